Source: an optimization exercise on an open RTL-to-GDS flow (aim: small area). Production flows keep margins and buffers that such runs may drop. RTL that was checked went through simulation tests only; none was proved equivalent to the original. Runs are listed by start time; runs that overlapped did not see each other's results, and the first one shown may already differ from the original design. Not every run is shown, and edits may drop behaviour that the tests do not exercise. Function not checked in run 2: the RTL went through the layout flow alone.

==> flow/config.mk <==
export PLATFORM = sky130hd
export DESIGN_NAME = gpio_axil
export DESIGN_NICKNAME = gpio_axil
export VERILOG_FILES = /design/flow/design.v
export SDC_FILE = /design/flow/constraint.sdc
export NUM_CORES = 4
export LEC_CHECK = 0
export CAP_MARGIN = 20
export CORE_MARGIN = 2
export CORE_UTILIZATION = 40
export SLEW_MARGIN = 20
==> flow/constraint.sdc <==
create_clock -name core_clock -period 5.0 [get_ports {clk}]
set_input_delay 1.0000 -clock core_clock [delete_from_list [all_inputs] [get_ports {clk}]]
set_output_delay 1.0000 -clock core_clock [all_outputs]
set_load 0.01 [all_outputs]
==> flow/design.v <==
`resetall
`timescale 1ns / 1ps
`default_nettype none
module gpio_axil #
(
    parameter NUM_GPIO = 32,  
    parameter AXIL_ADDR_WIDTH = 16,
    parameter AXIL_ADDR_BASE = 0,
    parameter RB_NEXT_PTR = 0
)
(
    input  wire                         clk,
    input  wire                         rst,
    input  wire [AXIL_ADDR_WIDTH-1:0]   s_axil_awaddr,
    input  wire [2:0]                   s_axil_awprot,
    input  wire                         s_axil_awvalid,
    output wire                         s_axil_awready,
    input  wire [31:0]                  s_axil_wdata,
    input  wire [3:0]                   s_axil_wstrb,
    input  wire                         s_axil_wvalid,
    output wire                         s_axil_wready,
    output wire [1:0]                   s_axil_bresp,
    output wire                         s_axil_bvalid,
    input  wire                         s_axil_bready,
    input  wire [AXIL_ADDR_WIDTH-1:0]   s_axil_araddr,
    input  wire [2:0]                   s_axil_arprot,
    input  wire                         s_axil_arvalid,
    output wire                         s_axil_arready,
    output wire [31:0]                  s_axil_rdata,
    output wire [1:0]                   s_axil_rresp,
    output wire                         s_axil_rvalid,
    input  wire                         s_axil_rready,
    output wire                         irq,
    input  wire [NUM_GPIO-1:0]          gpio_i,
    output wire [NUM_GPIO-1:0]          gpio_t,
    output wire [NUM_GPIO-1:0]          gpio_o
);
reg s_axil_awready_reg, s_axil_awready_next;
reg s_axil_wready_reg, s_axil_wready_next;
reg s_axil_bvalid_reg, s_axil_bvalid_next;
reg s_axil_arready_reg, s_axil_arready_next;
reg [31:0] s_axil_rdata_reg;
reg s_axil_rvalid_reg, s_axil_rvalid_next;
reg do_axil_write, do_axil_read;
assign s_axil_awready = s_axil_awready_reg;
assign s_axil_wready = s_axil_wready_reg;
assign s_axil_bresp = 2'b00;
assign s_axil_bvalid = s_axil_bvalid_reg;
assign s_axil_arready = s_axil_arready_reg;
assign s_axil_rdata = s_axil_rdata_reg;
assign s_axil_rresp = 2'b00;
assign s_axil_rvalid = s_axil_rvalid_reg;
reg software_rst;
reg [31:0] data_direct_reg;
reg [31:0] data_output_reg;
reg [31:0]  data_input_reg;
assign gpio_o = data_output_reg[NUM_GPIO-1:0];
assign gpio_t = ~data_direct_reg[NUM_GPIO-1:0];
reg [31:0] irq_redge_en;
reg [31:0] irq_fedge_en;
reg [31:0] irq_status_summary;
reg [31:0] irq_status_summary_last;
reg [31:0] irq_bit_mask;
reg [31:0] data_input_reg_last;
wire [31:0] data_input_redge;
wire [31:0] data_input_fedge;
assign data_input_redge = (~data_input_reg_last & data_input_reg);
assign data_input_fedge = (data_input_reg_last & ~data_input_reg);
assign irq = (|(irq_status_summary & ~irq_status_summary_last));
always @* begin
    do_axil_write = 1'b0;
    s_axil_awready_next = 1'b0;
    s_axil_wready_next = 1'b0;
    s_axil_bvalid_next = s_axil_bvalid_reg && !s_axil_bready;
    if (s_axil_awvalid && s_axil_wvalid && (!s_axil_bvalid || s_axil_bready) && (!s_axil_awready && !s_axil_wready)) begin
        s_axil_awready_next = 1'b1;
        s_axil_wready_next = 1'b1;
        s_axil_bvalid_next = 1'b1;
        do_axil_write = 1'b1;
    end
end
always @(posedge clk) begin
    if (rst) begin
        s_axil_awready_reg <= 1'b0;
        s_axil_wready_reg <= 1'b0;
        s_axil_bvalid_reg <= 1'b0;
    end else begin
        s_axil_awready_reg <= s_axil_awready_next;
        s_axil_wready_reg <= s_axil_wready_next;
        s_axil_bvalid_reg <= s_axil_bvalid_next;
    end
end
always @(posedge clk) begin
    if (rst) begin
        software_rst <= 1'b0;
        data_output_reg <= 32'b0;
        data_input_reg <= 32'b0;
        data_direct_reg <= 32'b0;
        data_input_reg_last <= 32'b0;
        irq_status_summary_last <= 32'b0;
        irq_redge_en <= 32'b0;
        irq_fedge_en <= 32'b0;
        irq_bit_mask <= 32'b0;
    end else if (software_rst) begin
        software_rst <= 1'b0;
        data_output_reg <= 32'b0;
        data_input_reg <= 32'b0;
        data_direct_reg <= 32'b0;
    end else begin
        data_input_reg[NUM_GPIO-1:0] <= gpio_i;
        data_input_reg_last <= data_input_reg;
        irq_status_summary_last <= irq_status_summary;
        if (do_axil_write) begin
            case ({s_axil_awaddr >> 2, 2'b00})
                AXIL_ADDR_BASE+8'h10: begin
                    if (s_axil_wdata == 32'h0000000A) begin
                        software_rst <= 1'b1;
                    end
                end
                AXIL_ADDR_BASE+8'h24: begin
                    if (s_axil_wstrb[0]) begin
                        data_direct_reg[7:0] <= s_axil_wdata[7:0];
                    end
                    if (s_axil_wstrb[1]) begin
                        data_direct_reg[15:8] <= s_axil_wdata[15:8];
                    end
                    if (s_axil_wstrb[2]) begin
                        data_direct_reg[23:16] <= s_axil_wdata[23:16];
                    end
                    if (s_axil_wstrb[3]) begin
                        data_direct_reg[31:24] <= s_axil_wdata[31:24];
                    end
                end
                AXIL_ADDR_BASE+8'h28: begin
                    if (s_axil_wstrb[0]) begin
                        data_output_reg[7:0] <= s_axil_wdata[7:0];
                    end
                    if (s_axil_wstrb[1]) begin
                        data_output_reg[15:8] <= s_axil_wdata[15:8];
                    end
                    if (s_axil_wstrb[2]) begin
                        data_output_reg[23:16] <= s_axil_wdata[23:16];
                    end
                    if (s_axil_wstrb[3]) begin
                        data_output_reg[31:24] <= s_axil_wdata[31:24];
                    end
                end
                AXIL_ADDR_BASE+8'h30: begin
                    if (s_axil_wstrb[0]) begin
                        irq_redge_en[7:0] <= s_axil_wdata[7:0];
                    end
                    if (s_axil_wstrb[1]) begin
                        irq_redge_en[15:8] <= s_axil_wdata[15:8];
                    end
                    if (s_axil_wstrb[2]) begin
                        irq_redge_en[23:16] <= s_axil_wdata[23:16];
                    end
                    if (s_axil_wstrb[3]) begin
                        irq_redge_en[31:24] <= s_axil_wdata[31:24];
                    end
                end
                AXIL_ADDR_BASE+8'h34: begin
                    if (s_axil_wstrb[0]) begin
                        irq_fedge_en[7:0] <= s_axil_wdata[7:0];
                    end
                    if (s_axil_wstrb[1]) begin
                        irq_fedge_en[15:8] <= s_axil_wdata[15:8];
                    end
                    if (s_axil_wstrb[2]) begin
                        irq_fedge_en[23:16] <= s_axil_wdata[23:16];
                    end
                    if (s_axil_wstrb[3]) begin
                        irq_fedge_en[31:24] <= s_axil_wdata[31:24];
                    end
                end
                AXIL_ADDR_BASE+8'h38: begin
                    if (s_axil_wstrb[0]) begin
                        irq_bit_mask[7:0] <= s_axil_wdata[7:0];
                    end
                    if (s_axil_wstrb[1]) begin
                        irq_bit_mask[15:8] <= s_axil_wdata[15:8];
                    end
                    if (s_axil_wstrb[2]) begin
                        irq_bit_mask[23:16] <= s_axil_wdata[23:16];
                    end
                    if (s_axil_wstrb[3]) begin
                        irq_bit_mask[31:24] <= s_axil_wdata[31:24];
                    end
                end
                AXIL_ADDR_BASE+8'h3C: begin
                    if (s_axil_wdata == 32'd01) begin
                        irq_status_summary_last <= 32'd0;
                    end
                end
                default: ;
            endcase
        end  
    end
end
always @* begin
    do_axil_read = 1'b0;
    s_axil_arready_next = 1'b0;
    s_axil_rvalid_next = s_axil_rvalid_reg && !s_axil_rready;
    if (s_axil_arvalid && (!s_axil_rvalid || s_axil_rready) && (!s_axil_arready)) begin
        s_axil_arready_next = 1'b1;
        s_axil_rvalid_next = 1'b1;
        do_axil_read = 1'b1;
    end
end
always @(posedge clk) begin
    if (rst) begin
        s_axil_arready_reg <= 1'b0;
        s_axil_rvalid_reg <= 1'b0;
        s_axil_rdata_reg <= 32'd0;
    end else begin
        s_axil_arready_reg <= s_axil_arready_next;
        s_axil_rvalid_reg <= s_axil_rvalid_next;
        if (!(s_axil_rvalid_reg && !s_axil_rready)) begin
            s_axil_rdata_reg <= 32'd0;
        end
        if (do_axil_read) begin
            case ({s_axil_araddr >> 2, 2'b00})
                AXIL_ADDR_BASE+8'h00: s_axil_rdata_reg <= 32'h294EC110;
                AXIL_ADDR_BASE+8'h04: s_axil_rdata_reg <= 32'h00000100;
                AXIL_ADDR_BASE+8'h08: s_axil_rdata_reg <= RB_NEXT_PTR;
                AXIL_ADDR_BASE+8'h20: s_axil_rdata_reg <= NUM_GPIO;
                AXIL_ADDR_BASE+8'h24: s_axil_rdata_reg <= data_direct_reg;
                AXIL_ADDR_BASE+8'h28: s_axil_rdata_reg <= data_output_reg;
                AXIL_ADDR_BASE+8'h2C: s_axil_rdata_reg <= data_input_reg;
                AXIL_ADDR_BASE+8'h30: s_axil_rdata_reg <= irq_redge_en;
                AXIL_ADDR_BASE+8'h34: s_axil_rdata_reg <= irq_fedge_en;
                AXIL_ADDR_BASE+8'h38: s_axil_rdata_reg <= irq_bit_mask;
                AXIL_ADDR_BASE+8'h3C: s_axil_rdata_reg <= irq_status_summary_last;
                default: ;
            endcase
        end  
    end
end
always @* begin
    if (irq_status_summary_last == 32'd0) begin
        irq_status_summary = irq_bit_mask & (
                                (data_input_redge & irq_redge_en) |
                                (data_input_fedge & irq_fedge_en)
                            );
    end else begin
        irq_status_summary = irq_status_summary_last;
    end
end
endmodule
`resetall
==> flow/run.sh <==
#!/bin/bash
# synth_recipe.tcl (not shown) runs the flow's synth.tcl, then flattens the netlist and writes it again
# the make line also repeats each setting of config.mk as NAME=value (left out here)
make -C /OpenROAD-flow-scripts/flow DESIGN_CONFIG=/design/flow/config.mk WORK_HOME=/design/flow/orfs CLKGATE_MAP_FILE= SYNTH_SCRIPT=/design/flow/synth_recipe.tcl finish
==> summary.txt, run 1 <==
* DRT iter0 DRCs at 1227
* DRC viols at 0
* Routability congestion estimate at 0.846
* Largest net degree at the start of global routing at 89
* Setup WS pre-CTS at 0.962 ns
* DP Area at 0.0159 sq mm
* Ports at 219
* Cell family with most CP delay: compound AO/OA/AOI/OAI gates
* Hold-fix buffers, CTS at 0
* Fin nets at 1741
* Distinct cells, synth at 51
* Hold Violations, Final at 0
* Clk_skew at 0.0141 ns
* Die area at 0.0351 sq mm
* Synth top area cells: dfxtp_1 44%, mux2i_1 14%, nor2_1 5.8%
* R2R depth at 6
* Slew of the pin with the lowest slew margin at 1.04 ns
* Status: finished clean
* Post-CTS setup buffer count at 0
* Slowest CP cell: o21ai_0
* Total gr overflow at 0
* Max-slew headroom at the worst pin at 30.8%
* Synth top area share at 43.7%
* #FFs+latches synth at 293
* Ys Warns at 1
* Cell Rows at 67
* Antenna diodes at 0
* Period utilisation layout at 78.4%
* HPWL after DPL at 30700 um
* Initial antenna violation count at 0
* Setup WS post-layout at 1.08 ns
* CP cell instances: and3b_1 > o21ai_0 > nand4_1 > nor4_1 > a211oi_1 > clkdlybuf4s50_1
* Tmin final at 3.92 ns
* First-pass GRT wire length at 70400 um
* CTS sink cnt at 293
* Critical path class: reg -> out
* Final Setup Violations at 0
* Main synth FF type: dfxtp_1
* Core ar. at 0.0333 sq mm
* IO buf count at 204
* DRT antenna net count at 0
* DR vias/cell at 5.78
* Die Wd at 187 um
* Synthesized area per cell at 9.15 sq um
* Sequential element share of the synthesized area at 43.7%
* Post-synth top cells: 293 x dfxtp_1, 209 x nor2_1, 192 x mux2i_1, 89 x clkbuf_1, 65 x and3b_1
* Crit start category: flop
* RSZ-0062 raised after global routing: false
* Max Fanout on Critical Path at 4
* H-tree lvl count at 2
* CP Data Required Time at 4.00 ns
* Post-CTS sizing at 0
* Worst Path Arrival at 2.92 ns
* Fin area at 0.0170 sq mm
* Longest Clk Path Bufs at 3
* Cell count along the critical path at 6
* Crit path buf inv count at 1
* CP endpoint kind: output port
* EDFF count, synth at 0
* Min-Delay Path Class: reg -> reg
* Total iterations of the first detailed-routing run at 6
* Routed wire per std cell at 22.2 um
* Final wirelength at 46600 um
* Max Fclk at 255 MHz
* Count leader, synth: dfxtp_1
* Die H at 187 um
* Cells after Synth at 1468
* Hold Path Cell Cnt at 2
* Pins over their slew limit at 0
* Setup TNS at 0 ns
* Max_cap viols at 0
* Layout cells sized above 1 at 7.26%
* GRT Util Overall at 25.8%
* Core Util, Final at 51.2%
* Cell accounting for the most synthesized area: dfxtp_1
* CP max stage delay at 0.58 ns
* Vias at 12100
* Reg clk slew, reported paths at 0.06 ns
* Synthesized area at 0.0134 sq mm
* Inserted Clock Buffers at 35
* CTS tree: built
* Root buf cell: clkbuf_16
* Vias in the first global route at 11400
* Initial core utilization at 40.4%
* Worst-skew pair later-pin latency at 0.52 ns
* Layout area overhead at 26.8%
* Asr flop ratio synth at 0%
tightest hold or removal path: stages (launching register included):
cell and delay, ns:
dfxtp_1 0.31, nand2_1 0.05, a21oi_1 0.05
cells by family after synthesis:
kind of cell,share of synthesized area (%)
other cells,0.0279
compound gates,12.9
buf+inv,4.54
mux,14.4
flops,43.7
simple gates,24.5
through the flow:
step	hold WS, ns	std cells
finish	0.458	2101
global placement	0.453	2039
floorplan	0.458	1471
CTS	0.458	2101
detailed placement	0.450	2039
global route	0.498	2101
cell type report:
cell class                      count  area (sq um)
Fill cell                        3119         16200
Multi-Input combinational cell   1029          7030
Sequential cell                   293          5870
Timing Repair Buffer              236          2280
Clock buffer                       55          1080
Tap cell                          448           561
Inverter                           33           124
Clock inverter                      7          87.6
placed cells by master (no fill, tap or decap), drive strengths merged, types with 3 or more instances in the layout:
master	netlist	routed
nor3	18	18
and4	6	6
clkinv	0	4
inv	33	33
nor2b	40	40
and2	32	32
or2	3	3
and3	3	3
nand2b	10	10
a222oi	22	22
nand2	62	62
nor4	50	50
nor2	209	209
nor4bb	3	3
a2bb2oi	9	9
nand4	36	36
or4	6	6
nor4b	4	4
a31oi	13	13
o21ai	66	66
and4b	3	3
buf	27	33
nand3	10	10
clkdlybuf4s50	0	203
or3	5	5
nand3b	3	3
dfxtp	293	293
and3b	65	65
nor3b	10	10
a22o	14	14
clkbuf	89	55
a22oi	35	35
o22ai	31	31
mux2i	192	192
a221oi	20	20
a21o	13	13
a21oi	25	25
conb	1	4
final timing paths:
check | slack, ns | startpoint | end
worst max register to register | 2.38 | s_axil_wready_reg | data_output_reg[20]
worst max-delay path | 1.08 | data_input_reg[2] | irq
worst min register to register | 0.46 | s_axil_rdata_reg[8] | s_axil_rdata_reg[8]
worst min-delay path | 0.46 | s_axil_rdata_reg[8] | s_axil_rdata_reg[8]
per-layer routing:
metal,share of wire (%),GRT usage [%]
met5,0,0
met4,2.3,7.20
met3,7.8,4.33
met2,45,40.4
met1,45,36.4
Power of run 1 is not shown: the default activity estimate is doubtful for this run.
==> run 2, diff against run 1 <==
==> flow/design.v (replaced) <==
`resetall
`timescale 1ns / 1ps
`default_nettype none
module gpio_axil #
(
    parameter NUM_GPIO = 32,  
    parameter AXIL_ADDR_WIDTH = 16,
    parameter AXIL_ADDR_BASE = 0,
    parameter RB_NEXT_PTR = 0
)
(
    input  wire                         clk,
    input  wire                         rst,
    input  wire [AXIL_ADDR_WIDTH-1:0]   s_axil_awaddr,
    input  wire [2:0]                   s_axil_awprot,
    input  wire                         s_axil_awvalid,
    output wire                         s_axil_awready,
    input  wire [31:0]                  s_axil_wdata,
    input  wire [3:0]                   s_axil_wstrb,
    input  wire                         s_axil_wvalid,
    output wire                         s_axil_wready,
    output wire [1:0]                   s_axil_bresp,
    output wire                         s_axil_bvalid,
    input  wire                         s_axil_bready,
    input  wire [AXIL_ADDR_WIDTH-1:0]   s_axil_araddr,
    input  wire [2:0]                   s_axil_arprot,
    input  wire                         s_axil_arvalid,
    output wire                         s_axil_arready,
    output wire [31:0]                  s_axil_rdata,
    output wire [1:0]                   s_axil_rresp,
    output wire                         s_axil_rvalid,
    input  wire                         s_axil_rready,
    output wire                         irq,
    input  wire [NUM_GPIO-1:0]          gpio_i,
    output wire [NUM_GPIO-1:0]          gpio_t,
    output wire [NUM_GPIO-1:0]          gpio_o
);
reg s_axil_awready_reg;
reg s_axil_bvalid_reg;
reg s_axil_arready_reg;
reg s_axil_rvalid_reg;
reg [31:0] s_axil_rdata_reg;
assign s_axil_awready = s_axil_awready_reg;
assign s_axil_wready = s_axil_awready_reg;
assign s_axil_bresp = 2'b00;
assign s_axil_bvalid = s_axil_bvalid_reg;
assign s_axil_arready = s_axil_arready_reg;
assign s_axil_rdata = s_axil_rdata_reg;
assign s_axil_rresp = 2'b00;
assign s_axil_rvalid = s_axil_rvalid_reg;
reg software_rst;
reg [31:0] data_direct_reg;
reg [31:0] data_output_reg;
reg [31:0] data_input_reg;
reg [31:0] data_input_reg_last;
reg [31:0] irq_redge_en;
reg [31:0] irq_fedge_en;
reg [31:0] irq_bit_mask;
reg [31:0] irq_status_summary_last;
assign gpio_o = data_output_reg[NUM_GPIO-1:0];
assign gpio_t = ~data_direct_reg[NUM_GPIO-1:0];
wire do_axil_write = s_axil_awvalid && s_axil_wvalid && !s_axil_awready_reg &&
                     (!s_axil_bvalid_reg || s_axil_bready);
wire do_axil_read  = s_axil_arvalid && !s_axil_arready_reg &&
                     (!s_axil_rvalid_reg || s_axil_rready);
wire       wr_hi_zero = (s_axil_awaddr[15:6] == 10'd0);
wire [3:0] wr_word    = s_axil_awaddr[5:2];
wire       wr_blk     = do_axil_write && wr_hi_zero;
wire wr_swrst  = wr_blk && (wr_word == 4'h4) && (s_axil_wdata == 32'h0000000A);
wire wr_clear  = wr_blk && (wr_word == 4'hF) && (s_axil_wdata == 32'h00000001);
wire wr_dir    = wr_blk && (wr_word == 4'h9);
wire wr_out    = wr_blk && (wr_word == 4'hA);
wire wr_redge  = wr_blk && (wr_word == 4'hC);
wire wr_fedge  = wr_blk && (wr_word == 4'hD);
wire wr_mask   = wr_blk && (wr_word == 4'hE);
wire kill = rst || software_rst;
wire [31:0] wdk = s_axil_wdata & {32{!kill}};
wire [3:0] en_dir   = ({4{wr_dir}}   & s_axil_wstrb) | {4{kill}};
wire [3:0] en_out   = ({4{wr_out}}   & s_axil_wstrb) | {4{kill}};
wire [3:0] en_redge = ({4{wr_redge}} & s_axil_wstrb) | {4{rst}};
wire [3:0] en_fedge = ({4{wr_fedge}} & s_axil_wstrb) | {4{rst}};
wire [3:0] en_mask  = ({4{wr_mask}}  & s_axil_wstrb) | {4{rst}};
function [31:0] ld;
    input [31:0] q;
    input [31:0] d;
    input [3:0]  en;
    integer b;
    begin
        for (b = 0; b < 4; b = b + 1)
            ld[b*8 +: 8] = (q[b*8 +: 8] & {8{!en[b]}}) | (d[b*8 +: 8] & {8{en[b]}});
    end
endfunction
wire [31:0] new_events = irq_bit_mask & (
                            (~data_input_reg_last & data_input_reg & irq_redge_en) |
                            (data_input_reg_last & ~data_input_reg & irq_fedge_en));
wire status_zero = (irq_status_summary_last == 32'd0);
wire capture     = status_zero && !software_rst;
wire status_kill = rst || wr_clear;
assign irq = status_zero && (|new_events);
always @(posedge clk) begin
    s_axil_awready_reg <= !rst && do_axil_write;
    s_axil_bvalid_reg  <= !rst && (do_axil_write || (s_axil_bvalid_reg && !s_axil_bready));
    s_axil_arready_reg <= !rst && do_axil_read;
    s_axil_rvalid_reg  <= !rst && (do_axil_read || (s_axil_rvalid_reg && !s_axil_rready));
    software_rst       <= !rst && wr_swrst;
    data_direct_reg <= ld(data_direct_reg, wdk, en_dir);
    data_output_reg <= ld(data_output_reg, wdk, en_out);
    irq_redge_en    <= ld(irq_redge_en, wdk, en_redge);
    irq_fedge_en    <= ld(irq_fedge_en, wdk, en_fedge);
    irq_bit_mask    <= ld(irq_bit_mask, wdk, en_mask);
    data_input_reg  <= gpio_i & {32{!kill}};
    data_input_reg_last <= software_rst ? data_input_reg_last : data_input_reg;
    irq_status_summary_last <= {32{!status_kill}} &
                               (irq_status_summary_last | ({32{capture}} & new_events));
end
wire       rd_hold    = s_axil_rvalid_reg && !s_axil_rready;
wire       rd_blk     = !rd_hold && (s_axil_araddr[15:6] == 10'd0);
wire [3:0] rd_word    = s_axil_araddr[5:2];
wire rs_id    = rd_blk && (rd_word == 4'h0);
wire rs_rev   = rd_blk && (rd_word == 4'h1);
wire rs_cnt   = rd_blk && (rd_word == 4'h8);
wire rs_dir   = rd_blk && (rd_word == 4'h9);
wire rs_out   = rd_blk && (rd_word == 4'hA);
wire rs_in    = rd_blk && (rd_word == 4'hB);
wire rs_redge = rd_blk && (rd_word == 4'hC);
wire rs_fedge = rd_blk && (rd_word == 4'hD);
wire rs_mask  = rd_blk && (rd_word == 4'hE);
wire rs_stat  = rd_blk && (rd_word == 4'hF);
always @(posedge clk) begin
    s_axil_rdata_reg <= ({32{rd_hold}}  & s_axil_rdata_reg) |
                        ({32{rs_id}}    & 32'h294EC110) |
                        ({32{rs_rev}}   & 32'h00000100) |
                        ({32{rs_cnt}}   & NUM_GPIO) |
                        ({32{rs_dir}}   & data_direct_reg) |
                        ({32{rs_out}}   & data_output_reg) |
                        ({32{rs_in}}    & data_input_reg) |
                        ({32{rs_redge}} & irq_redge_en) |
                        ({32{rs_fedge}} & irq_fedge_en) |
                        ({32{rs_mask}}  & irq_bit_mask) |
                        ({32{rs_stat}}  & irq_status_summary_last);
end
endmodule
`resetall
==> flow/flow/run.sh (new file) <==
#!/bin/bash
# Standard layout, with the smallest buffer on the ports.
set -o pipefail
bash standard.sh "BUFFER_PORTS_ARGS=-buffer_cell sky130_fd_sc_hd__buf_1" finish > standard.log 2>&1
==> flow/standard.sh (new file) <==
#!/bin/bash
# synth_recipe.tcl (not shown) runs the flow's synth.tcl, then flattens the netlist and writes it again
# the make line also repeats each setting of config.mk as NAME=value (left out here)
make -C /OpenROAD-flow-scripts/flow DESIGN_CONFIG=/design/flow/config.mk WORK_HOME=/design/flow/orfs CLKGATE_MAP_FILE= SYNTH_SCRIPT=/design/flow/synth_recipe.tcl "${@:-finish}"
--- a/flow/config.mk
+++ b/flow/config.mk
@@ -7,5 +7,6 @@
 export LEC_CHECK = 0
 export CAP_MARGIN = 20
 export CORE_MARGIN = 2
-export CORE_UTILIZATION = 40
+export CORE_UTILIZATION = 50
+export CTS_BUF_LIST = sky130_fd_sc_hd__clkbuf_4
 export SLEW_MARGIN = 20
removed: flow/run.sh
==> summary.txt, run 2 <==
* Initial core utilization at 51.0% (was 40.4%)
* RSZ-0062 raised after global routing: false (unchanged)
* Max_cap viols at 0 (unchanged)
* CTS sink cnt at 293 (unchanged)
* Ys Warns at 1 (unchanged)
* DRT antenna net count at 0 (unchanged)
* Distinct cells, synth at 44 (was 51)
* Worst r2r src: irq_status_summary_last[11] (was s_axil_wready_reg)
* CTS tree: built (unchanged)
* Layout area overhead at 18.4% (was 26.8%)
* Min-Delay Path Class: reg -> reg (unchanged)
* Vias in the first global route at 8410 (was 11400)
* IO buf count at 204 (unchanged)
* Status: finished clean (unchanged)
* Fin nets at 1243 (was 1741)
* CP Data Required Time at 4.00 ns (about the same)
* Die Wd at 156 um (was 187 um)
* Hold-fix buffers, CTS at 0 (unchanged)
* WL met2 at 15600 um (was 20800 um)
* Routability congestion estimate at 0.832 (was 0.846)
* Cell Rows at 55 (was 67)
* Max Fanout on Critical Path at 2 (was 4)
* Main synth FF type: edfxtp_1 (was dfxtp_1)
* Max-slew headroom at the worst pin at 26.6% (was 30.8%)
* Initial antenna violation count at 4 (was 0)
* Hold wc startpoint: data_input_reg[19] (was s_axil_rdata_reg[8])
* Period utilisation layout at 82.5% (was 78.4%)
* EDFF count, synth at 192 (was 0)
* Post-CTS setup buffer count at 0 (unchanged)
* DRT iter0 DRCs at 858 (was 1227)
* Post-CTS sizing at 0 (unchanged)
* Worst Path Arrival at 3.12 ns (was 2.92 ns)
* Worst-skew pair later-pin latency at 0.68 ns (was 0.52 ns)
* Total gr overflow at 0 (unchanged)
* Slew of the pin with the lowest slew margin at 1.10 ns (was 1.04 ns)
* Crit start category: flop (unchanged)
* Inserted Clock Buffers at 76 (was 35)
* Layout cells sized above 1 at 13.8% (was 7.26%)
* Total iterations of the first detailed-routing run at 5 (was 6)
* DRC viols at 0 (unchanged)
* Longest Clk Path Bufs at 3 (unchanged)
* First-pass GRT wire length at 48800 um (was 70400 um)
* Worst hold slack at 0.471 ns (was 0.458 ns)
* Final Setup Violations at 0 (unchanged)
* Die area at 0.0243 sq mm (was 0.0351 sq mm)
* Root buf cell: clkbuf_4 (was clkbuf_16)
* Routed wire per std cell at 22.8 um (was 22.2 um)
* H-tree lvl count at 3 (was 2)
* Largest net degree at the start of global routing at 48 (was 89)
* Vias at 8675 (was 12100)
* Synthesized area at 0.0115 sq mm (was 0.0134 sq mm)
* Routed length on met3 at 3120 um (was 3630 um)
* Critical path class: reg -> out (unchanged)
* Hold Path Cell Cnt at 0 (was 2)
* Die H at 156 um (was 187 um)
* CP endpoint kind: output port (unchanged)
* Setup TNS at 0 ns (unchanged)
* HPWL after DPL at 22000 um (was 30700 um)
* Most frequent cells in the layout: 204 x buf_1, 192 x edfxtp_1, 111 x clkbuf_4, 101 x dfxtp_1 (was 292 x dfxtp_1, 208 x nor2_1, 203 x clkdlybuf4s50_1, 192 x mux2i_1, 65 x and3b_1)
* DR vias/cell at 5.87 (was 5.78)
* Hold Violations, Final at 0 (unchanged)
* R2R depth at 6 (unchanged)
* Most common cell after layout, fill and taps aside: buf_1 (was dfxtp_1)
* Pins over their slew limit at 0 (unchanged)
* Sequential element share of the synthesized area at 67.5% (was 43.7%)
* DR top layer: met5 (was met4)
* Cells after Synth at 869 (was 1468)
* Reg clk slew, reported paths at 0.07 ns (was 0.06 ns)
* GRT Util Overall at 27.4% (was 25.8%)
* Count leader, synth: edfxtp_1 (was dfxtp_1)
* Tmin final at 4.12 ns (was 3.92 ns)
* Max Fclk at 243 MHz (was 255 MHz)
* Synth top area cells: edfxtp_1 50%, dfxtp_1 18%, a222oi_1 4.5% (was dfxtp_1 44%, mux2i_1 14%, nor2_1 5.8%)
* Post-synth top cells: 192 x edfxtp_1, 101 x dfxtp_1, 64 x and2_1, 64 x nand2_1, 52 x a222oi_1 (was 293 x dfxtp_1, 209 x nor2_1, 192 x mux2i_1, 89 x clkbuf_1, 65 x and3b_1)
* Synthesized area per cell at 13.3 sq um (was 9.15 sq um)
* Synth top area share at 49.9% (was 43.7%)
* Core ar. at 0.0226 sq mm (was 0.0333 sq mm)
* Fillers at 1950 (was 3119)
* Cell accounting for the most synthesized area: edfxtp_1 (was dfxtp_1)
* #FFs+latches synth at 293 (unchanged)
* Clk_skew at 0.0578 ns (was 0.0141 ns)
* Asr flop ratio synth at 0% (unchanged)
* Ports at 219 (unchanged)
* Final wirelength at 33700 um (was 46600 um)
* Met1 wire length at 14100 um (was 21000 um)
[run 2: cell types whose count changed in the layout (fill, tap and decap cells not counted), sizes merged, moves of 31 or more]
cell	change
clkdlybuf4s50	-203
buf	+196
dfxtp	-192
edfxtp	+192
mux2i	-192
nor2	-189
and3b	-65
clkbuf	+56
nor2b	-39
nand4b	+36
o21ai	-34
and2	+32
o21a	+31
o22ai	-31
[run 2: critical path, cell delays in order, from the launching register on]
cell       delay [ns]
edfxtp_1         0.39
nand3b_1         0.09
o21ai_0          0.12
a2111oi_1        0.87
nand4_1          0.32
o41a_1           0.52
buf_1            0.14
[run 2: kinds of logic after synthesis]
kind of cell / Yosys count / synth area share, %
simple gates: 292 / 16.0
flops: 293 / 67.5
buf+inv: 84 / 3.38
other cells: 1 / 0.0325
compound gates: 199 / 13.2
[run 2: through the flow]
stage / util (%) / area, sq um / instances / setup WS, ns
finish: 60.3 / 13700 / 1478 / 0.877
global route: 60.3 / 13700 / 1478 / 0.766
CTS: 60.3 / 13600 / 1476 / 0.650
detailed placement: 55.9 / 12600 / 1337 / 1.39
global placement: 55.9 / 12600 / 1337 / 1.46
floorplan: - / 11600 / 872 / 2.09
[run 2: path summary, 6_finish.rpt]
kind,end,slack (ns)
setup / recovery,irq,0.88
hold / removal,data_input_reg_last[19],0.47
setup reg to reg,irq_status_summary_last[14],2.42
hold reg to reg,data_input_reg_last[19],0.47
[run 2: metal layers]
layer | vias to the layer above | track usage, %
met5 | - | 0
met4 | 2 | 11.3
met3 | 67 | 7.31
met2 | 457 | 42.9
met1 | 4160 | 36.5
li1 | 3989 | -
[run 2: area by class of cell]
type	count	area (sq um)	area share, %
clock inverter	28	163	1.19
antenna	2	5.00	0.0366
clock buffer	111	833	6.10
inverter	35	131	0.962
sequential	293	7790	57.0
timing repair buffer	229	966	7.07
tap	285	357	2.61
multi-input combinational	495	3420	25.0
Power of run 2 is not shown: the default activity estimate is doubtful for this run.
==> run 3, diff against run 2 <==
==> flow/design.v (replaced) <==
`resetall
`timescale 1ns / 1ps
`default_nettype none
module gpio_axil #
(
    parameter NUM_GPIO = 32,  
    parameter AXIL_ADDR_WIDTH = 16,
    parameter AXIL_ADDR_BASE = 0,
    parameter RB_NEXT_PTR = 0
)
(
    input  wire                         clk,
    input  wire                         rst,
    input  wire [AXIL_ADDR_WIDTH-1:0]   s_axil_awaddr,
    input  wire [2:0]                   s_axil_awprot,
    input  wire                         s_axil_awvalid,
    output wire                         s_axil_awready,
    input  wire [31:0]                  s_axil_wdata,
    input  wire [3:0]                   s_axil_wstrb,
    input  wire                         s_axil_wvalid,
    output wire                         s_axil_wready,
    output wire [1:0]                   s_axil_bresp,
    output wire                         s_axil_bvalid,
    input  wire                         s_axil_bready,
    input  wire [AXIL_ADDR_WIDTH-1:0]   s_axil_araddr,
    input  wire [2:0]                   s_axil_arprot,
    input  wire                         s_axil_arvalid,
    output wire                         s_axil_arready,
    output wire [31:0]                  s_axil_rdata,
    output wire [1:0]                   s_axil_rresp,
    output wire                         s_axil_rvalid,
    input  wire                         s_axil_rready,
    output wire                         irq,
    input  wire [NUM_GPIO-1:0]          gpio_i,
    output wire [NUM_GPIO-1:0]          gpio_t,
    output wire [NUM_GPIO-1:0]          gpio_o
);
localparam [31:0] ID_VALUE  = 32'h294EC110;
localparam [31:0] REV_VALUE = 32'h00000100;
localparam [31:0] PTR_VALUE = RB_NEXT_PTR;
localparam [31:0] CNT_VALUE = NUM_GPIO;
reg s_axil_awready_reg;
reg s_axil_bvalid_reg;
reg s_axil_arready_reg;
reg s_axil_rvalid_reg;
reg [31:0] s_axil_rdata_reg;
assign s_axil_awready = s_axil_awready_reg;
assign s_axil_wready = s_axil_awready_reg;
assign s_axil_bresp = 2'b00;
assign s_axil_bvalid = s_axil_bvalid_reg;
assign s_axil_arready = s_axil_arready_reg;
assign s_axil_rdata = s_axil_rdata_reg;
assign s_axil_rresp = 2'b00;
assign s_axil_rvalid = s_axil_rvalid_reg;
reg software_rst;
reg [31:0] data_direct_reg;
reg [31:0] data_output_reg;
reg [31:0] data_input_reg;
reg [31:0] data_input_reg_last;
assign gpio_o = data_output_reg[NUM_GPIO-1:0];
assign gpio_t = ~data_direct_reg[NUM_GPIO-1:0];
reg [31:0] irq_redge_en;
reg [31:0] irq_fedge_en;
reg [31:0] irq_bit_mask;
reg [31:0] irq_status_summary_last;
wire do_axil_write = s_axil_awvalid && s_axil_wvalid && !s_axil_awready_reg &&
                     (!s_axil_bvalid_reg || s_axil_bready);
wire do_axil_read  = s_axil_arvalid && !s_axil_arready_reg &&
                     (!s_axil_rvalid_reg || s_axil_rready);
wire       wr_blk  = do_axil_write && (s_axil_awaddr[15:6] == 10'd0);
wire [3:0] wr_word = s_axil_awaddr[5:2];
wire wr_swrst = wr_blk && (wr_word == 4'h4) && (s_axil_wdata == 32'h0000000A);
wire wr_clear = wr_blk && (wr_word == 4'hF) && (s_axil_wdata == 32'h00000001);
wire [3:0] st_dir   = {4{wr_blk && (wr_word == 4'h9)}} & s_axil_wstrb;
wire [3:0] st_out   = {4{wr_blk && (wr_word == 4'hA)}} & s_axil_wstrb;
wire [3:0] st_redge = {4{wr_blk && (wr_word == 4'hC)}} & s_axil_wstrb;
wire [3:0] st_fedge = {4{wr_blk && (wr_word == 4'hD)}} & s_axil_wstrb;
wire [3:0] st_mask  = {4{wr_blk && (wr_word == 4'hE)}} & s_axil_wstrb;
wire kill = rst || software_rst;
wire [31:0] nx_dir, nx_out, nx_redge, nx_fedge, nx_mask, nx_last;
genvar gb;
generate
    for (gb = 0; gb < 4; gb = gb + 1) begin : g_byte
        gpio_axil_ld8 u_dir (
            .q(data_direct_reg[gb*8 +: 8]), .d(s_axil_wdata[gb*8 +: 8]),
            .hold(!st_dir[gb] && !kill), .load(st_dir[gb] && !kill),
            .y(nx_dir[gb*8 +: 8]));
        gpio_axil_ld8 u_out (
            .q(data_output_reg[gb*8 +: 8]), .d(s_axil_wdata[gb*8 +: 8]),
            .hold(!st_out[gb] && !kill), .load(st_out[gb] && !kill),
            .y(nx_out[gb*8 +: 8]));
        gpio_axil_ld8 u_redge (
            .q(irq_redge_en[gb*8 +: 8]), .d(s_axil_wdata[gb*8 +: 8]),
            .hold(!st_redge[gb] && !rst), .load(st_redge[gb] && !rst),
            .y(nx_redge[gb*8 +: 8]));
        gpio_axil_ld8 u_fedge (
            .q(irq_fedge_en[gb*8 +: 8]), .d(s_axil_wdata[gb*8 +: 8]),
            .hold(!st_fedge[gb] && !rst), .load(st_fedge[gb] && !rst),
            .y(nx_fedge[gb*8 +: 8]));
        gpio_axil_ld8 u_mask (
            .q(irq_bit_mask[gb*8 +: 8]), .d(s_axil_wdata[gb*8 +: 8]),
            .hold(!st_mask[gb] && !rst), .load(st_mask[gb] && !rst),
            .y(nx_mask[gb*8 +: 8]));
        gpio_axil_ld8 u_last (
            .q(data_input_reg_last[gb*8 +: 8]), .d(data_input_reg[gb*8 +: 8]),
            .hold(software_rst), .load(!software_rst),
            .y(nx_last[gb*8 +: 8]));
    end
endgenerate
wire [31:0] new_events;
wire [31:0] nx_status;
reg  status_zero;
wire capture     = status_zero && !software_rst;
wire status_clr  = rst || wr_clear;
genvar gi;
generate
    for (gi = 0; gi < 32; gi = gi + 1) begin : g_irq
        gpio_axil_irq1 u_irq (
            .cur(data_input_reg[gi]), .prev(data_input_reg_last[gi]),
            .redge(irq_redge_en[gi]), .fedge(irq_fedge_en[gi]), .mask(irq_bit_mask[gi]),
            .status(irq_status_summary_last[gi]), .capture(capture), .clr(status_clr),
            .event_o(new_events[gi]), .status_next(nx_status[gi]));
    end
endgenerate
assign irq = status_zero && (|new_events);
wire       rd_hold = s_axil_rvalid_reg && !s_axil_rready;
wire       rd_blk  = !rd_hold && (s_axil_araddr[15:6] == 10'd0);
wire [3:0] rd_word = s_axil_araddr[5:2];
wire [7:0] rd_sel = {
    rd_hold,
    rd_blk && (rd_word == 4'hF),    
    rd_blk && (rd_word == 4'hE),    
    rd_blk && (rd_word == 4'hD),    
    rd_blk && (rd_word == 4'hC),    
    rd_blk && (rd_word == 4'hB),    
    rd_blk && (rd_word == 4'hA),    
    rd_blk && (rd_word == 4'h9)     
};
wire rs_id  = rd_blk && (rd_word == 4'h0);
wire rs_rev = rd_blk && (rd_word == 4'h1);
wire rs_ptr = rd_blk && (rd_word == 4'h2);
wire rs_cnt = rd_blk && (rd_word == 4'h8);
wire [31:0] rd_const = ({32{rs_id}}  & ID_VALUE) |
                       ({32{rs_rev}} & REV_VALUE) |
                       ({32{rs_ptr}} & PTR_VALUE) |
                       ({32{rs_cnt}} & CNT_VALUE);
wire [31:0] nx_rdata;
genvar gr;
generate
    for (gr = 0; gr < 32; gr = gr + 1) begin : g_rd
        if ((ID_VALUE[gr] | REV_VALUE[gr] | PTR_VALUE[gr] | CNT_VALUE[gr]) != 1'b0) begin : g_c
            gpio_axil_rd8c u_rd (
                .sel(rd_sel),
                .d({s_axil_rdata_reg[gr], irq_status_summary_last[gr], irq_bit_mask[gr],
                    irq_fedge_en[gr], irq_redge_en[gr], data_input_reg[gr],
                    data_output_reg[gr], data_direct_reg[gr]}),
                .c(rd_const[gr]), .y(nx_rdata[gr]));
        end else begin : g_n
            gpio_axil_rd8 u_rd (
                .sel(rd_sel),
                .d({s_axil_rdata_reg[gr], irq_status_summary_last[gr], irq_bit_mask[gr],
                    irq_fedge_en[gr], irq_redge_en[gr], data_input_reg[gr],
                    data_output_reg[gr], data_direct_reg[gr]}),
                .y(nx_rdata[gr]));
        end
    end
endgenerate
always @(posedge clk) begin
    s_axil_awready_reg <= !rst && do_axil_write;
    s_axil_bvalid_reg  <= !rst && (do_axil_write || (s_axil_bvalid_reg && !s_axil_bready));
    s_axil_arready_reg <= !rst && do_axil_read;
    s_axil_rvalid_reg  <= !rst && (do_axil_read || (s_axil_rvalid_reg && !s_axil_rready));
    software_rst       <= !rst && wr_swrst;
    data_direct_reg <= nx_dir;
    data_output_reg <= nx_out;
    irq_redge_en    <= nx_redge;
    irq_fedge_en    <= nx_fedge;
    irq_bit_mask    <= nx_mask;
    data_input_reg  <= gpio_i & {32{!kill}};
    data_input_reg_last <= nx_last;
    irq_status_summary_last <= nx_status;
    status_zero <= status_clr || (status_zero && (software_rst || !(|new_events)));
    s_axil_rdata_reg <= nx_rdata;
end
endmodule
module gpio_axil_ld8
(
    input  wire [7:0] q,
    input  wire [7:0] d,
    input  wire       hold,
    input  wire       load,
    output wire [7:0] y
);
assign y = (q & {8{hold}}) | (d & {8{load}});
endmodule
module gpio_axil_irq1
(
    input  wire cur,
    input  wire prev,
    input  wire redge,
    input  wire fedge,
    input  wire mask,
    input  wire status,
    input  wire capture,
    input  wire clr,
    output wire event_o,
    output wire status_next
);
wire rise_n, fall_n, keep_n;
gpio_axil_nand4b u_rise (.a_n(prev), .b(cur),  .c(redge), .d(mask), .y(rise_n));
gpio_axil_nand4b u_fall (.a_n(cur),  .b(prev), .c(fedge), .d(mask), .y(fall_n));
gpio_axil_nand2  u_ev   (.a(rise_n), .b(fall_n), .y(event_o));
gpio_axil_aoi21  u_keep (.a1(capture), .a2(event_o), .b1(status), .y(keep_n));
gpio_axil_nor2   u_next (.a(clr), .b(keep_n), .y(status_next));
endmodule
module gpio_axil_rd8
(
    input  wire [7:0] sel,
    input  wire [7:0] d,
    output wire       y
);
wire [2:0] t;
gpio_axil_aoi222 u_t0 (.a1(sel[0]), .a2(d[0]), .b1(sel[1]), .b2(d[1]), .c1(sel[2]), .c2(d[2]), .y(t[0]));
gpio_axil_aoi222 u_t1 (.a1(sel[3]), .a2(d[3]), .b1(sel[4]), .b2(d[4]), .c1(sel[5]), .c2(d[5]), .y(t[1]));
gpio_axil_aoi22  u_t2 (.a1(sel[6]), .a2(d[6]), .b1(sel[7]), .b2(d[7]), .y(t[2]));
gpio_axil_nand3  u_y  (.a(t[0]), .b(t[1]), .c(t[2]), .y(y));
endmodule
module gpio_axil_rd8c
(
    input  wire [7:0] sel,
    input  wire [7:0] d,
    input  wire       c,
    output wire       y
);
wire [2:0] t;
gpio_axil_aoi222 u_t0 (.a1(sel[0]), .a2(d[0]), .b1(sel[1]), .b2(d[1]), .c1(sel[2]), .c2(d[2]), .y(t[0]));
gpio_axil_aoi222 u_t1 (.a1(sel[3]), .a2(d[3]), .b1(sel[4]), .b2(d[4]), .c1(sel[5]), .c2(d[5]), .y(t[1]));
gpio_axil_aoi221 u_t2 (.a1(sel[6]), .a2(d[6]), .b1(sel[7]), .b2(d[7]), .c1(c), .y(t[2]));
gpio_axil_nand3  u_y  (.a(t[0]), .b(t[1]), .c(t[2]), .y(y));
endmodule
module gpio_axil_nand2 (input wire a, input wire b, output wire y);
assign y = ~(a & b);
endmodule
module gpio_axil_nand3 (input wire a, input wire b, input wire c, output wire y);
assign y = ~(a & b & c);
endmodule
module gpio_axil_nor2 (input wire a, input wire b, output wire y);
assign y = ~(a | b);
endmodule
module gpio_axil_nand4b (input wire a_n, input wire b, input wire c, input wire d, output wire y);
assign y = ~(~a_n & b & c & d);
endmodule
module gpio_axil_aoi21 (input wire a1, input wire a2, input wire b1, output wire y);
assign y = ~((a1 & a2) | b1);
endmodule
module gpio_axil_aoi22 (input wire a1, input wire a2, input wire b1, input wire b2, output wire y);
assign y = ~((a1 & a2) | (b1 & b2));
endmodule
module gpio_axil_aoi221 (input wire a1, input wire a2, input wire b1, input wire b2, input wire c1,
                         output wire y);
assign y = ~((a1 & a2) | (b1 & b2) | c1);
endmodule
module gpio_axil_aoi222 (input wire a1, input wire a2, input wire b1, input wire b2, input wire c1,
                         input wire c2, output wire y);
assign y = ~((a1 & a2) | (b1 & b2) | (c1 & c2));
endmodule
`resetall
==> flow/flow/run.sh (replaced) <==
#!/bin/bash
# Standard layout, except: combinational cells start at their smallest drive
# strength, the ports get the smallest buffer, and the clock tree uses
# larger leaf clusters.
set -o pipefail
here=$(cd "$(dirname "$0")" && pwd)
bash standard.sh \
  "PRE_FLOORPLAN_TCL=$here/downsize.tcl" \
  "BUFFER_PORTS_ARGS=-buffer_cell sky130_fd_sc_hd__buf_1" \
  "CTS_ARGS=-sink_clustering_enable -repair_clock_nets -buf_list sky130_fd_sc_hd__clkbuf_8 -sink_clustering_size 24 -sink_clustering_max_diameter 80" \
  finish > standard.log 2>&1
==> flow/flow/downsize.tcl (new file) <==
# Before floorplanning: put every combinational cell at the smallest drive
# strength of its function. The repairs later in the flow size up whatever
# timing, slew or capacitance needs.
set lib_area {}
foreach lib [get_libs *] {
  foreach cell [get_lib_cells -quiet [get_name $lib]/*] {
    dict set lib_area [get_name $cell] [get_property $cell area]
  }
}
set dont_use {}
foreach c $::env(DONT_USE_CELLS) { lappend dont_use $c }
set n 0
foreach inst [[ord::get_db_block] getInsts] {
  set master [[$inst getMaster] getName]
  if {![regexp {^(sky130_fd_sc_hd__[a-z0-9]+)_([0-9]+)$} $master -> base drive]} { continue }
  if {[regexp {__(df|edf|sdf|dl|conb|tap|fill|decap|clk)} $base]} { continue }
  set best $master
  set best_area [dict get $lib_area $master]
  foreach cand [dict keys $lib_area ${base}_*] {
    if {![regexp "^${base}_\[0-9\]+\$" $cand]} { continue }
    if {[lsearch -exact $dont_use $cand] >= 0} { continue }
    set a [dict get $lib_area $cand]
    if {$a < $best_area - 1e-6} { set best $cand; set best_area $a }
  }
  if {$best ne $master} {
    replace_cell $inst [get_lib_cells $best]
    incr n
  }
}
puts "downsize: $n cells set to their smallest drive strength"
--- a/flow/config.mk
+++ b/flow/config.mk
@@ -8,5 +8,5 @@
 export CAP_MARGIN = 20
 export CORE_MARGIN = 2
 export CORE_UTILIZATION = 50
-export CTS_BUF_LIST = sky130_fd_sc_hd__clkbuf_4
 export SLEW_MARGIN = 20
+export SYNTH_HIERARCHICAL = 1
==> summary.txt, run 3 <==
* Status: did not finish (was finished clean)
* Stopped at: floorplan
* Tool error: [ERROR STA-0124] instance type 'odb__dbInst' is not an instance.
* Ys Warns at 7 (was 1)
==> run 4, diff against run 3 <==
--- a/flow/flow/run.sh
+++ b/flow/flow/run.sh
@@ -7,5 +7,5 @@
 bash standard.sh \
   "PRE_FLOORPLAN_TCL=$here/downsize.tcl" \
   "BUFFER_PORTS_ARGS=-buffer_cell sky130_fd_sc_hd__buf_1" \
-  "CTS_ARGS=-sink_clustering_enable -repair_clock_nets -buf_list sky130_fd_sc_hd__clkbuf_8 -sink_clustering_size 24 -sink_clustering_max_diameter 80" \
+  "CTS_ARGS=-sink_clustering_enable -repair_clock_nets -buf_list sky130_fd_sc_hd__clkbuf_8 -sink_clustering_size 16 -sink_clustering_max_diameter 50" \
   finish > standard.log 2>&1
==> summary.txt, run 4 <==
* Stopped at: floorplan (unchanged)
* Status: did not finish (unchanged)
* Ys Warns at 7 (unchanged)
* Tool error: [ERROR STA-0124] instance type 'odb__dbInst' is not an instance. (unchanged)
==> run 5, diff against run 4 <==
==> flow/flow/downsize.tcl (replaced) <==
# Before floorplanning: put every combinational cell at the smallest drive
# strength of its function. The repairs later in the flow size up whatever
# timing, slew or capacitance needs.
set ds_dont_use $::env(DONT_USE_CELLS)
set ds_count 0
foreach inst [get_cells *] {
  set master [get_property $inst ref_name]
  if {![regexp {^(sky130_fd_sc_hd__[a-z0-9]+)_([0-9]+)$} $master -> base drive]} { continue }
  if {[regexp {__(df|edf|sdf|dl|conb|tap|fill|decap|clk)} $base]} { continue }
  set best $master
  set best_area [get_property [lindex [get_lib_cells */$master] 0] area]
  foreach cand [get_lib_cells */${base}_*] {
    set cname [get_name $cand]
    if {![regexp "^${base}_\[0-9\]+\$" $cname]} { continue }
    if {[lsearch -exact $ds_dont_use $cname] >= 0} { continue }
    set a [get_property $cand area]
    if {$a < $best_area - 1e-6} { set best $cname; set best_area $a }
  }
  if {$best ne $master} {
    replace_cell $inst [lindex [get_lib_cells */$best] 0]
    incr ds_count
  }
}
puts "downsize: $ds_count cells set to their smallest drive strength"
==> summary.txt, run 5 <==
* Ys Warns at 7 (unchanged)
* CP max stage delay at 0.85 ns
* RSZ-0062 raised after global routing: false
* Multi-input combinational cell area at 0.00470 sq mm
* Cells after Synth at 1034
* Final wirelength at 36300 um
* Pins over their slew limit at 0
* Root buf cell: clkbuf_8
* Longest Clk Path Bufs at 3
* Largest net degree at the start of global routing at 34
* DRT iter0 DRCs at 1017
* Hold wc startpoint: irq_status_summary_last[20]
* Most frequent cells in the layout: 294 x dfxtp_1, 204 x buf_1, 192 x a22o_1, 64 x nand4b_1, 64 x a222oi_1
* CP cell instances: nand4b_1 > nand2_1 > nor4_1 > nand4_1 > o21a_1 > buf_1
* Most common cell after layout, fill and taps aside: dfxtp_1
* IO buf count at 204
* Final Setup Violations at 0
* HPWL after DPL at 23500 um
* CP Data Required Time at 4.00 ns
* Worst Path Arrival at 2.70 ns
* Post-CTS sizing at 0
* Hold Path End: irq_status_summary_last[20]
* CTS tree: built
* Initial antenna violation count at 0
* Ports at 219
* Vias in the first global route at 8908
* Layout cells sized above 1 at 6.70%
* GRT Util Overall at 30.5%
* Fin nets at 1346
* Vias at 9785
* Die Wd at 152 um
* Inserted Clock Buffers at 30
* Post-CTS setup buffer count at 0
* Worst r2r src: software_rst
* Core ar. at 0.0212 sq mm
* Max_cap viols at 0
* Die area at 0.0230 sq mm
* DRC viols at 0
* Worst-skew pair later-pin latency at 0.60 ns
* Hold Path Cell Cnt at 2
* Slew of the pin with the lowest slew margin at 1.11 ns
* Total iterations of the first detailed-routing run at 6
* Hold-fix buffers, CTS at 0
* Setup TNS at 0 ns
* RR Endpoint: data_input_reg_last[13]
* Hold Violations, Final at 0
* Max-slew headroom at the worst pin at 25.7%
* Critical path class: reg -> out
* Reg2reg setup slack at 2.12 ns
* Die H at 152 um
* Routability congestion estimate at 0.859
* Register Area at 0.00589 sq mm
* Initial core utilization at 51.3%
* Min-Delay Path Class: reg -> reg
* Clk_skew at 0.0327 ns
* DR vias/cell at 6.40
* Reg clk slew, reported paths at 0.09 ns
* DRT antenna net count at 0
* Fillers at 1938
* Tmin final at 3.70 ns
* CP endpoint kind: output port
* Routed wire per std cell at 23.7 um
* Crit start category: flop
* CTS sink cnt at 294
* Cell Rows at 53
* R2R depth at 4
* Period utilisation layout at 74.0%
* Max Fanout on Critical Path at 4
* Total gr overflow at 0
* Status: finished clean (was did not finish)
* Max Fclk at 270 MHz
* H-tree lvl count at 1
* First-pass GRT wire length at 53200 um
* Slowest CP cell: nor4_1
run 5: layout make-up:
type	count	area share, %
sequential	294	46.5
inverter	36	1.07
multi-input combinational	647	37.1
clock buffer	30	3.26
tap	275	2.72
antenna	2	0.0395
clock inverter	22	2.06
timing repair buffer	224	7.33
run 5: through the flow:
| step | cells | utilization, % | hold WS [ns] | cell area (sq um) | setup WS (ns) |
|---|---|---|---|---|---|
| floorplan | 1037 | - | 0.452 | 10900 | 0.611 |
| global placement | 1476 | 56.5 | 0.463 | 12000 | 1.17 |
| detailed placement | 1476 | 56.5 | 0.468 | 12000 | 1.18 |
| CTS | 1528 | 59.7 | 0.493 | 12700 | 1.36 |
| global route | 1528 | 59.7 | 0.508 | 12700 | 1.29 |
| finish | 1530 | 59.7 | 0.490 | 12700 | 1.30 |
run 5: how the worst max path moves through the flow:
stage | start | cells after the start | slack (ns) | end
after floorplan | s_axil_araddr[10] | 5 | 0.61 | s_axil_rdata_reg[0]
after global placement | s_axil_awaddr[7] | 6 | 1.17 | data_output_reg[17]
after detailed placement | s_axil_awaddr[7] | 7 | 1.18 | data_output_reg[9]
after CTS | data_input_reg[1] | 6 | 1.36 | irq
after global routing | data_input_reg[1] | 6 | 1.29 | irq
final | data_input_reg[1] | 6 | 1.30 | irq
run 5: critical path: cells and delay by family, from the launching register on:
kind | cells | cell delay, ns
AO/OA/AOI/OAI | 1 | 0.27
buffers and inverters | 1 | 0.14
flip-flops | 1 | 0.40
AND/OR/NAND/NOR | 4 | 1.28
run 5: layer usage:
metal  vias to the layer above  part of all wire [%]  GRT usage [%]  wire length, um
li1                       4504                     -              -                -
met1                      4755                    42           41.8            15300
met2                       447                    46           48.6            16800
met3                        79                   8.4           5.36             3030
met4                         0                   3.2           10.9             1170
met5                         -                     0              0                0
Power of run 5 is not shown: the default activity estimate is doubtful for this run.
==> run 6, diff against run 5 <==
--- a/flow/flow/run.sh
+++ b/flow/flow/run.sh
@@ -7,5 +7,5 @@
 bash standard.sh \
   "PRE_FLOORPLAN_TCL=$here/downsize.tcl" \
   "BUFFER_PORTS_ARGS=-buffer_cell sky130_fd_sc_hd__buf_1" \
-  "CTS_ARGS=-sink_clustering_enable -repair_clock_nets -buf_list sky130_fd_sc_hd__clkbuf_8 -sink_clustering_size 16 -sink_clustering_max_diameter 50" \
+  "CTS_ARGS=-sink_clustering_enable -repair_clock_nets -buf_list sky130_fd_sc_hd__clkbuf_16 -sink_clustering_size 30 -sink_clustering_max_diameter 60" \
   finish > standard.log 2>&1
==> summary.txt, run 6 <==
* Crit start category: flop (unchanged)
* Total gr overflow at 0 (unchanged)
* Initial antenna violation count at 0 (unchanged)
* CP Data Required Time at 4.00 ns (about the same)
* Hold-fix buffers, CTS at 0 (unchanged)
* Hold Violations, Final at 0 (unchanged)
* Hold Path End: irq_status_summary_last[20] (unchanged)
* Worst r2r src: software_rst (unchanged)
* CTS tree: built (unchanged)
* Max Fclk at 279 MHz (was 270 MHz)
* Tmin final at 3.58 ns (was 3.70 ns)
* DR vias/cell at 6.43 (was 6.40)
* Worst-skew pair later-pin latency at 0.52 ns (was 0.60 ns)
* Fillers at 1928 (was 1938)
* Total iterations of the first detailed-routing run at 8 (was 6)
* IO buf count at 204 (unchanged)
* Hold Path Cell Cnt at 2 (unchanged)
* Die H at 152 um (unchanged)
* Die area at 0.0230 sq mm (unchanged)
* GRT Util Overall at 30.4% (was 30.5%)
* R2R depth at 5 (was 4)
* Max_cap viols at 0 (unchanged)
* Status: finished clean (unchanged)
* Critical path class: reg -> out (unchanged)
* Inserted Clock Buffers at 19 (was 30)
* Root buf cell: clkbuf_16 (was clkbuf_8)
* Core ar. at 0.0212 sq mm (unchanged)
* Routability congestion estimate at 0.859 (unchanged)
* Layout cells sized above 1 at 5.11% (was 6.70%)
* Period utilisation layout at 71.6% (was 74.0%)
* Max Fanout on Critical Path at 4 (unchanged)
* Die Wd at 152 um (unchanged)
* Clk_skew at 0.0193 ns (was 0.0327 ns)
* Post-CTS sizing at 0 (unchanged)
* Longest Clk Path Bufs at 3 (unchanged)
* Cells after Synth at 1034 (unchanged)
* Setup TNS at 0 ns (unchanged)
* Most common cell after layout, fill and taps aside: dfxtp_1 (unchanged)
* H-tree lvl count at 1 (unchanged)
* HPWL after DPL at 23500 um (unchanged)
* Min-Delay Path Class: reg -> reg (unchanged)
* Max-slew headroom at the worst pin at 24.8% (was 25.7%)
* Most frequent cells in the layout: 294 x dfxtp_1, 204 x buf_1, 192 x a22o_1, 64 x nand4b_1, 64 x a222oi_1 (unchanged)
* Reg2reg setup slack at 2.09 ns (was 2.12 ns)
* Reg clk slew, reported paths at 0.09 ns (about the same)
* Fin nets at 1335 (was 1346)
* Cell Rows at 53 (unchanged)
* Post-CTS setup buffer count at 0 (unchanged)
* RSZ-0062 raised after global routing: false (unchanged)
* DRT iter0 DRCs at 1080 (was 1017)
* Vias in the first global route at 8856 (was 8908)
* Ports at 219 (unchanged)
* RR Endpoint: status_zero (was data_input_reg_last[13])
* Largest net degree at the start of global routing at 34 (unchanged)
* DRT antenna net count at 0 (unchanged)
* Worst Path Arrival at 2.58 ns (was 2.70 ns)
* Initial core utilization at 51.3% (unchanged)
* Hold wc startpoint: irq_status_summary_last[20] (unchanged)
* CP endpoint kind: output port (unchanged)
* Final wirelength at 36100 um (was 36300 um)
* First-pass GRT wire length at 53000 um (was 53200 um)
* CTS sink cnt at 294 (unchanged)
* Final Setup Violations at 0 (unchanged)
* Pins over their slew limit at 0 (unchanged)
* DRC viols at 0 (unchanged)
* Slew of the pin with the lowest slew margin at 1.13 ns (was 1.11 ns)
* Routed wire per std cell at 24.0 um (was 23.7 um)
* Vias at 9703 (was 9785)
* Ys Warns at 7 (unchanged)
run 6: layer usage:
metal,routed length [um],track usage [%],share of wire [%],vias up
met5,0,0,0,-
met4,1130,10.2,3.1,0
met3,2690,4.49,7.4,77
met2,16600,48.6,46,422
met1,15800,42.3,44,4734
li1,-,-,-,4470
run 6: area by class of cell:
cell class / count / area (sq um) / share of cell area [%]
sequential: 294 / 5890 / 46.6
multi-input combinational: 647 / 4700 / 37.2
timing repair buffer: 224 / 928 / 7.35
clock buffer: 19 / 475 / 3.76
tap: 275 / 344 / 2.72
clock inverter: 13 / 169 / 1.34
inverter: 36 / 135 / 1.07
antenna: 1 / 2.50 / 0.0198
run 6: per-stage QoR:
| step | utilization, % | hold WS (ns) | setup WS [ns] | std cells | area (sq um) |
|---|---|---|---|---|---|
| floorplan | - | 0.452 | 0.611 | 1037 | 10900 |
| global placement | 56.5 | 0.463 | 1.17 | 1476 | 12000 |
| detailed placement | 56.5 | 0.468 | 1.18 | 1476 | 12000 |
| CTS | 59.5 | 0.490 | 1.44 | 1508 | 12600 |
| global route | 59.5 | 0.507 | 1.41 | 1508 | 12600 |
| finish | 59.6 | 0.488 | 1.42 | 1509 | 12600 |
run 6: critical path: stages (launching register included):
cell and delay [ns]:
dfxtp_1 0.39, nand4b_1 0.13, nand2_1 0.08, nor4_1 0.83
nand4_1 0.22, o21a_1 0.27, buf_1 0.14
run 6: worst max-delay path by stage:
stage | to | cells past startpoint | startpoint | slack (ns)
floorplan | s_axil_rdata_reg[0] | 5 | s_axil_araddr[10] | 0.61
global placement | data_output_reg[17] | 6 | s_axil_awaddr[7] | 1.17
detailed placement | data_output_reg[9] | 7 | s_axil_awaddr[7] | 1.18
CTS | irq | 6 | data_input_reg[1] | 1.44
global route | data_output_reg[14] | 7 | s_axil_awaddr[7] | 1.41
finish | irq | 6 | data_input_reg[1] | 1.42
Power of run 6 is not shown: the default activity estimate is doubtful for this run.
==> run 7, diff against run 6 <==
--- a/flow/design.v
+++ b/flow/design.v
@@ -53,12 +53,12 @@
 assign s_axil_rresp = 2'b00;
 assign s_axil_rvalid = s_axil_rvalid_reg;
 reg software_rst;
-reg [31:0] data_direct_reg;
+reg [31:0] data_tristate_reg;  
 reg [31:0] data_output_reg;
 reg [31:0] data_input_reg;
 reg [31:0] data_input_reg_last;
 assign gpio_o = data_output_reg[NUM_GPIO-1:0];
-assign gpio_t = ~data_direct_reg[NUM_GPIO-1:0];
+assign gpio_t = data_tristate_reg[NUM_GPIO-1:0];
 reg [31:0] irq_redge_en;
 reg [31:0] irq_fedge_en;
 reg [31:0] irq_bit_mask;
@@ -81,10 +81,10 @@
 genvar gb;
 generate
     for (gb = 0; gb < 4; gb = gb + 1) begin : g_byte
-        gpio_axil_ld8 u_dir (
-            .q(data_direct_reg[gb*8 +: 8]), .d(s_axil_wdata[gb*8 +: 8]),
-            .hold(!st_dir[gb] && !kill), .load(st_dir[gb] && !kill),
-            .y(nx_dir[gb*8 +: 8]));
+        gpio_axil_ld8n u_dir (
+            .q_n(data_tristate_reg[gb*8 +: 8]), .d(s_axil_wdata[gb*8 +: 8]),
+            .hold_n(st_dir[gb] || kill), .load(st_dir[gb] && !kill),
+            .y_n(nx_dir[gb*8 +: 8]));
         gpio_axil_ld8 u_out (
             .q(data_output_reg[gb*8 +: 8]), .d(s_axil_wdata[gb*8 +: 8]),
             .hold(!st_out[gb] && !kill), .load(st_out[gb] && !kill),
@@ -126,24 +126,24 @@
 wire       rd_hold = s_axil_rvalid_reg && !s_axil_rready;
 wire       rd_blk  = !rd_hold && (s_axil_araddr[15:6] == 10'd0);
 wire [3:0] rd_word = s_axil_araddr[5:2];
-wire [7:0] rd_sel = {
+wire [6:0] rd_sel = {
     rd_hold,
     rd_blk && (rd_word == 4'hF),    
     rd_blk && (rd_word == 4'hE),    
     rd_blk && (rd_word == 4'hD),    
     rd_blk && (rd_word == 4'hC),    
     rd_blk && (rd_word == 4'hB),    
-    rd_blk && (rd_word == 4'hA),    
-    rd_blk && (rd_word == 4'h9)     
+    rd_blk && (rd_word == 4'hA)     
 };
+wire rd_dir_n = !(rd_blk && (rd_word == 4'h9));
 wire rs_id  = rd_blk && (rd_word == 4'h0);
 wire rs_rev = rd_blk && (rd_word == 4'h1);
 wire rs_ptr = rd_blk && (rd_word == 4'h2);
 wire rs_cnt = rd_blk && (rd_word == 4'h8);
-wire [31:0] rd_const = ({32{rs_id}}  & ID_VALUE) |
-                       ({32{rs_rev}} & REV_VALUE) |
-                       ({32{rs_ptr}} & PTR_VALUE) |
-                       ({32{rs_cnt}} & CNT_VALUE);
+wire [31:0] rd_const_n = ~(({32{rs_id}}  & ID_VALUE) |
+                           ({32{rs_rev}} & REV_VALUE) |
+                           ({32{rs_ptr}} & PTR_VALUE) |
+                           ({32{rs_cnt}} & CNT_VALUE));
 wire [31:0] nx_rdata;
 genvar gr;
 generate
@@ -153,14 +153,16 @@
                 .sel(rd_sel),
                 .d({s_axil_rdata_reg[gr], irq_status_summary_last[gr], irq_bit_mask[gr],
                     irq_fedge_en[gr], irq_redge_en[gr], data_input_reg[gr],
-                    data_output_reg[gr], data_direct_reg[gr]}),
-                .c(rd_const[gr]), .y(nx_rdata[gr]));
+                    data_output_reg[gr]}),
+                .sel_n(rd_dir_n), .d_n(data_tristate_reg[gr]),
+                .c_n(rd_const_n[gr]), .y(nx_rdata[gr]));
         end else begin : g_n
             gpio_axil_rd8 u_rd (
                 .sel(rd_sel),
                 .d({s_axil_rdata_reg[gr], irq_status_summary_last[gr], irq_bit_mask[gr],
                     irq_fedge_en[gr], irq_redge_en[gr], data_input_reg[gr],
-                    data_output_reg[gr], data_direct_reg[gr]}),
+                    data_output_reg[gr]}),
+                .sel_n(rd_dir_n), .d_n(data_tristate_reg[gr]),
                 .y(nx_rdata[gr]));
         end
     end
@@ -171,7 +173,7 @@
     s_axil_arready_reg <= !rst && do_axil_read;
     s_axil_rvalid_reg  <= !rst && (do_axil_read || (s_axil_rvalid_reg && !s_axil_rready));
     software_rst       <= !rst && wr_swrst;
-    data_direct_reg <= nx_dir;
+    data_tristate_reg <= nx_dir;
     data_output_reg <= nx_out;
     irq_redge_en    <= nx_redge;
     irq_fedge_en    <= nx_fedge;
@@ -215,34 +217,51 @@
 endmodule
 module gpio_axil_rd8
 (
-    input  wire [7:0] sel,
-    input  wire [7:0] d,
+    input  wire [6:0] sel,
+    input  wire [6:0] d,
+    input  wire       sel_n,
+    input  wire       d_n,
     output wire       y
 );
 wire [2:0] t;
 gpio_axil_aoi222 u_t0 (.a1(sel[0]), .a2(d[0]), .b1(sel[1]), .b2(d[1]), .c1(sel[2]), .c2(d[2]), .y(t[0]));
 gpio_axil_aoi222 u_t1 (.a1(sel[3]), .a2(d[3]), .b1(sel[4]), .b2(d[4]), .c1(sel[5]), .c2(d[5]), .y(t[1]));
-gpio_axil_aoi22  u_t2 (.a1(sel[6]), .a2(d[6]), .b1(sel[7]), .b2(d[7]), .y(t[2]));
+gpio_axil_a2bb2oi u_t2 (.a1_n(sel_n), .a2_n(d_n), .b1(sel[6]), .b2(d[6]), .y(t[2]));
 gpio_axil_nand3  u_y  (.a(t[0]), .b(t[1]), .c(t[2]), .y(y));
 endmodule
 module gpio_axil_rd8c
 (
-    input  wire [7:0] sel,
-    input  wire [7:0] d,
-    input  wire       c,
+    input  wire [6:0] sel,
+    input  wire [6:0] d,
+    input  wire       sel_n,
+    input  wire       d_n,
+    input  wire       c_n,
     output wire       y
 );
 wire [2:0] t;
 gpio_axil_aoi222 u_t0 (.a1(sel[0]), .a2(d[0]), .b1(sel[1]), .b2(d[1]), .c1(sel[2]), .c2(d[2]), .y(t[0]));
 gpio_axil_aoi222 u_t1 (.a1(sel[3]), .a2(d[3]), .b1(sel[4]), .b2(d[4]), .c1(sel[5]), .c2(d[5]), .y(t[1]));
-gpio_axil_aoi221 u_t2 (.a1(sel[6]), .a2(d[6]), .b1(sel[7]), .b2(d[7]), .c1(c), .y(t[2]));
-gpio_axil_nand3  u_y  (.a(t[0]), .b(t[1]), .c(t[2]), .y(y));
+gpio_axil_a2bb2oi u_t2 (.a1_n(sel_n), .a2_n(d_n), .b1(sel[6]), .b2(d[6]), .y(t[2]));
+gpio_axil_nand4  u_y  (.a(t[0]), .b(t[1]), .c(t[2]), .d(c_n), .y(y));
+endmodule
+module gpio_axil_ld8n
+(
+    input  wire [7:0] q_n,
+    input  wire [7:0] d,
+    input  wire       hold_n,
+    input  wire       load,
+    output wire [7:0] y_n
+);
+assign y_n = ~((~q_n & {8{~hold_n}}) | (d & {8{load}}));
 endmodule
 module gpio_axil_nand2 (input wire a, input wire b, output wire y);
 assign y = ~(a & b);
 endmodule
 module gpio_axil_nand3 (input wire a, input wire b, input wire c, output wire y);
 assign y = ~(a & b & c);
+endmodule
+module gpio_axil_nand4 (input wire a, input wire b, input wire c, input wire d, output wire y);
+assign y = ~(a & b & c & d);
 endmodule
 module gpio_axil_nor2 (input wire a, input wire b, output wire y);
 assign y = ~(a | b);
@@ -260,6 +279,10 @@
                          output wire y);
 assign y = ~((a1 & a2) | (b1 & b2) | c1);
 endmodule
+module gpio_axil_a2bb2oi (input wire a1_n, input wire a2_n, input wire b1, input wire b2,
+                          output wire y);
+assign y = ~((~a1_n & ~a2_n) | (b1 & b2));
+endmodule
 module gpio_axil_aoi222 (input wire a1, input wire a2, input wire b1, input wire b2, input wire c1,
                          input wire c2, output wire y);
 assign y = ~((a1 & a2) | (b1 & b2) | (c1 & c2));
--- a/flow/flow/run.sh
+++ b/flow/flow/run.sh
@@ -7,5 +7,5 @@
 bash standard.sh \
   "PRE_FLOORPLAN_TCL=$here/downsize.tcl" \
   "BUFFER_PORTS_ARGS=-buffer_cell sky130_fd_sc_hd__buf_1" \
-  "CTS_ARGS=-sink_clustering_enable -repair_clock_nets -buf_list sky130_fd_sc_hd__clkbuf_16 -sink_clustering_size 30 -sink_clustering_max_diameter 60" \
+  "CTS_ARGS=-sink_clustering_enable -repair_clock_nets -dont_use_dummy_load -buf_list sky130_fd_sc_hd__clkbuf_8 -sink_clustering_size 20 -sink_clustering_max_diameter 50" \
   finish > standard.log 2>&1
==> summary.txt, run 7 <==
* First-pass GRT wire length at 51800 um (was 53000 um)
* Ports at 219 (unchanged)
* Max_cap viols at 0 (unchanged)
* CTS sink cnt at 294 (unchanged)
* Clk_skew at 0.0438 ns (was 0.0193 ns)
* Hold Violations, Final at 0 (unchanged)
* Pins over their slew limit at 0 (unchanged)
* Status: finished clean (unchanged)
* Worst-skew pair later-pin latency at 0.54 ns (was 0.52 ns)
* Reg clk slew, reported paths at 0.07 ns (was 0.09 ns)
* Crit start category: input pin (was flop)
* Hold-fix buffers, CTS at 0 (unchanged)
* Max-slew headroom at the worst pin at 23.8% (was 24.8%)
* Critical path class: in -> reg (was reg -> out)
* Longest Clk Path Bufs at 3 (unchanged)
* DR vias/cell at 6.51 (was 6.43)
* Min-Delay Path Class: reg -> reg (unchanged)
* Setup TNS at 0 ns (unchanged)
* Vias at 9629 (was 9703)
* Die Wd at 151 um (was 152 um)
* Root buf cell: clkbuf_8 (was clkbuf_16)
* Die area at 0.0228 sq mm (was 0.0230 sq mm)
* Die H at 151 um (was 152 um)
* Initial core utilization at 51.2% (was 51.3%)
* Routed wire per std cell at 24.0 um (about the same)
* DRT antenna net count at 0 (unchanged)
* GRT Util Overall at 30.0% (was 30.4%)
* Fin nets at 1317 (was 1335)
* Post-route insts no fill at 1478 (was 1509)
* Post-CTS setup buffer count at 0 (unchanged)
* Largest net degree at the start of global routing at 37 (was 34)
* Tmin final at 3.40 ns (was 3.58 ns)
* Post-CTS sizing at 0 (unchanged)
* Most frequent cells in the layout: 293 x dfxtp_1, 204 x buf_1, 160 x a22o_1 (was 294 x dfxtp_1, 204 x buf_1, 192 x a22o_1, 64 x nand4b_1, 64 x a222oi_1)
* Initial antenna violation count at 2 (was 0)
* Total gr overflow at 0 (unchanged)
* Final wirelength at 35500 um (was 36100 um)
* HPWL after DPL at 22300 um (was 23500 um)
* Cell Rows at 53 (unchanged)
* Cells after Synth at 1004 (was 1034)
* Ys Warns at 7 (unchanged)
* CP endpoint kind: flop (was output port)
* DRC viols at 0 (unchanged)
* H-tree lvl count at 2 (was 1)
* RSZ-0062 raised after global routing: false (unchanged)
* Core ar. at 0.0211 sq mm (was 0.0212 sq mm)
* Core Util, Final at 58.5% (was 59.6%)
* Final Setup Violations at 0 (unchanged)
* Most common cell after layout, fill and taps aside: dfxtp_1 (unchanged)
* Slew of the pin with the lowest slew margin at 1.14 ns (was 1.13 ns)
* DRT iter0 DRCs at 920 (was 1080)
* Max Fclk at 294 MHz (was 279 MHz)
* Total iterations of the first detailed-routing run at 6 (was 8)
* Max Fanout on Critical Path at 8 (was 4)
* Period utilisation layout at 68.0% (was 71.6%)
* Vias in the first global route at 8789 (was 8856)
* CP Data Required Time at 5.40 ns (was 4.00 ns)
* Routability congestion estimate at 0.810 (was 0.859)
* Layout cells sized above 1 at 5.49% (was 5.11%)
* CTS tree: built (unchanged)
* Worst Path Arrival at 3.80 ns (was 2.58 ns)
* IO buf count at 204 (unchanged)
* Dpl cells at 1443 (was 1476)
* Inserted Clock Buffers at 34 (was 19)
-- run 7: layout make-up --
cell class / instances / area (sq um)
diodes: 1 / 2.50
clock buffers: 34 / 468
fillers: 1928 / 8750
inverters: 8 / 30.0
multi-input cells: 644 / 4710
flip-flops and latches: 294 / 5890
well taps: 275 / 344
repair buffers: 222 / 901
-- run 7: layer usage --
| layer | vias to the layer above | wire [um] | track usage, % |
|---|---|---|---|
| met5 | - | 0 | 0 |
| met4 | 0 | 797 | 9.35 |
| met3 | 60 | 2980 | 5.69 |
| met2 | 461 | 15800 | 46.2 |
| met1 | 4718 | 15900 | 42.8 |
| li1 | 4390 | - | - |
-- run 7: worst paths after layout --
path	startpoint	endpoint	slack, ns	depth (start not counted)
worst max-delay path	s_axil_awaddr[7]	data_tristate_reg[16]	1.60	7
worst min-delay path	irq_status_summary_last[24]	irq_status_summary_last[24]	0.49	2
worst max register to register	s_axil_awready_reg	data_tristate_reg[16]	2.13	6
worst min register to register	irq_status_summary_last[24]	irq_status_summary_last[24]	0.49	2
-- run 7: worst max-delay path, stage by stage --
cell,delay [ns]
buf_1,0.07
or4_1,0.58
or2_0,0.31
or4_1,0.73
nor3_1,0.76
buf_4,0.27
a2bb2oi_1,0.06
-- run 7: per-stage QoR --
stage,cell area (sq um),hold WS [ns],setup WS (ns)
after CTS,12300,0.488,1.66
after global routing,12300,0.505,1.52
final,12300,0.485,1.60
after global placement,11900,0.462,1.10
after detailed placement,11900,0.473,1.11
after floorplan,10800,0.451,0.937
Power of run 7 is not shown: the default activity estimate is doubtful for this run.
==> run 8, diff against run 7 <==
==> flow/flow/run.sh (replaced) <==
#!/bin/bash
# Standard layout, except: combinational cells start at their smallest drive
# strength, the ports get the smallest buffer, and the clock tree uses
# larger leaf clusters.
set -o pipefail
here=$(cd "$(dirname "$0")" && pwd)
bash standard.sh \
  "PRE_FLOORPLAN_TCL=$here/downsize.tcl" \
  "BUFFER_PORTS_ARGS=-buffer_cell sky130_fd_sc_hd__buf_1" \
  "CTS_ARGS=-sink_clustering_enable -repair_clock_nets -dont_use_dummy_load -buf_list sky130_fd_sc_hd__clkbuf_16 -sink_clustering_size 36 -sink_clustering_max_diameter 70" \
  finish > standard.log 2>&1
==> summary.txt, run 8 <==
* Routed wire per std cell at 24.0 um (about the same)
* Hold Path End: data_tristate_reg[9] (was irq_status_summary_last[24])
* Longest Clk Path Bufs at 3 (unchanged)
* Worst-skew pair later-pin latency at 0.50 ns (was 0.54 ns)
* Cells after Synth at 1004 (unchanged)
* CP endpoint kind: flop (unchanged)
* DRC viols at 0 (unchanged)
* Max_cap viols at 0 (unchanged)
* Min-Delay Path Class: reg -> reg (unchanged)
* Root buf cell: clkbuf_16 (was clkbuf_8)
* Post-CTS sizing at 0 (unchanged)
* Reg2reg setup slack at 2.15 ns (was 2.13 ns)
* Pins over their slew limit at 0 (unchanged)
* Routability congestion estimate at 0.810 (unchanged)
* Tmin final at 3.42 ns (was 3.40 ns)
* CP most frequent cell: or4_1 (unchanged)
* CP cell instances: buf_1 > or4_1 > or2_0 > or4_1 > nor3_1 > buf_4 > a2bb2oi_1 (unchanged)
* Final wirelength at 35100 um (was 35500 um)
* Layout cells sized above 1 at 3.97% (was 5.49%)
* DRT antenna net count at 0 (unchanged)
* Cell Rows at 53 (unchanged)
* Final Setup Violations at 0 (unchanged)
* GRT Util Overall at 29.6% (was 30.0%)
* Die H at 151 um (unchanged)
* Post-CTS setup buffer count at 0 (unchanged)
* Most frequent cells in the layout: 293 x dfxtp_1, 204 x buf_1, 160 x a22o_1 (unchanged)
* First-pass GRT wire length at 51200 um (was 51800 um)
* CP Data Required Time at 5.38 ns (was 5.40 ns)
* RR Endpoint: data_tristate_reg[22] (was data_tristate_reg[16])
* Largest net degree at the start of global routing at 37 (unchanged)
* Clk_skew at 0.0273 ns (was 0.0438 ns)
* Slowest CP cell: nor3_1 (unchanged)
* Total gr overflow at 0 (unchanged)
* Critical path class: in -> reg (unchanged)
* Worst Path Arrival at 3.80 ns (about the same)
* Most common cell after layout, fill and taps aside: dfxtp_1 (unchanged)
* Setup TNS at 0 ns (unchanged)
* Worst hold slack at 0.491 ns (was 0.485 ns)
* Die area at 0.0228 sq mm (unchanged)
* IO buf count at 204 (unchanged)
* Slew of the pin with the lowest slew margin at 1.17 ns (was 1.14 ns)
* DR vias/cell at 6.49 (was 6.51)
* Max Fanout on Critical Path at 8 (unchanged)
* Worst r2r src: s_axil_awready_reg (unchanged)
* Ports at 219 (unchanged)
* RSZ-0062 raised after global routing: false (unchanged)
* Vias at 9479 (was 9629)
* Hold Violations, Final at 0 (unchanged)
* CTS tree: built (unchanged)
* Total iterations of the first detailed-routing run at 6 (unchanged)
* Crit path buf inv count at 2 (unchanged)
* Inserted Clock Buffers at 15 (was 34)
* H-tree lvl count at 1 (was 2)
* Hold-fix buffers, CTS at 0 (unchanged)
* Status: finished clean (unchanged)
* R2R depth at 6 (unchanged)
* Period utilisation layout at 68.3% (was 68.0%)
* Max-slew headroom at the worst pin at 21.9% (was 23.8%)
* Cell family with most CP delay: simple AND/OR/NAND/NOR gates (unchanged)
* Crit start category: input pin (unchanged)
* HPWL after DPL at 22300 um (unchanged)
* Ys Warns at 7 (unchanged)
* DRT iter0 DRCs at 1033 (was 920)
* Initial core utilization at 51.2% (unchanged)
* CTS sink cnt at 294 (unchanged)
* Max Fclk at 293 MHz (was 294 MHz)
* Die Wd at 151 um (unchanged)
* Vias in the first global route at 8622 (was 8789)
* CP max stage delay at 0.74 ns (was 0.76 ns)
* Hold wc startpoint: data_tristate_reg[9] (was irq_status_summary_last[24])
* Hold Path Cell Cnt at 1 (was 2)
* Initial antenna violation count at 2 (unchanged)
* Core ar. at 0.0211 sq mm (unchanged)
* Reg clk slew, reported paths at 0.10 ns (was 0.07 ns)
* Fin nets at 1298 (was 1317)
==> run 8: cell type report <==
cell class / instances / area [sq um]
antenna: 3 / 7.51
fill: 1939 / 8830
tap: 275 / 344
multi-input combinational: 644 / 4710
clock buffer: 15 / 375
sequential: 294 / 5890
inverter: 8 / 30.0
timing repair buffer: 222 / 901
==> run 8: routing by layer <==
metal  GRT usage [%]  up-vias  wire, um
met2            45.8      441     15800
met4            9.35        0       778
met3            4.10       48      2880
li1                -     4367         -
met5               0        -         0
met1            42.8     4623     15700
==> run 8: worst max path at each step <==
stage / from / end / cells past startpoint
3_3_place_gp: s_axil_awaddr[7] / data_tristate_reg[17] / 7
2_1_floorplan: s_axil_araddr[10] / s_axil_rdata_reg[14] / 6
5_1_grt: s_axil_awaddr[7] / data_tristate_reg[27] / 6
4_1_cts: s_axil_awaddr[7] / data_tristate_reg[22] / 7
3_5_place_dp: s_axil_awaddr[7] / data_tristate_reg[22] / 7
6_report: s_axil_awaddr[7] / data_tristate_reg[22] / 7
==> run 8: through the flow <==
stage               util, %  cell area, sq um  setup WS, ns  cells
global placement       56.3             11900          1.10   1443
floorplan                 -             10800         0.937   1007
finish                 58.1             12300          1.58   1461
global route           58.1             12300          1.49   1460
detailed placement     56.3             11900          1.11   1443
CTS                    58.1             12200          1.62   1458
Power of run 8 is not shown: the default activity estimate is doubtful for this run.
==> run 9, diff against run 8 <==
--- a/flow/config.mk
+++ b/flow/config.mk
@@ -5,8 +5,8 @@
 export SDC_FILE = /design/flow/constraint.sdc
 export NUM_CORES = 4
 export LEC_CHECK = 0
-export CAP_MARGIN = 20
+export CAP_MARGIN = 5
 export CORE_MARGIN = 2
 export CORE_UTILIZATION = 50
-export SLEW_MARGIN = 20
+export SLEW_MARGIN = 5
 export SYNTH_HIERARCHICAL = 1
==> summary.txt, run 9 <==
* Status: finished clean (unchanged)
* Reg clk slew, reported paths at 0.10 ns (about the same)
* Clk_skew at 0.0273 ns (unchanged)
* Die H at 151 um (unchanged)
* Largest net degree at the start of global routing at 37 (unchanged)
* Vias at 9479 (unchanged)
* Slew of the pin with the lowest slew margin at 1.17 ns (unchanged)
* Tmin final at 3.42 ns (unchanged)
* Period utilisation layout at 68.3% (unchanged)
* DR top layer: met4 (unchanged)
* IO buf count at 204 (unchanged)
* Layout cells sized above 1 at 3.97% (unchanged)
* DRT antenna net count at 0 (unchanged)
* H-tree lvl count at 1 (unchanged)
* Die Wd at 151 um (unchanged)
* CP Data Required Time at 5.38 ns (about the same)
* Routability congestion estimate at 0.810 (unchanged)
* Total iterations of the first detailed-routing run at 6 (unchanged)
* Worst r2r src: s_axil_awready_reg (unchanged)
* Ys Warns at 7 (unchanged)
* Cells after Synth at 1004 (unchanged)
* Worst hold slack at 0.491 ns (unchanged)
* Setup TNS at 0 ns (unchanged)
* Pins over their slew limit at 0 (unchanged)
* Inserted Clock Buffers at 15 (unchanged)
* Final wirelength at 35100 um (unchanged)
* Cell Rows at 53 (unchanged)
* Fillers at 1939 (unchanged)
* Max-slew headroom at the worst pin at 21.9% (unchanged)
* Die area at 0.0228 sq mm (unchanged)
* CP endpoint kind: flop (unchanged)
* Critical Path Start: s_axil_awaddr[7] (unchanged)
* CP most frequent cell: or4_1 (unchanged)
* DP Area at 0.0119 sq mm (unchanged)
* Min-Delay Path Class: reg -> reg (unchanged)
* DRT iter0 DRCs at 1033 (unchanged)
* Most common cell after layout, fill and taps aside: dfxtp_1 (unchanged)
* RSZ-0062 raised after global routing: false (unchanged)
* Core ar. at 0.0211 sq mm (unchanged)
* Routed length on met3 at 2880 um (unchanged)
* Hold-fix buffers, CTS at 0 (unchanged)
* Fin nets at 1298 (unchanged)
* Fin area at 0.0123 sq mm (unchanged)
* Worst Path Arrival at 3.80 ns (about the same)
* Vias in the first global route at 8622 (unchanged)
* Hold Violations, Final at 0 (unchanged)
* Post-CTS setup buffer count at 0 (unchanged)
* Dpl cells at 1443 (unchanged)
* Max Fanout on Critical Path at 8 (unchanged)
* DRC viols at 0 (unchanged)
* CP max stage delay at 0.74 ns (about the same)
* RR Endpoint: data_tristate_reg[22] (unchanged)
* Ports at 219 (unchanged)
* DR vias/cell at 6.49 (unchanged)
* Longest Clk Path Bufs at 3 (unchanged)
* Worst-skew pair later-pin latency at 0.50 ns (about the same)
* CP cell instances: buf_1 > or4_1 > or2_0 > or4_1 > nor3_1 > buf_4 > a2bb2oi_1 (unchanged)
* GRT Util Overall at 29.6% (unchanged)
* Crit start category: input pin (unchanged)
* Critical path class: in -> reg (unchanged)
* First-pass GRT wire length at 51200 um (unchanged)
* Total gr overflow at 0 (unchanged)
* Reg2reg setup slack at 2.15 ns (about the same)
* Met1 wire length at 15700 um (unchanged)
* CTS tree: built (unchanged)
* Post-CTS sizing at 0 (unchanged)
* Initial core utilization at 51.2% (unchanged)
* Most frequent cells in the layout: 293 x dfxtp_1, 204 x buf_1, 160 x a22o_1 (unchanged)
* Slowest CP cell: nor3_1 (unchanged)
* Initial antenna violation count at 2 (unchanged)
* Routed wire per std cell at 24.0 um (unchanged)
* HPWL after DPL at 22300 um (unchanged)
* Max Fclk at 293 MHz (unchanged)
* Root buf cell: clkbuf_16 (unchanged)
* CTS sink cnt at 294 (unchanged)
* R2R depth at 6 (unchanged)
* Max_cap viols at 0 (unchanged)
* Final Setup Violations at 0 (unchanged)
* WL met2 at 15800 um (unchanged)
* Worst Setup EP: data_tristate_reg[22] (unchanged)
* Post-route insts no fill at 1461 (unchanged)
## run 9: metal layers
layer / vias up / global-route usage, %
met5: - / 0
met4: 0 / 9.35
met3: 48 / 4.10
met2: 441 / 45.8
met1: 4623 / 42.8
li1: 4367 / -
## run 9: worst min path at each step
stage                                start                          end  slack (ns)  cells past startpoint
2_1_floorplan   irq_status_summary_last[0]   irq_status_summary_last[0]        0.45                      2
3_3_place_gp   irq_status_summary_last[19]  irq_status_summary_last[19]        0.46                      2
3_5_place_dp   irq_status_summary_last[28]  irq_status_summary_last[28]        0.47                      2
4_1_cts              data_tristate_reg[20]        data_tristate_reg[20]        0.49                      1
5_1_grt               data_tristate_reg[8]         data_tristate_reg[8]        0.51                      1
6_report              data_tristate_reg[9]         data_tristate_reg[9]        0.49                      1
## run 9: critical path: cells and delay by family
family,cells,cell delay [ns]
simple gates,4,2.38
buf+inv,2,0.34
compound gates,1,0.07
## run 9: final cells by class
cell class | instances | area [sq um] | share of cell area (%)
timing repair buffer | 222 | 901 | 7.35
clock buffer | 15 | 375 | 3.06
multi-input combinational | 644 | 4710 | 38.4
sequential | 294 | 5890 | 48.0
tap | 275 | 344 | 2.81
inverter | 8 | 30.0 | 0.245
antenna | 3 | 7.51 | 0.0613
## run 9: stage by stage
| stage | util [%] | setup WS, ns |
|---|---|---|
| floorplan | - | 0.937 |
| global placement | 56.3 | 1.10 |
| detailed placement | 56.3 | 1.11 |
| CTS | 58.1 | 1.62 |
| global route | 58.1 | 1.49 |
| finish | 58.1 | 1.58 |
Power of run 9 is not shown: the default activity estimate is doubtful for this run.
==> run 10, diff against run 9 <==
--- a/flow/flow/run.sh
+++ b/flow/flow/run.sh
@@ -6,6 +6,7 @@
 here=$(cd "$(dirname "$0")" && pwd)
 bash standard.sh \
   "PRE_FLOORPLAN_TCL=$here/downsize.tcl" \
+  REMOVE_ABC_BUFFERS=1 \
   "BUFFER_PORTS_ARGS=-buffer_cell sky130_fd_sc_hd__buf_1" \
   "CTS_ARGS=-sink_clustering_enable -repair_clock_nets -dont_use_dummy_load -buf_list sky130_fd_sc_hd__clkbuf_16 -sink_clustering_size 36 -sink_clustering_max_diameter 70" \
   finish > standard.log 2>&1
--- a/flow/config.mk
+++ b/flow/config.mk
@@ -5,8 +5,9 @@
 export SDC_FILE = /design/flow/constraint.sdc
 export NUM_CORES = 4
 export LEC_CHECK = 0
-export CAP_MARGIN = 5
+export CAP_MARGIN = 20
 export CORE_MARGIN = 2
 export CORE_UTILIZATION = 50
-export SLEW_MARGIN = 5
+export GPL_TIMING_DRIVEN = 0
+export SLEW_MARGIN = 20
 export SYNTH_HIERARCHICAL = 1
==> summary.txt, run 10 <==
* IO buf count at 204 (unchanged)
* Longest Clk Path Bufs at 3 (unchanged)
* Register Area at 0.00589 sq mm (unchanged)
* Layout cells sized above 1 at 5.21% (was 3.97%)
* Fin nets at 1305 (was 1298)
* Max Fclk at 288 MHz (was 293 MHz)
* Post-CTS sizing at 0 (unchanged)
* Vias in the first global route at 8859 (was 8622)
* Initial antenna violation count at 2 (unchanged)
* Routability congestion estimate at 0.819 (was 0.810)
* HPWL after DPL at 24000 um (was 22300 um)
* Post-CTS setup buffer count at 0 (unchanged)
* Hold Path End: irq_status_summary_last[12] (was data_tristate_reg[9])
* Worst r2r src: s_axil_awready_reg (unchanged)
* Cells after Synth at 1004 (unchanged)
* Ports at 219 (unchanged)
* Reg2reg setup slack at 2.01 ns (was 2.15 ns)
* CP endpoint kind: flop (unchanged)
* RR Endpoint: data_tristate_reg[16] (was data_tristate_reg[22])
* Vias at 9686 (was 9479)
* Die Wd at 151 um (unchanged)
* First-pass GRT wire length at 52500 um (was 51200 um)
* Final Setup Violations at 0 (unchanged)
* Root buf cell: clkbuf_16 (unchanged)
* Max Fanout on Critical Path at 8 (unchanged)
* Clk_skew at 0.0433 ns (was 0.0273 ns)
* Crit start category: input pin (unchanged)
* Slew of the pin with the lowest slew margin at 1.05 ns (was 1.17 ns)
* Status: finished clean (unchanged)
* DR vias/cell at 6.60 (was 6.49)
* Multi-input combinational cell area at 0.00475 sq mm (was 0.00471 sq mm)
* DRT antenna net count at 0 (unchanged)
* Hold-fix buffers, CTS at 0 (unchanged)
* Tmin final at 3.47 ns (was 3.42 ns)
* Initial core utilization at 51.2% (unchanged)
* Fillers at 1887 (was 1939)
* RSZ-0062 raised after global routing: false (unchanged)
* Reg clk slew, reported paths at 0.09 ns (was 0.10 ns)
* Most frequent cells in the layout: 293 x dfxtp_1, 203 x buf_1, 160 x a22o_1 (was 293 x dfxtp_1, 204 x buf_1, 160 x a22o_1)
* Min-Delay Path Class: reg -> reg (unchanged)
* Core ar. at 0.0211 sq mm (unchanged)
* Cell Rows at 53 (unchanged)
* Period utilisation layout at 69.4% (was 68.3%)
* Max-slew headroom at the worst pin at 29.7% (was 21.9%)
* Inserted Clock Buffers at 15 (unchanged)
* Total gr overflow at 0 (unchanged)
* Most common cell after layout, fill and taps aside: dfxtp_1 (unchanged)
* Routed wire per std cell at 24.3 um (was 24.0 um)
* Largest net degree at the start of global routing at 35 (was 37)
* GRT Util Overall at 30.2% (was 29.6%)
* CP Data Required Time at 5.41 ns (was 5.38 ns)
* CTS tree: built (unchanged)
* Max_cap viols at 0 (unchanged)
* Pins over their slew limit at 0 (unchanged)
* Worst Path Arrival at 3.88 ns (was 3.80 ns)
* Critical path class: in -> reg (unchanged)
* Ys Warns at 7 (unchanged)
* Die area at 0.0228 sq mm (unchanged)
* Total iterations of the first detailed-routing run at 7 (was 6)
* Die H at 151 um (unchanged)
* Worst-skew pair later-pin latency at 0.51 ns (was 0.50 ns)
* DRC viols at 0 (unchanged)
* DRT iter0 DRCs at 1018 (was 1033)
* Hold Violations, Final at 0 (unchanged)
* CTS sink cnt at 294 (unchanged)
* Hold Path Cell Cnt at 2 (was 1)
* Final wirelength at 35600 um (was 35100 um)
* Hold wc startpoint: irq_status_summary_last[12] (was data_tristate_reg[9])
* H-tree lvl count at 1 (unchanged)
* Worst hold slack at 0.491 ns (about the same)
* R2R depth at 5 (was 6)
==> run 10: changes by cell type in the layout (fill, tap and decap cells not counted), moves of 3 or more <==
cell / delta
nor3_2: +4
nor3_1: -4
buf_16: +3
buf_6: +7
buf_4: -8
buf_12: +3
==> run 10: cell type report <==
cell class	count	area share, %
Antenna cell	2	0.0401
Clock buffer	15	3.01
Inverter	8	0.241
Multi-Input combinational cell	644	38.0
Sequential cell	294	47.2
Tap cell	275	2.76
Timing Repair Buffer	229	8.76
==> run 10: metal layers <==
layer / part of all wire (%) / up-vias / global-route usage, %
met2: 44 / 455 / 47.0
li1: - / 4383 / -
met1: 45 / 4776 / 44.0
met5: 0.037 / - / 0
met3: 7.5 / 70 / 4.13
met4: 2.6 / 2 / 8.18
==> run 10: critical path, stage by stage <==
cell and delay, ns:
buf_1 0.06, or4_1 0.59, or2_0 0.33, or4_1 0.77, o21ai_1 0.87, a2bb2oi_1 0.26
==> run 10: worst max-delay path by stage <==
| stage | start | endpoint | slack, ns | depth (start not counted) |
|---|---|---|---|---|
| global placement | s_axil_araddr[6] | s_axil_rdata_reg[5] | -2.11 | 7 |
| detailed placement | s_axil_awaddr[7] | data_tristate_reg[29] | 1.07 | 6 |
| CTS | s_axil_awaddr[7] | data_tristate_reg[16] | 1.58 | 6 |
| floorplan | s_axil_araddr[10] | s_axil_rdata_reg[14] | 0.94 | 6 |
| global route | s_axil_awaddr[7] | data_tristate_reg[16] | 1.43 | 6 |
| finish | s_axil_awaddr[7] | data_tristate_reg[16] | 1.53 | 6 |
==> run 10: metrics by stage <==
stage | cells | area (sq um) | TNS (ns) | setup WS, ns | utilization (%)
floorplan | 946 | 10600 | 0 | 0.937 | -
global placement | 1425 | 11700 | -94.47 | -2.11 | 55.4
detailed placement | 1450 | 12100 | 0 | 1.07 | 57.4
CTS | 1465 | 12500 | 0 | 1.58 | 59.2
global route | 1466 | 12500 | 0 | 1.43 | 59.2
finish | 1467 | 12500 | 0 | 1.53 | 59.2
Power of run 10 is not shown: the default activity estimate is doubtful for this run.
==> run 11, diff against run 10 <==
==> flow/flow/run.sh (replaced) <==
#!/bin/bash
# Standard layout, except: combinational cells start at their smallest drive
# strength, the ports get the smallest buffer, and the clock tree uses
# larger leaf clusters.
set -o pipefail
here=$(cd "$(dirname "$0")" && pwd)
bash standard.sh \
  "PRE_FLOORPLAN_TCL=$here/downsize.tcl" \
  "BUFFER_PORTS_ARGS=-buffer_cell sky130_fd_sc_hd__buf_1" \
  "CTS_ARGS=-sink_clustering_enable -repair_clock_nets -dont_use_dummy_load -buf_list {sky130_fd_sc_hd__clkbuf_8 sky130_fd_sc_hd__clkbuf_16} -sink_clustering_size 36 -sink_clustering_max_diameter 70" \
  finish > standard.log 2>&1
--- a/flow/config.mk
+++ b/flow/config.mk
@@ -8,6 +8,5 @@
 export CAP_MARGIN = 20
 export CORE_MARGIN = 2
 export CORE_UTILIZATION = 50
-export GPL_TIMING_DRIVEN = 0
 export SLEW_MARGIN = 20
 export SYNTH_HIERARCHICAL = 1
==> summary.txt, run 11 <==
* RSZ-0062 raised after global routing: false (unchanged)
* Worst r2r src: s_axil_awready_reg (unchanged)
* Cells after Synth at 1004 (unchanged)
* DR vias/cell at 6.49 (was 6.60)
* Worst hold slack at 0.491 ns (about the same)
* Period utilisation layout at 68.3% (was 69.4%)
* Routed wire per std cell at 24.0 um (was 24.3 um)
* Vias at 9479 (was 9686)
* Dpl cells at 1443 (was 1450)
* Reg2reg setup slack at 2.15 ns (was 2.01 ns)
* RR Endpoint: data_tristate_reg[22] (was data_tristate_reg[16])
* Reg clk slew, reported paths at 0.10 ns (was 0.09 ns)
* Post-CTS sizing at 0 (unchanged)
* Max-slew headroom at the worst pin at 21.9% (was 29.7%)
* DRT antenna net count at 0 (unchanged)
* Post-route insts no fill at 1461 (was 1467)
* Most common cell after layout, fill and taps aside: dfxtp_1 (unchanged)
* Max_cap viols at 0 (unchanged)
* Worst Setup EP: data_tristate_reg[22] (was data_tristate_reg[16])
* Most frequent cells in the layout: 293 x dfxtp_1, 204 x buf_1, 160 x a22o_1 (was 293 x dfxtp_1, 203 x buf_1, 160 x a22o_1)
* Setup WS post-layout at 1.58 ns (was 1.53 ns)
* Vias in the first global route at 8622 (was 8859)
* Total iterations of the first detailed-routing run at 6 (was 7)
* Crit start category: input pin (unchanged)
* Initial antenna violation count at 2 (unchanged)
* Inserted Clock Buffers at 15 (unchanged)
* Final wirelength at 35100 um (was 35600 um)
* Die H at 151 um (unchanged)
* Largest net degree at the start of global routing at 37 (was 35)
* CTS tree: built (unchanged)
* HPWL after DPL at 22300 um (was 24000 um)
* Fin nets at 1298 (was 1305)
* GRT Util Overall at 29.6% (was 30.2%)
* Final Setup Violations at 0 (unchanged)
* Setup WS pre-CTS at 1.11 ns (was 1.07 ns)
* Hold Violations, Final at 0 (unchanged)
* R2R depth at 6 (was 5)
* IO buf count at 204 (unchanged)
* Longest Clk Path Bufs at 3 (unchanged)
* Root buf cell: clkbuf_16 (unchanged)
* Status: finished clean (unchanged)
* Ports at 219 (unchanged)
* Post-CTS setup buffer count at 0 (unchanged)
* Initial core utilization at 51.2% (unchanged)
* Max Fanout on Critical Path at 8 (unchanged)
* Tmin final at 3.42 ns (was 3.47 ns)
* Die area at 0.0228 sq mm (unchanged)
* Routability congestion estimate at 0.810 (was 0.819)
* CP endpoint kind: flop (unchanged)
* H-tree lvl count at 1 (unchanged)
* Clk_skew at 0.0273 ns (was 0.0433 ns)
* Min-Delay Path Class: reg -> reg (unchanged)
* Critical Path Start: s_axil_awaddr[7] (unchanged)
* Critical path class: in -> reg (unchanged)
* DRC viols at 0 (unchanged)
* Total gr overflow at 0 (unchanged)
* Max Fclk at 293 MHz (was 288 MHz)
* Setup TNS at 0 ns (unchanged)
* Core ar. at 0.0211 sq mm (unchanged)
* Cell Rows at 53 (unchanged)
* First-pass GRT wire length at 51200 um (was 52500 um)
* Worst-skew pair later-pin latency at 0.50 ns (was 0.51 ns)
* Ys Warns at 7 (unchanged)
* CTS sink cnt at 294 (unchanged)
* CP Data Required Time at 5.38 ns (was 5.41 ns)
* Layout cells sized above 1 at 3.97% (was 5.21%)
* Die Wd at 151 um (unchanged)
* DRT iter0 DRCs at 1033 (was 1018)
* Pins over their slew limit at 0 (unchanged)
* Slew of the pin with the lowest slew margin at 1.17 ns (was 1.05 ns)
* Hold-fix buffers, CTS at 0 (unchanged)
* Worst Path Arrival at 3.80 ns (was 3.88 ns)
==> run 11: worst max-delay path: stages <==
cell and delay (ns):
buf_1 0.07, or4_1 0.60, or2_0 0.31, or4_1 0.73
nor3_1 0.74, buf_4 0.27, a2bb2oi_1 0.07
==> run 11: layout make-up <==
class | instances | area (sq um)
Multi-Input combinational cell | 644 | 4710
Timing Repair Buffer | 222 | 901
Antenna cell | 3 | 7.51
Clock buffer | 15 | 375
Inverter | 8 | 30.0
Tap cell | 275 | 344
Sequential cell | 294 | 5890
Fill cell | 1939 | 8830
==> run 11: stage by stage <==
step	instance area [sq um]	utilization, %
final	12300	58.1
after global routing	12300	58.1
after CTS	12200	58.1
after detailed placement	11900	56.3
after global placement	11900	56.3
after floorplan	10800	-
==> run 11: worst min-delay path by stage <==
stage	endpoint	startpoint	cells after the start
final	data_tristate_reg[9]	data_tristate_reg[9]	1
after global routing	data_tristate_reg[8]	data_tristate_reg[8]	1
after CTS	data_tristate_reg[20]	data_tristate_reg[20]	1
after detailed placement	irq_status_summary_last[28]	irq_status_summary_last[28]	2
after global placement	irq_status_summary_last[19]	irq_status_summary_last[19]	2
after floorplan	irq_status_summary_last[0]	irq_status_summary_last[0]	2
==> run 11: per-layer routing <==
metal	vias up	wire (um)	global-route usage, %
met5	-	0	0
met4	0	778	9.35
met3	48	2880	4.10
met2	441	15800	45.8
met1	4623	15700	42.8
li1	4367	-	-
Power of run 11 is not shown: the default activity estimate is doubtful for this run.
==> run 12, diff against run 11 <==
==> flow/flow/run.sh (replaced) <==
#!/bin/bash
# Standard layout, except: combinational cells start at their smallest drive
# strength, the ports get the smallest buffer, and the clock tree uses
# larger leaf clusters.
set -o pipefail
here=$(cd "$(dirname "$0")" && pwd)
bash standard.sh \
  "PRE_FLOORPLAN_TCL=$here/downsize.tcl" \
  "BUFFER_PORTS_ARGS=-buffer_cell sky130_fd_sc_hd__buf_1" \
  "CTS_ARGS=-sink_clustering_enable -repair_clock_nets -dont_use_dummy_load -buf_list sky130_fd_sc_hd__clkbuf_8 -sink_clustering_size 16 -sink_clustering_max_diameter 60" \
  finish > standard.log 2>&1
==> summary.txt, run 12 <==
* DRT iter0 DRCs at 995 (was 1033)
* Ports at 219 (unchanged)
* CTS sink cnt at 294 (unchanged)
* Reg2reg setup slack at 2.11 ns (was 2.15 ns)
* Worst Path Arrival at 2.40 ns (was 3.80 ns)
* Initial core utilization at 51.2% (unchanged)
* Hold-fix buffers, CTS at 0 (unchanged)
* Largest net degree at the start of global routing at 37 (unchanged)
* Max-slew headroom at the worst pin at 23.8% (was 21.9%)
* First-pass GRT wire length at 51400 um (was 51200 um)
* CP Data Required Time at 4.00 ns (was 5.38 ns)
* Routed wire per std cell at 24.1 um (was 24.0 um)
* Core ar. at 0.0211 sq mm (unchanged)
* Vias in the first global route at 8649 (was 8622)
* DRC viols at 0 (unchanged)
* Inserted Clock Buffers at 22 (was 15)
* Total gr overflow at 0 (unchanged)
* Fin nets at 1305 (was 1298)
* Hold wc startpoint: data_tristate_reg[9] (unchanged)
* Post-CTS sizing at 0 (unchanged)
* Final Setup Violations at 0 (unchanged)
* Slew of the pin with the lowest slew margin at 1.14 ns (was 1.17 ns)
* CTS tree: built (unchanged)
* Total iterations of the first detailed-routing run at 8 (was 6)
* DRT antenna net count at 0 (unchanged)
* GRT Util Overall at 29.7% (was 29.6%)
* Pins over their slew limit at 0 (unchanged)
* Status: finished clean (unchanged)
* Clk_skew at 0.0273 ns (about the same)
* Layout cells sized above 1 at 4.54% (was 3.97%)
* Post-CTS setup buffer count at 0 (unchanged)
* Max Fanout on Critical Path at 4 (was 8)
* Vias at 9527 (was 9479)
* Max Fclk at 294 MHz (was 293 MHz)
* RR Endpoint: data_tristate_reg[17] (was data_tristate_reg[22])
* Tmin final at 3.40 ns (was 3.42 ns)
* Final wirelength at 35400 um (was 35100 um)
* Max_cap viols at 0 (unchanged)
* Min-Delay Path Class: reg -> reg (unchanged)
* CP endpoint kind: output port (was flop)
* Critical path class: reg -> out (was in -> reg)
* Cells after Synth at 1004 (unchanged)
* Hold Path Cell Cnt at 1 (unchanged)
* Most common cell after layout, fill and taps aside: dfxtp_1 (unchanged)
* Cell Rows at 53 (unchanged)
* HPWL after DPL at 22300 um (unchanged)
* H-tree lvl count at 1 (unchanged)
* Hold Path End: data_tristate_reg[9] (unchanged)
* Longest Clk Path Bufs at 3 (unchanged)
* R2R depth at 6 (unchanged)
* Routability congestion estimate at 0.810 (unchanged)
* IO buf count at 204 (unchanged)
* RSZ-0062 raised after global routing: false (unchanged)
* Die area at 0.0228 sq mm (unchanged)
* Die H at 151 um (unchanged)
* Crit start category: flop (was input pin)
* Most frequent cells in the layout: 293 x dfxtp_1, 204 x buf_1, 160 x a22o_1 (unchanged)
* Fillers at 1945 (was 1939)
* Hold Violations, Final at 0 (unchanged)
* Setup TNS at 0 ns (unchanged)
* Ys Warns at 7 (unchanged)
* Period utilisation layout at 68.1% (was 68.3%)
* Root buf cell: clkbuf_8 (was clkbuf_16)
* Worst-skew pair later-pin latency at 0.56 ns (was 0.50 ns)
* Reg clk slew, reported paths at 0.10 ns (about the same)
* Die Wd at 151 um (unchanged)
* Initial antenna violation count at 1 (was 2)
* Worst r2r src: s_axil_awready_reg (unchanged)
* DR vias/cell at 6.49 (about the same)
==> run 12: cell types whose count changed in the layout (fill, tap and decap cells not counted) <==
cell / before / now
clkbuf_16: 15 / 0
diode_2: 3 / 2
clkbuf_8: 0 / 22
==> run 12: layout make-up <==
cell class	count	area, sq um	share of cell area, %
sequential	294	5890	48.3
multi-input combinational	644	4710	38.7
timing repair buffer	222	901	7.40
tap	275	344	2.83
clock buffer	22	303	2.49
inverter	8	30.0	0.247
antenna	2	5.00	0.0411
==> run 12: how the worst max path moves through the flow <==
| stage | startpoint | cells past startpoint | slack, ns | endpoint |
|---|---|---|---|---|
| global placement | s_axil_awaddr[7] | 7 | 1.10 | data_tristate_reg[17] |
| CTS | s_axil_awaddr[7] | 7 | 1.69 | data_tristate_reg[22] |
| floorplan | s_axil_araddr[10] | 6 | 0.94 | s_axil_rdata_reg[14] |
| finish | data_input_reg[1] | 6 | 1.60 | irq |
| global route | s_axil_awaddr[7] | 6 | 1.54 | data_tristate_reg[25] |
| detailed placement | s_axil_awaddr[7] | 7 | 1.11 | data_tristate_reg[22] |
==> run 12: worst max-delay path: stages, from the launching register on <==
cell and delay (ns):
dfxtp_1 0.39, nand4b_1 0.13, nand2_1 0.07, nor4_1 0.56, nand4_1 0.25, o21a_1 0.29, buf_1 0.15
==> run 12: routing by layer <==
layer  share of wire, %  GRT usage (%)  vias up  wire length (um)
met2                 45           46.4      442             15800
met4                2.3           8.93        0               799
met5                  0              0        -                 0
met3                7.7           4.04       54              2710
li1                   -              -     4372                 -
met1                 45           42.9     4659             16100
==> run 12: through the flow <==
stage	hold WS [ns]	instance area [sq um]	instances	setup WS, ns	util (%)
floorplan	0.451	10800	1007	0.937	-
global placement	0.462	11900	1443	1.10	56.3
detailed placement	0.473	11900	1443	1.11	56.3
CTS	0.494	12200	1465	1.69	57.7
global route	0.513	12200	1466	1.54	57.7
finish	0.492	12200	1467	1.60	57.8
Power of run 12 is not shown: the default activity estimate is doubtful for this run.
==> run 13, diff against run 12 <==
--- a/flow/design.v
+++ b/flow/design.v
@@ -55,8 +55,8 @@
 reg software_rst;
 reg [31:0] data_tristate_reg;  
 reg [31:0] data_output_reg;
-reg [31:0] data_input_reg;
-reg [31:0] data_input_reg_last;
+reg [31:0] data_input_reg_n;       
+reg [31:0] data_input_reg_last_n;  
 assign gpio_o = data_output_reg[NUM_GPIO-1:0];
 assign gpio_t = data_tristate_reg[NUM_GPIO-1:0];
 reg [31:0] irq_redge_en;
@@ -102,7 +102,7 @@
             .hold(!st_mask[gb] && !rst), .load(st_mask[gb] && !rst),
             .y(nx_mask[gb*8 +: 8]));
         gpio_axil_ld8 u_last (
-            .q(data_input_reg_last[gb*8 +: 8]), .d(data_input_reg[gb*8 +: 8]),
+            .q(data_input_reg_last_n[gb*8 +: 8]), .d(data_input_reg_n[gb*8 +: 8]),
             .hold(software_rst), .load(!software_rst),
             .y(nx_last[gb*8 +: 8]));
     end
@@ -116,7 +116,7 @@
 generate
     for (gi = 0; gi < 32; gi = gi + 1) begin : g_irq
         gpio_axil_irq1 u_irq (
-            .cur(data_input_reg[gi]), .prev(data_input_reg_last[gi]),
+            .cur_n(data_input_reg_n[gi]), .prev_n(data_input_reg_last_n[gi]),
             .redge(irq_redge_en[gi]), .fedge(irq_fedge_en[gi]), .mask(irq_bit_mask[gi]),
             .status(irq_status_summary_last[gi]), .capture(capture), .clr(status_clr),
             .event_o(new_events[gi]), .status_next(nx_status[gi]));
@@ -126,16 +126,18 @@
 wire       rd_hold = s_axil_rvalid_reg && !s_axil_rready;
 wire       rd_blk  = !rd_hold && (s_axil_araddr[15:6] == 10'd0);
 wire [3:0] rd_word = s_axil_araddr[5:2];
-wire [6:0] rd_sel = {
+wire [5:0] rd_sel = {
     rd_hold,
     rd_blk && (rd_word == 4'hF),    
     rd_blk && (rd_word == 4'hE),    
     rd_blk && (rd_word == 4'hD),    
     rd_blk && (rd_word == 4'hC),    
-    rd_blk && (rd_word == 4'hB),    
     rd_blk && (rd_word == 4'hA)     
 };
-wire rd_dir_n = !(rd_blk && (rd_word == 4'h9));
+wire [1:0] rd_sel_n = {
+    !(rd_blk && (rd_word == 4'hB)),  
+    !(rd_blk && (rd_word == 4'h9))   
+};
 wire rs_id  = rd_blk && (rd_word == 4'h0);
 wire rs_rev = rd_blk && (rd_word == 4'h1);
 wire rs_ptr = rd_blk && (rd_word == 4'h2);
@@ -152,17 +154,15 @@
             gpio_axil_rd8c u_rd (
                 .sel(rd_sel),
                 .d({s_axil_rdata_reg[gr], irq_status_summary_last[gr], irq_bit_mask[gr],
-                    irq_fedge_en[gr], irq_redge_en[gr], data_input_reg[gr],
-                    data_output_reg[gr]}),
-                .sel_n(rd_dir_n), .d_n(data_tristate_reg[gr]),
+                    irq_fedge_en[gr], irq_redge_en[gr], data_output_reg[gr]}),
+                .sel_n(rd_sel_n), .d_n({data_input_reg_n[gr], data_tristate_reg[gr]}),
                 .c_n(rd_const_n[gr]), .y(nx_rdata[gr]));
         end else begin : g_n
             gpio_axil_rd8 u_rd (
                 .sel(rd_sel),
                 .d({s_axil_rdata_reg[gr], irq_status_summary_last[gr], irq_bit_mask[gr],
-                    irq_fedge_en[gr], irq_redge_en[gr], data_input_reg[gr],
-                    data_output_reg[gr]}),
-                .sel_n(rd_dir_n), .d_n(data_tristate_reg[gr]),
+                    irq_fedge_en[gr], irq_redge_en[gr], data_output_reg[gr]}),
+                .sel_n(rd_sel_n), .d_n({data_input_reg_n[gr], data_tristate_reg[gr]}),
                 .y(nx_rdata[gr]));
         end
     end
@@ -178,8 +178,8 @@
     irq_redge_en    <= nx_redge;
     irq_fedge_en    <= nx_fedge;
     irq_bit_mask    <= nx_mask;
-    data_input_reg  <= gpio_i & {32{!kill}};
-    data_input_reg_last <= nx_last;
+    data_input_reg_n <= ~(gpio_i & {32{!kill}});
+    data_input_reg_last_n <= nx_last;
     irq_status_summary_last <= nx_status;
     status_zero <= status_clr || (status_zero && (software_rst || !(|new_events)));
     s_axil_rdata_reg <= nx_rdata;
@@ -197,8 +197,8 @@
 endmodule
 module gpio_axil_irq1
 (
-    input  wire cur,
-    input  wire prev,
+    input  wire cur_n,
+    input  wire prev_n,
     input  wire redge,
     input  wire fedge,
     input  wire mask,
@@ -209,39 +209,39 @@
     output wire status_next
 );
 wire rise_n, fall_n, keep_n;
-gpio_axil_nand4b u_rise (.a_n(prev), .b(cur),  .c(redge), .d(mask), .y(rise_n));
-gpio_axil_nand4b u_fall (.a_n(cur),  .b(prev), .c(fedge), .d(mask), .y(fall_n));
+gpio_axil_nand4b u_rise (.a_n(cur_n),  .b(prev_n), .c(redge), .d(mask), .y(rise_n));
+gpio_axil_nand4b u_fall (.a_n(prev_n), .b(cur_n),  .c(fedge), .d(mask), .y(fall_n));
 gpio_axil_nand2  u_ev   (.a(rise_n), .b(fall_n), .y(event_o));
 gpio_axil_aoi21  u_keep (.a1(capture), .a2(event_o), .b1(status), .y(keep_n));
 gpio_axil_nor2   u_next (.a(clr), .b(keep_n), .y(status_next));
 endmodule
 module gpio_axil_rd8
 (
-    input  wire [6:0] sel,
-    input  wire [6:0] d,
-    input  wire       sel_n,
-    input  wire       d_n,
+    input  wire [5:0] sel,
+    input  wire [5:0] d,
+    input  wire [1:0] sel_n,
+    input  wire [1:0] d_n,
     output wire       y
 );
 wire [2:0] t;
 gpio_axil_aoi222 u_t0 (.a1(sel[0]), .a2(d[0]), .b1(sel[1]), .b2(d[1]), .c1(sel[2]), .c2(d[2]), .y(t[0]));
 gpio_axil_aoi222 u_t1 (.a1(sel[3]), .a2(d[3]), .b1(sel[4]), .b2(d[4]), .c1(sel[5]), .c2(d[5]), .y(t[1]));
-gpio_axil_a2bb2oi u_t2 (.a1_n(sel_n), .a2_n(d_n), .b1(sel[6]), .b2(d[6]), .y(t[2]));
+gpio_axil_o22a   u_t2 (.a1(sel_n[0]), .a2(d_n[0]), .b1(sel_n[1]), .b2(d_n[1]), .x(t[2]));
 gpio_axil_nand3  u_y  (.a(t[0]), .b(t[1]), .c(t[2]), .y(y));
 endmodule
 module gpio_axil_rd8c
 (
-    input  wire [6:0] sel,
-    input  wire [6:0] d,
-    input  wire       sel_n,
-    input  wire       d_n,
+    input  wire [5:0] sel,
+    input  wire [5:0] d,
+    input  wire [1:0] sel_n,
+    input  wire [1:0] d_n,
     input  wire       c_n,
     output wire       y
 );
 wire [2:0] t;
 gpio_axil_aoi222 u_t0 (.a1(sel[0]), .a2(d[0]), .b1(sel[1]), .b2(d[1]), .c1(sel[2]), .c2(d[2]), .y(t[0]));
 gpio_axil_aoi222 u_t1 (.a1(sel[3]), .a2(d[3]), .b1(sel[4]), .b2(d[4]), .c1(sel[5]), .c2(d[5]), .y(t[1]));
-gpio_axil_a2bb2oi u_t2 (.a1_n(sel_n), .a2_n(d_n), .b1(sel[6]), .b2(d[6]), .y(t[2]));
+gpio_axil_o22a   u_t2 (.a1(sel_n[0]), .a2(d_n[0]), .b1(sel_n[1]), .b2(d_n[1]), .x(t[2]));
 gpio_axil_nand4  u_y  (.a(t[0]), .b(t[1]), .c(t[2]), .d(c_n), .y(y));
 endmodule
 module gpio_axil_ld8n
@@ -279,9 +279,8 @@
                          output wire y);
 assign y = ~((a1 & a2) | (b1 & b2) | c1);
 endmodule
-module gpio_axil_a2bb2oi (input wire a1_n, input wire a2_n, input wire b1, input wire b2,
-                          output wire y);
-assign y = ~((~a1_n & ~a2_n) | (b1 & b2));
+module gpio_axil_o22a (input wire a1, input wire a2, input wire b1, input wire b2, output wire x);
+assign x = (a1 | a2) & (b1 | b2);
 endmodule
 module gpio_axil_aoi222 (input wire a1, input wire a2, input wire b1, input wire b2, input wire c1,
                          input wire c2, output wire y);
==> summary.txt, run 13 <==
* Layout cells sized above 1 at 4.69% (was 4.54%)
* DRC viols at 0 (unchanged)
* Reg2reg setup slack at 2.09 ns (was 2.11 ns)
* HPWL after DPL at 23100 um (was 22300 um)
* Min-Delay Path Class: reg -> reg (unchanged)
* Vias in the first global route at 9048 (was 8649)
* Met1 wire length at 16100 um (about the same)
* Routed length on met3 at 3640 um (was 2710 um)
* Cell Rows at 53 (unchanged)
* Critical Path Start: data_input_reg_n[16] (was data_input_reg[1])
* Worst-skew pair later-pin latency at 0.57 ns (was 0.56 ns)
* DR vias/cell at 6.59 (was 6.49)
* Max Fclk at 290 MHz (was 294 MHz)
* Total iterations of the first detailed-routing run at 9 (was 8)
* Dpl cells at 1446 (was 1443)
* Reg clk slew, reported paths at 0.09 ns (was 0.10 ns)
* RR Endpoint: data_output_reg[14] (was data_tristate_reg[17])
* DRT antenna net count at 0 (unchanged)
* Total gr overflow at 0 (unchanged)
* Status: finished clean (unchanged)
* Vias at 9694 (was 9527)
* Fin area at 0.0121 sq mm (was 0.0122 sq mm)
* GRT Util Overall at 31.8% (was 29.7%)
* Period utilisation layout at 69.1% (was 68.1%)
* Post-CTS setup buffer count at 0 (unchanged)
* Pins over their slew limit at 0 (unchanged)
* Worst Path Arrival at 2.45 ns (was 2.40 ns)
* Core ar. at 0.0210 sq mm (was 0.0211 sq mm)
* CP endpoint kind: output port (unchanged)
* Register Area at 0.00589 sq mm (about the same)
* Worst r2r src: s_axil_awready_reg (unchanged)
* Die Wd at 150 um (was 151 um)
* CP Data Required Time at 4.00 ns (about the same)
* Initial core utilization at 51.0% (was 51.2%)
* R2R depth at 6 (unchanged)
* Fin nets at 1310 (was 1305)
* Largest net degree at the start of global routing at 34 (was 37)
* Ys Warns at 7 (unchanged)
* Multi-input combinational cell area at 0.00462 sq mm (was 0.00471 sq mm)
* RSZ-0062 raised after global routing: false (unchanged)
* Clk_skew at 0.0386 ns (was 0.0273 ns)
* Routed wire per std cell at 25.1 um (was 24.1 um)
* Core Util, Final at 57.7% (was 57.8%)
* Most common cell after layout, fill and taps aside: dfxtp_1 (unchanged)
* Die area at 0.0226 sq mm (was 0.0228 sq mm)
* Setup TNS at 0 ns (unchanged)
* Initial antenna violation count at 2 (was 1)
* Hold-fix buffers, CTS at 0 (unchanged)
* Final Setup Violations at 0 (unchanged)
* Max-slew headroom at the worst pin at 27.9% (was 23.8%)
* Fillers at 1899 (was 1945)
* DRT iter0 DRCs at 1139 (was 995)
* H-tree lvl count at 1 (unchanged)
* Post-route insts no fill at 1472 (was 1467)
* Crit start category: flop (unchanged)
* Final wirelength at 36900 um (was 35400 um)
* Post-CTS sizing at 0 (unchanged)
* Routability congestion estimate at 0.836 (was 0.810)
* Max Fanout on Critical Path at 4 (unchanged)
* Hold Violations, Final at 0 (unchanged)
* DR top layer: met4 (unchanged)
* CTS tree: built (unchanged)
* Critical path class: reg -> out (unchanged)
* Ports at 219 (unchanged)
* Root buf cell: clkbuf_8 (unchanged)
* Slew of the pin with the lowest slew margin at 1.08 ns (was 1.14 ns)
* IO buf count at 204 (unchanged)
* Inserted Clock Buffers at 24 (was 22)
* First-pass GRT wire length at 54700 um (was 51400 um)
* Worst Setup EP: irq (unchanged)
* Die H at 150 um (was 151 um)
* Most frequent cells in the layout: 294 x dfxtp_1, 204 x buf_1, 160 x a22o_1, 69 x nand2_1 (was 293 x dfxtp_1, 204 x buf_1, 160 x a22o_1)
* CTS sink cnt at 294 (unchanged)
* DP Area at 0.0118 sq mm (was 0.0119 sq mm)
* Longest Clk Path Bufs at 3 (unchanged)
* Cells after Synth at 1004 (unchanged)
* Max_cap viols at 0 (unchanged)
* Tmin final at 3.45 ns (was 3.40 ns)
* WL met2 at 16300 um (was 15800 um)
-- run 13: cell count changes in the layout (fill, tap and decap cells not counted), moves of 2 or more --
cell / change
and2_1: -32
clkbuf_8: +2
o22a_1: +32
a2bb2oi_1: -32
o21ai_1: -4
o21ai_0: +4
nand2_1: +31
buf_4: +3
-- run 13: worst min-delay path by stage --
| stage | start | endpoint | cells after the start |
|---|---|---|---|
| finish | irq_status_summary_last[31] | s_axil_rdata_reg[31] | 2 |
| global route | data_tristate_reg[25] | data_tristate_reg[25] | 1 |
| CTS | irq_status_summary_last[22] | s_axil_rdata_reg[22] | 2 |
| detailed placement | irq_status_summary_last[30] | s_axil_rdata_reg[30] | 2 |
| global placement | irq_status_summary_last[3] | s_axil_rdata_reg[3] | 2 |
| floorplan | irq_status_summary_last[0] | s_axil_rdata_reg[0] | 2 |
-- run 13: final cells by class --
type / count / share of cell area (%)
inverter: 8 / 0.247
sequential: 294 / 48.5
tap: 275 / 2.84
antenna: 2 / 0.0412
multi-input combinational: 644 / 38.0
clock buffer: 24 / 2.72
timing repair buffer: 225 / 7.61
-- run 13: stage by stage --
step / worst slack [ns] / hold slack [ns]
floorplan: 1.36 / 0.449
detailed placement: 1.06 / 0.465
global placement: 1.08 / 0.461
finish: 1.55 / 0.491
global route: 1.47 / 0.511
CTS: 1.55 / 0.489
-- run 13: worst max-delay path: stages (launching register included) --
cell and delay [ns]:
dfxtp_1 0.39, nand4b_1 0.13, nand2_1 0.08, nor4_1 0.68, nand4_1 0.21, o21a_1 0.23
buf_1 0.17
-- run 13: metal layers --
metal  global-route usage (%)  vias to the layer above
li1                         -                     4395
met1                     45.7                     4687
met4                     8.77                        0
met3                     5.61                       61
met5                        0                        -
met2                     49.1                      551
Power of run 13 is not shown: the default activity estimate is doubtful for this run.
==> run 14, diff against run 13 <==
==> flow/flow/run.sh (replaced) <==
#!/bin/bash
# Standard layout, except: combinational cells start at their smallest drive
# strength, the ports get the smallest buffer, and the clock tree uses
# larger leaf clusters.
set -o pipefail
here=$(cd "$(dirname "$0")" && pwd)
bash standard.sh \
  "PRE_FLOORPLAN_TCL=$here/downsize.tcl" \
  "BUFFER_PORTS_ARGS=-buffer_cell sky130_fd_sc_hd__buf_1" \
  "CTS_ARGS=-sink_clustering_enable -repair_clock_nets -dont_use_dummy_load -buf_list sky130_fd_sc_hd__clkbuf_8 -sink_clustering_size 18 -sink_clustering_max_diameter 60" \
  finish > standard.log 2>&1
==> summary.txt, run 14 <==
* Layout cells sized above 1 at 4.69% (unchanged)
* Largest net degree at the start of global routing at 34 (unchanged)
* Reg2reg setup slack at 2.08 ns (was 2.09 ns)
* Max Fclk at 289 MHz (was 290 MHz)
* Die Wd at 150 um (unchanged)
* Multi-input combinational cell area at 0.00462 sq mm (unchanged)
* Initial antenna violation count at 2 (unchanged)
* Fin nets at 1310 (unchanged)
* Register Area at 0.00589 sq mm (unchanged)
* Hold-fix buffers, CTS at 0 (unchanged)
* Slowest CP cell: nor4_1 (unchanged)
* Reg clk slew, reported paths at 0.11 ns (was 0.09 ns)
* Setup WS post-layout at 1.54 ns (was 1.55 ns)
* IO buf count at 204 (unchanged)
* Vias at 9729 (was 9694)
* Initial core utilization at 51.0% (unchanged)
* Slew of the pin with the lowest slew margin at 1.05 ns (was 1.08 ns)
* Fillers at 1897 (was 1899)
* CTS sink cnt at 294 (unchanged)
* Final Setup Violations at 0 (unchanged)
* Period utilisation layout at 69.1% (about the same)
* Total gr overflow at 0 (unchanged)
* Cell Rows at 53 (unchanged)
* Worst Path Arrival at 2.46 ns (was 2.45 ns)
* RSZ-0062 raised after global routing: false (unchanged)
* CTS tree: built (unchanged)
* Most common cell after layout, fill and taps aside: dfxtp_1 (unchanged)
* CP max stage delay at 0.67 ns (was 0.68 ns)
* Hold wc startpoint: irq_status_summary_last[8] (was irq_status_summary_last[31])
* Ports at 219 (unchanged)
* Inserted Clock Buffers at 24 (unchanged)
* Total iterations of the first detailed-routing run at 6 (was 9)
* Vias in the first global route at 9042 (was 9048)
* Max Fanout on Critical Path at 4 (unchanged)
* Cells after Synth at 1004 (unchanged)
* Routability congestion estimate at 0.836 (unchanged)
* Setup WS pre-CTS at 1.06 ns (unchanged)
* DR vias/cell at 6.61 (was 6.59)
* DRT antenna net count at 0 (unchanged)
* Critical path class: reg -> out (unchanged)
* Post-route insts no fill at 1472 (unchanged)
* Worst r2r src: s_axil_awready_reg (unchanged)
* Hold Path Cell Cnt at 2 (unchanged)
* DRC viols at 0 (unchanged)
* Clk_skew at 0.0487 ns (was 0.0386 ns)
* CP cell instances: nand4b_1 > nand2_1 > nor4_1 > nand4_1 > o21a_1 > buf_1 (unchanged)
* Max_cap viols at 0 (unchanged)
* Longest Clk Path Bufs at 3 (unchanged)
* Ys Warns at 7 (unchanged)
* Hold Path End: s_axil_rdata_reg[8] (was s_axil_rdata_reg[31])
* GRT Util Overall at 31.8% (about the same)
* Die area at 0.0226 sq mm (unchanged)
* DRT iter0 DRCs at 1171 (was 1139)
* Most frequent cells in the layout: 294 x dfxtp_1, 204 x buf_1, 160 x a22o_1, 69 x nand2_1 (unchanged)
* Setup TNS at 0 ns (unchanged)
* Crit start category: flop (unchanged)
* R2R depth at 6 (unchanged)
* Min-Delay Path Class: reg -> reg (unchanged)
* Core ar. at 0.0210 sq mm (unchanged)
* Root buf cell: clkbuf_8 (unchanged)
* Core Util, Final at 57.7% (unchanged)
* Tmin final at 3.46 ns (was 3.45 ns)
* RR Endpoint: data_tristate_reg[2] (was data_output_reg[14])
* First-pass GRT wire length at 54600 um (was 54700 um)
* Routed wire per std cell at 25.1 um (about the same)
* H-tree lvl count at 1 (unchanged)
* Die H at 150 um (unchanged)
* CP endpoint kind: output port (unchanged)
* Final wirelength at 36900 um (about the same)
* Worst-skew pair later-pin latency at 0.56 ns (was 0.57 ns)
* Dpl cells at 1446 (unchanged)
* Pins over their slew limit at 0 (unchanged)
* Status: finished clean (unchanged)
* Post-CTS sizing at 0 (unchanged)
* CP Data Required Time at 4.00 ns (about the same)
* Max-slew headroom at the worst pin at 28.9% (was 27.9%)
* Post-CTS setup buffer count at 0 (unchanged)
* Hold Violations, Final at 0 (unchanged)
* HPWL after DPL at 23100 um (unchanged)
[run 14: cell type report]
| type | count | area share, % |
|---|---|---|
| Timing Repair Buffer | 225 | 7.61 |
| Tap cell | 275 | 2.84 |
| Antenna cell | 2 | 0.0412 |
| Inverter | 8 | 0.247 |
| Sequential cell | 294 | 48.5 |
| Multi-Input combinational cell | 644 | 38.0 |
| Clock buffer | 24 | 2.72 |
[run 14: how the worst max path moves through the flow]
stage,cells past startpoint,to,start
finish,6,irq,data_input_reg_n[16]
global route,6,irq,data_input_reg_n[16]
CTS,6,irq,data_input_reg_n[16]
detailed placement,7,data_tristate_reg[0],s_axil_awaddr[7]
global placement,7,data_tristate_reg[2],s_axil_awaddr[7]
floorplan,5,s_axil_rdata_reg[14],s_axil_araddr[10]
[run 14: layer usage]
metal  track usage, %  share of wire [%]  wire (um)
met2             49.0                 45      16400
met1             45.7                 44      16100
met5                0                  0          0
met3             5.85                9.6       3560
met4             8.73                2.1        780
[run 14: metrics by stage]
| stage | hold slack, ns | cell area (sq um) |
|---|---|---|
| after global routing | 0.461 | 12100 |
| after CTS | 0.448 | 12100 |
| after detailed placement | 0.465 | 11800 |
| after floorplan | 0.449 | 10700 |
| final | 0.445 | 12100 |
| after global placement | 0.461 | 11800 |
[run 14: worst max-delay path: cells and delay by family (launching register included)]
kind	cells	cell delay (ns)
flops	1	0.40
simple gates	4	1.09
buf+inv	1	0.17
compound gates	1	0.23
Power of run 14 is not shown: the default activity estimate is doubtful for this run.
==> run 15, diff against run 14 <==
==> flow/flow/run.sh (replaced) <==
#!/bin/bash
# Standard layout, except: combinational cells start at their smallest drive
# strength, the ports get the smallest buffer, and the clock tree uses
# larger leaf clusters.
set -o pipefail
here=$(cd "$(dirname "$0")" && pwd)
bash standard.sh \
  "PRE_FLOORPLAN_TCL=$here/downsize.tcl" \
  "BUFFER_PORTS_ARGS=-buffer_cell sky130_fd_sc_hd__buf_1" \
  "CTS_ARGS=-sink_clustering_enable -repair_clock_nets -dont_use_dummy_load -buf_list sky130_fd_sc_hd__clkbuf_8 -sink_clustering_size 20 -sink_clustering_max_diameter 50" \
  finish > standard.log 2>&1
==> summary.txt, run 15 <==
* Status: finished clean (unchanged)
* Total gr overflow at 0 (unchanged)
* Reg2reg setup slack at 2.08 ns (about the same)
* Root buf cell: clkbuf_8 (unchanged)
* Worst hold slack at 0.459 ns (was 0.445 ns)
* Total iterations of the first detailed-routing run at 8 (was 6)
* CP endpoint kind: output port (unchanged)
* Fin nets at 1315 (was 1310)
* Setup TNS at 0 ns (unchanged)
* Period utilisation layout at 68.8% (was 69.1%)
* Post-CTS setup buffer count at 0 (unchanged)
* Cell Rows at 53 (unchanged)
* Final wirelength at 37000 um (was 36900 um)
* Fin area at 0.0122 sq mm (was 0.0121 sq mm)
* Die Wd at 150 um (unchanged)
* Ys Warns at 7 (unchanged)
* Longest Clk Path Bufs at 3 (unchanged)
* Largest net degree at the start of global routing at 34 (unchanged)
* Layout cells sized above 1 at 5.08% (was 4.69%)
* DRT antenna net count at 0 (unchanged)
* H-tree lvl count at 1 (unchanged)
* Vias in the first global route at 9127 (was 9042)
* Max Fanout on Critical Path at 4 (unchanged)
* Reg clk slew, reported paths at 0.08 ns (was 0.11 ns)
* IO buf count at 204 (unchanged)
* Slew of the pin with the lowest slew margin at 1.07 ns (was 1.05 ns)
* Post-CTS sizing at 0 (unchanged)
* Pins over their slew limit at 0 (unchanged)
* CTS tree: built (unchanged)
* Vias at 9783 (was 9729)
* Max_cap viols at 0 (unchanged)
* Inserted Clock Buffers at 29 (was 24)
* GRT Util Overall at 31.9% (was 31.8%)
* Most common cell after layout, fill and taps aside: dfxtp_1 (unchanged)
* Hold Violations, Final at 0 (unchanged)
* Core ar. at 0.0210 sq mm (unchanged)
* DRC viols at 0 (unchanged)
* Max Fclk at 291 MHz (was 289 MHz)
* RSZ-0062 raised after global routing: false (unchanged)
* Critical path class: reg -> out (unchanged)
* Initial core utilization at 51.0% (unchanged)
* Routability congestion estimate at 0.836 (unchanged)
* Die area at 0.0226 sq mm (unchanged)
* Final Setup Violations at 0 (unchanged)
* CTS sink cnt at 294 (unchanged)
* Tmin final at 3.44 ns (was 3.46 ns)
* Setup WS post-layout at 1.56 ns (was 1.54 ns)
* Worst Path Arrival at 2.44 ns (was 2.46 ns)
* Initial antenna violation count at 2 (unchanged)
* HPWL after DPL at 23100 um (unchanged)
* Die H at 150 um (unchanged)
* DP Area at 0.0118 sq mm (unchanged)
* DR vias/cell at 6.62 (was 6.61)
* CP Data Required Time at 4.00 ns (about the same)
* Crit start category: flop (unchanged)
* Routed wire per std cell at 25.0 um (was 25.1 um)
* Worst-skew pair later-pin latency at 0.60 ns (was 0.56 ns)
* DRT iter0 DRCs at 1131 (was 1171)
* Min-Delay Path Class: reg -> reg (unchanged)
* Max-slew headroom at the worst pin at 28.7% (was 28.9%)
* First-pass GRT wire length at 54800 um (was 54600 um)
* Cells after Synth at 1004 (unchanged)
* Ports at 219 (unchanged)
* Hold-fix buffers, CTS at 0 (unchanged)
* Setup WS pre-CTS at 1.06 ns (unchanged)
* Clk_skew at 0.0607 ns (was 0.0487 ns)
* Most frequent cells in the layout: 294 x dfxtp_1, 204 x buf_1, 160 x a22o_1, 69 x nand2_1 (unchanged)
-- run 15: path summary, 6_finish.rpt --
| path | start | cells past startpoint | to |
|---|---|---|---|
| setup / recovery | data_input_reg_n[16] | 6 | irq |
| setup reg to reg | s_axil_awready_reg | 6 | data_tristate_reg[2] |
| hold / removal | irq_status_summary_last[30] | 2 | s_axil_rdata_reg[30] |
| hold reg to reg | irq_status_summary_last[30] | 2 | s_axil_rdata_reg[30] |
-- run 15: final cells by class --
cell class,count,area [sq um]
Sequential cell,294,5890
Antenna cell,2,5.00
Clock buffer,29,399
Multi-Input combinational cell,644,4620
Tap cell,275,344
Fill cell,1888,8820
Timing Repair Buffer,225,923
Inverter,8,30.0
-- run 15: through the flow --
step                      util (%)  std cells
after detailed placement      56.1       1446
after floorplan                  -       1007
after global placement        56.1       1446
after global routing          58.0       1476
after CTS                     58.0       1475
final                         58.1       1477
-- run 15: metal layers --
| metal | routed length [um] | track usage [%] | vias to the layer above |
|---|---|---|---|
| met4 | 754 | 9.86 | 0 |
| met1 | 16200 | 45.9 | 4806 |
| met3 | 3580 | 5.82 | 65 |
| li1 | - | - | 4401 |
| met5 | 0 | 0 | - |
| met2 | 16500 | 48.5 | 511 |
-- run 15: worst max-delay path, stage by stage (launching register included) --
cell and delay, ns:
dfxtp_1 0.38, nand4b_1 0.14, nand2_1 0.08, nor4_1 0.67, nand4_1 0.22, o21a_1 0.23
buf_1 0.18
Power of run 15 is not shown: the default activity estimate is doubtful for this run.
==> run 16, diff against run 15 <==
==> flow/flow/run.sh (replaced) <==
#!/bin/bash
# Standard layout, except: combinational cells start at their smallest drive
# strength, the ports get the smallest buffer, and the clock tree uses
# larger leaf clusters.
set -o pipefail
here=$(cd "$(dirname "$0")" && pwd)
bash standard.sh \
  "PRE_FLOORPLAN_TCL=$here/downsize.tcl" \
  "BUFFER_PORTS_ARGS=-buffer_cell sky130_fd_sc_hd__buf_1" \
  "CTS_ARGS=-sink_clustering_enable -repair_clock_nets -dont_use_dummy_load -buf_list sky130_fd_sc_hd__clkbuf_8 -sink_clustering_size 24 -sink_clustering_max_diameter 45" \
  finish > standard.log 2>&1
--- a/flow/config.mk
+++ b/flow/config.mk
@@ -7,6 +7,6 @@
 export LEC_CHECK = 0
 export CAP_MARGIN = 20
 export CORE_MARGIN = 2
-export CORE_UTILIZATION = 50
+export CORE_UTILIZATION = 57
 export SLEW_MARGIN = 20
 export SYNTH_HIERARCHICAL = 1
==> summary.txt, run 16 <==
* Initial antenna violation count at 3 (was 2)
* Total iterations of the first detailed-routing run at 6 (was 8)
* Period utilisation layout at 69.7% (was 68.8%)
* RR Endpoint: data_output_reg[23] (was data_tristate_reg[2])
* CP cell instances: nand4b_1 > nand2_1 > nor4_1 > nand4_1 > o21a_1 > buf_1 (unchanged)
* Cell family with most CP delay: simple AND/OR/NAND/NOR gates (unchanged)
* Setup TNS at 0 ns (unchanged)
* Longest Clk Path Bufs at 3 (unchanged)
* GRT Util Overall at 34.7% (was 31.9%)
* Hold-fix buffers, CTS at 0 (unchanged)
* Vias at 9911 (was 9783)
* Post-CTS setup buffer count at 0 (unchanged)
* Hold wc startpoint: irq_status_summary_last[29] (was irq_status_summary_last[30])
* Die Wd at 141 um (was 150 um)
* Cells after Synth at 1004 (unchanged)
* Core Util, Final at 65.4% (was 58.1%)
* Crit start category: flop (unchanged)
* Cell Rows at 50 (was 53)
* Crit path buf inv count at 1 (unchanged)
* Setup WS pre-CTS at 1.19 ns (was 1.06 ns)
* Final Setup Violations at 0 (unchanged)
* Ys Warns at 7 (unchanged)
* Routability congestion estimate at 0.838 (was 0.836)
* Worst r2r src: s_axil_awready_reg (unchanged)
* RSZ-0062 raised after global routing: false (unchanged)
* HPWL after DPL at 22100 um (was 23100 um)
* CTS sink cnt at 294 (unchanged)
* Clk_skew at 0.0594 ns (was 0.0607 ns)
* Worst Path Arrival at 2.49 ns (was 2.44 ns)
* Max_cap viols at 0 (unchanged)
* Most frequent cells in the layout: 294 x dfxtp_1, 204 x buf_1, 160 x a22o_1, 69 x nand2_1 (unchanged)
* Most common cell after layout, fill and taps aside: dfxtp_1 (unchanged)
* CP max stage delay at 0.74 ns (was 0.67 ns)
* Layout cells sized above 1 at 5.00% (was 5.08%)
* DRT antenna net count at 0 (unchanged)
* Vias in the first global route at 9150 (was 9127)
* H-tree lvl count at 1 (unchanged)
* Slowest CP cell: nor4_1 (unchanged)
* Reg2reg setup slack at 2.14 ns (was 2.08 ns)
* Post-route insts no fill at 1436 (was 1477)
* Routed wire per std cell at 25.1 um (was 25.0 um)
* Critical path class: reg -> out (unchanged)
* Inserted Clock Buffers at 29 (unchanged)
* Worst-skew pair later-pin latency at 0.60 ns (about the same)
* CP Data Required Time at 4.00 ns (about the same)
* Slew of the pin with the lowest slew margin at 1.07 ns (about the same)
* Hold Path End: s_axil_rdata_reg[29] (was s_axil_rdata_reg[30])
* Post-CTS sizing at 0 (unchanged)
* Fin nets at 1314 (was 1315)
* IO buf count at 204 (unchanged)
* Pins over their slew limit at 0 (unchanged)
* DR vias/cell at 6.90 (was 6.62)
* CTS tree: built (unchanged)
* Max Fclk at 287 MHz (was 291 MHz)
* Total gr overflow at 0 (unchanged)
* Hold Path Cell Cnt at 2 (unchanged)
* Max Fanout on Critical Path at 4 (unchanged)
* Die H at 141 um (was 150 um)
* Ports at 219 (unchanged)
* Status: finished clean (unchanged)
* Min-Delay Path Class: reg -> reg (unchanged)
* DRC viols at 0 (unchanged)
* Max-slew headroom at the worst pin at 28.5% (was 28.7%)
* First-pass GRT wire length at 53200 um (was 54800 um)
* Root buf cell: clkbuf_8 (unchanged)
* Dpl cells at 1404 (was 1446)
* Reg clk slew, reported paths at 0.07 ns (was 0.08 ns)
* R2R depth at 6 (unchanged)
* DRT iter0 DRCs at 1285 (was 1131)
* Initial core utilization at 57.7% (was 51.0%)
* Core ar. at 0.0186 sq mm (was 0.0210 sq mm)
* Fillers at 1578 (was 1888)
* Setup WS post-layout at 1.51 ns (was 1.56 ns)
* CP endpoint kind: output port (unchanged)
* Hold Violations, Final at 0 (unchanged)
* Final wirelength at 36000 um (was 37000 um)
* Largest net degree at the start of global routing at 36 (was 34)
* Tmin final at 3.49 ns (was 3.44 ns)
* Die area at 0.0199 sq mm (was 0.0226 sq mm)
==> run 16: worst reg2reg max path: cells and delay by family (launching register included) <==
| kind | cells | cell delay (ns) |
|---|---|---|
| and+or+nand+nor | 3 | 1.49 |
| AOI/OAI and AO/OA | 2 | 0.64 |
| DFF | 1 | 0.33 |
| buffers and inverters | 1 | 0.28 |
==> run 16: how the worst max path moves through the flow <==
| stage | end | from | depth (start not counted) |
|---|---|---|---|
| finish | irq | data_input_reg_n[16] | 6 |
| global route | irq | data_input_reg_n[16] | 6 |
| CTS | irq | data_input_reg_n[16] | 6 |
| detailed placement | data_output_reg[22] | s_axil_awaddr[7] | 7 |
| global placement | data_output_reg[21] | s_axil_awaddr[7] | 7 |
| floorplan | s_axil_rdata_reg[14] | s_axil_araddr[10] | 5 |
==> run 16: cell type report <==
class / count / area (sq um) / share of cell area [%]
flip-flops and latches: 294 / 5890 / 48.5
multi-input cells: 644 / 4620 / 38.0
repair buffers: 224 / 916 / 7.54
clock buffers: 29 / 399 / 3.29
well taps: 234 / 293 / 2.41
inverters: 8 / 30.0 / 0.247
diodes: 3 / 7.51 / 0.0618
==> run 16: stage by stage <==
stage               hold WS, ns  area, sq um
floorplan                 0.449        10700
detailed placement        0.467        11700
CTS                       0.473        12100
finish                    0.487        12100
global placement          0.464        11700
global route              0.497        12100
==> run 16: layer usage <==
layer  share of wire (%)  vias to the layer above  track usage [%]  routed length (um)
li1                    -                     4411                -                   -
met1                  42                     4790             48.3               15000
met2                  44                      621             51.6               15700
met3                  11                       89             9.21                4080
met4                 3.5                        0             13.7                1250
met5                   0                        -                0                   0
Power of run 16 is not shown: the default activity estimate is doubtful for this run.
==> run 17, diff against run 16 <==
==> flow/flow/run.sh (replaced) <==
#!/bin/bash
# Standard layout, except: combinational cells start at their smallest drive
# strength, the ports get the smallest buffer, and the clock tree uses
# larger leaf clusters.
set -o pipefail
here=$(cd "$(dirname "$0")" && pwd)
bash standard.sh \
  "PRE_FLOORPLAN_TCL=$here/downsize.tcl" \
  "BUFFER_PORTS_ARGS=-buffer_cell sky130_fd_sc_hd__buf_1" \
  "CTS_ARGS=-sink_clustering_enable -repair_clock_nets -dont_use_dummy_load -buf_list sky130_fd_sc_hd__clkbuf_8 -sink_clustering_size 20 -sink_clustering_max_diameter 60" \
  finish > standard.log 2>&1
==> summary.txt, run 17 <==
* Most common cell after layout, fill and taps aside: dfxtp_1 (unchanged)
* Cell family with most CP delay: simple AND/OR/NAND/NOR gates (unchanged)
* Max_cap viols at 0 (unchanged)
* Largest net degree at the start of global routing at 36 (unchanged)
* Total gr overflow at 0 (unchanged)
* HPWL after DPL at 22100 um (unchanged)
* CTS tree: built (unchanged)
* Crit start category: flop (unchanged)
* Final wirelength at 36000 um (about the same)
* Clk_skew at 0.0498 ns (was 0.0594 ns)
* Max Fanout on Critical Path at 4 (unchanged)
* CP max stage delay at 0.70 ns (was 0.74 ns)
* DRT iter0 DRCs at 1293 (was 1285)
* First-pass GRT wire length at 53200 um (about the same)
* CP cell instances: nand4b_1 > nand2_1 > nor4_1 > nand4_1 > o21a_1 > buf_1 (unchanged)
* Most frequent cells in the layout: 294 x dfxtp_1, 204 x buf_1, 160 x a22o_1, 69 x nand2_1 (unchanged)
* Pins over their slew limit at 0 (unchanged)
* Core ar. at 0.0186 sq mm (unchanged)
* Post-CTS sizing at 0 (unchanged)
* Worst-skew pair later-pin latency at 0.55 ns (was 0.60 ns)
* Reg clk slew, reported paths at 0.12 ns (was 0.07 ns)
* H-tree lvl count at 1 (unchanged)
* CTS sink cnt at 294 (unchanged)
* Status: finished clean (unchanged)
* Die Wd at 141 um (unchanged)
* Max Fclk at 291 MHz (was 287 MHz)
* Multi-input combinational cell area at 0.00462 sq mm (unchanged)
* Period utilisation layout at 68.6% (was 69.7%)
* Fin nets at 1305 (was 1314)
* IO buf count at 204 (unchanged)
* CP Data Required Time at 4.00 ns (about the same)
* Cells after Synth at 1004 (unchanged)
* Worst Path Arrival at 2.43 ns (was 2.49 ns)
* Longest Clk Path Bufs at 3 (unchanged)
* DR vias/cell at 6.96 (was 6.90)
* Inserted Clock Buffers at 20 (was 29)
* Slowest CP cell: nor4_1 (unchanged)
* Total iterations of the first detailed-routing run at 9 (was 6)
* Post-CTS setup buffer count at 0 (unchanged)
* Ports at 219 (unchanged)
* Routability congestion estimate at 0.838 (unchanged)
* Crit path buf inv count at 1 (unchanged)
* RSZ-0062 raised after global routing: false (unchanged)
* Root buf cell: clkbuf_8 (unchanged)
* DRT antenna net count at 0 (unchanged)
* Ys Warns at 7 (unchanged)
* Final Setup Violations at 0 (unchanged)
* CP endpoint kind: output port (unchanged)
* Max-slew headroom at the worst pin at 27.3% (was 28.5%)
* Initial antenna violation count at 2 (was 3)
* Initial core utilization at 57.7% (unchanged)
* Hold-fix buffers, CTS at 0 (unchanged)
* Min-Delay Path Class: reg -> reg (unchanged)
* Vias in the first global route at 9096 (was 9150)
* Die area at 0.0199 sq mm (unchanged)
* Setup TNS at 0 ns (unchanged)
* Hold Violations, Final at 0 (unchanged)
* Reg2reg setup slack at 2.07 ns (was 2.14 ns)
* Routed wire per std cell at 25.2 um (was 25.1 um)
* DRC viols at 0 (unchanged)
* Die H at 141 um (unchanged)
* Critical path class: reg -> out (unchanged)
* Register Area at 0.00589 sq mm (unchanged)
* Vias at 9923 (was 9911)
* Slew of the pin with the lowest slew margin at 1.09 ns (was 1.07 ns)
* Tmin final at 3.43 ns (was 3.49 ns)
* Cell Rows at 50 (unchanged)
* GRT Util Overall at 34.6% (was 34.7%)
* Fillers at 1598 (was 1578)
* Layout cells sized above 1 at 4.29% (was 5.00%)
## run 17: cell types whose count changed in the layout (fill, tap and decap cells not counted), sizes merged
cell | previous run | this run
clkbuf | 29 | 20
diode | 3 | 2
## run 17: layout make-up
class,instances,area share (%)
antenna,2,0.0416
multi-input combinational,644,38.4
inverter,8,0.250
tap,234,2.44
timing repair buffer,224,7.62
clock buffer,20,2.29
sequential,294,49.0
## run 17: worst register-to-register path, delay by kind of cell (launching register included)
family	cells	cell delay [ns]
buf+inv	1	0.28
flops	1	0.34
compound gates	1	0.20
simple gates	4	2.01
## run 17: metrics by stage
stage / hold WS [ns] / cell area (sq um) / utilization (%) / worst slack [ns] / instances
final: 0.482 / 12000 / 64.7 / 1.57 / 1426
after detailed placement: 0.467 / 11700 / 63.2 / 1.19 / 1404
after global routing: 0.503 / 12000 / 64.7 / 1.34 / 1425
after CTS: 0.478 / 12000 / 64.7 / 1.60 / 1424
after floorplan: 0.449 / 10700 / - / 1.36 / 1007
after global placement: 0.464 / 11700 / 63.2 / 1.26 / 1404
## run 17: worst paths after layout
path / endpoint / cells past startpoint / from
setup / recovery: irq / 6 / data_input_reg_n[19]
hold / removal: s_axil_rdata_reg[6] / 2 / irq_status_summary_last[6]
setup reg to reg: data_output_reg[19] / 6 / s_axil_awready_reg
hold reg to reg: s_axil_rdata_reg[6] / 2 / irq_status_summary_last[6]
## run 17: layer usage
| metal | track usage [%] | wire [um] |
|---|---|---|
| met1 | 48.0 | 14700 |
| met2 | 51.9 | 15600 |
| met3 | 9.24 | 4350 |
| met4 | 12.9 | 1380 |
| met5 | 0 | 0 |
Power of run 17 is not shown: the default activity estimate is doubtful for this run.
==> run 18, diff against run 17 <==
==> flow/flow/run.sh (replaced) <==
#!/bin/bash
# Standard layout, except: combinational cells start at their smallest drive
# strength, the ports get the smallest buffer, and the clock tree uses
# larger leaf clusters.
set -o pipefail
here=$(cd "$(dirname "$0")" && pwd)
bash standard.sh \
  "PRE_FLOORPLAN_TCL=$here/downsize.tcl" \
  "BUFFER_PORTS_ARGS=-buffer_cell sky130_fd_sc_hd__buf_1" \
  "CTS_ARGS=-sink_clustering_enable -repair_clock_nets -dont_use_dummy_load -buf_list sky130_fd_sc_hd__clkbuf_8 -sink_clustering_size 16 -sink_clustering_max_diameter 60" \
  finish > standard.log 2>&1
==> summary.txt, run 18 <==
* Core ar. at 0.0186 sq mm (unchanged)
* DRT iter0 DRCs at 1345 (was 1293)
* Cell Rows at 50 (unchanged)
* Slowest CP cell: nor4_1 (unchanged)
* RSZ-0062 raised after global routing: false (unchanged)
* Period utilisation layout at 69.1% (was 68.6%)
* Longest Clk Path Bufs at 3 (unchanged)
* DR vias/cell at 6.93 (was 6.96)
* HPWL after DPL at 22100 um (unchanged)
* Busiest grt layer: met2 (unchanged)
* Status: finished clean (unchanged)
* Post-CTS setup buffer count at 0 (unchanged)
* Initial core utilization at 57.7% (unchanged)
* H-tree lvl count at 1 (unchanged)
* Routability congestion estimate at 0.838 (unchanged)
* Largest net degree at the start of global routing at 36 (unchanged)
* Hold Violations, Final at 0 (unchanged)
* IO buf count at 204 (unchanged)
* Reg clk slew, reported paths at 0.10 ns (was 0.12 ns)
* Ys Warns at 7 (unchanged)
* CP max stage delay at 0.71 ns (was 0.70 ns)
* Most frequent cells in the layout: 294 x dfxtp_1, 204 x buf_1, 160 x a22o_1, 69 x nand2_1 (unchanged)
* Worst Path Arrival at 2.45 ns (was 2.43 ns)
* Tmin final at 3.45 ns (was 3.43 ns)
* Routing usage on met1 at 48.5% (was 48.0%)
* Initial antenna violation count at 2 (unchanged)
* Min-Delay Path Class: reg -> reg (unchanged)
* Total iterations of the first detailed-routing run at 8 (was 9)
* Cell family with most CP delay: simple AND/OR/NAND/NOR gates (unchanged)
* Ports at 219 (unchanged)
* CP Data Required Time at 4.00 ns (about the same)
* Die area at 0.0199 sq mm (unchanged)
* DRC viols at 0 (unchanged)
* Most common cell after layout, fill and taps aside: dfxtp_1 (unchanged)
* Crit path buf inv count at 1 (unchanged)
* Hold-fix buffers, CTS at 0 (unchanged)
* Vias in the first global route at 9073 (was 9096)
* Setup TNS at 0 ns (unchanged)
* Root buf cell: clkbuf_8 (unchanged)
* Max_cap viols at 0 (unchanged)
* Routed wire per std cell at 25.2 um (about the same)
* GRT Util Overall at 34.7% (was 34.6%)
* Pins over their slew limit at 0 (unchanged)
* Routing usage on met2 at 51.7% (was 51.9%)
* First-pass GRT wire length at 53200 um (about the same)
* Final wirelength at 36000 um (about the same)
* Vias at 9896 (was 9923)
* Inserted Clock Buffers at 23 (was 20)
* Reg2reg setup slack at 2.10 ns (was 2.07 ns)
* Die H at 141 um (unchanged)
* Fillers at 1579 (was 1598)
* Worst-skew pair later-pin latency at 0.56 ns (was 0.55 ns)
* Layout cells sized above 1 at 4.53% (was 4.29%)
* Total gr overflow at 0 (unchanged)
* Slew of the pin with the lowest slew margin at 1.07 ns (was 1.09 ns)
* Crit start category: flop (unchanged)
* CTS tree: built (unchanged)
* CP cell instances: nand4b_1 > nand2_1 > nor4_1 > nand4_1 > o21a_1 > buf_1 (unchanged)
* Die Wd at 141 um (unchanged)
* GR Layer Usage met3 at 8.83% (was 9.24%)
* Cells after Synth at 1004 (unchanged)
* DRT antenna net count at 0 (unchanged)
* CP endpoint kind: output port (unchanged)
* Max Fanout on Critical Path at 4 (unchanged)
* Max Fclk at 290 MHz (was 291 MHz)
* Max-slew headroom at the worst pin at 28.7% (was 27.3%)
* Clk_skew at 0.0403 ns (was 0.0498 ns)
* Post-CTS sizing at 0 (unchanged)
* CTS sink cnt at 294 (unchanged)
* Critical path class: reg -> out (unchanged)
* Final Setup Violations at 0 (unchanged)
* Fin nets at 1308 (was 1305)
==> run 18: path summary, 6_finish.rpt <==
| kind | startpoint | end | depth (start not counted) |
|---|---|---|---|
| worst min-delay path | irq_status_summary_last[9] | s_axil_rdata_reg[9] | 2 |
| worst min register to register | irq_status_summary_last[9] | s_axil_rdata_reg[9] | 2 |
| worst max-delay path | data_input_reg_n[16] | irq | 6 |
| worst max register to register | s_axil_awready_reg | data_output_reg[22] | 6 |
==> run 18: through the flow <==
stage,hold WS [ns],utilization (%),cell area [sq um],setup slack (ns),instances
after floorplan,0.449,-,10700,1.36,1007
after global placement,0.464,63.2,11700,1.26,1404
after detailed placement,0.467,63.2,11700,1.19,1404
after CTS,0.475,64.9,12100,1.57,1427
after global routing,0.502,64.9,12100,1.33,1428
final,0.490,64.9,12100,1.55,1429
==> run 18: area by class of cell <==
cell class	count	area, sq um	area share (%)
well taps	234	293	2.43
repair buffers	224	916	7.59
clock buffers	23	317	2.62
flip-flops and latches	294	5890	48.8
inverters	8	30.0	0.249
diodes	2	5.00	0.0415
multi-input cells	644	4620	38.3
==> run 18: tightest hold or removal path: stages (launching register included) <==
cell	delay, ns
dfxtp_1	0.35
a222oi_1	0.07
nand3_1	0.06
==> run 18: routing by layer <==
layer / share of wire (%) / up-vias / routed length, um
met5: 0 / - / 0
met4: 3.6 / 0 / 1300
met3: 12 / 97 / 4350
met2: 44 / 654 / 15700
met1: 41 / 4749 / 14700
li1: - / 4396 / -
Power of run 18 is not shown: the default activity estimate is doubtful for this run.
==> run 19, diff against run 18 <==
==> flow/flow/run.sh (replaced) <==
#!/bin/bash
# Standard layout, except: combinational cells start at their smallest drive
# strength, the ports get the smallest buffer, and the clock tree uses
# larger leaf clusters.
set -o pipefail
here=$(cd "$(dirname "$0")" && pwd)
bash standard.sh \
  "PRE_FLOORPLAN_TCL=$here/downsize.tcl" \
  "BUFFER_PORTS_ARGS=-buffer_cell sky130_fd_sc_hd__buf_1" \
  "CTS_ARGS=-sink_clustering_enable -repair_clock_nets -dont_use_dummy_load -buf_list sky130_fd_sc_hd__clkbuf_8 -sink_clustering_size 18 -sink_clustering_max_diameter 60" \
  finish > standard.log 2>&1
==> summary.txt, run 19 <==
* Vias at 9891 (was 9896)
* Hold wc startpoint: irq_status_summary_last[0] (was irq_status_summary_last[9])
* Cell family with most CP delay: simple AND/OR/NAND/NOR gates (unchanged)
* DRT antenna net count at 0 (unchanged)
* Cells after Synth at 1004 (unchanged)
* Hold Violations, Final at 0 (unchanged)
* Routability congestion estimate at 0.838 (unchanged)
* Layout cells sized above 1 at 4.37% (was 4.53%)
* Min-Delay Path Class: reg -> reg (unchanged)
* Pins over their slew limit at 0 (unchanged)
* Worst Path Arrival at 2.45 ns (about the same)
* Ports at 219 (unchanged)
* CP endpoint kind: output port (unchanged)
* RSZ-0062 raised after global routing: false (unchanged)
* Final wirelength at 36000 um (about the same)
* Final Setup Violations at 0 (unchanged)
* Fillers at 1593 (was 1579)
* Initial antenna violation count at 1 (was 2)
* Cell Rows at 50 (unchanged)
* Slew of the pin with the lowest slew margin at 1.10 ns (was 1.07 ns)
* Fin nets at 1306 (was 1308)
* Root buf cell: clkbuf_8 (unchanged)
* Tmin final at 3.45 ns (about the same)
* Worst-skew pair later-pin latency at 0.55 ns (was 0.56 ns)
* Post-CTS sizing at 0 (unchanged)
* CP Data Required Time at 4.00 ns (about the same)
* Largest net degree at the start of global routing at 36 (unchanged)
* Reg clk slew, reported paths at 0.11 ns (was 0.10 ns)
* HPWL after DPL at 22100 um (unchanged)
* Total gr overflow at 0 (unchanged)
* Period utilisation layout at 69.0% (was 69.1%)
* Clk_skew at 0.0404 ns (was 0.0403 ns)
* Hold-fix buffers, CTS at 0 (unchanged)
* Vias in the first global route at 9051 (was 9073)
* CTS sink cnt at 294 (unchanged)
* CP cell instances: nand4b_1 > nand2_1 > nor4_1 > nand4_1 > o21a_1 > buf_1 (unchanged)
* Critical Path Start: data_input_reg_n[19] (was data_input_reg_n[16])
* H-tree lvl count at 1 (unchanged)
* CP max stage delay at 0.70 ns (was 0.71 ns)
* GRT Util Overall at 34.6% (was 34.7%)
* Max-slew headroom at the worst pin at 26.3% (was 28.7%)
* Longest Clk Path Bufs at 3 (unchanged)
* DRT iter0 DRCs at 1294 (was 1345)
* DR vias/cell at 6.94 (was 6.93)
* Inserted Clock Buffers at 21 (was 23)
* Die H at 141 um (unchanged)
* Status: finished clean (unchanged)
* First-pass GRT wire length at 53000 um (was 53200 um)
* Ys Warns at 7 (unchanged)
* Worst r2r src: s_axil_awready_reg (unchanged)
* DRC viols at 0 (unchanged)
* Initial core utilization at 57.7% (unchanged)
* Die Wd at 141 um (unchanged)
* Core ar. at 0.0186 sq mm (unchanged)
* CTS tree: built (unchanged)
* Die area at 0.0199 sq mm (unchanged)
* Critical path class: reg -> out (unchanged)
* Post-CTS setup buffer count at 0 (unchanged)
* Routed wire per std cell at 25.3 um (was 25.2 um)
* Crit path buf inv count at 1 (unchanged)
* Max Fclk at 290 MHz (about the same)
* Max Fanout on Critical Path at 4 (unchanged)
* Crit start category: flop (unchanged)
* Slowest CP cell: nor4_1 (unchanged)
* Most common cell after layout, fill and taps aside: dfxtp_1 (unchanged)
* Setup TNS at 0 ns (unchanged)
* Total iterations of the first detailed-routing run at 9 (was 8)
* Max_cap viols at 0 (unchanged)
* IO buf count at 204 (unchanged)
* Most frequent cells in the layout: 294 x dfxtp_1, 204 x buf_1, 160 x a22o_1, 69 x nand2_1 (unchanged)
==> run 19: worst paths after layout <==
check,cells past startpoint,slack (ns),end
worst min-delay path,2,0.49,s_axil_rdata_reg[0]
worst min register to register,2,0.49,s_axil_rdata_reg[0]
worst max-delay path,6,1.55,irq
worst max register to register,5,2.11,data_output_reg[6]
==> run 19: final cells by class <==
cell class | count | area, sq um | share of cell area, %
diodes | 1 | 2.50 | 0.0208
clock buffers | 21 | 289 | 2.40
inverters | 8 | 30.0 | 0.250
multi-input cells | 644 | 4620 | 38.4
flip-flops and latches | 294 | 5890 | 48.9
well taps | 234 | 293 | 2.43
repair buffers | 224 | 916 | 7.61
==> run 19: worst register-to-register path: stages (launching register included) <==
cell	delay, ns
dfxtp_1	0.34
nand3b_1	0.27
or2_0	0.36
nor4b_1	0.90
a21oi_1	0.58
a22o_1	0.34
==> run 19: stage by stage <==
| step | setup slack [ns] | hold WS, ns | area (sq um) | instances | util [%] |
|---|---|---|---|---|---|
| floorplan | 1.36 | 0.449 | 10700 | 1007 | - |
| global placement | 1.26 | 0.464 | 11700 | 1404 | 63.2 |
| detailed placement | 1.19 | 0.467 | 11700 | 1404 | 63.2 |
| CTS | 1.58 | 0.491 | 12000 | 1425 | 64.7 |
| global route | 1.32 | 0.503 | 12000 | 1425 | 64.7 |
| finish | 1.55 | 0.489 | 12000 | 1426 | 64.8 |
==> run 19: metal layers <==
layer	up-vias	wire length, um	global-route usage [%]	share of wire, %
met3	89	4340	9.85	12
met1	4769	14800	48.1	41
li1	4399	-	-	-
met5	-	0	0	0
met2	634	15800	51.7	44
met4	0	1090	12.1	3.0
Power of run 19 is not shown: the default activity estimate is doubtful for this run.
==> run 20, diff against run 19 <==
==> flow/flow/run.sh (replaced) <==
#!/bin/bash
# Standard layout, except: combinational cells start at their smallest drive
# strength, the ports get the smallest buffer, and the clock tree uses
# larger leaf clusters.
set -o pipefail
here=$(cd "$(dirname "$0")" && pwd)
bash standard.sh \
  "PRE_FLOORPLAN_TCL=$here/downsize.tcl" \
  "BUFFER_PORTS_ARGS=-buffer_cell sky130_fd_sc_hd__buf_1" \
  "CTS_ARGS=-sink_clustering_enable -repair_clock_nets -dont_use_dummy_load -buf_list sky130_fd_sc_hd__clkbuf_8 -sink_clustering_size 16 -sink_clustering_max_diameter 60" \
  finish > standard.log 2>&1
--- a/flow/config.mk
+++ b/flow/config.mk
@@ -7,6 +7,6 @@
 export LEC_CHECK = 0
 export CAP_MARGIN = 20
 export CORE_MARGIN = 2
-export CORE_UTILIZATION = 57
+export CORE_UTILIZATION = 62
 export SLEW_MARGIN = 20
 export SYNTH_HIERARCHICAL = 1
==> summary.txt, run 20 <==
* Die area at 0.0184 sq mm (was 0.0199 sq mm)
* Total iterations of the first detailed-routing run at 11 (was 9)
* HPWL after DPL at 22000 um (was 22100 um)
* CTS tree: built (unchanged)
* Multi-input combinational cell area at 0.00462 sq mm (unchanged)
* Max Fclk at 288 MHz (was 290 MHz)
* Hold Path Cell Cnt at 2 (unchanged)
* Fin nets at 1307 (was 1306)
* Pins over their slew limit at 0 (unchanged)
* RSZ-0062 raised after global routing: false (unchanged)
* Fillers at 1397 (was 1593)
* Final wirelength at 35100 um (was 36000 um)
* DP Area at 0.0117 sq mm (about the same)
* Routed wire per std cell at 24.8 um (was 25.3 um)
* Vias at 9980 (was 9891)
* Worst Path Arrival at 2.47 ns (was 2.45 ns)
* Core ar. at 0.0171 sq mm (was 0.0186 sq mm)
* Initial antenna violation count at 0 (was 1)
* Initial core utilization at 62.6% (was 57.7%)
* Post-CTS setup buffer count at 0 (unchanged)
* Crit start category: flop (unchanged)
* Period utilisation layout at 69.3% (was 69.0%)
* Slew of the pin with the lowest slew margin at 1.07 ns (was 1.10 ns)
* Min-Delay Path Class: reg -> reg (unchanged)
* CP Data Required Time at 4.00 ns (about the same)
* Register Area at 0.00589 sq mm (unchanged)
* Core Util, Final at 70.3% (was 64.8%)
* DR vias/cell at 7.04 (was 6.94)
* Ys Warns at 7 (unchanged)
* Post-CTS sizing at 0 (unchanged)
* Root buf cell: clkbuf_8 (unchanged)
* Fin area at 0.0120 sq mm (unchanged)
* Clk_skew at 0.0399 ns (was 0.0404 ns)
* Antenna diodes at 0 (was 1)
* Final Setup Violations at 0 (unchanged)
* Worst hold slack at 0.488 ns (was 0.489 ns)
* Most frequent cells in the layout: 294 x dfxtp_1, 204 x buf_1, 160 x a22o_1, 69 x nand2_1 (unchanged)
* First-pass GRT wire length at 52900 um (was 53000 um)
* Tmin final at 3.47 ns (was 3.45 ns)
* IO buf count at 204 (unchanged)
* Layout cells sized above 1 at 4.45% (was 4.37%)
* Max_cap viols at 0 (unchanged)
* Hold-fix buffers, CTS at 0 (unchanged)
* Worst-skew pair later-pin latency at 0.55 ns (about the same)
* Largest net degree at the start of global routing at 34 (was 36)
* Die H at 135 um (was 141 um)
* Cell Rows at 48 (was 50)
* Reg clk slew, reported paths at 0.09 ns (was 0.11 ns)
* Critical path class: reg -> out (unchanged)
* DRC viols at 0 (unchanged)
* CTS sink cnt at 294 (unchanged)
* Longest Clk Path Bufs at 3 (unchanged)
* Max-slew headroom at the worst pin at 28.4% (was 26.3%)
* Most common cell after layout, fill and taps aside: dfxtp_1 (unchanged)
* Status: finished clean (unchanged)
* Hold Violations, Final at 0 (unchanged)
* Ports at 219 (unchanged)
* H-tree lvl count at 1 (unchanged)
* Die Wd at 135 um (was 141 um)
* DRT antenna net count at 0 (unchanged)
* Max Fanout on Critical Path at 4 (unchanged)
* Routability congestion estimate at 0.895 (was 0.838)
* CP endpoint kind: output port (unchanged)
* Vias in the first global route at 9286 (was 9051)
* Setup TNS at 0 ns (unchanged)
* Cells after Synth at 1004 (unchanged)
* DRT iter0 DRCs at 1363 (was 1294)
* R2R depth at 6 (was 5)
* GRT Util Overall at 37.3% (was 34.6%)
* Total gr overflow at 0 (unchanged)
* Inserted Clock Buffers at 22 (was 21)
-- run 20: worst paths after layout --
| kind | start | end | slack, ns |
|---|---|---|---|
| worst max-delay path | data_input_reg_n[16] | irq | 1.53 |
| worst max register to register | s_axil_awready_reg | data_tristate_reg[1] | 2.08 |
| worst min-delay path | irq_status_summary_last[0] | s_axil_rdata_reg[0] | 0.49 |
| worst min register to register | irq_status_summary_last[0] | s_axil_rdata_reg[0] | 0.49 |
-- run 20: area by class of cell --
type / instances / share of cell area [%]
repair buffers: 224 / 7.61
clock buffers: 22 / 2.52
inverters: 8 / 0.250
multi-input cells: 644 / 38.4
flip-flops and latches: 294 / 48.9
well taps: 225 / 2.34
-- run 20: metal layers --
| layer | global-route usage [%] | routed length, um | vias to the layer above |
|---|---|---|---|
| met3 | 7.74 | 4360 | 120 |
| met5 | 0 | 0 | - |
| li1 | - | - | 4388 |
| met1 | 51.8 | 14200 | 4774 |
| met4 | 15.9 | 1320 | 0 |
| met2 | 56.7 | 15200 | 698 |
-- run 20: worst max-delay path: stages, from the launching register on --
cell	delay, ns
dfxtp_1	0.40
nand4b_1	0.13
nand2_1	0.08
nor4_1	0.70
nand4_1	0.20
o21a_1	0.27
buf_1	0.14
-- run 20: through the flow --
stage,std cells,worst slack (ns)
6_report,1417,1.53
5_1_grt,1417,1.46
4_1_cts,1417,1.52
3_5_place_dp,1395,1.14
3_3_place_gp,1395,1.15
2_1_floorplan,1007,1.36
Power of run 20 is not shown: the default activity estimate is doubtful for this run.

## port drivers added, routing unchanged
The results above use ideal ports. As a check the final layouts listed here were re-extracted and re-timed, cells and wires unchanged. Step 1, drivers: a clkbuf_16 drives clk and a buf_2 each remaining input, both assumed. Step 2, shift: input delay + t, output delay - t, t = (earliest + latest rising clock arrival at the registers) / 2. This alone moves slack from input paths to output paths. Three values: ideal, step 1, step 2; two values: the first two.
run | t (ns) | slack for setup (ns) | worst register clock-pin slew, ns | worst slew at a driven data input, ns
run 1 | 0.561 | 1.081 / 1.030 / 0.894 | 0.06 / 0.06 | 0.06
run 2 | 0.696 | 0.877 / 0.831 / 1.411 | 0.07 / 0.07 | 0.07
run 5 | 0.630 | 1.298 / 1.254 / 1.072 | 0.10 / 0.10 | 0.08
run 6 | 0.555 | 1.418 / 1.370 / 1.107 | 0.10 / 0.10 | 0.08
run 7 | 0.562 | 1.601 / 1.626 / 1.065 | 0.10 / 0.10 | 0.08
run 8 | 0.538 | 1.584 / 1.612 / 1.074 | 0.11 / 0.11 | 0.09
run 9 | 0.538 | 1.584 / 1.612 / 1.074 | 0.11 / 0.11 | 0.09
run 10 | 0.536 | 1.529 / 1.557 / 1.020 | 0.12 / 0.12 | 0.08
run 11 | 0.538 | 1.584 / 1.612 / 1.074 | 0.11 / 0.11 | 0.09
run 12 | 0.589 | 1.596 / 1.553 / 1.039 | 0.11 / 0.11 | 0.07
run 13 | 0.595 | 1.547 / 1.502 / 1.038 | 0.11 / 0.11 | 0.09
run 14 | 0.585 | 1.544 / 1.500 / 1.040 | 0.11 / 0.11 | 0.08
run 15 | 0.615 | 1.558 / 1.515 / 1.074 | 0.11 / 0.11 | 0.08
run 16 | 0.617 | 1.514 / 1.468 / 1.081 | 0.11 / 0.11 | 0.08
run 17 | 0.574 | 1.569 / 1.526 / 1.038 | 0.12 / 0.12 | 0.08
run 18 | 0.589 | 1.546 / 1.504 / 1.077 | 0.10 / 0.10 | 0.08
run 19 | 0.578 | 1.549 / 1.504 / 1.067 | 0.11 / 0.11 | 0.08
run 20 | 0.571 | 1.534 / 1.494 / 1.064 | 0.10 / 0.10 | 0.08
After both steps setup and hold are still met in every run listed. The setup slack of run 12, which loses most, moves by -0.043 ns with the drivers and by -0.557 ns with both steps.
